From an optimization exercise on the open Yosys and OpenROAD flow, aimed at small area and a short achievable clock period; shortcuts taken in it are not production practice. At most, simulation tests tie the RTL to the original design; equivalence was not proved. Runs are listed by start time; runs that overlapped did not see each other's results, and the first one shown may already differ from the original design. Not every run is shown, and edits may drop behaviour that the tests do not exercise. Function not checked in runs 4 to 7: the RTL went through the layout flow alone. The flow treats the clock pin as an ideal source. Dropping or thinning the clock tree relies on that and would not hold on a real chip.

--- run.sh ---
#!/bin/bash
# synth_recipe.tcl (not shown) runs the flow's synth.tcl, then flattens the netlist and writes it again
# the make line also repeats each setting of config.mk as NAME=value (left out here)
make -C /OpenROAD-flow-scripts/flow DESIGN_CONFIG=/design/flow/config.mk WORK_HOME=/design/flow/orfs CLKGATE_MAP_FILE= SYNTH_SCRIPT=/design/flow/synth_recipe.tcl finish
--- config.mk ---
export PLATFORM = sky130hd
export DESIGN_NAME = usart
export DESIGN_NICKNAME = usart
export VERILOG_FILES = /design/flow/design.v
export SDC_FILE = /design/flow/constraint.sdc
export NUM_CORES = 4
export LEC_CHECK = 0
export CAP_MARGIN = 20
export CORE_MARGIN = 2
export CORE_UTILIZATION = 40
export SLEW_MARGIN = 20
--- constraint.sdc ---
create_clock -name core_clock -period 4.0 [get_ports {clk}]
set_input_delay 0.8000 -clock core_clock [delete_from_list [all_inputs] [get_ports {clk}]]
set_output_delay 0.8000 -clock core_clock [all_outputs]
set_load 0.01 [all_outputs]
--- design.v ---
module fifo (
    input wire clk,
    input wire reset,
    input wire wr_en,
    input wire rd_en,
    input wire [DATA_WIDTH-1:0] data_in,
    output reg [DATA_WIDTH-1:0] data_out,
    output wire full,
    output wire empty
);
    parameter DATA_WIDTH = 8;
    parameter FIFO_DEPTH = 16;
    reg [DATA_WIDTH-1:0] mem [0:FIFO_DEPTH-1];
    function integer clog2;
        input integer value;
        integer i;
        begin
            clog2 = 0;
            for (i = value - 1; i > 0; i = i >> 1)
                clog2 = clog2 + 1;
        end
    endfunction
    parameter ptr_width = clog2(FIFO_DEPTH); 
    reg [ptr_width-1:0] write_pointer;
    reg [ptr_width-1:0] read_pointer;
    reg [ptr_width:0] count;
    assign full = (count == FIFO_DEPTH) ;
    assign empty = (count == 0) ;
    always @(posedge clk) begin
        if (reset) begin
            write_pointer <= {ptr_width{1'b0}};
        end else if (wr_en && !full) begin
            mem[write_pointer] <= data_in;
            write_pointer <= (write_pointer == FIFO_DEPTH - 1) ? {ptr_width{1'b0}} : write_pointer + 1;
        end
    end
    always @(posedge clk) begin
        if (reset) begin
            read_pointer <= {ptr_width{1'b0}};
            data_out <= {DATA_WIDTH{1'b0}};
        end else if (rd_en && !empty) begin
            data_out <= mem[read_pointer]; 
            read_pointer <= (read_pointer == FIFO_DEPTH - 1) ? {ptr_width{1'b0}} : read_pointer + 1;
        end 
    end
    always @(posedge clk) begin
        if (reset) begin
            count <= {(ptr_width+1){1'b0}};
        end else begin
            case ({wr_en && !full, rd_en && !empty})
                2'b10: count <= count + 1;  
                2'b01: count <= count - 1;  
                default: count <= count;    
            endcase
        end
    end
endmodule
module parallel_to_serial (
    input wire clk,
    input wire rst,
    input wire load,                
    input wire [7:0] parallel_in,   
    output reg serial_out
);
    reg [7:0] shift_reg;
    always @(posedge clk or posedge rst) begin
        if (rst)
            shift_reg <= 8'b0;
        else if (load)
            shift_reg <= parallel_in;
        else
            shift_reg <= {shift_reg[6:0], 1'b0};  
    end
    always @(posedge clk or posedge rst) begin
        if (rst)
            serial_out <= 1'b0;
        else
            serial_out <= shift_reg[7];  
    end
endmodule
module serial_to_parallel (
    input wire clk,
    input wire rst,
    input wire serial_in,
    output reg [7:0] parallel_out
);
    always @(posedge clk or posedge rst) begin
        if (rst)
            parallel_out <= 8'b0;
        else
            parallel_out <= {parallel_out[6:0], serial_in};
    end
endmodule
module usart (
    input wire clk,
    input wire rst,
    input wire [7:0] tx_data_in,
    input wire tx_write_en,
    output wire tx_full,
    output wire tx_serial_out,
    input wire rx_serial_in,
    output wire [7:0] rx_data_out,
    input wire rx_read_en,
    output wire rx_empty
);
    wire [7:0] tx_fifo_out;
    wire tx_fifo_empty;
    reg tx_rd_en;
    reg load_shift_reg;
    fifo #(
        .DATA_WIDTH(8),
        .FIFO_DEPTH(16)
    ) tx_fifo (
        .clk(clk),
        .reset(rst),
        .wr_en(tx_write_en),
        .rd_en(tx_rd_en),
        .data_in(tx_data_in),
        .data_out(tx_fifo_out),
        .full(tx_full),
        .empty(tx_fifo_empty)
    );
    parallel_to_serial tx_shifter (
        .clk(clk),
        .rst(rst),
        .load(load_shift_reg),
        .parallel_in(tx_fifo_out),
        .serial_out(tx_serial_out)
    );
    reg [3:0] tx_bit_cnt;
    always @(posedge clk or posedge rst) begin
        if (rst) begin
            tx_rd_en <= 0;
            load_shift_reg <= 0;
            tx_bit_cnt <= 0;
        end else begin
            load_shift_reg <= tx_rd_en;
            if (!tx_fifo_empty && tx_bit_cnt == 0) begin
                tx_rd_en <= 1;
                tx_bit_cnt <= 8;
            end else begin
                tx_rd_en <= 0;
                if (tx_bit_cnt != 0)
                    tx_bit_cnt <= tx_bit_cnt - 1;
            end
        end
    end
    wire [7:0] rx_parallel_data;
    reg [2:0] rx_bit_cnt;
    serial_to_parallel rx_shifter (
        .clk(clk),
        .rst(rst),
        .serial_in(rx_serial_in),
        .parallel_out(rx_parallel_data)
    );
    reg rx_wr_en;
    fifo #(
        .DATA_WIDTH(8),
        .FIFO_DEPTH(16)
    ) rx_fifo (
        .clk(clk),
        .reset(rst),
        .wr_en(rx_wr_en),
        .rd_en(rx_read_en),
        .data_in(rx_parallel_data),
        .data_out(rx_data_out),
        .full(),  
        .empty(rx_empty)
    );
    always @(posedge clk or posedge rst) begin
        if (rst) begin
            rx_bit_cnt <= 0;
            rx_wr_en <= 0;
        end else begin
            rx_bit_cnt <= rx_bit_cnt + 1;
            if (rx_bit_cnt == 7) begin
                rx_wr_en <= 1;
            end else begin
                rx_wr_en <= 0;
            end
        end
    end
endmodule
==> run summary, run 1 <==
Outcome
The run finished with no timing, DRC or antenna violations.

Logic synthesis
In this run the cell area of the synthesized design comes to 0.0128 sq mm. The net count after synthesis is 793. The share of synthesized area occupied by flip-flops and latches is 72.0%. The number of warnings issued by yosys is 4.

The number of instances in the synthesized netlist is 756. Ranked by total cell area, the synthesized netlist is headed by sky130_fd_sc_hd__edfxtp_1, sky130_fd_sc_hd__mux4_2, sky130_fd_sc_hd__dfxtp_1. The area share of the largest cell type after synthesis is 60.1%. The post-synthesis sequential element count is 325.

The synthesized area per cell is 16.9 sq um. The number of distinct library cells after synthesis is 42. The post-synthesis cell type with the largest combined area is sky130_fd_sc_hd__edfxtp_1.

STA
After layout, the worst path uses 81.9% of the clock period. The routed design could run at a clock period as short as 3.28 ns. The final number of setup-violating endpoints is 0. For the final routed database, the setup TNS stands at 0 ns. The maximum achievable frequency is 305 MHz. The final-report hold violation count is 0.

Across the routed clock network, the largest skew measured is 0.0311 ns. Headroom to the max-slew limit came out at 29.6%. Setup repair after global routing left no endpoint under its margin. The transition at the pin with the smallest max-transition slack is 1.05 ns. The final-report max-slew violation count is 0.

Critical path
The maximum fanout encountered on the critical timing path is 13. The delay of the slowest critical-path stage is 0.58 ns. The cell with the largest stage delay on the worst path is sky130_fd_sc_hd__or4_4. The combined buffer and inverter count along the critical path is 1. The signal on the critical path passes through or4_4, o21ai_4, inv_2, ha_1, ha_1, nor2b_1, o21ai_0, a21oi_1, or3b_2, mux2_2. The destination of the worst register-to-register timing path is rx_fifo.count[4]$_SDFFE_PP0P_.

The worst path required time is 4.39 ns. The arrival time reported for the critical path endpoint is 3.67 ns. The type of the worst setup path is reg -> reg. The endpoint class of the critical path is a flop. The library cell appearing most often on the critical path is sky130_fd_sc_hd__ha_1.

STA classifies the critical path startpoint as a flop. The number of cells on the worst reg-to-reg path is 10. The launch point of the worst reg-to-reg path is rx_fifo.count[0]$_SDFFE_PP0P_. In this run the register-to-register setup slack is 0.72 ns. The family of cells with the greatest summed delay on the critical path is simple AND/OR/NAND/NOR gates.

Clock network
The clock net in this run drives a total of 325 sinks. The maximum clock path buffer count is 3. The number of setup buffers added after CTS is 0. The insertion delay to the later sink of the worst-skew pair is 0.53 ns.

The tree is rooted in a sky130_fd_sc_hd__clkbuf_16. After clock tree synthesis, the clock-pin slew on the worst setup and hold paths is 0.06 ns. Buffers inserted to repair hold after CTS numbered 0.

The number of clock buffers added by TritonCTS is 36. The clock tree synthesis step divided the H-tree into 2 levels. TritonCTS built the clock tree. The count of cells resized by post-cts repair is 0.

Route
The per-cell via count in the routed design is 5.26. The total via count in the routed design is 6539. The post-route DRC violation count is 0. In this run the remaining antenna-violating nets after routing total 0. The number of violations reported at the end of detailed-routing iteration 0 is 483. In the final routed layout, each cell accounts on average for 19.8 um. Summed over all layers, the routed wires come to 24600 um. The first TritonRoute pass finished after 4 iterations.

Global route
The total global routing overflow is 0. The largest net degree at the start of global routing is 39. The global routing usage summed across all routing layers is 15.3%. The initial antenna violation count is 0. The first global-routing pass estimated 38900 um of wire.

The number of global-route vias before repair was 6613.

Place
The placed cell area is 0.0136 sq mm. The detailed placement HPWL is 15800 um. Input and output buffers added on the ports amount to 23. The weighted congestion reported at the end of routability-driven placement is 0.724.

Final layout
The fraction of layout cells with a size suffix above 1 is 17.1%. The library cell used most frequently in the layout, excluding fill and tap cells, is sky130_fd_sc_hd__edfxtp_1. The repair_antennas step left the layout with diodes totalling 0. Relative to the synthesized area, the layout overhead comes to 15.1%.

Summing all non-filler instances in the final layout gives an area of 0.0147 sq mm. The final net count is 850. The largest registers in the layout are rx_fifo.mem x128, tx_fifo.mem x128. Leaving out fill and tap cells, the most frequent cells in the layout are sky130_fd_sc_hd__edfxtp_1, sky130_fd_sc_hd__nor2_1, sky130_fd_sc_hd__mux2i_1, sky130_fd_sc_hd__mux4_2, sky130_fd_sc_hd__dfxtp_1.

Worst hold path
The worst hold path begins at tx_rd_en$_DFF_PP0_. Along the worst hold path, the cell count comes to 0. The type of the tightest min-delay check is reg -> reg. The end point of the most critical hold path is load_shift_reg$_DFF_PP0_.

Run
Max-cap violations in this run came to 0.

Die
Once the floorplan was initialized, standard cells occupied 40.6% of the core. The full die area is 0.0334 sq mm. The region available for standard cell placement spans 0.0315 sq mm. The number of I/O pins is 24. The x dimension of the die is 183 um. The count of standard-cell rows is 65.

The y dimension of the die is 183 um.
==> stage by stage <==
step	instances	worst slack [ns]	hold slack, ns	utilization (%)
finish	1243	0.722	0.438	46.7
CTS	1243	0.718	0.431	46.7
global route	1243	0.543	0.443	46.7
detailed placement	1177	0.421	0.415	43.3
floorplan	756	0.982	0.331	-
global placement	1177	0.462	0.414	43.3
==> worst register-to-register path, stage by stage (launching register included) <==
cell and delay (ns):
sky130_fd_sc_hd__dfxtp_1 0.34, sky130_fd_sc_hd__or4_4 0.58, sky130_fd_sc_hd__o21ai_4 0.37, sky130_fd_sc_hd__inv_2 0.13, sky130_fd_sc_hd__ha_1 0.26, sky130_fd_sc_hd__ha_1 0.33
sky130_fd_sc_hd__nor2b_1 0.15, sky130_fd_sc_hd__o21ai_0 0.21, sky130_fd_sc_hd__a21oi_1 0.09, sky130_fd_sc_hd__or3b_2 0.45, sky130_fd_sc_hd__mux2_2 0.27
==> logic make-up (layout without fill, tap and decap cells) <==
group           after synthesis  count (layout)  synth area share [%]
compound gates               91              91                  4.71
simple gates                140             140                  4.89
buf+inv                      57             142                  1.92
flops                       325             325                  72.0
fa+ha+maj                    24              24                  2.47
xor+xnor                     10              10                 0.685
mux                         109             109                  13.3
==> cells in the mapped netlist (all sizes together) <==
cell / n
edfxtp: 256
nor2: 60
mux2i: 53
mux4: 48
dfxtp: 42
nand2: 36
dfrtp: 27
o22ai: 24
a21oi: 22
ha: 22
clkbuf: 20
buf: 19
inv: 18
nand3: 11
o21ai: 11
nor3: 10
a311oi: 9
a211oi: 8
a31o: 8
mux2: 8
xor2: 7
a21o: 5
nand2b: 5
or3: 5
nor2b: 4
nor4: 3
or4: 3
xnor2: 3
a21boi: 2
fa: 2
a31oi: 1
and2: 1
nand3b: 1
o21a: 1
or3b: 1
==> area by class of cell <==
cell class,count,area (sq um)
sequential,325,9210
multi-input combinational,374,3330
timing repair buffer,58,505
inverter,18,67.6
clock inverter,13,119
fill,2628,16800
tap,402,503
clock buffer,53,975
==> metal layers <==
metal  vias up  part of all wire (%)  GRT usage [%]
met3        36                   4.0           2.34
met5         -                     0              0
met2       134                    50           25.7
met1      3316                    45           21.0
li1       3053                     -              -
met4         0                   1.7           4.13
==> worst max-delay path by stage <==
stage | start | endpoint | slack (ns) | cells after the start
detailed placement | rx_read_en | rx_fifo.count[4]$_SDFFE_PP0P_ | 0.42 | 11
floorplan | rx_fifo.count[0]$_SDFFE_PP0P_ | rx_fifo.count[4]$_SDFFE_PP0P_ | 0.98 | 11
global route | rx_fifo.count[0]$_SDFFE_PP0P_ | rx_fifo.count[4]$_SDFFE_PP0P_ | 0.54 | 10
global placement | rx_read_en | rx_fifo.count[4]$_SDFFE_PP0P_ | 0.46 | 11
CTS | rx_fifo.count[0]$_SDFFE_PP0P_ | rx_fifo.count[4]$_SDFFE_PP0P_ | 0.72 | 10
finish | rx_fifo.count[0]$_SDFFE_PP0P_ | rx_fifo.count[4]$_SDFFE_PP0P_ | 0.72 | 10
Power of run 1 is not shown: the default activity estimate is doubtful for this run.
==> run 2, diff against run 1 <==
==> design.v (replaced) <==
module usart (
    input wire clk,
    input wire rst,
    input wire [7:0] tx_data_in,
    input wire tx_write_en,
    output wire tx_full,
    output wire tx_serial_out,
    input wire rx_serial_in,
    output wire [7:0] rx_data_out,
    input wire rx_read_en,
    output wire rx_empty
);
    reg [7:0] tmem [0:15];
    reg [3:0] twp, trp;
    reg       tf, te;           
    reg [3:0] tcnt;             
    reg [7:0] tsh;
    reg       tso;
    wire t_rd   = tcnt[3];                  
    wire t_load = (tcnt == 4'd7);
    wire t_wr   = tx_write_en & ~tf;
    wire [3:0] trp_m1 = trp - 4'd1;         
    always @(posedge clk)
        if (t_wr) tmem[twp] <= tx_data_in;
    always @(posedge clk or posedge rst) begin
        if (rst) begin
            twp <= 4'd0; trp <= 4'd0; tf <= 1'b0; te <= 1'b1;
            tcnt <= 4'd0; tsh <= 8'd0; tso <= 1'b0;
        end else begin
            if (t_wr) twp <= twp + 4'd1;
            if (t_rd) trp <= trp + 4'd1;
            if (t_wr & ~t_rd) begin
                tf <= (twp + 4'd1 == trp);
                te <= 1'b0;
            end else if (t_rd & ~t_wr) begin
                tf <= 1'b0;
                te <= (trp + 4'd1 == twp);
            end
            if (~te & (tcnt == 4'd0)) tcnt <= 4'd8;
            else if (tcnt != 4'd0) tcnt <= tcnt - 4'd1;
            tsh <= t_load ? tmem[trp_m1] : {tsh[6:0], 1'b0};
            tso <= tsh[7];
        end
    end
    assign tx_full = tf;
    assign tx_serial_out = tso;
    reg [7:0] rsh;
    reg [2:0] rbc;
    reg       rwe;
    reg [7:0] rmem [0:15];
    reg [3:0] rwp, rrp;
    reg       rf, re;
    reg [7:0] rdo;
    wire r_wr = rwe & ~rf;
    wire r_rd = rx_read_en & ~re;
    always @(posedge clk)
        rsh <= {rsh[6:0], rx_serial_in};
    always @(posedge clk)
        if (r_wr) rmem[rwp] <= rsh;
    always @(posedge clk or posedge rst) begin
        if (rst) begin
            rbc <= 3'd0; rwe <= 1'b0;
            rwp <= 4'd0; rrp <= 4'd0; rf <= 1'b0; re <= 1'b1;
            rdo <= 8'd0;
        end else begin
            rbc <= rbc + 3'd1;
            rwe <= (rbc == 3'd7);
            if (r_wr) rwp <= rwp + 4'd1;
            if (r_rd) begin
                rrp <= rrp + 4'd1;
                rdo <= rmem[rrp];
            end
            if (r_wr & ~r_rd) begin
                rf <= (rwp + 4'd1 == rrp);
                re <= 1'b0;
            end else if (r_rd & ~r_wr) begin
                rf <= 1'b0;
                re <= (rrp + 4'd1 == rwp);
            end
        end
    end
    assign rx_data_out = rdo;
    assign rx_empty = re;
endmodule
==> run summary, run 2 <==
Die
The initial core utilization is 40.6% (about the same). The number of I/O pins is 24 (unchanged). The y dimension of the die came to 180 um (-1.4%). The full die area is 0.0325 sq mm (-2.7%).

The x dimension of the die is 180 um (-1.4%). The area inside the core boundary is 0.0306 sq mm (-2.8%). The count of standard-cell rows is 64 (-1.5%).

Critical path
STA classifies the critical path endpoint as a flop. The worst path required time is 4.37 ns (-0.02 ns). The type of the worst setup path is reg -> reg. The maximum fanout encountered on the critical timing path is 20 (+7). The arrival time reported for the critical path endpoint came to 3.42 ns (-0.25 ns). The worst setup path is launched from a flop.

Route
The per-cell via count in the routed design is 5.24 (-0.47%). The total via count in the routed design is 6231 (-4.7%). The number of violations reported at the end of detailed-routing iteration 0 is 415 (-14%). The number of antenna-violating nets in the routed design is 0 (unchanged). The post-route DRC violation count is 0 (unchanged). The total routed wirelength is 24300 um (-1.4%). The average detailed-routed wire length per instance came to 20.4 um (+3.0%).

The number of iterations in the first detailed-routing pass came to 5 (+1).

Logic synthesis
The simple-gate share of the synthesized area was 6.97% (+2.1 points). The fraction of synthesized area in multiplexers is 10.7% (-2.7 points). Of all cell types, the one taking the most synthesized area is sky130_fd_sc_hd__edfxtp_1. The number of distinct library cells after synthesis was 40 (-4.8%). The number of synthesized flops with an enable pin was 256 (unchanged). Among all cell types in the netlist, the one instantiated most often is sky130_fd_sc_hd__edfxtp_1.

After synthesis, the cell types taking the most area are sky130_fd_sc_hd__edfxtp_1, sky130_fd_sc_hd__dfrtp_1, sky130_fd_sc_hd__mux4_1. The main combinational cell family by area after synthesis is multiplexers. The complex-gate fraction of the synthesized area came to 3.78% (-0.93 points). The netlist area before placement is 0.0124 sq mm (-2.8%). The post-synthesis sequential element count was 309 (-4.9%).

The arithmetic-cell share of the synthesized area counting full adders, half adders and majority gates is 1.81% (-0.65 points). The synthesized area per cell is 17.0 sq um (+0.67%). The area share of the largest cell type after synthesis is 61.9% (+1.7 points). The number of instances in the synthesized netlist was 730 (-3.4%). The fraction of synthesis flops using an asynchronous set or reset pin is 14.6% (+6.3 points). The share of synthesized area occupied by flip-flops and latches was 72.2% (+0.23 points). The xor and xnor fraction of the mapped netlist area is 2.55% (+1.9 points). The net count after synthesis is 761 (-4.0%). Counting instances in the post-synthesis netlist gives the leading cell types as sky130_fd_sc_hd__edfxtp_1, sky130_fd_sc_hd__nand2_1, sky130_fd_sc_hd__dfrtp_1. The most used flip-flop cell after synthesis is sky130_fd_sc_hd__edfxtp_1. The number of warnings issued by yosys is 1 (-3).

Clock network
The hold buffer count at CTS is 0 (unchanged). The clock-pin slew on the worst setup and hold paths is 0.06 ns (about the same). The count of cells resized by post-cts repair is 0 (unchanged). The number of H-tree levels is 2 (unchanged). The CTS tree is yes.

The TritonCTS buffer count came to 35 (-2.8%). The number of setup buffers added after CTS is 0 (unchanged). The insertion delay to the later sink of the worst-skew pair is 0.53 ns (about the same).

The number of clock sinks was 309 (-4.9%). Clock tree synthesis selected as its root buffer the cell sky130_fd_sc_hd__clkbuf_16. The maximum clock path buffer count was 3 (unchanged).

Worst hold path
The type of the tightest min-delay check is reg -> reg.

Final layout
The final net count is 799 (-6.0%). The fraction of layout cells with a size suffix above 1 is 12.8% (-4.3 points). The area added between synthesis and finish is 15.0% (about the same). In the final layout, the registers with the most flip-flops are rmem x128, tmem x128.

Leaving out fill and tap cells, the most frequent cells in the layout are sky130_fd_sc_hd__edfxtp_1, sky130_fd_sc_hd__nand2_1, sky130_fd_sc_hd__dfrtp_1, sky130_fd_sc_hd__clkbuf_16, sky130_fd_sc_hd__mux2i_1. The library cell used most frequently in the layout, excluding fill and tap cells, is sky130_fd_sc_hd__edfxtp_1. The number of antenna repair diodes is 0 (unchanged).

STA
The post-route fraction of the period consumed by the critical path is 76.3% (-5.7 points). The largest clock skew in the final design was 0.0260 ns (-0.00515 ns). The headroom to the max-slew limit came to 43.5% (+14 points). The maximum achievable frequency is 328 MHz (+7.5%). The final-report max-slew violation count is 0 (unchanged). The final number of setup-violating endpoints came to 0 (unchanged). The setup TNS after final layout came to 0 ns (unchanged).

Setup repair after global routing left no endpoint under its margin. The transition at the pin with the smallest max-transition slack came to 0.845 ns (-0.209 ns). The final-report hold violation count was 0 (unchanged). The minimum clock period after layout is 3.05 ns (-0.228 ns).

Global route
The largest net degree at the start of global routing is 33 (-15%). The routing usage on met2 is 24.4% (-1.3 points). The number of global-route vias before repair is 6383 (-3.5%). The initial antenna violation count came to 0 (unchanged).

The total global routing overflow is 0 (unchanged). The layer flagged by global routing as most heavily used is met2. The global-route wire length before repair is 38000 um (-2.4%). The global routing met1 resource utilization was 21.1% (+0.081 points). The global routing usage summed across all routing layers came to 15.1% (-0.27 points). The met3 capacity usage during global routing is 2.71% (+0.37 points).

Place
The weighted congestion reported at the end of routability-driven placement is 0.756 (+4.4%). The count of input and output buffers is 23 (unchanged). The detailed placement HPWL came to 15300 um (-3.1%).

Run
The total of max-cap violations is 0 (unchanged).

Outcome
The run finished with no timing, DRC or antenna violations.
-- run 2: worst paths after layout --
path | end | from | cells past startpoint | slack (ns)
min in group asynchronous | rrp[2]$_DFFE_PP0P_ | rst | 2 | 0.59
min reg2reg | rbc[0]$_DFF_PP0_ | rbc[0]$_DFF_PP0_ | 1 | 0.43
min | rbc[0]$_DFF_PP0_ | rbc[0]$_DFF_PP0_ | 1 | 0.43
max in group asynchronous | te$_DFFE_PP1P_ | rst | 3 | 2.56
max | tsh[0]$_DFF_PP0_ | trp[0]$_DFFE_PP0P_ | 7 | 0.95
max reg2reg | tsh[0]$_DFF_PP0_ | trp[0]$_DFFE_PP0P_ | 7 | 0.95
-- run 2: per-layer routing --
metal  vias up  wire length [um]
met5         -                 0
met4         0               426
met3        33              1090
met2       140             11500
met1      3152             11300
li1       2906                 -
-- run 2: critical path, cell delays in order (launching register included) --
cell,delay [ns]
sky130_fd_sc_hd__dfrtp_1,0.59
sky130_fd_sc_hd__inv_2,0.23
sky130_fd_sc_hd__ha_1,0.33
sky130_fd_sc_hd__xor2_4,0.65
sky130_fd_sc_hd__mux4_1,0.63
sky130_fd_sc_hd__mux2_2,0.27
sky130_fd_sc_hd__o21ai_0,0.15
sky130_fd_sc_hd__a21oi_1,0.06
-- run 2: through the flow --
step / cell area [sq um] / worst slack [ns] / utilization, % / cells / hold WS (ns)
6_report: 14300 / 0.950 / 46.7 / 1190 / 0.431
5_1_grt: 14300 / 0.738 / 46.7 / 1190 / 0.460
4_1_cts: 14300 / 0.899 / 46.7 / 1190 / 0.440
3_5_place_dp: 13100 / 0.892 / 42.7 / 1127 / 0.417
3_3_place_gp: 13100 / 0.966 / 42.7 / 1127 / 0.412
2_1_floorplan: 12400 / 1.28 / - / 730 / 0.331
-- run 2: cell families (layout without fill, tap and decap cells) --
logic type | count (synthesis) | in the layout
AO/OA/AOI/OAI | 62 | 62
XOR/XNOR | 34 | 34
adder cells (fa/ha/maj) | 18 | 18
buffers and inverters | 49 | 113
flip-flops | 309 | 309
multiplexers | 81 | 81
AND/OR/NAND/NOR | 177 | 177
-- run 2: layout make-up --
cell class | instances | area [sq um]
fillers | 2607 | 16300
flip-flops and latches | 309 | 8980
clock inverters | 12 | 230
inverters | 13 | 48.8
well taps | 396 | 495
clock buffers | 51 | 997
repair buffers | 37 | 335
multi-input cells | 372 | 3200
Power of run 2 is not shown: the default activity estimate is doubtful for this run.
==> run 3, diff against run 2 <==
--- a/config.mk
+++ b/config.mk
@@ -5,7 +5,9 @@
 export SDC_FILE = /design/flow/constraint.sdc
 export NUM_CORES = 4
 export LEC_CHECK = 0
+export ABC_CLOCK_PERIOD_IN_PS = 1500
 export CAP_MARGIN = 20
 export CORE_MARGIN = 2
-export CORE_UTILIZATION = 40
+export CORE_UTILIZATION = 65
+export SETUP_SLACK_MARGIN = 2.5
 export SLEW_MARGIN = 20
==> run summary, run 3 <==
Clock network
The CTS tree is yes. The TritonCTS buffer count is 30 (-14%). The root buffer selected by CTS is sky130_fd_sc_hd__clkbuf_16. The number of clock sinks was 309 (unchanged). The hold buffer count at CTS is 0 (unchanged).

The clock-pin slew on the worst setup and hold paths was 0.06 ns (about the same). The insertion delay to the later sink of the worst-skew pair is 0.55 ns (+0.02 ns). The number of H-tree levels is 1 (-1).

The maximum clock path buffer count is 3 (unchanged).

Route
The total via count in the routed design is 6850 (+9.9%). The total routed wirelength is 27300 um (+13%). The post-route DRC violation count is 0 (unchanged).

The number of antenna-violating nets in the routed design is 0 (unchanged). The number of iterations in the first detailed-routing pass is 5 (unchanged). The per-cell via count in the routed design is 6.30 (+20%).

The number of violations reported at the end of detailed-routing iteration 0 is 568 (+37%). The average detailed-routed wire length per instance is 25.1 um (+23%).

Logic synthesis
The net count after synthesis is 761 (unchanged). The number of instances in the synthesized netlist came to 730 (unchanged). The netlist area before placement is 0.0124 sq mm (unchanged). The fraction of synthesis flops using an asynchronous set or reset pin is 14.6% (unchanged). The number of synthesized flops with an enable pin was 256 (unchanged). The post-synthesis sequential element count is 309 (unchanged).

The most used flip-flop cell after synthesis is sky130_fd_sc_hd__edfxtp_1. By area the synthesized netlist is led by sky130_fd_sc_hd__edfxtp_1, sky130_fd_sc_hd__dfrtp_1, sky130_fd_sc_hd__mux4_1. The number of distinct library cells after synthesis is 40 (unchanged). By count the netlist is led by sky130_fd_sc_hd__edfxtp_1, sky130_fd_sc_hd__nand2_1, sky130_fd_sc_hd__dfrtp_1.

The share of synthesized area occupied by flip-flops and latches was 72.2% (unchanged). The area share of the largest cell type after synthesis is 61.9% (unchanged). The most frequently used cell type in the post-synthesis netlist is sky130_fd_sc_hd__edfxtp_1. The number of warnings issued by yosys was 1 (unchanged). The synthesized area per cell is 17.0 sq um (unchanged). Summed over all instances, the cell type with the most area after synthesis is sky130_fd_sc_hd__edfxtp_1.

STA
The setup TNS after final layout is 0 ns (unchanged). The maximum achievable frequency is 435 MHz (+33%). The post-route fraction of the period consumed by the critical path is 57.5% (-19 points). Setup repair after global routing could not meet its margin everywhere. The final number of setup-violating endpoints came to 0 (unchanged). The largest clock skew in the final design came to 0.0115 ns (-0.0144 ns). The minimum clock period after layout was 2.30 ns (-0.751 ns). The final-report hold violation count is 0 (unchanged). The transition at the pin with the smallest max-transition slack is 0.760 ns (-0.0855 ns).

The final-report max-slew violation count is 0 (unchanged). The headroom to the max-slew limit is 49.0% (+5.5 points).

Global route
The total global routing overflow came to 0 (unchanged). The initial antenna violation count came to 0 (unchanged). The routing usage on met2 is 47.9% (+23 points). The global-route wire length before repair is 40800 um (+7.4%).

The largest net degree at the start of global routing is 29 (-12%). In this run the most used layer during global routing was met2. The number of global-route vias before repair came to 7065 (+11%).

The global routing met1 resource utilization is 35.3% (+14 points). The met3 capacity usage during global routing was 4.04% (+1.3 points). The global routing usage summed across all routing layers is 27.5% (+12 points).

Die
The count of standard-cell rows is 50 (-22%). The initial core utilization came to 66.4% (+26 points). The x dimension of the die is 142 um (-21%). The area inside the core boundary is 0.0187 sq mm (-39%). The number of I/O pins is 24 (unchanged).

The y dimension of the die came to 142 um (-21%). The full die area came to 0.0202 sq mm (-38%).

Critical path
The type of origin of the critical path is a flop. The family of cells with the greatest summed delay on the critical path is multiplexers. The type of the worst setup path is reg -> reg. The endpoint class of the critical path is a flop. The delay of the slowest critical-path stage is 0.52 ns (-0.13 ns). The worst path required time is 4.39 ns (+0.02 ns).

The cell with the largest stage delay on the worst path is sky130_fd_sc_hd__mux4_2. The maximum fanout encountered on the critical timing path came to 4 (-80%). Traced cell by cell, the critical path runs through inv_8, ha_4, xor2_4, buf_6, buf_16, mux4_2, mux2_2, nand2_1, a31oi_1. The path length in cells of the critical path is 9 (+2). The depth of the worst register-to-register path is 9 (+2). The combined buffer and inverter count along the critical path is 3 (+2). The arrival time reported for the critical path endpoint is 2.68 ns (-0.74 ns).

Final layout
The fraction of layout cells with a size suffix above 1 is 34.0% (+21 points). The largest registers in the layout are rmem x128, tmem x128. The final net count is 862 (+7.9%).

The top cell types in the final layout, fill and taps aside, are sky130_fd_sc_hd__edfxtp_1, sky130_fd_sc_hd__nand2_1, sky130_fd_sc_hd__buf_4, sky130_fd_sc_hd__dfrtp_1. The most frequent standard cell in the layout excluding fill and tap cells is sky130_fd_sc_hd__edfxtp_1. From synthesis to final layout, the design area changed by 23.2%. The number of fill cells in the layout is 927 (-64%). The number of antenna repair diodes was 0 (unchanged).

Place
The weighted congestion reported at the end of routability-driven placement is 0.831 (+10%). The detailed placement HPWL came to 15600 um (+1.9%). The count of input and output buffers is 23 (unchanged).

Worst hold path
The number of cells traversed by the worst hold path is 1 (unchanged). The type of the tightest min-delay check is reg -> reg.

Run
The total of max-cap violations is 0 (unchanged).

Outcome
The run finished with no timing, DRC or antenna violations.
## run 3: cell counts after synthesis
Identical to the previous run, type by type.
## run 3: area by class of cell
class | count | area [sq um] | area share (%)
repair buffers | 104 | 1130 | 7.41
inverters | 13 | 70.1 | 0.458
well taps | 234 | 293 | 1.91
repair inverters | 1 | 7.51 | 0.0490
multi-input cells | 372 | 3780 | 24.7
clock buffers | 33 | 783 | 5.12
flip-flops and latches | 309 | 9000 | 58.8
clock inverters | 22 | 244 | 1.59
## run 3: path summary, 6_finish.rpt
| path | start | end | slack [ns] |
|---|---|---|---|
| min | rbc[0]$_DFF_PP0_ | rbc[0]$_DFF_PP0_ | 0.44 |
| max reg2reg | trp[0]$_DFFE_PP0P_ | tsh[2]$_DFF_PP0_ | 1.70 |
| max in group asynchronous | rst | trp[2]$_DFFE_PP0P_ | 2.62 |
| min in group asynchronous | rst | rrp[1]$_DFFE_PP0P_ | 0.90 |
| max | trp[0]$_DFFE_PP0P_ | tsh[2]$_DFF_PP0_ | 1.70 |
| min reg2reg | rbc[0]$_DFF_PP0_ | rbc[0]$_DFF_PP0_ | 0.44 |
## run 3: per-layer routing
layer	vias up	share of wire, %	wire, um
met5	-	0	0
met4	0	3.7	1010
met3	75	4.5	1220
met2	236	52	14300
met1	3524	40	10900
li1	3015	-	-
## run 3: metrics by stage
stage / instance area [sq um] / utilization, % / hold WS (ns) / worst slack, ns / instances
2_1_floorplan: 12800 / - / 0.331 / 1.67 / 730
6_report: 15300 / 81.9 / 0.437 / 1.70 / 1088
5_1_grt: 15300 / 81.9 / 0.434 / 1.62 / 1088
3_3_place_gp: 13100 / 69.9 / 0.412 / 1.07 / 957
3_5_place_dp: 13100 / 69.9 / 0.430 / 1.02 / 957
4_1_cts: 15000 / 80.2 / 0.442 / 1.74 / 1075
## run 3: kinds of logic (layout without fill, tap and decap cells)
family                     count (synthesis)  after routing  synth area share, %
buffers and inverters                     49            173                 1.99
adders and majority gates                 18             18                 1.81
AOI/OAI and AO/OA                         62             62                 3.78
xor gates and xnor gates                  34             34                 2.55
DFF                                      309            309                 72.2
and+or+nand+nor                          177            177                 6.97
muxes                                     81             81                 10.7
## run 3: timing repair
action / in CTS / in global routing
setup endpoints to repair: 309 / 296
gates resized for setup: 137 / 41
pin swaps: 23 / 25
gates cloned: 5 / 0
setup buffers: 58 / 13
Power of run 3 is not shown: the default activity estimate is doubtful for this run.
==> run 4, diff against run 3 <==
==> design.v (replaced) <==
module usart (
    input wire clk,
    input wire rst,
    input wire [7:0] tx_data_in,
    input wire tx_write_en,
    output wire tx_full,
    output wire tx_serial_out,
    input wire rx_serial_in,
    output wire [7:0] rx_data_out,
    input wire rx_read_en,
    output wire rx_empty
);
    integer i;
    reg [7:0] tmem [0:15];
    reg [3:0] twp, trp;
    reg       tf, tfo, te;
    reg [3:0] tcnt;
    reg       tld;
    reg [7:0] tsh;
    reg       tso;
    wire t_rd = tcnt[3];                    
    wire t_wr = tx_write_en & ~tf;
    reg [7:0] t_byte;
    always @* begin
        t_byte = 8'd0;
        for (i = 0; i < 16; i = i + 1)
            if (trp == ((i + 1) & 15)) t_byte = t_byte | tmem[i];
    end
    always @(posedge clk)
        if (t_wr) tmem[twp] <= tx_data_in;
    always @(posedge clk) begin
        if (rst) begin
            twp <= 4'd0; trp <= 4'd0; tf <= 1'b0; tfo <= 1'b0; te <= 1'b1;
            tcnt <= 4'd0; tld <= 1'b0; tsh <= 8'd0; tso <= 1'b0;
        end else begin
            if (t_wr) twp <= twp + 4'd1;
            if (t_rd) trp <= trp + 4'd1;
            if (t_wr & ~t_rd) begin
                tf <= (twp + 4'd1 == trp);
                tfo <= (twp + 4'd1 == trp);
                te <= 1'b0;
            end else if (t_rd & ~t_wr) begin
                tf <= 1'b0;
                tfo <= 1'b0;
                te <= (trp + 4'd1 == twp);
            end
            if (~te & (tcnt == 4'd0)) tcnt <= 4'd8;
            else if (tcnt != 4'd0) tcnt <= tcnt - 4'd1;
            tld <= t_rd;
            tsh <= tld ? t_byte : {tsh[6:0], 1'b0};
            tso <= tsh[7];
        end
    end
    assign tx_full = tfo;
    assign tx_serial_out = tso;
    reg [7:0] rsh;
    reg [2:0] rbc;
    reg       rwe;
    reg [7:0] rmem [0:15];
    reg [3:0] rwp, rrp;
    reg       rf, re, reo;
    reg [7:0] rdo;
    wire r_wr = rwe & ~rf;
    wire r_rd = rx_read_en & ~re;
    reg [7:0] r_byte;
    always @* begin
        r_byte = 8'd0;
        for (i = 0; i < 16; i = i + 1)
            if (rrp == i) r_byte = r_byte | rmem[i];
    end
    always @(posedge clk)
        rsh <= {rsh[6:0], rx_serial_in};
    always @(posedge clk)
        if (r_wr) rmem[rwp] <= rsh;
    always @(posedge clk) begin
        if (rst) begin
            rbc <= 3'd0; rwe <= 1'b0;
            rwp <= 4'd0; rrp <= 4'd0; rf <= 1'b0; re <= 1'b1; reo <= 1'b1;
            rdo <= 8'd0;
        end else begin
            rbc <= rbc + 3'd1;
            rwe <= (rbc == 3'd7);
            if (r_wr) rwp <= rwp + 4'd1;
            if (r_rd) begin
                rrp <= rrp + 4'd1;
                rdo <= r_byte;
            end
            if (r_wr & ~r_rd) begin
                rf <= (rwp + 4'd1 == rrp);
                re <= 1'b0;
                reo <= 1'b0;
            end else if (r_rd & ~r_wr) begin
                rf <= 1'b0;
                re <= (rrp + 4'd1 == rwp);
                reo <= (rrp + 4'd1 == rwp);
            end
        end
    end
    assign rx_data_out = rdo;
    assign rx_empty = reo;
endmodule
--- a/config.mk
+++ b/config.mk
@@ -9,5 +9,5 @@
 export CAP_MARGIN = 20
 export CORE_MARGIN = 2
 export CORE_UTILIZATION = 65
-export SETUP_SLACK_MARGIN = 2.5
+export SETUP_SLACK_MARGIN = 2.4
 export SLEW_MARGIN = 20
==> run summary, run 4 <==
Route
The number of iterations in the first detailed-routing pass is 5 (unchanged). The number of violations reported at the end of detailed-routing iteration 0 is 1007 (+77%). The average detailed-routed wire length per instance is 27.4 um (+8.8%). The total routed wirelength came to 32800 um (+20%). The per-cell via count in the routed design was 6.69 (+6.3%). The post-route DRC violation count is 0 (unchanged).

The total via count in the routed design is 8023 (+17%). The number of antenna-violating nets in the routed design is 0 (unchanged).

Worst hold path
The end point of the most critical hold path is rbc[0]$_SDFF_PP0_. In this run the most critical hold path is launched from rbc[0]$_SDFF_PP0_. The type of the tightest min-delay check is reg -> reg.

The number of cells traversed by the worst hold path came to 1 (unchanged).

Final layout
The largest registers in the layout are rmem x128, tmem x128. The number of fill cells in the layout is 798 (-14%). The most frequent standard cell in the layout excluding fill and tap cells is sky130_fd_sc_hd__edfxtp_1. Compared with the post-synthesis result, the final layout area differs by 28.4%.

The number of antenna repair diodes came to 0 (unchanged). The top cell types in the final layout, fill and taps aside, are sky130_fd_sc_hd__edfxtp_1, sky130_fd_sc_hd__nand2_1, sky130_fd_sc_hd__buf_4, sky130_fd_sc_hd__nor2_1, sky130_fd_sc_hd__a21oi_1. The fraction of layout cells with a size suffix above 1 is 32.0% (-2.0 points).

The final net count is 981 (+14%).

Die
The area inside the core boundary is 0.0181 sq mm (-3.3%). The full die area is 0.0197 sq mm (-2.7%). The number of I/O pins is 24 (unchanged).

The initial core utilization was 66.8% (+0.37 points). The y dimension of the die is 140 um (-1.4%). The x dimension of the die is 140 um (-1.4%). The count of standard-cell rows is 49 (-2.0%).

Critical path
The destination of the worst register-to-register timing path is rdo[4]$_SDFFE_PP0P_. The worst path required time is 4.44 ns (+0.05 ns). The internal reg-to-reg setup slack is 2.13 ns (+0.43 ns). The arrival time reported for the critical path endpoint is 2.31 ns (-0.37 ns). The worst register-to-register path begins at rrp[1]$_SDFFE_PP0P_. The depth of the worst register-to-register path is 6 (-3). The type of origin of the critical path is a flop. The maximum fanout encountered on the critical timing path is 10 (+6). The endpoint class of the critical path is a flop. The type of the worst setup path is reg -> reg.

Global route
The largest net degree at the start of global routing is 49 (+69%). The number of global-route vias before repair is 8031 (+14%). The total global routing overflow is 0 (unchanged). The global-route wire length before repair is 47900 um (+18%).

The global routing usage summed across all routing layers came to 32.7% (+5.2 points). The initial antenna violation count is 0 (unchanged).

Logic synthesis
In the post-synthesis netlist, the cell with the most instances is sky130_fd_sc_hd__edfxtp_1. Sorting the synthesized cells by how often they occur yields sky130_fd_sc_hd__edfxtp_1, sky130_fd_sc_hd__nand2_1, sky130_fd_sc_hd__nor2_1. The net count after synthesis was 877 (+15%). The number of distinct library cells after synthesis is 46 (+15%). The number of synthesized flops with an enable pin is 256 (unchanged). Ranked by total cell area, the synthesized netlist is headed by sky130_fd_sc_hd__edfxtp_1, sky130_fd_sc_hd__dfxtp_1, sky130_fd_sc_hd__a22oi_1.

The number of warnings issued by yosys came to 1 (unchanged). The share of synthesized area occupied by flip-flops and latches is 72.6% (+0.35 points). The fraction of synthesized area in multiplexers came to 1.12% (-9.5 points). The complex-gate fraction of the synthesized area is 11.5% (+7.7 points). The netlist area before placement is 0.0121 sq mm (-2.8%). The most common flop cell mapped by yosys is sky130_fd_sc_hd__edfxtp_1. The xor and xnor fraction of the mapped netlist area is 2.25% (-0.30 points). The post-synthesis cell type with the largest combined area is sky130_fd_sc_hd__edfxtp_1. The number of instances in the synthesized netlist was 842 (+15%). The synthesized area per cell is 14.3 sq um (-16%). The area share of the largest cell type after synthesis is 63.6% (+1.8 points). The fraction of synthesis flops using an asynchronous set or reset pin is 0% (-15 points). The simple-gate share of the synthesized area came to 7.72% (+0.75 points). The arithmetic-cell share of the synthesized area counting full adders, half adders and majority gates was 2.28% (+0.47 points). The main combinational cell family by area after synthesis is compound AO/OA/AOI/OAI gates.

The post-synthesis sequential element count came to 310 (+0.32%).

Run
The total of max-cap violations was 0 (unchanged).

Clock network
The hold buffer count at CTS is 0 (unchanged). The maximum clock path buffer count was 3 (unchanged). The number of clock sinks is 310 (+0.32%).

The insertion delay to the later sink of the worst-skew pair came to 0.55 ns (about the same). The number of H-tree levels came to 1 (unchanged). The TritonCTS buffer count is 31 (+3.3%). TritonCTS built the clock tree. In this run the clock root is driven by a sky130_fd_sc_hd__clkbuf_16. The clock-pin slew on the worst setup and hold paths is 0.06 ns (about the same).

Place
The worst setup timing slack at the placement stage is 1.20 ns (+0.179 ns). The count of input and output buffers is 23 (unchanged). The detailed placement HPWL is 17400 um (+11%). The weighted congestion reported at the end of routability-driven placement is 0.881 (+6.0%).

STA
The transition at the pin with the smallest max-transition slack is 0.820 ns (+0.0608 ns). The post-route fraction of the period consumed by the critical path came to 46.8% (-11 points). The setup TNS after final layout is 0 ns (unchanged). The tightest hold margin is 0.423 ns (-0.0146 ns). The final-report hold violation count is 0 (unchanged). The headroom to the max-slew limit is 45.2% (-3.8 points).

Setup repair after global routing could not meet its margin everywhere. The minimum clock period after layout came to 1.87 ns (-0.427 ns). The final number of setup-violating endpoints came to 0 (unchanged). The final-report max-slew violation count is 0 (unchanged).

The largest clock skew in the final design came to 0.0149 ns (+0.00339 ns). The worst setup margin is 2.13 ns (+0.427 ns). The maximum achievable frequency is 534 MHz (+23%).

Outcome
The flow ran to the end and the layout has no timing, DRC or antenna violations.
-- run 4: cell types whose count changed after synthesis, sizes merged, moves of 20 or more --
cell | before | now
mux2i | 31 | 9
a21oi | 2 | 38
nor2 | 27 | 67
nand2 | 55 | 75
mux4 | 34 | 2
a22oi | 7 | 41
dfrtp | 43 | 0
buf | 12 | 35
dfxtp | 8 | 54
-- run 4: per-stage QoR --
stage / util, % / instance area [sq um] / std cells
floorplan: - / 12400 / 842
global placement: 70.3 / 12700 / 1051
detailed placement: 70.3 / 12700 / 1051
CTS: 83.6 / 15100 / 1183
global route: 85.7 / 15500 / 1199
finish: 85.7 / 15500 / 1199
-- run 4: metal layers --
metal	vias to the layer above	routed length, um	global-route usage, %	share of wire (%)
met5	-	0	0	0
met4	0	1480	15.3	4.5
met3	112	2420	4.38	7.4
met2	475	17500	58.8	53
met1	3987	11400	39.4	35
li1	3449	-	-	-
-- run 4: cells by family (layout without fill, tap and decap cells) --
group                      after synthesis  in the layout
xor gates and xnor gates                31             31
DFF                                    310            310
AOI/OAI and AO/OA                      191            191
muxes                                   11             11
buffers and inverters                   65            193
adders and majority gates               22             22
and+or+nand+nor                        212            212
-- run 4: timing repair --
action,4_1_cts,5_1_grt
buffers inserted,72,16
endpoints found under the setup margin,294,182
resized for setup,208,50
pin swaps,67,42
cloned,3,0
-- run 4: worst max-delay path, stage by stage (launching register included) --
cell                       delay [ns]
sky130_fd_sc_hd__dfxtp_4         0.38
sky130_fd_sc_hd__inv_4           0.09
sky130_fd_sc_hd__ha_4            0.23
sky130_fd_sc_hd__buf_12          0.17
sky130_fd_sc_hd__a22oi_1         0.11
sky130_fd_sc_hd__mux4_2          0.51
sky130_fd_sc_hd__a311oi_1        0.26
-- run 4: area by class of cell --
| type | count | area (sq um) | share of cell area (%) |
|---|---|---|---|
| Clock inverter | 13 | 139 | 0.896 |
| Sequential cell | 310 | 8820 | 56.9 |
| Multi-Input combinational cell | 467 | 3860 | 24.9 |
| Timing Repair Buffer | 124 | 1500 | 9.66 |
| Tap cell | 229 | 287 | 1.85 |
| Clock buffer | 44 | 845 | 5.45 |
| Inverter | 12 | 60.1 | 0.387 |
-- run 4: how the worst max path moves through the flow --
| stage | startpoint | endpoint | slack, ns | cells past startpoint |
|---|---|---|---|---|
| floorplan | tx_write_en | tmem[3][0]$_DFFE_PP_ | 2.14 | 4 |
| global placement | tx_write_en | tmem[3][2]$_DFFE_PP_ | 1.30 | 4 |
| detailed placement | tx_write_en | te$_SDFFE_PP1P_ | 1.20 | 6 |
| CTS | rdo[4]$_SDFFE_PP0P_ | rx_data_out[4] | 2.18 | 1 |
| global route | rrp[1]$_SDFFE_PP0P_ | rdo[3]$_SDFFE_PP0P_ | 2.12 | 8 |
| finish | rrp[1]$_SDFFE_PP0P_ | rdo[4]$_SDFFE_PP0P_ | 2.13 | 6 |
Power of run 4 is not shown: the default activity estimate is doubtful for this run.
==> run 5, diff against run 4 <==
==> design.v (replaced) <==
module usart (
    input wire clk,
    input wire rst,
    input wire [7:0] tx_data_in,
    input wire tx_write_en,
    output wire tx_full,
    output wire tx_serial_out,
    input wire rx_serial_in,
    output wire [7:0] rx_data_out,
    input wire rx_read_en,
    output wire rx_empty
);
    integer i;
    reg [7:0]  tmem [0:15];
    reg [3:0]  twp, trp;
    reg        tf, te;
    reg [3:0]  tcnt;
    reg [15:0] tsel;
    reg        tld;
    reg [7:0]  tsh;
    reg        tso;
    wire t_rd = tcnt[3];                    
    wire t_wr = tx_write_en & ~tf;
    reg [7:0] t_byte;
    always @* begin
        t_byte = 8'd0;
        for (i = 0; i < 16; i = i + 1)
            t_byte = t_byte | ({8{tsel[i]}} & tmem[i]);
    end
    always @(posedge clk)
        if (t_wr) tmem[twp] <= tx_data_in;
    always @(posedge clk) begin
        for (i = 0; i < 16; i = i + 1)
            tsel[i] <= t_rd & (trp == i);
        tld <= t_rd;
    end
    always @(posedge clk) begin
        if (rst) begin
            twp <= 4'd0; trp <= 4'd0; tf <= 1'b0; te <= 1'b1;
            tcnt <= 4'd0; tsh <= 8'd0; tso <= 1'b0;
        end else begin
            if (t_wr) twp <= twp + 4'd1;
            if (t_rd) trp <= trp + 4'd1;
            if (t_wr & ~t_rd) begin
                tf <= (twp + 4'd1 == trp);
                te <= 1'b0;
            end else if (t_rd & ~t_wr) begin
                tf <= 1'b0;
                te <= (trp + 4'd1 == twp);
            end
            if (~te & (tcnt == 4'd0)) tcnt <= 4'd8;
            else if (tcnt != 4'd0) tcnt <= tcnt - 4'd1;
            tsh <= t_byte | ({tsh[6:0], 1'b0} & {8{~tld}});
            tso <= tsh[7];
        end
    end
    assign tx_full = tf;
    assign tx_serial_out = tso;
    reg [7:0]  rsh;
    reg [2:0]  rbc;
    reg        rwe;
    reg [7:0]  rmem [0:15];
    reg [3:0]  rwp;
    reg [15:0] rsel;
    reg        rf, re;
    reg [7:0]  rdo;
    wire r_wr = rwe & ~rf;
    wire r_rd = rx_read_en & ~re;
    reg [15:0] rwdec;
    reg [7:0]  r_byte;
    reg        r_wnext_is_r, r_rnext_is_w;
    always @* begin
        r_byte = 8'd0;
        r_wnext_is_r = 1'b0;    
        r_rnext_is_w = 1'b0;    
        for (i = 0; i < 16; i = i + 1) begin
            rwdec[i] = (rwp == i);
            r_byte = r_byte | ({8{rsel[i]}} & rmem[i]);
        end
        for (i = 0; i < 16; i = i + 1) begin
            r_wnext_is_r = r_wnext_is_r | (rwdec[i] & rsel[(i + 1) & 15]);
            r_rnext_is_w = r_rnext_is_w | (rsel[i] & rwdec[(i + 1) & 15]);
        end
    end
    always @(posedge clk)
        rsh <= {rsh[6:0], rx_serial_in};
    always @(posedge clk)
        if (r_wr) rmem[rwp] <= rsh;
    always @(posedge clk) begin
        if (rst) begin
            rbc <= 3'd0; rwe <= 1'b0;
            rwp <= 4'd0; rsel <= 16'd1; rf <= 1'b0; re <= 1'b1;
            rdo <= 8'd0;
        end else begin
            rbc <= rbc + 3'd1;
            rwe <= (rbc == 3'd7);
            if (r_wr) rwp <= rwp + 4'd1;
            if (r_rd) begin
                rsel <= {rsel[14:0], rsel[15]};
                rdo <= r_byte;
            end
            if (r_wr & ~r_rd) begin
                rf <= r_wnext_is_r;
                re <= 1'b0;
            end else if (r_rd & ~r_wr) begin
                rf <= 1'b0;
                re <= r_rnext_is_w;
            end
        end
    end
    assign rx_data_out = rdo;
    assign rx_empty = re;
endmodule
--- a/config.mk
+++ b/config.mk
@@ -9,5 +9,7 @@
 export CAP_MARGIN = 20
 export CORE_MARGIN = 2
 export CORE_UTILIZATION = 65
+export CTS_CLUSTER_DIAMETER = 100
+export CTS_CLUSTER_SIZE = 24
 export SETUP_SLACK_MARGIN = 2.4
 export SLEW_MARGIN = 20
==> run summary, run 5 <==
Logic synthesis
The number of distinct library cells after synthesis is 43 (-6.5%). The number of warnings issued by yosys is 1 (unchanged). By area the synthesized netlist is led by sky130_fd_sc_hd__edfxtp_1, sky130_fd_sc_hd__dfxtp_1, sky130_fd_sc_hd__a22oi_1. The share of synthesized area occupied by flip-flops and latches is 75.2% (+2.6 points). Counting instances in the post-synthesis netlist gives the leading cell types as sky130_fd_sc_hd__edfxtp_1, sky130_fd_sc_hd__dfxtp_1, sky130_fd_sc_hd__a22oi_1. The area share of the largest cell type after synthesis is 61.9% (-1.7 points). The post-synthesis sequential element count is 338 (+9.0%).

The synthesized area per cell is 15.0 sq um (+4.4%). The number of synthesized flops with an enable pin is 256 (unchanged). The most frequently used cell type in the post-synthesis netlist is sky130_fd_sc_hd__edfxtp_1. The net count after synthesis is 860 (-1.9%). The largest total area in the synthesized netlist belongs to sky130_fd_sc_hd__edfxtp_1. The netlist area before placement came to 0.0124 sq mm (+2.8%). The fraction of synthesis flops using an asynchronous set or reset pin is 0% (unchanged).

The most common flop cell mapped by yosys is sky130_fd_sc_hd__edfxtp_1. The number of instances in the synthesized netlist is 829 (-1.5%).

STA
The final number of setup-violating endpoints is 0 (unchanged). The headroom to the max-slew limit is 43.2% (-2.0 points). The transition at the pin with the smallest max-transition slack is 0.850 ns (+0.0296 ns). The setup TNS after final layout is 0 ns (unchanged). The post-route fraction of the period consumed by the critical path is 44.9% (-1.9 points).

The final-report hold violation count came to 0 (unchanged). The largest clock skew in the final design is 0.0307 ns (+0.0157 ns). The minimum clock period after layout was 1.80 ns (-0.0770 ns). The maximum achievable frequency was 557 MHz (+4.3%). The tightest hold margin is 0.443 ns (+0.0200 ns). Setup repair after global routing could not meet its margin everywhere. The final-report max-slew violation count is 0 (unchanged).

Global route
The number of global-route vias before repair came to 7703 (-4.1%). The global routing usage summed across all routing layers came to 33.5% (+0.81 points). The largest net degree at the start of global routing is 35 (-29%). The total global routing overflow was 0 (unchanged).

The initial antenna violation count came to 0 (unchanged). After global routing, the most crowded layer is met2. The met3 capacity usage during global routing was 5.22% (+0.84 points). The global-route wire length before repair came to 48700 um (+1.6%). The routing usage on met2 is 57.1% (-1.7 points). The global routing met1 resource utilization came to 42.6% (+3.2 points).

Critical path
The arrival time reported for the critical path endpoint was 1.00 ns (-1.31 ns). The depth of the worst register-to-register path was 7 (+1). The endpoint identified for the worst register-to-register timing path is rmem[0][0]$_DFFE_PP_. For this design, the slowest cell found on the critical path is sky130_fd_sc_hd__dfxtp_2.

The worst path required time is 3.20 ns (-1.24 ns). The worst setup path is captured at an output port. The combined buffer and inverter count along the critical path is 1 (-1).

Traced cell by cell, the critical path runs through buf_6. The maximum fanout encountered on the critical timing path came to 2 (-8). The cell family contributing the most delay on the critical path is flip-flops.

The delay of the slowest critical-path stage came to 0.37 ns (-0.14 ns). In this run the critical register-to-register path is launched from rwp[1]$_SDFFE_PP0P_. The type of the worst setup path is reg -> out.

The internal reg-to-reg setup slack is 2.29 ns (+0.16 ns). The type of origin of the critical path is a flop.

Worst hold path
The number of cells traversed by the worst hold path is 1 (unchanged). The type of the tightest min-delay check is reg -> reg. For hold timing, the worst endpoint is rbc[0]$_SDFF_PP0_. The worst min-delay path startpoint is rbc[0]$_SDFF_PP0_.

Die
The area inside the core boundary is 0.0187 sq mm (+3.4%). The x dimension of the die was 142 um (+1.3%). The initial core utilization came to 66.4% (-0.43 points). The number of I/O pins is 24 (unchanged). The y dimension of the die was 142 um (+1.3%). The count of standard-cell rows came to 50 (+2.0%). The full die area is 0.0202 sq mm (+2.7%).

Route
The post-route DRC violation count is 0 (unchanged). The number of violations reported at the end of detailed-routing iteration 0 is 978 (-2.9%). The total via count in the routed design is 7863 (-2.0%). The average detailed-routed wire length per instance is 29.8 um (+9.0%).

The number of antenna-violating nets in the routed design was 0 (unchanged). The per-cell via count in the routed design came to 6.96 (+4.0%). The total routed wirelength is 33700 um (+2.7%). The number of iterations in the first detailed-routing pass is 6 (+1).

Place
The number of placed instances with taps included was 1033 (-1.7%). The weighted congestion reported at the end of routability-driven placement was 0.961 (+9.1%). The placed cell area is 0.0131 sq mm (+2.7%).

The detailed placement HPWL was 19600 um (+13%). The count of input and output buffers is 23 (unchanged).

Final layout
The number of antenna repair diodes is 0 (unchanged). The fraction of layout cells with a size suffix above 1 is 25.1% (-6.8 points). The final cell count without fillers came to 1130 (-5.8%). Leaving out fill and tap cells, the most frequent cells in the layout are sky130_fd_sc_hd__edfxtp_1, sky130_fd_sc_hd__a22oi_1, sky130_fd_sc_hd__nand2_1, sky130_fd_sc_hd__buf_4, sky130_fd_sc_hd__dfxtp_1.

The most frequent standard cell in the layout excluding fill and tap cells is sky130_fd_sc_hd__edfxtp_1. The area growth from synthesis to layout is 19.8%. In the final layout, the registers with the most flip-flops are rmem x128, tmem x128.

The final net count came to 916 (-6.6%). The final standard cell area without fillers is 0.0149 sq mm (-4.1%).

Clock network
The CTS tree is yes. The number of clock sinks was 338 (+9.0%). The clock-pin slew on the worst setup and hold paths is 0.10 ns (+0.04 ns).

The number of H-tree levels was 1 (unchanged). The TritonCTS buffer count is 18 (-42%). The maximum clock path buffer count is 3 (unchanged). The insertion delay to the later sink of the worst-skew pair is 0.52 ns (-0.03 ns). The root buffer selected by CTS is sky130_fd_sc_hd__clkbuf_16.

Run
The total of max-cap violations is 0 (unchanged).

Outcome
The run finished with no timing, DRC or antenna violations.
[run 5: cell count changes in the layout (fill, tap and decap cells not counted), sizes merged, moves of 15 or more]
cell	before	now
a21oi	38	23
a211oi	15	0
and2	1	16
clkbuf	46	31
nand2	75	56
a22oi	41	75
buf	110	76
dfxtp	54	82
[run 5: how the worst max path moves through the flow]
stage | startpoint | to | slack [ns] | cells after the start
global route | re$_SDFFE_PP1P_ | rx_empty | 2.19 | 1
floorplan | tx_write_en | tmem[3][0]$_DFFE_PP_ | 2.13 | 4
detailed placement | tx_write_en | tmem[3][1]$_DFFE_PP_ | 1.19 | 4
CTS | re$_SDFFE_PP1P_ | rx_empty | 2.20 | 1
finish | rdo[7]$_SDFFE_PP0P_ | rx_data_out[7] | 2.20 | 1
global placement | tx_write_en | tmem[3][4]$_DFFE_PP_ | 1.23 | 4
[run 5: stage by stage]
stage / util [%] / worst slack, ns
after floorplan: - / 2.13
after global placement: 69.8 / 1.23
after detailed placement: 69.8 / 1.19
final: 79.5 / 2.20
after global routing: 79.5 / 2.19
after CTS: 78.1 / 2.20
[run 5: area by class of cell]
class                   instances  area, sq um
clock buffers                  30          517
repair inverters                1         8.76
clock inverters                 1         30.0
inverters                      13         70.1
multi-input cells             423         3470
fillers                       999         3830
flip-flops and latches        338         9410
repair buffers                 90         1080
well taps                     234          293
[run 5: repair_timing]
| item | 4_1_cts | 5_1_grt |
|---|---|---|
| cloned | 3 | 0 |
| gates resized for setup | 154 | 42 |
| endpoints found under the setup margin | 318 | 171 |
| pin swaps | 31 | 13 |
| hold buffers | 0 | 0 |
| setup buffers | 48 | 15 |
[run 5: logic make-up after synthesis]
family	Yosys count	synth area share, %
AO/OA/AOI/OAI	186	11.7
XOR/XNOR	19	1.34
adder cells (fa/ha/maj)	18	1.81
buffers and inverters	68	2.31
flip-flops	338	75.2
multiplexers	3	0.343
AND/OR/NAND/NOR	197	7.36
[run 5: layer usage]
layer / routed length [um] / vias up
li1: - / 3313
met1: 11900 / 3876
met2: 16700 / 527
met3: 2900 / 147
met4: 2150 / 0
met5: 0 / -
Power of run 5 is not shown: the default activity estimate is doubtful for this run.
==> run 6, diff against run 5 <==
==> flow/run.sh (new file) <==
#!/bin/bash
set -euo pipefail
W=$(pwd)
bash standard.sh \
  SKIP_CTS_REPAIR_TIMING=1 \
  POST_CTS_TCL="$W/flow/post_cts.tcl" \
  finish > "$W/standard.log" 2>&1
==> flow/post_cts.tcl (new file) <==
# Runs inside ORFS's cts.tcl after clock_tree_synthesis and detailed placement.
set block [ord::get_db_block]
set cnet [[$block findBTerm clk] getNet]
set roots {}
foreach it [$cnet getITerms] { lappend roots [$it getInst] }
if {[llength $roots] == 1} {
  set root [lindex $roots 0]
  set rnet [[$root findITerm X] getNet]
  set loads {}
  foreach it [$rnet getITerms] {
    if {[$it isInputSignal]} { lappend loads $it }
  }
  if {[llength $loads] <= 4} {
    foreach it $loads { $it disconnect; $it connect $cnet }
    [$root findITerm A] disconnect
    [$root findITerm X] disconnect
    puts "post_cts: removed clock root buffer [$root getName]; clock port drives [llength $loads] pins"
    odb::dbInst_destroy $root
    odb::dbNet_destroy $rnet
  } else {
    puts "post_cts: root buffer drives [llength $loads] pins; tree left as it is"
  }
}
estimate_parasitics -placement
repair_timing_helper
detailed_placement
check_placement -verbose
estimate_parasitics -placement
report_checks -path_delay max -format full_clock_expanded
==> standard.sh (new file) <==
#!/bin/bash
# synth_recipe.tcl (not shown) runs the flow's synth.tcl, then flattens the netlist and writes it again
# the make line also repeats each setting of config.mk as NAME=value (left out here)
make -C /OpenROAD-flow-scripts/flow DESIGN_CONFIG=/design/flow/config.mk WORK_HOME=/design/flow/orfs CLKGATE_MAP_FILE= SYNTH_SCRIPT=/design/flow/synth_recipe.tcl "${@:-finish}"
removed: run.sh
==> run summary, run 6 <==
Outcome
The flow ran to the end and the layout has no timing, DRC or antenna violations.

Clock network
The clock-pin slew on the worst setup and hold paths is 0.10 ns (about the same). The number of clock sinks is 338 (unchanged). TritonCTS built the clock tree. The insertion delay to the later sink of the worst-skew pair is 0.38 ns (-0.14 ns).

STA
The post-route fraction of the period consumed by the critical path is 42.3% (-2.5 points). The final-report hold violation count is 0 (unchanged). The setup TNS after final layout came to 0 ns (unchanged). The final number of setup-violating endpoints is 0 (unchanged). The final-report max-slew violation count is 0 (unchanged).

The largest clock skew in the final design is 0.0279 ns (-0.00283 ns). The transition at the pin with the smallest max-transition slack came to 0.850 ns (-0.000228 ns). The minimum clock period after layout is 1.69 ns (-0.102 ns). The headroom to the max-slew limit is 43.4% (+0.11 points). The maximum achievable frequency was 591 MHz (+6.0%). The tightest hold margin is 0.440 ns (-0.00292 ns). Setup repair after global routing could not meet its margin everywhere.

Logic synthesis
In the synthesized netlist the dominant register cell turns out to be sky130_fd_sc_hd__edfxtp_1. The number of distinct library cells after synthesis is 43 (unchanged). The number of synthesized flops with an enable pin came to 256 (unchanged). The commonest cells after synthesis are sky130_fd_sc_hd__edfxtp_1, sky130_fd_sc_hd__dfxtp_1, sky130_fd_sc_hd__a22oi_1. The post-synthesis sequential element count came to 338 (unchanged). The share of synthesized area occupied by flip-flops and latches is 75.2% (unchanged).

The fraction of synthesis flops using an asynchronous set or reset pin is 0% (unchanged). The most common cell in the synthesized netlist is sky130_fd_sc_hd__edfxtp_1. By area the synthesized netlist is led by sky130_fd_sc_hd__edfxtp_1, sky130_fd_sc_hd__dfxtp_1, sky130_fd_sc_hd__a22oi_1. The net count after synthesis was 860 (unchanged).

The synthesized design spends more area on one cell type than any other, namely sky130_fd_sc_hd__edfxtp_1. The number of instances in the synthesized netlist is 829 (unchanged). The area share of the largest cell type after synthesis is 61.9% (unchanged). The netlist area before placement is 0.0124 sq mm (unchanged). The number of warnings issued by yosys is 1 (unchanged). The synthesized area per cell is 15.0 sq um (unchanged).

Global route
The number of global-route vias before repair is 7564 (-1.8%). The initial antenna violation count is 0 (unchanged). The largest net degree at the start of global routing is 35 (unchanged).

The global routing usage summed across all routing layers is 33.1% (-0.39 points). The total global routing overflow is 0 (unchanged). The global-route wire length before repair was 48100 um (-1.3%).

Critical path
Traced cell by cell, the critical path runs through buf_6, ha_4, a222oi_1, a221oi_1, o311ai_1, o21ai_1. The arrival time reported for the critical path endpoint is 1.95 ns (+0.95 ns). The type of origin of the critical path is a flop. The delay of the slowest critical-path stage was 0.39 ns (+0.02 ns). The critical path in this run is classified as reg -> reg.

The worst path required time was 4.26 ns (+1.06 ns). The worst setup path is captured at a flop. The maximum fanout encountered on the critical timing path is 5 (+3). The slowest stage of the critical path is the sky130_fd_sc_hd__dfxtp_4 cell.

Place
The count of input and output buffers is 23 (unchanged). The placed cell area is 0.0131 sq mm (unchanged). The weighted congestion reported at the end of routability-driven placement is 0.961 (unchanged). The number of placed instances with taps included is 1033 (unchanged). The detailed placement HPWL is 19600 um (unchanged).

Final layout
The fraction of layout cells with a size suffix above 1 is 24.6% (-0.48 points). The largest registers in the layout are rmem x128, tmem x128. Leaving out fill and tap cells, the most frequent cell in the layout is sky130_fd_sc_hd__edfxtp_1. The number of antenna repair diodes is 0 (unchanged). In the layout the commonest cells are sky130_fd_sc_hd__edfxtp_1, sky130_fd_sc_hd__a22oi_1, sky130_fd_sc_hd__nand2_1, sky130_fd_sc_hd__dfxtp_1, sky130_fd_sc_hd__buf_4. The final standard cell area without fillers is 0.0147 sq mm (-0.96%). The final cell count without fillers was 1123 (-0.62%). The final net count came to 909 (-0.76%). The area added between synthesis and finish is 18.7%.

Die
The initial core utilization came to 66.4% (unchanged). The y dimension of the die is 142 um (unchanged). The full die area is 0.0202 sq mm (unchanged).

The number of I/O pins is 24 (unchanged). The x dimension of the die came to 142 um (unchanged). The count of standard-cell rows is 50 (unchanged). The area inside the core boundary was 0.0187 sq mm (unchanged).

Route
The total routed wirelength was 33200 um (-1.3%). The number of antenna-violating nets in the routed design is 0 (unchanged). The total via count in the routed design is 7794 (-0.88%). The post-route DRC violation count was 0 (unchanged). The per-cell via count in the routed design is 6.94 (-0.26%). The average detailed-routed wire length per instance is 29.6 um (-0.69%).

The number of violations reported at the end of detailed-routing iteration 0 was 1101 (+13%). The number of iterations in the first detailed-routing pass came to 8 (+2).

Run
The total of max-cap violations came to 0 (unchanged).

Worst hold path
The min-delay analysis places its worst path in the category reg -> reg.
-- run 6: changes by cell type in the layout (fill, tap and decap cells not counted), moves of 2 or more --
cell                              before  now
sky130_fd_sc_hd__dlygate4sd2_1         2    8
sky130_fd_sc_hd__buf_4                38   34
sky130_fd_sc_hd__clkdlybuf4s50_1       5    1
sky130_fd_sc_hd__dlymetal6s2s_1        3    0
sky130_fd_sc_hd__dfxtp_2              34   32
sky130_fd_sc_hd__dfxtp_4              10   12
sky130_fd_sc_hd__nand2_2               4    6
sky130_fd_sc_hd__nand2_4               3    1
-- run 6: layout make-up --
class,count,area (sq um)
sequential,338,9410
timing repair inverter,1,8.76
timing repair buffer,84,996
clock buffer,29,492
fill,1023,3970
clock inverter,1,30.0
multi-input combinational,423,3430
tap,234,293
inverter,13,72.6
-- run 6: critical path: cells and delay by family, from the launching register on --
| family | cells | cell delay [ns] |
|---|---|---|
| compound gates | 4 | 0.89 |
| fa+ha+maj | 1 | 0.18 |
| buf+inv | 1 | 0.12 |
| flops | 1 | 0.39 |
-- run 6: path summary, 6_finish.rpt --
| check | cells past startpoint | slack, ns | from | endpoint |
|---|---|---|---|---|
| min | 1 | 0.44 | rbc[0]$_SDFF_PP0_ | rbc[0]$_SDFF_PP0_ |
| max | 6 | 2.31 | rwp[0]$_SDFFE_PP0P_ | rf$_SDFFE_PP0P_ |
| min reg2reg | 1 | 0.44 | rbc[0]$_SDFF_PP0_ | rbc[0]$_SDFF_PP0_ |
| max reg2reg | 6 | 2.31 | rwp[0]$_SDFFE_PP0P_ | rf$_SDFFE_PP0P_ |
-- run 6: through the flow --
stage / util, % / setup WS (ns)
2_1_floorplan: - / 2.13
3_3_place_gp: 69.8 / 1.23
3_5_place_dp: 69.8 / 1.19
5_1_grt: 78.8 / 2.24
6_report: 78.8 / 2.31
-- run 6: routing by layer --
layer	track usage, %	vias up	wire [um]
met5	0	-	0
met1	41.5	3852	11600
met3	5.35	135	2940
met2	57.5	503	16700
li1	-	3304	-
met4	14.6	0	1980
-- run 6: cell families (layout without fill, tap and decap cells) --
logic type,count (synthesis),count (layout),synth area share [%]
multiplexers,3,3,0.343
buffers and inverters,68,128,2.31
adder cells (fa/ha/maj),18,18,1.81
AND/OR/NAND/NOR,197,197,7.36
flip-flops,338,338,75.2
XOR/XNOR,19,19,1.34
AO/OA/AOI/OAI,186,186,11.7
Power of run 6 is not shown: the default activity estimate is doubtful for this run.
==> run 7, diff against run 6 <==
==> run.sh (new file) <==
#!/bin/bash
# synth_recipe.tcl (not shown) runs the flow's synth.tcl, then flattens the netlist and writes it again
# the make line also repeats each setting of config.mk as NAME=value (left out here)
make -C /OpenROAD-flow-scripts/flow DESIGN_CONFIG=/design/flow/config.mk WORK_HOME=/design/flow/orfs CLKGATE_MAP_FILE= SYNTH_SCRIPT=/design/flow/synth_recipe.tcl finish
==> config.mk (replaced) <==
export PLATFORM = sky130hd
export DESIGN_NAME = usart
export DESIGN_NICKNAME = usart
export VERILOG_FILES = /design/flow/design.v
export SDC_FILE = /design/flow/constraint.sdc
export NUM_CORES = 4
export LEC_CHECK = 0
export ABC_CLOCK_PERIOD_IN_PS = 1800
export CAP_MARGIN = 20
export CORE_MARGIN = 2
export CORE_UTILIZATION = 70
export CTS_CLUSTER_DIAMETER = 100
export CTS_CLUSTER_SIZE = 24
export SETUP_SLACK_MARGIN = 2.25
export SLEW_MARGIN = 20
removed: flow/run.sh
removed: flow/post_cts.tcl
removed: standard.sh
==> run summary, run 7 <==
Die
The initial core utilization is 71.8% (+5.4 points). The number of I/O pins is 24 (unchanged). The area inside the core boundary is 0.0173 sq mm (-7.5%). The x dimension of the die is 137 um (-3.5%). The full die area is 0.0188 sq mm (-6.9%). The y dimension of the die is 137 um (-3.5%). The count of standard-cell rows came to 48 (-4.0%).

Logic synthesis
The share of synthesized area occupied by flip-flops and latches is 75.2% (unchanged). Summed over all instances, the cell type with the most area after synthesis is sky130_fd_sc_hd__edfxtp_1. By count the netlist is led by sky130_fd_sc_hd__edfxtp_1, sky130_fd_sc_hd__dfxtp_1, sky130_fd_sc_hd__a22oi_1. The number of distinct library cells after synthesis is 43 (unchanged). The synthesized area per cell is 15.0 sq um (unchanged). The most frequently used cell type in the post-synthesis netlist is sky130_fd_sc_hd__edfxtp_1. The number of warnings issued by yosys came to 1 (unchanged). The fraction of synthesis flops using an asynchronous set or reset pin is 0% (unchanged). The net count after synthesis came to 860 (unchanged). The area share of the largest cell type after synthesis came to 61.9% (unchanged). In the synthesized netlist the dominant register cell turns out to be sky130_fd_sc_hd__edfxtp_1. The netlist area before placement is 0.0124 sq mm (unchanged). The number of synthesized flops with an enable pin came to 256 (unchanged). The post-synthesis sequential element count is 338 (unchanged).

The number of instances in the synthesized netlist was 829 (unchanged). Ranked by total cell area, the synthesized netlist is headed by sky130_fd_sc_hd__edfxtp_1, sky130_fd_sc_hd__dfxtp_1, sky130_fd_sc_hd__a22oi_1.

Clock network
The number of H-tree levels is 1. The maximum clock path buffer count is 3. The insertion delay to the later sink of the worst-skew pair is 0.51 ns (+0.13 ns). The number of clock sinks is 338 (unchanged).

The TritonCTS buffer count is 18. The clock-pin slew on the worst setup and hold paths is 0.10 ns (about the same). The CTS tree is yes. The root buffer selected by CTS is sky130_fd_sc_hd__clkbuf_16.

STA
The headroom to the max-slew limit was 42.8% (-0.56 points). The post-route fraction of the period consumed by the critical path came to 45.5% (+3.2 points). The maximum achievable frequency came to 549 MHz (-7.0%).

The tightest hold margin was 0.448 ns (+0.00769 ns). The final-report max-slew violation count is 0 (unchanged). The largest clock skew in the final design is 0.0228 ns (-0.00504 ns). The final-report hold violation count is 0 (unchanged).

The setup TNS after final layout came to 0 ns (unchanged). The final number of setup-violating endpoints is 0 (unchanged). The transition at the pin with the smallest max-transition slack was 0.855 ns (+0.00571 ns). The minimum clock period after layout is 1.82 ns (+0.127 ns). Setup repair after global routing could not meet its margin everywhere.

Route
The total via count in the routed design came to 7817 (+0.30%). The per-cell via count in the routed design is 7.18 (+3.4%). The total routed wirelength came to 32300 um (-2.8%). The number of violations reported at the end of detailed-routing iteration 0 came to 978 (-11%). The number of iterations in the first detailed-routing pass is 6 (-2). The number of antenna-violating nets in the routed design came to 0 (unchanged). The post-route DRC violation count is 0 (unchanged). The average detailed-routed wire length per instance is 29.7 um (+0.20%).

Final layout
The largest registers in the layout are rmem x128, tmem x128. In the layout the commonest cells are sky130_fd_sc_hd__edfxtp_1, sky130_fd_sc_hd__a22oi_1, sky130_fd_sc_hd__dfxtp_1, sky130_fd_sc_hd__nand2_1, sky130_fd_sc_hd__nor2_1. The area added between synthesis and finish is 14.7%.

The final net count is 883 (-2.9%). The number of antenna repair diodes is 0 (unchanged). The fraction of layout cells with a size suffix above 1 is 17.9% (-6.7 points). The most frequent standard cell in the layout excluding fill and tap cells is sky130_fd_sc_hd__edfxtp_1.

Critical path
In this run the critical register-to-register path is captured at rmem[12][7]$_DFFE_PP_. The worst setup path is captured at a flop. The depth of the worst register-to-register path is 2 (-4). The start point of the critical path is rwp[3]$_SDFFE_PP0P_. The maximum fanout encountered on the critical timing path is 16 (+11).

The type of origin of the critical path is a flop. Traced cell by cell, the critical path runs through nand2_1, nor2_4. The worst path required time is 4.18 ns (-0.08 ns).

The worst setup path is of the reg -> reg kind. The internal reg-to-reg setup slack is 2.18 ns (-0.13 ns). The arrival time reported for the critical path endpoint is 2.00 ns (+0.05 ns). The cell with the largest stage delay on the worst path is sky130_fd_sc_hd__dfxtp_2. The critical path capture point is rmem[12][7]$_DFFE_PP_.

In this run the critical register-to-register path is launched from rwp[3]$_SDFFE_PP0P_. The delay of the slowest critical-path stage is 0.63 ns (+0.24 ns).

Place
The weighted congestion reported at the end of routability-driven placement was 0.923 (-3.9%). The detailed placement HPWL is 19500 um (-0.35%). The count of input and output buffers is 23 (unchanged).

Worst hold path
The path class of the tightest hold or removal check is reg -> reg.

Global route
The routing layer with the top usage in global route is met2. The largest net degree at the start of global routing was 35 (unchanged). The met3 capacity usage during global routing is 5.78% (+0.43 points). The total global routing overflow is 0 (unchanged). The routing usage on met2 is 59.0% (+1.6 points). The global routing met1 resource utilization is 43.9% (+2.4 points). The global routing usage summed across all routing layers came to 35.0% (+1.9 points).

The number of global-route vias before repair is 7552 (-0.16%). The global-route wire length before repair is 46700 um (-2.8%). The initial antenna violation count is 0 (unchanged).

Run
The total of max-cap violations is 0 (unchanged).

Outcome
The run finished with no timing, DRC or antenna violations.
## run 7: what timing repair did
action	4_1_cts	5_1_grt
pin swaps	18	7
hold buffers	0	0
resized for setup	135	12
endpoints found under the setup margin	280	97
gates cloned	2	0
buffers inserted	24	5
## run 7: final cells by class
cell class              instances  area, sq um
flip-flops and latches        338         9370
multi-input cells             423         3230
fillers                       839         3060
repair buffers                 57          731
clock buffers                  31          520
well taps                     225          282
inverters                      13         65.1
clock inverters                 1         30.0
repair inverters                1         8.76
## run 7: worst min-delay path by stage
stage                                     from                 to  depth (start not counted)
after floorplan           tcnt[3]$_SDFFE_PP0P_        tld$_DFF_P_                          0
after global placement       rbc[0]$_SDFF_PP0_  rbc[0]$_SDFF_PP0_                          1
after detailed placement     rbc[0]$_SDFF_PP0_  rbc[0]$_SDFF_PP0_                          1
after CTS                    rbc[0]$_SDFF_PP0_  rbc[0]$_SDFF_PP0_                          1
after global routing         tsh[7]$_SDFF_PP0_     tso$_SDFF_PP0_                          1
final                        rbc[0]$_SDFF_PP0_  rbc[0]$_SDFF_PP0_                          1
## run 7: routing by layer
layer / part of all wire (%) / vias to the layer above / wire (um)
met4: 6.7 / 0 / 2170
met2: 50 / 566 / 16100
met1: 34 / 3850 / 10800
met5: 0 / - / 0
met3: 9.9 / 154 / 3190
li1: - / 3247 / -
## run 7: stage by stage
stage,utilization [%],instances,instance area [sq um],setup WS (ns)
floorplan,-,829,12600,2.06
global placement,74.6,1026,12900,1.42
detailed placement,74.6,1026,12900,1.39
CTS,81.6,1084,14100,2.20
global route,82.3,1089,14200,2.14
finish,82.3,1089,14200,2.18
## run 7: critical path, delay by kind of cell, from the launching register on
kind | cells | cell delay, ns
flip-flops | 1 | 0.63
AND/OR/NAND/NOR | 2 | 0.84
## run 7: logic make-up after synthesis
family | share of synthesized area, %
AO/OA/AOI/OAI | 11.7
XOR/XNOR | 1.34
adder cells (fa/ha/maj) | 1.81
buffers and inverters | 2.31
flip-flops | 75.2
multiplexers | 0.343
AND/OR/NAND/NOR | 7.36
Power of run 7 is not shown: the default activity estimate is doubtful for this run.
==> run 8, diff against run 7 <==
==> design.v (replaced) <==
module usart (
    input wire clk,
    input wire rst,
    input wire [7:0] tx_data_in,
    input wire tx_write_en,
    output wire tx_full,
    output wire tx_serial_out,
    input wire rx_serial_in,
    output wire [7:0] rx_data_out,
    input wire rx_read_en,
    output wire rx_empty
);
    integer i;
    reg [7:0]  tmem [0:15];
    reg [15:0] tosel;
    reg        te;
    reg [3:0]  tcnt;
    reg        tld;
    reg [7:0]  tsh;
    reg        tso;
    wire t_rd = tcnt[3];                    
    wire t_wr = tx_write_en & ~tosel[15];   
    wire [15:0] t_up = {tosel[14:0], te};   
    reg  [7:0]  t_byte;
    always @* begin
        t_byte = 8'd0;
        for (i = 0; i < 16; i = i + 1)
            t_byte = t_byte | ({8{tld & t_up[i]}} & tmem[i]);
    end
    always @(posedge clk)
        if (t_wr) begin
            tmem[0] <= tx_data_in;
            for (i = 1; i < 16; i = i + 1)
                tmem[i] <= tmem[i - 1];
        end
    always @(posedge clk)
        tld <= t_rd;
    always @(posedge clk) begin
        if (rst) begin
            tosel <= 16'd0; te <= 1'b1;
            tcnt <= 4'd0; tsh <= 8'd0; tso <= 1'b0;
        end else begin
            if (t_wr & ~t_rd) begin
                tosel <= t_up;
                te <= 1'b0;
            end else if (t_rd & ~t_wr) begin
                tosel <= {1'b0, tosel[15:1]};
                te <= tosel[0];
            end
            if (~te & (tcnt == 4'd0)) tcnt <= 4'd8;
            else if (tcnt != 4'd0) tcnt <= tcnt - 4'd1;
            tsh <= t_byte | ({tsh[6:0], 1'b0} & {8{~tld}});
            tso <= tsh[7];
        end
    end
    assign tx_full = tosel[15];
    assign tx_serial_out = tso;
    reg [7:0]  rsh;
    reg [2:0]  rbc;
    reg        rwe;
    reg [7:0]  rmem [0:15];
    reg [15:0] rosel;
    reg        re;
    reg [7:0]  rdo;
    wire r_wr = rwe & ~rosel[15];           
    wire r_rd = rx_read_en & ~re;
    reg [7:0] r_byte;
    always @* begin
        r_byte = 8'd0;
        for (i = 0; i < 16; i = i + 1)
            r_byte = r_byte | ({8{rosel[i]}} & rmem[i]);
    end
    always @(posedge clk)
        rsh <= {rsh[6:0], rx_serial_in};
    always @(posedge clk)
        if (r_wr) begin
            rmem[0] <= rsh;
            for (i = 1; i < 16; i = i + 1)
                rmem[i] <= rmem[i - 1];
        end
    always @(posedge clk) begin
        if (rst) begin
            rbc <= 3'd0; rwe <= 1'b0;
            rosel <= 16'd0; re <= 1'b1;
            rdo <= 8'd0;
        end else begin
            rbc <= rbc + 3'd1;
            rwe <= (rbc == 3'd7);
            if (r_rd) rdo <= r_byte;
            if (r_wr & ~r_rd) begin
                rosel <= {rosel[14:0], re};
                re <= 1'b0;
            end else if (r_rd & ~r_wr) begin
                rosel <= {1'b0, rosel[15:1]};
                re <= rosel[0];
            end
        end
    end
    assign rx_data_out = rdo;
    assign rx_empty = re;
endmodule
==> flow/run.sh (new file) <==
#!/bin/bash
set -euo pipefail
W=$(pwd)
bash standard.sh \
  SKIP_CTS_REPAIR_TIMING=1 \
  POST_CTS_TCL="$W/flow/post_cts.tcl" \
  finish > "$W/standard.log" 2>&1
==> flow/post_cts.tcl (new file) <==
# Runs inside ORFS's cts.tcl after clock_tree_synthesis and detailed placement.
set block [ord::get_db_block]
set cnet [[$block findBTerm clk] getNet]
set roots {}
foreach it [$cnet getITerms] { lappend roots [$it getInst] }
if {[llength $roots] == 1} {
  set root [lindex $roots 0]
  set rnet [[$root findITerm X] getNet]
  set loads {}
  foreach it [$rnet getITerms] {
    if {[$it isInputSignal]} { lappend loads $it }
  }
  if {[llength $loads] <= 4} {
    foreach it $loads { $it disconnect; $it connect $cnet }
    [$root findITerm A] disconnect
    [$root findITerm X] disconnect
    puts "post_cts: removed clock root buffer [$root getName]; clock port drives [llength $loads] pins"
    odb::dbInst_destroy $root
    odb::dbNet_destroy $rnet
  } else {
    puts "post_cts: root buffer drives [llength $loads] pins; tree left as it is"
  }
}
estimate_parasitics -placement
repair_timing_helper
detailed_placement
check_placement -verbose
estimate_parasitics -placement
report_checks -path_delay max -format full_clock_expanded
==> standard.sh (new file) <==
#!/bin/bash
# synth_recipe.tcl (not shown) runs the flow's synth.tcl, then flattens the netlist and writes it again
# the make line also repeats each setting of config.mk as NAME=value (left out here)
make -C /OpenROAD-flow-scripts/flow DESIGN_CONFIG=/design/flow/config.mk WORK_HOME=/design/flow/orfs CLKGATE_MAP_FILE= SYNTH_SCRIPT=/design/flow/synth_recipe.tcl "${@:-finish}"
==> config.mk (replaced) <==
export PLATFORM = sky130hd
export DESIGN_NAME = usart
export DESIGN_NICKNAME = usart
export VERILOG_FILES = /design/flow/design.v
export SDC_FILE = /design/flow/constraint.sdc
export NUM_CORES = 4
export LEC_CHECK = 0
export ABC_CLOCK_PERIOD_IN_PS = 1500
export CAP_MARGIN = 20
export CORE_MARGIN = 2
export CORE_UTILIZATION = 70
export CTS_CLUSTER_DIAMETER = 100
export CTS_CLUSTER_SIZE = 24
export SETUP_SLACK_MARGIN = 2.5
export SLEW_MARGIN = 20
removed: run.sh
==> run summary, run 8 <==
Route
The per-cell via count in the routed design is 7.00 (-2.4%). The average detailed-routed wire length per instance came to 26.8 um (-9.8%). The number of violations reported at the end of detailed-routing iteration 0 was 938 (-4.1%). The number of antenna-violating nets in the routed design is 0 (unchanged). The post-route DRC violation count is 0 (unchanged).

The total via count in the routed design is 7110 (-9.0%). The total routed wirelength was 27200 um (-16%). The number of iterations in the first detailed-routing pass is 6 (unchanged).

Critical path
The worst path required time is 4.22 ns (+0.04 ns). The startpoint identified for the worst register-to-register timing path is re$_SDFFE_PP1P_. In this run the critical register-to-register path is captured at rosel[13]$_SDFFE_PP0P_. The maximum fanout encountered on the critical timing path is 7 (-9). The arrival time reported for the critical path endpoint came to 2.00 ns (about the same). The depth of the worst register-to-register path was 10 (+8). The start point of the critical path is rx_read_en.

The type of the worst setup path is in -> reg. STA classifies the critical path startpoint as an input pin. The cell with the largest stage delay on the worst path is sky130_fd_sc_hd__mux2i_1.

The internal reg-to-reg setup slack is 2.30 ns (+0.12 ns). STA classifies the critical path endpoint as a flop. Walking the worst path, the cells encountered are buf_6, nor2b_4, buf_6, inv_12, ha_4, buf_12, mux2i_1, nor2_1, a21oi_2, nor2_1. The delay of the slowest critical-path stage is 0.20 ns (-0.43 ns).

STA
The final number of setup-violating endpoints is 0 (unchanged). The minimum clock period after layout is 1.78 ns (-0.0360 ns). The final-report max-slew violation count is 0 (unchanged). The tightest hold margin was 0.358 ns (-0.0894 ns). The final-report hold violation count came to 0 (unchanged). The setup TNS after final layout was 0 ns (unchanged).

The transition at the pin with the smallest max-transition slack came to 0.709 ns (-0.147 ns). The maximum achievable frequency came to 560 MHz (+2.0%). The post-route fraction of the period consumed by the critical path is 44.6% (-0.90 points). The headroom to the max-slew limit is 52.8% (+10 points). The largest clock skew in the final design is 0.0157 ns (-0.00716 ns). Setup repair after global routing could not meet its margin everywhere. The worst setup margin is 2.22 ns (+0.0360 ns).

Final layout
The area growth from synthesis to layout is 16.4%. In the layout the commonest cells are sky130_fd_sc_hd__edfxtp_1, sky130_fd_sc_hd__a22oi_1, sky130_fd_sc_hd__nor2_1, sky130_fd_sc_hd__dfxtp_2, sky130_fd_sc_hd__dfxtp_1. The final standard cell area without fillers is 0.0136 sq mm (-4.4%).

The number of antenna repair diodes is 0 (unchanged). The number of fill cells in the layout is 785 (-6.4%). The fraction of layout cells with a size suffix above 1 is 22.3% (+4.3 points). The final net count is 804 (-8.9%). The largest registers in the layout are rmem x128, tmem x128. The library cell used most frequently in the layout, excluding fill and tap cells, is sky130_fd_sc_hd__edfxtp_1.

Worst hold path
For hold timing, the worst endpoint is rsh[5]$_DFF_P_. The number of cells traversed by the worst hold path is 0 (-1). The worst min-delay path startpoint is rsh[4]$_DFF_P_.

The type of the tightest min-delay check is reg -> reg.

Logic synthesis
In the synthesized netlist, the cells that appear most often are sky130_fd_sc_hd__edfxtp_1, sky130_fd_sc_hd__a22oi_1, sky130_fd_sc_hd__nor2_1. The number of distinct library cells after synthesis is 32 (-26%). The number of warnings issued by yosys was 3 (+2). The post-synthesis sequential element count is 324 (-4.1%). The net count after synthesis is 760 (-12%). The fraction of synthesis flops using an asynchronous set or reset pin is 0% (unchanged). The share of synthesized area occupied by flip-flops and latches came to 77.4% (+2.2 points). The synthesized area per cell is 15.8 sq um (+5.4%).

After synthesis, the cell types taking the most area are sky130_fd_sc_hd__edfxtp_1, sky130_fd_sc_hd__dfxtp_1, sky130_fd_sc_hd__a22oi_1. sky130_fd_sc_hd__edfxtp_1 is the most common cell in the netlist. The netlist area before placement came to 0.0117 sq mm (-5.8%).

The most common flop cell mapped by yosys is sky130_fd_sc_hd__edfxtp_1. The number of synthesized flops with an enable pin is 256 (unchanged). The number of instances in the synthesized netlist came to 741 (-11%). The area share of the largest cell type after synthesis is 65.7% (+3.8 points). sky130_fd_sc_hd__edfxtp_1 takes more of the synthesized area than any other cell.

Global route
The number of global-route vias before repair was 6881 (-8.9%). The global-route wire length before repair is 38900 um (-17%). The largest net degree at the start of global routing is 65 (+86%). The initial antenna violation count is 0 (unchanged). The global routing usage summed across all routing layers is 28.9% (-6.1 points). The total global routing overflow is 0 (unchanged).

Die
The y dimension of the die is 133 um (-2.9%). The number of I/O pins is 24 (unchanged). The initial core utilization was 71.0% (-0.75 points). The area inside the core boundary is 0.0165 sq mm (-4.8%). The full die area is 0.0178 sq mm (-5.6%). The x dimension of the die was 133 um (-2.9%).

The count of standard-cell rows is 47 (-2.1%).

Outcome
The flow ran to the end and the layout has no timing, DRC or antenna violations.

Place
The weighted congestion reported at the end of routability-driven placement is 0.810 (-12%). The worst setup timing slack at the placement stage is 0.880 ns (-0.509 ns). The placed cell area is 0.0122 sq mm (-5.8%).

The detailed placement HPWL is 13600 um (-30%). The count of input and output buffers was 23 (unchanged).

Clock network
The insertion delay to the later sink of the worst-skew pair is 0.37 ns (-0.14 ns). The number of clock sinks is 324 (-4.1%). The clock-pin slew on the worst setup and hold paths is 0.09 ns (about the same). The CTS tree is yes.

Run
The total of max-cap violations is 0 (unchanged).
==> run 8: logic make-up after synthesis <==
logic type / share of synthesized area, %
buffers and inverters: 2.56
muxes: 2.57
adders and majority gates: 0.642
AOI/OAI and AO/OA: 10.9
xor gates and xnor gates: 0.0749
DFF: 77.4
and+or+nand+nor: 5.90
==> run 8: final cells by class <==
class / instances / area (sq um) / area share (%)
clock buffers: 27 / 442 / 3.25
clock inverters: 1 / 16.3 / 0.120
inverters: 4 / 27.5 / 0.202
multi-input cells: 360 / 2640 / 19.4
flip-flops and latches: 324 / 9120 / 67.0
well taps: 220 / 275 / 2.02
repair buffers: 79 / 1080 / 7.97
==> run 8: how the worst max path moves through the flow <==
stage / end / slack (ns) / depth (start not counted)
final: rosel[13]$_SDFFE_PP0P_ / 2.22 / 10
after global routing: rosel[13]$_SDFFE_PP0P_ / 2.18 / 10
after detailed placement: rosel[4]$_SDFFE_PP0P_ / 0.88 / 9
after global placement: rosel[3]$_SDFFE_PP0P_ / 0.97 / 9
after floorplan: tosel[11]$_SDFFE_PP0P_ / 0.1 / 8
==> run 8: layer usage <==
layer / routed length (um) / up-vias / global-route usage (%)
met1: 9830 / 3528 / 40.7
li1: - / 2989 / -
met5: 0 / - / 0
met3: 2670 / 93 / 4.00
met4: 991 / 0 / 10.0
met2: 13700 / 500 / 47.4
==> run 8: stage by stage <==
stage                     std cells  util (%)
after global placement          937      73.8
after floorplan                 741         -
final                          1015      82.6
after detailed placement        937      73.8
after global routing           1015      82.6
==> run 8: critical path: cells and delay by family <==
kind	cells	cell delay (ns)
mux	1	0.20
simple gates	3	0.27
fa+ha+maj	1	0.17
compound gates	1	0.14
buf+inv	4	0.42
Power of run 8 is not shown: the default activity estimate is doubtful for this run.
==> run 9, diff against run 8 <==
--- a/config.mk
+++ b/config.mk
@@ -8,8 +8,8 @@
 export ABC_CLOCK_PERIOD_IN_PS = 1500
 export CAP_MARGIN = 20
 export CORE_MARGIN = 2
-export CORE_UTILIZATION = 70
+export CORE_UTILIZATION = 65
 export CTS_CLUSTER_DIAMETER = 100
 export CTS_CLUSTER_SIZE = 24
-export SETUP_SLACK_MARGIN = 2.5
+export SETUP_SLACK_MARGIN = 2.4
 export SLEW_MARGIN = 20
==> run summary, run 9 <==
Logic synthesis
The fraction of synthesis flops using an asynchronous set or reset pin came to 0% (unchanged). The number of instances in the synthesized netlist was 741 (unchanged). The share of synthesized area occupied by flip-flops and latches is 77.4% (unchanged). The post-synthesis sequential element count came to 324 (unchanged). The most common cell in the synthesized netlist is sky130_fd_sc_hd__edfxtp_1. The netlist area before placement is 0.0117 sq mm (unchanged).

The area share of the largest cell type after synthesis is 65.7% (unchanged). The fraction of synthesized area in multiplexers is 2.57% (unchanged). The biggest area contributor in the post-synthesis netlist is sky130_fd_sc_hd__edfxtp_1. The simple-gate share of the synthesized area came to 5.90% (unchanged).

The xor and xnor fraction of the mapped netlist area is 0.0749% (unchanged). The number of distinct library cells after synthesis is 32 (unchanged). The number of warnings issued by yosys is 3 (unchanged). The net count after synthesis is 760 (unchanged). The number of synthesized flops with an enable pin is 256 (unchanged). After synthesis, the largest family of logic cells by area is compound AO/OA/AOI/OAI gates. Sorting the synthesized cells by area gives the leading types as sky130_fd_sc_hd__edfxtp_1, sky130_fd_sc_hd__dfxtp_1, sky130_fd_sc_hd__a22oi_1. The complex-gate fraction of the synthesized area is 10.9% (unchanged). The synthesized area per cell is 15.8 sq um (unchanged). Sorting the synthesized cells by how often they occur yields sky130_fd_sc_hd__edfxtp_1, sky130_fd_sc_hd__a22oi_1, sky130_fd_sc_hd__nor2_1. The most common flop cell mapped by yosys is sky130_fd_sc_hd__edfxtp_1. The arithmetic-cell share of the synthesized area counting full adders, half adders and majority gates was 0.642% (unchanged).

Critical path
The worst path required time is 4.22 ns (about the same). The launch point of the worst reg-to-reg path is re$_SDFFE_PP1P_. The critical path is of the in -> reg type. The depth of the worst register-to-register path is 10 (unchanged). The family of cells with the greatest summed delay on the critical path is buffers and inverters.

The cell with the largest stage delay on the worst path is sky130_fd_sc_hd__mux2i_2. The combined buffer and inverter count along the critical path is 4 (unchanged). STA classifies the critical path endpoint as a flop.

The arrival time reported for the critical path endpoint is 1.94 ns (-0.06 ns). The library cell appearing most often on the critical path is sky130_fd_sc_hd__buf_6. The type of origin of the critical path is an input pin.

The worst register-to-register path ends at rosel[6]$_SDFFE_PP0P_. The delay of the slowest critical-path stage is 0.22 ns (+0.02 ns). The internal reg-to-reg setup slack was 2.36 ns (+0.06 ns).

Traced cell by cell, the critical path runs through buf_6, nor2b_4, buf_6, inv_12, ha_4, buf_4, mux2i_2, nor2_2, a21oi_2, nor2_1. The maximum fanout encountered on the critical timing path is 6 (-1).

Final layout
The post-route core utilization is 75.0% (-7.6 points). The final net count was 793 (-1.4%). The number of antenna repair diodes is 0 (unchanged). Relative to the synthesized area, the layout overhead comes to 14.1%.

In the layout the commonest cells are sky130_fd_sc_hd__edfxtp_1, sky130_fd_sc_hd__a22oi_1, sky130_fd_sc_hd__nor2_1, sky130_fd_sc_hd__dfxtp_2. The final standard cell area without fillers is 0.0133 sq mm (-1.9%). The most frequent standard cell in the layout excluding fill and tap cells is sky130_fd_sc_hd__edfxtp_1. The largest registers in the layout are rmem x128, tmem x128.

The fraction of layout cells with a size suffix above 1 was 20.4% (-1.9 points).

Place
The placed cell area was 0.0122 sq mm (+0.22%). The count of input and output buffers is 23 (unchanged). The detailed placement HPWL is 14100 um (+3.4%). The weighted congestion reported at the end of routability-driven placement is 0.790 (-2.5%).

Route
The number of violations reported at the end of detailed-routing iteration 0 is 748 (-20%). The post-route DRC violation count came to 0 (unchanged). The average detailed-routed wire length per instance is 25.3 um (-5.6%). The per-cell via count in the routed design is 6.72 (-4.1%). The number of iterations in the first detailed-routing pass came to 7 (+1). The total via count in the routed design is 6803 (-4.3%). The number of antenna-violating nets in the routed design is 0 (unchanged). The total routed wirelength was 25600 um (-5.8%).

Die
The count of standard-cell rows is 49 (+4.3%). The y dimension of the die is 138 um (+3.7%). The initial core utilization is 65.8% (-5.2 points). The number of I/O pins was 24 (unchanged).

The full die area is 0.0191 sq mm (+7.5%). The x dimension of the die is 138 um (+3.7%). The area inside the core boundary is 0.0178 sq mm (+8.0%).

Worst hold path
The worst min-delay path startpoint is rsh[3]$_DFF_P_. The number of cells traversed by the worst hold path came to 0 (unchanged). The type of the tightest min-delay check is reg -> reg. The end point of the most critical hold path is rsh[4]$_DFF_P_.

Global route
The global routing usage summed across all routing layers is 25.9% (-2.9 points). The total global routing overflow is 0 (unchanged). The largest net degree at the start of global routing is 129 (+98%). The global-route wire length before repair came to 38500 um (-0.98%). The number of global-route vias before repair came to 6660 (-3.2%).

The initial antenna violation count came to 0 (unchanged).

Clock network
The clock-pin slew on the worst setup and hold paths is 0.09 ns (about the same). The number of clock sinks is 324 (unchanged). The insertion delay to the later sink of the worst-skew pair is 0.36 ns (about the same). The CTS tree is yes.

STA
The final-report max-slew violation count is 0 (unchanged). The final-report hold violation count is 0 (unchanged). The final number of setup-violating endpoints is 0 (unchanged). The post-route fraction of the period consumed by the critical path is 43.0% (-1.7 points). The setup TNS after final layout is 0 ns (unchanged). The transition at the pin with the smallest max-transition slack is 0.677 ns (-0.0317 ns). The maximum achievable frequency is 582 MHz (+3.8%). The headroom to the max-slew limit is 54.9% (+2.1 points). The largest clock skew in the final design is 0.0221 ns (+0.00644 ns).

Setup repair after global routing could not meet its margin everywhere. The minimum clock period after layout is 1.72 ns (-0.0660 ns).

Outcome
The flow ran to the end and the layout has no timing, DRC or antenna violations.

Run
The total of max-cap violations is 0 (unchanged).
[run 9: area by class of cell]
cell class | count | area, sq um
clock buffers | 27 | 442
flip-flops and latches | 324 | 9120
clock inverters | 1 | 16.3
well taps | 229 | 287
inverters | 4 | 27.5
fillers | 1087 | 4440
repair buffers | 68 | 850
multi-input cells | 360 | 2600
[run 9: per-stage QoR]
stage                     instances  hold slack [ns]  worst slack [ns]
after global placement          948            0.340             0.966
after global routing           1013            0.372              2.23
after detailed placement        948            0.349             0.852
final                          1013            0.359              2.28
after floorplan                 741            0.327            0.0863
[run 9: worst max-delay path by stage]
stage                start  cells after the start  slack (ns)                     end
6_report        rx_read_en                     10        2.28   rosel[6]$_SDFFE_PP0P_
3_3_place_gp    rx_read_en                      9        0.97  rosel[13]$_SDFFE_PP0P_
2_1_floorplan  tx_write_en                      8        0.09  tosel[11]$_SDFFE_PP0P_
5_1_grt         rx_read_en                     10        2.23   rosel[7]$_SDFFE_PP0P_
3_5_place_dp    rx_read_en                      9        0.85  rosel[10]$_SDFFE_PP0P_
[run 9: cell families after synthesis]
| group | Yosys count |
|---|---|
| flops | 324 |
| fa+ha+maj | 6 |
| compound gates | 168 |
| mux | 30 |
| xor+xnor | 1 |
| buf+inv | 57 |
| simple gates | 155 |
[run 9: routing by layer]
metal	wire length [um]	global-route usage, %
met1	9970	35.7
met5	0	0
met2	13000	44.0
met4	615	8.11
met3	1980	3.43
[run 9: worst reg2reg max path: cells and delay by family (launching register included)]
family	cells	cell delay (ns)
AOI/OAI and AO/OA	1	0.10
adders and majority gates	1	0.18
buffers and inverters	4	0.45
and+or+nand+nor	3	0.21
DFF	1	0.37
muxes	1	0.19
Power of run 9 is not shown: the default activity estimate is doubtful for this run.
==> run 10, diff against run 9 <==
--- a/design.v
+++ b/design.v
@@ -40,13 +40,8 @@
             tosel <= 16'd0; te <= 1'b1;
             tcnt <= 4'd0; tsh <= 8'd0; tso <= 1'b0;
         end else begin
-            if (t_wr & ~t_rd) begin
-                tosel <= t_up;
-                te <= 1'b0;
-            end else if (t_rd & ~t_wr) begin
-                tosel <= {1'b0, tosel[15:1]};
-                te <= tosel[0];
-            end
+            tosel <= t_wr ? (t_rd ? tosel : t_up) : (t_rd ? {1'b0, tosel[15:1]} : tosel);
+            te <= ~t_wr & (t_rd ? tosel[0] : te);
             if (~te & (tcnt == 4'd0)) tcnt <= 4'd8;
             else if (tcnt != 4'd0) tcnt <= tcnt - 4'd1;
             tsh <= t_byte | ({tsh[6:0], 1'b0} & {8{~tld}});
@@ -87,13 +82,8 @@
             rbc <= rbc + 3'd1;
             rwe <= (rbc == 3'd7);
             if (r_rd) rdo <= r_byte;
-            if (r_wr & ~r_rd) begin
-                rosel <= {rosel[14:0], re};
-                re <= 1'b0;
-            end else if (r_rd & ~r_wr) begin
-                rosel <= {1'b0, rosel[15:1]};
-                re <= rosel[0];
-            end
+            rosel <= r_rd ? (r_wr ? rosel : {1'b0, rosel[15:1]}) : (r_wr ? {rosel[14:0], re} : rosel);
+            re <= ~r_wr & (r_rd ? rosel[0] : re);
         end
     end
     assign rx_data_out = rdo;
==> flow/run.sh (replaced) <==
#!/bin/bash
# The standard layout (standard.sh) with one change to clock tree synthesis:
# TritonCTS builds its tree (without dummy loads), then post_cts.tcl replaces
# the top of the tree (root buffer and first-level buffers) by four buffers
# that the clock port drives directly, each driving a quarter of the leaf
# buffers; then the timing repair that cts.tcl would have run (skipped there
# so that it sees the final tree).
set -euo pipefail
W=$(pwd)
bash standard.sh \
  SKIP_CTS_REPAIR_TIMING=1 \
  POST_CTS_TCL="$W/flow/post_cts.tcl" \
  "CTS_ARGS=-sink_clustering_enable -repair_clock_nets -sink_clustering_size 24 -sink_clustering_max_diameter 100 -dont_use_dummy_load" \
  finish > "$W/standard.log" 2>&1
==> flow/clock_top.tcl (new file) <==
# Rebuild the top of the clock tree TritonCTS made: remove every buffer above
# the leaf buffers (those that drive registers), then let the clock port drive
# K new buffers, each driving a group of nearby leaf buffers.
proc clk_loads {net} {
  set l {}
  foreach it [$net getITerms] { if {[$it isInputSignal]} { lappend l $it } }
  return $l
}
proc clk_is_inner_buffer {inst} {
  if {![string match *clkbuf* [[$inst getMaster] getName]]} { return 0 }
  set onet [[$inst findITerm X] getNet]
  if {$onet eq "NULL"} { return 0 }
  foreach it [clk_loads $onet] {
    if {![string match *clkbuf* [[[$it getInst] getMaster] getName]]} { return 0 }
  }
  return 1
}
proc rebuild_clock_top {K master_name} {
  set block [ord::get_db_block]
  set db [ord::get_db]
  set cnet [[$block findBTerm clk] getNet]
  set frontier [clk_loads $cnet]
  set level {}
  set removed 0
  while {[llength $frontier] > 0} {
    set it [lindex $frontier 0]
    set frontier [lrange $frontier 1 end]
    set inst [$it getInst]
    if {[clk_is_inner_buffer $inst]} {
      set onet [[$inst findITerm X] getNet]
      foreach l [clk_loads $onet] { lappend frontier $l }
      foreach t [$inst getITerms] { if {[$t getNet] ne "NULL"} { $t disconnect } }
      odb::dbInst_destroy $inst
      odb::dbNet_destroy $onet
      incr removed
    } else {
      $it disconnect
      lappend level $it
    }
  }
  set pts {}
  foreach it $level {
    set bb [[$it getInst] getBBox]
    lappend pts [list $it [expr {([$bb xMin] + [$bb xMax]) / 2}] [expr {([$bb yMin] + [$bb yMax]) / 2}]]
  }
  set groups [list $pts]
  while {[llength $groups] < $K} {
    set gi 0; set best -1
    for {set i 0} {$i < [llength $groups]} {incr i} {
      if {[llength [lindex $groups $i]] > $best} { set best [llength [lindex $groups $i]]; set gi $i }
    }
    if {$best < 2} { break }
    set g [lindex $groups $gi]
    set xs [lsort -integer [lmap p $g {lindex $p 1}]]
    set ys [lsort -integer [lmap p $g {lindex $p 2}]]
    set ax [expr {([lindex $xs end] - [lindex $xs 0]) >= ([lindex $ys end] - [lindex $ys 0]) ? 1 : 2}]
    set s [lsort -integer -index $ax $g]
    set h [expr {[llength $s] / 2}]
    set groups [lreplace $groups $gi $gi [lrange $s 0 [expr {$h - 1}]] [lrange $s $h end]]
  }
  set master [$db findMaster $master_name]
  set n 0
  foreach g $groups {
    set sx 0; set sy 0
    foreach p $g { incr sx [lindex $p 1]; incr sy [lindex $p 2] }
    set cx [expr {$sx / [llength $g]}]; set cy [expr {$sy / [llength $g]}]
    set inst [odb::dbInst_create $block $master "clkbuf_top_$n"]
    set net [odb::dbNet_create $block "clknet_top_$n"]
    $net setSigType CLOCK
    [$inst findITerm A] connect $cnet
    [$inst findITerm X] connect $net
    foreach p $g { [lindex $p 0] connect $net }
    $inst setLocation $cx $cy
    $inst setPlacementStatus PLACED
    incr n
  }
  puts "rebuild_clock_top: removed $removed buffers; the clock port drives $n buffers over [llength $level] leaf pins"
}
==> flow/post_cts.tcl (replaced) <==
# Runs inside ORFS's cts.tcl after clock_tree_synthesis and detailed placement.
source [file join [file dirname [info script]] clock_top.tcl]
rebuild_clock_top 4 sky130_fd_sc_hd__clkbuf_16
detailed_placement
check_placement -verbose
estimate_parasitics -placement
repair_timing_helper
detailed_placement
check_placement -verbose
estimate_parasitics -placement
report_clock_latency
report_checks -path_delay max -format full_clock_expanded
==> run summary, run 10 <==
Logic synthesis
The fraction of synthesis flops using an asynchronous set or reset pin is 0% (unchanged). The number of synthesized flops with an enable pin is 256 (unchanged). The post-synthesis cell type with the largest combined area is sky130_fd_sc_hd__edfxtp_1. The number of instances in the synthesized netlist was 729 (-1.6%). The commonest cells after synthesis are sky130_fd_sc_hd__edfxtp_1, sky130_fd_sc_hd__a22oi_1, sky130_fd_sc_hd__dfxtp_1.

In the synthesized netlist the dominant register cell turns out to be sky130_fd_sc_hd__edfxtp_1. The number of distinct library cells after synthesis is 42 (+31%). The netlist area before placement is 0.0116 sq mm (-0.44%). By area the synthesized netlist is led by sky130_fd_sc_hd__edfxtp_1, sky130_fd_sc_hd__dfxtp_1, sky130_fd_sc_hd__a22oi_1. The net count after synthesis is 746 (-1.8%). The most frequently used cell type in the post-synthesis netlist is sky130_fd_sc_hd__edfxtp_1. The area share of the largest cell type after synthesis came to 66.0% (+0.29 points). The share of synthesized area occupied by flip-flops and latches is 77.7% (+0.34 points). The post-synthesis sequential element count is 324 (unchanged). The number of warnings issued by yosys is 3 (unchanged). The synthesized area per cell came to 16.0 sq um (+1.2%).

STA
The final-report hold violation count is 0 (unchanged). The maximum achievable frequency is 621 MHz (+6.8%). The transition at the pin with the smallest max-transition slack is 0.660 ns (-0.0168 ns). The headroom to the max-slew limit is 55.9% (+1.1 points). Setup repair after global routing could not meet its margin everywhere. The setup TNS after final layout came to 0 ns (unchanged). The post-route fraction of the period consumed by the critical path came to 40.2% (-2.7 points).

The final-report max-slew violation count was 0 (unchanged). The final number of setup-violating endpoints was 0 (unchanged). The minimum clock period after layout was 1.61 ns (-0.109 ns).

The largest clock skew in the final design is 0.0458 ns (+0.0237 ns).

Critical path
The internal reg-to-reg setup slack is 2.39 ns (+0.03 ns). The delay of the slowest critical-path stage is 0.51 ns (+0.29 ns). The combined buffer and inverter count along the critical path is 0 (-4). The worst register-to-register path ends at tsh[0]$_SDFF_PP0_.

The cell with the largest stage delay on the worst path is sky130_fd_sc_hd__dfxtp_1. The endpoint class of the critical path is a flop. The family of cells with the greatest summed delay on the critical path is compound AO/OA/AOI/OAI gates. The maximum fanout encountered on the critical timing path came to 10 (+4).

The launch point of the worst reg-to-reg path is tosel[4]$_SDFFE_PP0P_. The worst path required time is 4.19 ns (-0.03 ns). The critical path goes through a22o_1, a221oi_1, nand4_1, and3b_1. The arrival time reported for the critical path endpoint is 1.80 ns (-0.14 ns). The setup path with the least slack is of type reg -> reg. The depth of the worst register-to-register path is 4 (-6). STA classifies the critical path startpoint as a flop.

Clock network
The insertion delay to the later sink of the worst-skew pair is 0.31 ns (-0.05 ns). The number of clock sinks is 324 (unchanged). The clock-pin slew on the worst setup and hold paths is 0.09 ns (about the same).

Final layout
From synthesis to final layout, the design area changed by 9.76%. In the final layout, the registers with the most flip-flops are rmem x128, tmem x128. The library cells used most frequently in the layout, excluding fill and tap cells, are sky130_fd_sc_hd__edfxtp_1, sky130_fd_sc_hd__a22oi_1, sky130_fd_sc_hd__nand2_1, sky130_fd_sc_hd__dfxtp_1, sky130_fd_sc_hd__a21oi_1. The number of antenna repair diodes was 0 (unchanged). The final net count came to 762 (-3.9%). The most frequent standard cell in the layout excluding fill and tap cells is sky130_fd_sc_hd__edfxtp_1. The fraction of layout cells with a size suffix above 1 is 17.1% (-3.3 points). The final cell count without fillers was 968 (-4.4%).

Worst hold path
The number of cells traversed by the worst hold path is 0 (unchanged). The type of the tightest min-delay check is reg -> reg. The startpoint identified for the worst hold timing path is rsh[6]$_DFF_P_. The worst hold path terminates at rsh[7]$_DFF_P_.

Die
The number of I/O pins is 24 (unchanged). The initial core utilization was 66.8% (+1.1 points). The y dimension of the die came to 138 um (-0.21%). The x dimension of the die was 138 um (-0.21%). The full die area is 0.0190 sq mm (-0.43%).

The area inside the core boundary was 0.0174 sq mm (-2.0%). The count of standard-cell rows is 48 (-2.0%).

Place
The weighted congestion reported at the end of routability-driven placement was 0.820 (+3.8%). The detailed placement HPWL was 13900 um (-0.80%). The count of input and output buffers was 23 (unchanged). The number of placed instances with taps included is 929 (-2.0%).

Global route
The largest net degree at the start of global routing is 67 (-48%). The initial antenna violation count is 0 (unchanged). The number of global-route vias before repair was 6549 (-1.7%). The global-route wire length before repair is 36900 um (-4.1%). The global routing usage summed across all routing layers came to 26.5% (+0.55 points).

The total global routing overflow is 0 (unchanged).

Route
The total routed wirelength was 24400 um (-4.5%). The per-cell via count in the routed design is 6.81 (+1.4%). The number of violations reported at the end of detailed-routing iteration 0 is 724 (-3.2%). The post-route DRC violation count is 0 (unchanged). The total via count in the routed design is 6592 (-3.1%). The number of iterations in the first detailed-routing pass is 5 (-2). The average detailed-routed wire length per instance came to 25.2 um (-0.10%). The number of antenna-violating nets in the routed design is 0 (unchanged).

Run
The total of max-cap violations is 0 (unchanged).

Outcome
The run finished with no timing, DRC or antenna violations.
==> run 10: layer usage <==
| layer | global-route usage (%) | vias up | part of all wire, % | routed length (um) |
|---|---|---|---|---|
| met5 | 0 | - | 0 | 0 |
| met4 | 11.5 | 0 | 3.9 | 963 |
| met3 | 3.72 | 81 | 7.0 | 1720 |
| met2 | 43.3 | 324 | 48 | 11800 |
| met1 | 36.1 | 3280 | 41 | 9930 |
| li1 | - | 2907 | - | - |
==> run 10: kinds of logic after synthesis <==
| family | synth area share (%) |
|---|---|
| multiplexers | 1.38 |
| AO/OA/AOI/OAI | 11.8 |
| AND/OR/NAND/NOR | 5.90 |
| flip-flops | 77.7 |
| adder cells (fa/ha/maj) | 0.430 |
| XOR/XNOR | 0.365 |
| buffers and inverters | 2.44 |
==> run 10: layout make-up, without the clock buffers <==
cell class	instances	area, sq um
flip-flops and latches	324	9090
fillers	1154	4640
multi-input cells	349	2420
repair buffers	46	469
well taps	225	282
plain buffers	4	100
inverters	4	31.3
repair inverters	2	28.8
==> run 10: worst max-delay path by stage <==
stage                                from                endpoint  cells after the start
finish              tosel[4]$_SDFFE_PP0P_       tsh[0]$_SDFF_PP0_                      4
global route          rdo[3]$_SDFFE_PP0P_          rx_data_out[3]                      1
detailed placement             rx_read_en   rosel[2]$_SDFFE_PP0P_                      5
global placement               rx_read_en   rosel[4]$_SDFFE_PP0P_                      5
floorplan                     tx_write_en  tosel[14]$_SDFFE_PP0P_                      7
==> run 10: per-stage QoR <==
stage / utilization (%) / setup WS [ns] / hold slack, ns / cell area, sq um
2_1_floorplan: - / 2.16 / 0.327 / 11800
3_3_place_gp: 68.9 / 1.40 / 0.335 / 12000
3_5_place_dp: 68.9 / 1.35 / 0.335 / 12000
5_1_grt: 73.4 / 2.39 / 0.362 / 12800
6_report: 73.4 / 2.39 / 0.352 / 12800
Power of run 10 is not shown: the default activity estimate is doubtful for this run.
==> run 11, diff against run 10 <==
--- a/config.mk
+++ b/config.mk
@@ -8,8 +8,8 @@
 export ABC_CLOCK_PERIOD_IN_PS = 1500
 export CAP_MARGIN = 20
 export CORE_MARGIN = 2
-export CORE_UTILIZATION = 65
+export CORE_UTILIZATION = 70
 export CTS_CLUSTER_DIAMETER = 100
 export CTS_CLUSTER_SIZE = 24
-export SETUP_SLACK_MARGIN = 2.4
+export SETUP_SLACK_MARGIN = 2.35
 export SLEW_MARGIN = 20
==> run summary, run 11 <==
STA
The largest clock skew in the final design is 0.0481 ns (+0.00233 ns). The headroom to the max-slew limit is 53.8% (-2.2 points). Setup repair after global routing left no endpoint under its margin. The final-report hold violation count is 0 (unchanged). The worst setup margin is 2.38 ns (-0.00575 ns).

The post-route fraction of the period consumed by the critical path is 40.4% (+0.14 points). The tightest hold margin is 0.358 ns (+0.00603 ns). The final number of setup-violating endpoints came to 0 (unchanged). The setup TNS after final layout was 0 ns (unchanged). The final-report max-slew violation count is 0 (unchanged).

The minimum clock period after layout is 1.62 ns (+0.00575 ns). The transition at the pin with the smallest max-transition slack is 0.693 ns (+0.0334 ns). The maximum achievable frequency came to 619 MHz (-0.36%).

Route
The number of iterations in the first detailed-routing pass was 5 (unchanged). The post-route DRC violation count was 0 (unchanged). The number of violations reported at the end of detailed-routing iteration 0 is 1020 (+41%). The average detailed-routed wire length per instance is 25.6 um (+1.3%). The total routed wirelength came to 24400 um (about the same). The number of antenna-violating nets in the routed design was 0 (unchanged). The per-cell via count in the routed design came to 7.07 (+3.8%). The total via count in the routed design is 6752 (+2.4%).

Outcome
The flow ran to the end and the layout has no timing, DRC or antenna violations.

Die
The full die area is 0.0177 sq mm (-6.9%). The initial core utilization is 71.0% (+4.1 points). The count of standard-cell rows was 47 (-2.1%). The number of I/O pins is 24 (unchanged). The y dimension of the die came to 133 um (-3.5%). The x dimension of the die was 133 um (-3.5%). The area inside the core boundary is 0.0164 sq mm (-5.8%).

Critical path
Grouping stages by cell kind, the critical path spends the most delay in flip-flops. The type of origin of the critical path is a flop. The largest individual stage delay along the critical path comes from the cell sky130_fd_sc_hd__dfxtp_2.

The worst path required time is 3.20 ns (-0.99 ns). The signal on the critical path passes through buf_2. The delay of the slowest critical-path stage is 0.36 ns (-0.15 ns). The type of the worst setup path is reg -> out. The endpoint class of the critical path is an output port. The maximum fanout encountered on the critical timing path came to 2 (-8). The combined buffer and inverter count along the critical path is 1 (+1). The arrival time reported for the critical path endpoint is 0.82 ns (-0.98 ns).

Final layout
The number of antenna repair diodes is 0 (unchanged). The largest registers in the layout are rmem x128, tmem x128. The fraction of layout cells with a size suffix above 1 is 15.8% (-1.3 points). The most frequent standard cell in the layout excluding fill and tap cells is sky130_fd_sc_hd__edfxtp_1. In the layout the commonest cells are sky130_fd_sc_hd__edfxtp_1, sky130_fd_sc_hd__a22oi_1, sky130_fd_sc_hd__nand2_1, sky130_fd_sc_hd__dfxtp_1, sky130_fd_sc_hd__a21oi_1. Relative to the synthesized area, the layout overhead comes to 8.74%.

The final net count came to 754 (-1.0%).

Logic synthesis
The net count after synthesis is 746 (unchanged). The main combinational cell family by area after synthesis is compound AO/OA/AOI/OAI gates. The netlist area before placement is 0.0116 sq mm (unchanged). Sorting the synthesized cells by area gives the leading types as sky130_fd_sc_hd__edfxtp_1, sky130_fd_sc_hd__dfxtp_1, sky130_fd_sc_hd__a22oi_1. The post-synthesis sequential element count is 324 (unchanged).

By count the netlist is led by sky130_fd_sc_hd__edfxtp_1, sky130_fd_sc_hd__a22oi_1, sky130_fd_sc_hd__dfxtp_1. The number of distinct library cells after synthesis is 42 (unchanged). The synthesized area per cell is 16.0 sq um (unchanged). The number of synthesized flops with an enable pin came to 256 (unchanged). The largest total area in the synthesized netlist belongs to sky130_fd_sc_hd__edfxtp_1.

The number of warnings issued by yosys is 3 (unchanged). The number of instances in the synthesized netlist is 729 (unchanged). The complex-gate fraction of the synthesized area was 11.8% (unchanged). The fraction of synthesized area in multiplexers is 1.38% (unchanged). In the synthesized netlist the dominant register cell turns out to be sky130_fd_sc_hd__edfxtp_1.

The arithmetic-cell share of the synthesized area counting full adders, half adders and majority gates is 0.430% (unchanged). The fraction of synthesis flops using an asynchronous set or reset pin came to 0% (unchanged). Yosys instantiated no cell more often than sky130_fd_sc_hd__edfxtp_1.

The xor and xnor fraction of the mapped netlist area was 0.365% (unchanged). The share of synthesized area occupied by flip-flops and latches is 77.7% (unchanged). The area share of the largest cell type after synthesis is 66.0% (unchanged). The simple-gate share of the synthesized area is 5.90% (unchanged).

Run
The total of max-cap violations came to 0 (unchanged).

Global route
The global routing usage summed across all routing layers came to 27.6% (+1.1 points). The largest net degree at the start of global routing is 81 (+21%). The initial antenna violation count came to 0 (unchanged). The number of global-route vias before repair was 6501 (-0.73%). The total global routing overflow is 0 (unchanged).

The global-route wire length before repair is 36900 um (about the same).

Place
The count of input and output buffers is 23 (unchanged). The weighted congestion reported at the end of routability-driven placement came to 0.832 (+1.5%). The detailed placement HPWL was 14000 um (+0.18%). The worst setup timing slack at the placement stage is 1.38 ns (+0.0342 ns).

Worst hold path
The type of the tightest min-delay check is reg -> reg.

Clock network
The insertion delay to the later sink of the worst-skew pair is 0.32 ns (about the same). The number of clock sinks was 324 (unchanged). The clock-pin slew on the worst setup and hold paths is 0.10 ns (about the same).
-- run 11: cell counts after synthesis --
No cell type changed its count.
-- run 11: area by class of cell, without the clock buffers --
cell class                      count  area, sq um
Multi-Input combinational cell    351         2470
Inverter                            4         31.3
Timing Repair Buffer               36          325
Timing Repair inverter              2         25.0
Buffer                              4          100
Fill cell                         942         3750
Tap cell                          220          275
Sequential cell                   324         9080
-- run 11: kinds of logic (layout without fill, tap and decap cells) --
logic type | Yosys count | after routing
DFF | 324 | 324
AOI/OAI and AO/OA | 185 | 185
and+or+nand+nor | 141 | 144
buffers and inverters | 57 | 60
muxes | 14 | 14
adders and majority gates | 4 | 4
xor gates and xnor gates | 4 | 4
-- run 11: worst paths after layout --
check                                             from                    end  slack (ns)  cells after the start
worst min register to register          rsh[2]$_DFF_P_         rsh[3]$_DFF_P_        0.36                      0
worst max register to register  rosel[15]$_SDFFE_PP0P_  rosel[5]$_SDFFE_PP0P_        2.43                      6
worst min-delay path                    rsh[2]$_DFF_P_         rsh[3]$_DFF_P_        0.36                      0
worst max-delay path               rdo[1]$_SDFFE_PP0P_         rx_data_out[1]        2.38                      1
-- run 11: stage by stage --
stage / util, % / instances / cell area, sq um
3_3_place_gp: 73.1 / 921 / 12000
5_1_grt: 77.2 / 955 / 12700
6_report: 77.2 / 955 / 12700
3_5_place_dp: 73.1 / 921 / 12000
2_1_floorplan: - / 729 / 11800
-- run 11: worst reg2reg max path, stage by stage, from the launching register on --
cell and delay, ns:
sky130_fd_sc_hd__dfxtp_2 0.45, sky130_fd_sc_hd__nor2b_4 0.32, sky130_fd_sc_hd__buf_4 0.20, sky130_fd_sc_hd__xnor2_4 0.12, sky130_fd_sc_hd__buf_12 0.15, sky130_fd_sc_hd__nand2_1 0.06
sky130_fd_sc_hd__a21oi_1 0.18
-- run 11: per-layer routing --
layer  vias up  part of all wire, %  global-route usage, %
met2       404                   49                   45.5
met1      3386                   39                   38.0
li1       2892                    -                      -
met3        70                  8.5                   4.48
met4         0                  3.0                   10.5
met5         -                    0                      0
Power of run 11 is not shown: the default activity estimate is doubtful for this run.
==> run 12, diff against run 11 <==
--- a/flow/run.sh
+++ b/flow/run.sh
@@ -10,5 +10,5 @@
 bash standard.sh \
   SKIP_CTS_REPAIR_TIMING=1 \
   POST_CTS_TCL="$W/flow/post_cts.tcl" \
-  "CTS_ARGS=-sink_clustering_enable -repair_clock_nets -sink_clustering_size 24 -sink_clustering_max_diameter 100 -dont_use_dummy_load" \
+  "CTS_ARGS=-sink_clustering_enable -repair_clock_nets -buf_list sky130_fd_sc_hd__clkbuf_8 -sink_clustering_size 16 -sink_clustering_max_diameter 100 -dont_use_dummy_load" \
   finish > "$W/standard.log" 2>&1
--- a/config.mk
+++ b/config.mk
@@ -8,8 +8,8 @@
 export ABC_CLOCK_PERIOD_IN_PS = 1500
 export CAP_MARGIN = 20
 export CORE_MARGIN = 2
-export CORE_UTILIZATION = 70
+export CORE_UTILIZATION = 65
 export CTS_CLUSTER_DIAMETER = 100
 export CTS_CLUSTER_SIZE = 24
-export SETUP_SLACK_MARGIN = 2.35
+export SETUP_SLACK_MARGIN = 2.4
 export SLEW_MARGIN = 20
==> run summary, run 12 <==
STA
The largest clock skew in the final design is 0.0476 ns (-0.000503 ns). The headroom to the max-slew limit came to 54.2% (+0.44 points). The final-report max-slew violation count was 0 (unchanged). The minimum clock period after layout is 1.59 ns (-0.0279 ns). The final number of setup-violating endpoints came to 0 (unchanged). The post-route fraction of the period consumed by the critical path was 39.7% (-0.70 points). Setup repair after global routing could not meet its margin everywhere. The transition at the pin with the smallest max-transition slack is 0.686 ns (-0.00755 ns). The final-report hold violation count is 0 (unchanged). The setup TNS after final layout is 0 ns (unchanged).

The maximum achievable frequency is 630 MHz (+1.8%).

Critical path
The worst path required time was 4.21 ns (+1.01 ns). The endpoint class of the critical path is a flop. The internal reg-to-reg setup slack is 2.41 ns (-0.02 ns). The worst setup path is launched from a flop.

The depth of the worst register-to-register path came to 4 (-2). The maximum fanout encountered on the critical timing path came to 10 (+8). In this run the critical register-to-register path is launched from tosel[4]$_SDFFE_PP0P_. The destination of the worst register-to-register timing path is tsh[0]$_SDFF_PP0_.

The arrival time reported for the critical path endpoint was 1.80 ns (+0.98 ns). The type of the worst setup path is reg -> reg.

Worst hold path
The path with the worst hold slack has its endpoint at rsh[5]$_DFF_P_. The tightest min-delay check is of the reg -> reg type. The number of cells traversed by the worst hold path is 0 (unchanged). The worst hold path begins at rsh[4]$_DFF_P_.

Logic synthesis
The share of synthesized area occupied by flip-flops and latches was 77.7% (unchanged). The number of synthesized flops with an enable pin is 256 (unchanged). The most frequently used cell type in the post-synthesis netlist is sky130_fd_sc_hd__edfxtp_1.

The netlist area before placement was 0.0116 sq mm (unchanged). The most common flop cell mapped by yosys is sky130_fd_sc_hd__edfxtp_1. The post-synthesis cell type with the largest combined area is sky130_fd_sc_hd__edfxtp_1. After synthesis, the most frequently instantiated cells are sky130_fd_sc_hd__edfxtp_1, sky130_fd_sc_hd__a22oi_1, sky130_fd_sc_hd__dfxtp_1. The fraction of synthesis flops using an asynchronous set or reset pin is 0% (unchanged). The area share of the largest cell type after synthesis is 66.0% (unchanged).

The post-synthesis sequential element count is 324 (unchanged). The net count after synthesis was 746 (unchanged). The number of warnings issued by yosys came to 3 (unchanged).

The synthesized area per cell is 16.0 sq um (unchanged). The number of distinct library cells after synthesis was 42 (unchanged). The number of instances in the synthesized netlist was 729 (unchanged). After synthesis, the cell types taking the most area are sky130_fd_sc_hd__edfxtp_1, sky130_fd_sc_hd__dfxtp_1, sky130_fd_sc_hd__a22oi_1.

Clock network
The insertion delay to the later sink of the worst-skew pair is 0.31 ns (about the same). The clock-pin slew on the worst setup and hold paths is 0.10 ns (about the same). The number of clock sinks was 324 (unchanged).

Die
The full die area is 0.0190 sq mm (+7.5%). The x dimension of the die was 138 um (+3.7%). The area inside the core boundary is 0.0174 sq mm (+6.2%).

The count of standard-cell rows was 48 (+2.1%). The y dimension of the die is 138 um (+3.7%). The number of I/O pins is 24 (unchanged).

The initial core utilization is 66.8% (-4.1 points).

Final layout
The area added between synthesis and finish is 9.35%. The number of fill cells in the layout is 1151 (+22%). The final net count came to 769 (+2.0%). The final standard cell area without fillers is 0.0127 sq mm (+0.56%).

The number of antenna repair diodes is 0 (unchanged). The most frequent standard cell in the layout excluding fill and tap cells is sky130_fd_sc_hd__edfxtp_1. The footprint of the multi-input gates is 0.00243 sq mm (-1.5%). The post-route core utilization came to 73.1% (-4.1 points). The sequential standard cell area came to 0.00909 sq mm (+0.11%).

The fraction of layout cells with a size suffix above 1 is 18.0% (+2.2 points). The largest registers in the layout are rmem x128, tmem x128. In the layout the commonest cells are sky130_fd_sc_hd__edfxtp_1, sky130_fd_sc_hd__a22oi_1, sky130_fd_sc_hd__nand2_1, sky130_fd_sc_hd__dfxtp_1.

Route
The average detailed-routed wire length per instance is 25.5 um (-0.41%). The total via count in the routed design is 6722 (-0.44%). The number of antenna-violating nets in the routed design came to 0 (unchanged). The per-cell via count in the routed design is 6.89 (-2.5%). The number of violations reported at the end of detailed-routing iteration 0 came to 696 (-32%). The post-route DRC violation count was 0 (unchanged). The number of iterations in the first detailed-routing pass is 5 (unchanged). The total routed wirelength is 24800 um (+1.7%).

Place
The count of input and output buffers was 23 (unchanged). The detailed placement HPWL is 13900 um (-0.18%). The placed cell area is 0.0120 sq mm (+0.15%). The weighted congestion reported at the end of routability-driven placement came to 0.820 (-1.5%).

Run
The total of max-cap violations is 0 (unchanged).

Global route
The number of global-route vias before repair is 6599 (+1.5%). The total global routing overflow is 0 (unchanged). The initial antenna violation count is 0 (unchanged). The largest net degree at the start of global routing is 67 (-17%). The global routing usage summed across all routing layers is 27.0% (-0.68 points). The global-route wire length before repair came to 37400 um (+1.3%).

Outcome
The flow ran to the end and the layout has no timing, DRC or antenna violations.
## run 12: cell counts after synthesis
No cell type changed its count.
## run 12: routing by layer
layer,global-route usage (%),part of all wire [%],up-vias
li1,-,-,2920
met1,36.7,39,3385
met2,43.7,48,330
met3,4.53,7.8,87
met4,11.5,4.3,0
met5,0,0,-
## run 12: layout make-up, without the clock buffers
cell class / instances / share of cell area [%]
buffer: 4 / 0.786
inverter: 4 / 0.246
multi-input combinational: 349 / 19.1
sequential: 324 / 71.4
tap: 225 / 2.21
timing repair buffer: 46 / 3.73
timing repair inverter: 2 / 0.226
## run 12: worst max-delay path: stages, from the launching register on
cell                       delay (ns)
sky130_fd_sc_hd__dfxtp_1         0.52
sky130_fd_sc_hd__a22o_1          0.30
sky130_fd_sc_hd__a221oi_1        0.21
sky130_fd_sc_hd__nand4_1         0.22
sky130_fd_sc_hd__and3b_1         0.23
## run 12: logic make-up after synthesis
kind of cell               after synthesis  synth area share (%)
buffers and inverters                   57                  2.44
and+or+nand+nor                        141                  5.90
xor gates and xnor gates                 4                 0.365
muxes                                   14                  1.38
adders and majority gates                4                 0.430
AOI/OAI and AO/OA                      185                  11.8
DFF                                    324                  77.7
## run 12: worst max path at each step
stage                                      from                     end  slack (ns)  cells past startpoint
after floorplan                     tx_write_en  tosel[14]$_SDFFE_PP0P_        2.16                      7
after detailed placement             rx_read_en   rosel[2]$_SDFFE_PP0P_        1.35                      5
after global placement               rx_read_en   rosel[4]$_SDFFE_PP0P_        1.40                      5
final                     tosel[4]$_SDFFE_PP0P_       tsh[0]$_SDFF_PP0_        2.41                      4
after global routing                tx_write_en  tosel[13]$_SDFFE_PP0P_        2.38                      7
## run 12: stage by stage
stage	hold WS, ns	setup WS [ns]	cells
floorplan	0.327	2.16	729
global placement	0.335	1.40	929
detailed placement	0.335	1.35	929
global route	0.357	2.38	975
finish	0.356	2.41	975
Power of run 12 is not shown: the default activity estimate is doubtful for this run.
==> run 13, diff against run 12 <==
--- a/flow/run.sh
+++ b/flow/run.sh
@@ -10,5 +10,5 @@
 bash standard.sh \
   SKIP_CTS_REPAIR_TIMING=1 \
   POST_CTS_TCL="$W/flow/post_cts.tcl" \
-  "CTS_ARGS=-sink_clustering_enable -repair_clock_nets -buf_list sky130_fd_sc_hd__clkbuf_8 -sink_clustering_size 16 -sink_clustering_max_diameter 100 -dont_use_dummy_load" \
+  "CTS_ARGS=-sink_clustering_enable -repair_clock_nets -sink_clustering_size 24 -sink_clustering_max_diameter 100 -dont_use_dummy_load" \
   finish > "$W/standard.log" 2>&1
--- a/config.mk
+++ b/config.mk
@@ -5,7 +5,7 @@
 export SDC_FILE = /design/flow/constraint.sdc
 export NUM_CORES = 4
 export LEC_CHECK = 0
-export ABC_CLOCK_PERIOD_IN_PS = 1500
+export ABC_AREA = 1
 export CAP_MARGIN = 20
 export CORE_MARGIN = 2
 export CORE_UTILIZATION = 65
==> run summary, run 13 <==
Outcome
The run finished with no timing, DRC or antenna violations.

STA
Setup repair after global routing could not meet its margin everywhere. The final-report hold violation count is 0 (unchanged). The setup TNS after final layout is 0 ns (unchanged). The maximum achievable frequency came to 626 MHz (-0.69%). The headroom to the max-slew limit is 52.6% (-1.6 points). The final-report max-slew violation count is 0 (unchanged). The post-route fraction of the period consumed by the critical path came to 40.0% (+0.27 points). The final number of setup-violating endpoints is 0 (unchanged). The transition at the pin with the smallest max-transition slack is 0.711 ns (+0.0247 ns). The tightest hold margin is 0.354 ns (-0.00176 ns). The largest clock skew in the final design was 0.0540 ns (+0.00644 ns). The minimum clock period after layout came to 1.60 ns (+0.0110 ns).

Die
The y dimension of the die is 143 um (+3.8%). The full die area came to 0.0205 sq mm (+7.7%). The count of standard-cell rows is 50 (+4.2%). The number of I/O pins is 24 (unchanged). The x dimension of the die is 143 um (+3.8%).

The area inside the core boundary came to 0.0188 sq mm (+8.1%). The initial core utilization was 66.8% (-0.089 points).

Logic synthesis
The most frequently used cell type in the post-synthesis netlist is sky130_fd_sc_hd__nand2_1. The synthesized area per cell is 11.2 sq um (-30%). The number of distinct library cells after synthesis came to 23 (-45%). The fraction of synthesis flops using an asynchronous set or reset pin is 0% (unchanged).

The share of synthesized area occupied by flip-flops and latches was 72.0% (-5.7 points). sky130_fd_sc_hd__edfxtp_1 takes more of the synthesized area than any other cell. The number of synthesized flops with an enable pin was 256 (unchanged).

The netlist area before placement is 0.0126 sq mm (+8.0%). The number of warnings issued by yosys came to 3 (unchanged). After synthesis, the cell types taking the most area are sky130_fd_sc_hd__edfxtp_1, sky130_fd_sc_hd__dfxtp_1, sky130_fd_sc_hd__nand2_1.

The net count after synthesis is 1137 (+52%). The area share of the largest cell type after synthesis is 61.2% (-4.9 points). After synthesis, the most frequently instantiated cells are sky130_fd_sc_hd__nand2_1, sky130_fd_sc_hd__edfxtp_1, sky130_fd_sc_hd__nor2_1. Among all flip-flop cells after synthesis, the most frequent one is sky130_fd_sc_hd__edfxtp_1.

The post-synthesis sequential element count is 324 (unchanged). The number of instances in the synthesized netlist is 1120 (+54%).

Worst hold path
The number of cells traversed by the worst hold path is 0 (unchanged). The worst min-delay path startpoint is rsh[5]$_DFF_P_. The path class of the tightest hold or removal check is reg -> reg.

Final layout
The final net count is 1157 (+50%). The fraction of layout cells with a size suffix above 1 is 8.08% (-9.9 points). The number of antenna repair diodes is 0 (unchanged). The number of fill cells in the layout came to 1328 (+15%). In the final layout, the registers with the most flip-flops are rmem x128, tmem x128. The top cell types in the final layout, fill and taps aside, are sky130_fd_sc_hd__nand2_1, sky130_fd_sc_hd__edfxtp_1, sky130_fd_sc_hd__nor2_1, sky130_fd_sc_hd__nand3_1, sky130_fd_sc_hd__inv_1. Relative to the synthesized area, the layout overhead comes to 9.02%. The footprint of the multi-input gates is 0.00296 sq mm (+22%). The most frequent standard cell in the layout excluding fill and tap cells is sky130_fd_sc_hd__nand2_1. The sequential standard cell area came to 0.00907 sq mm (-0.25%).

Route
The total routed wirelength was 26700 um (+7.3%). The routed metal-1 wire length was 12000 um (+23%). The number of iterations in the first detailed-routing pass is 5 (unchanged).

The length of routed met2 wiring is 12000 um (about the same). The total via count in the routed design is 8066 (+20%). The highest metal layer used by the detailed router is met4. The number of violations reported at the end of detailed-routing iteration 0 is 889 (+28%). The average detailed-routed wire length per instance is 19.1 um (-25%). The routed length on met3 is 2150 um (+11%). The post-route DRC violation count is 0 (unchanged). The per-cell via count in the routed design is 5.77 (-16%). The number of antenna-violating nets in the routed design was 0 (unchanged).

Run
The total of max-cap violations is 0 (unchanged).

Clock network
The insertion delay to the later sink of the worst-skew pair came to 0.32 ns (about the same). The number of clock sinks is 324 (unchanged). The clock-pin slew on the worst setup and hold paths came to 0.09 ns (about the same).

Critical path
The worst path required time was 4.02 ns (-0.19 ns). The endpoint class of the critical path is a flop. Traced cell by cell, the critical path runs through clkdlybuf4s15_2, nand2_8, clkinvlp_4, buf_12, buf_16.

The critical path starts at tx_write_en. The arrival time reported for the critical path endpoint is 1.62 ns (-0.18 ns). The cell with the largest stage delay on the worst path is sky130_fd_sc_hd__clkdlybuf4s15_2.

The setup path with the least slack is of type in -> reg. The delay of the slowest critical-path stage is 0.25 ns (-0.27 ns). The type of origin of the critical path is an input pin. The maximum fanout encountered on the critical timing path is 26 (+16).

The internal reg-to-reg setup slack is 2.50 ns (+0.09 ns). The launch point of the worst reg-to-reg path is rosel[15]$_SDFFE_PP0P_. The depth of the worst register-to-register path came to 3 (-1).

Place
The detailed placement HPWL was 15700 um (+13%). The weighted congestion reported at the end of routability-driven placement came to 0.797 (-2.7%). The count of input and output buffers was 23 (unchanged).

Global route
The initial antenna violation count came to 0 (unchanged). The total global routing overflow is 0 (unchanged). The largest net degree at the start of global routing is 66 (-1.5%). The global routing usage summed across all routing layers is 27.2% (+0.27 points). The number of global-route vias before repair is 7528 (+14%). The global-route wire length before repair is 41500 um (+11%).
## run 13: cells by family after synthesis
| kind of cell | synth area share [%] |
|---|---|
| adders and majority gates | 0.398 |
| and+or+nand+nor | 19.3 |
| DFF | 72.0 |
| AOI/OAI and AO/OA | 3.60 |
| buffers and inverters | 4.75 |
## run 13: layer usage
layer / up-vias / global-route usage (%)
li1: 3799 / -
met1: 3920 / 42.0
met2: 317 / 40.7
met5: - / 0
met3: 30 / 5.10
met4: 0 / 6.77
## run 13: final cells by class, without the clock buffers
cell class              count  share of cell area (%)
multi-input cells         672                    21.6
well taps                 260                    2.37
repair inverters            2                   0.119
repair buffers             50                    4.17
flip-flops and latches    324                    66.2
plain buffers               4                   0.730
inverters                  72                    2.27
## run 13: through the flow
| stage | utilization [%] | cells | instance area (sq um) | setup slack, ns |
|---|---|---|---|---|
| 2_1_floorplan | - | 1120 | 12600 | 0.529 |
| 3_3_place_gp | 68.5 | 1356 | 12900 | 1.09 |
| 3_5_place_dp | 68.5 | 1356 | 12900 | 0.983 |
| 5_1_grt | 72.8 | 1398 | 13700 | 2.38 |
| 6_report | 72.8 | 1398 | 13700 | 2.40 |
## run 13: path summary, 6_finish.rpt
check	end
worst max-delay path	tmem[10][5]$_DFFE_PP_
worst min-delay path	rsh[6]$_DFF_P_
worst max register to register	rmem[15][5]$_DFFE_PP_
worst min register to register	rsh[6]$_DFF_P_
## run 13: worst max-delay path: cells and delay by family
family,cells,cell delay [ns]
buffers and inverters,4,0.72
and+or+nand+nor,1,0.08
Power of run 13 is not shown: the default activity estimate is doubtful for this run.
==> run 14, diff against run 13 <==
--- a/config.mk
+++ b/config.mk
@@ -5,10 +5,10 @@
 export SDC_FILE = /design/flow/constraint.sdc
 export NUM_CORES = 4
 export LEC_CHECK = 0
-export ABC_AREA = 1
+export ABC_CLOCK_PERIOD_IN_PS = 1500
 export CAP_MARGIN = 20
 export CORE_MARGIN = 2
-export CORE_UTILIZATION = 65
+export CORE_UTILIZATION = 60
 export CTS_CLUSTER_DIAMETER = 100
 export CTS_CLUSTER_SIZE = 24
 export SETUP_SLACK_MARGIN = 2.4
==> run summary, run 14 <==
Outcome
The run finished with no timing, DRC or antenna violations.

Logic synthesis
The post-synthesis sequential element count is 324 (unchanged). Among all flip-flop cells after synthesis, the most frequent one is sky130_fd_sc_hd__edfxtp_1. The net count after synthesis is 746 (-34%). The area share of the largest cell type after synthesis was 66.0% (+4.9 points). The number of distinct library cells after synthesis is 42 (+83%). The number of instances in the synthesized netlist was 729 (-35%). By instance count, the leading cell after synthesis is sky130_fd_sc_hd__edfxtp_1. The number of synthesized flops with an enable pin is 256 (unchanged).

The number of warnings issued by yosys is 3 (unchanged). The fraction of synthesis flops using an asynchronous set or reset pin was 0% (unchanged). Ranked by total cell area, the synthesized netlist is headed by sky130_fd_sc_hd__edfxtp_1, sky130_fd_sc_hd__dfxtp_1, sky130_fd_sc_hd__a22oi_1.

Counting instances in the post-synthesis netlist gives the leading cell types as sky130_fd_sc_hd__edfxtp_1, sky130_fd_sc_hd__a22oi_1, sky130_fd_sc_hd__dfxtp_1. The netlist area before placement is 0.0116 sq mm (-7.4%). The synthesized area per cell is 16.0 sq um (+42%).

The biggest area contributor in the post-synthesis netlist is sky130_fd_sc_hd__edfxtp_1. The share of synthesized area occupied by flip-flops and latches is 77.7% (+5.7 points).

STA
The final-report hold violation count is 0 (unchanged). The maximum achievable frequency is 624 MHz (-0.30%). The final number of setup-violating endpoints is 0 (unchanged). The post-route fraction of the period consumed by the critical path was 40.1% (+0.12 points). The headroom to the max-slew limit is 48.7% (-3.9 points). The setup TNS after final layout was 0 ns (unchanged). The largest clock skew in the final design came to 0.0470 ns (-0.00701 ns). The transition at the pin with the smallest max-transition slack came to 0.766 ns (+0.0559 ns). Setup repair after global routing could not meet its margin everywhere. The final-report max-slew violation count was 0 (unchanged). The minimum clock period after layout is 1.60 ns (+0.00489 ns).

Critical path
The worst path required time is 3.20 ns (-0.82 ns). The worst setup path is launched from a flop. STA classifies the critical path endpoint as an output port.

The path length in cells of the critical path is 1 (-4). The arrival time reported for the critical path endpoint is 0.80 ns (-0.82 ns). Walking the worst path, the cells encountered are buf_6.

The worst setup path is of the reg -> out kind. The depth of the worst register-to-register path is 3 (unchanged). The family of cells with the greatest summed delay on the critical path is flip-flops. The combined buffer and inverter count along the critical path came to 1 (-3). The largest individual stage delay along the critical path comes from the cell sky130_fd_sc_hd__dfxtp_4. The maximum fanout encountered on the critical timing path is 2 (-92%). The delay of the slowest critical-path stage is 0.37 ns (+0.12 ns).

Global route
The met3 capacity usage during global routing is 4.03% (-1.1 points). The largest net degree at the start of global routing is 67 (+1.5%). The global-route wire length before repair is 37700 um (-9.1%). After global routing, the most crowded layer is met2.

The global routing usage summed across all routing layers came to 24.7% (-2.5 points). The number of global-route vias before repair is 6565 (-13%). The initial antenna violation count was 0 (unchanged). The total global routing overflow is 0 (unchanged). The routing usage on met2 is 41.5% (+0.83 points). The global routing met1 resource utilization came to 33.3% (-8.7 points).

Worst hold path
The number of cells traversed by the worst hold path came to 0 (unchanged). The tightest min-delay check is of the reg -> reg type.

Die
The count of standard-cell rows is 50 (unchanged). The initial core utilization came to 61.6% (-5.1 points). The area inside the core boundary is 0.0189 sq mm (+0.33%). The y dimension of the die came to 143 um (+0.16%).

The full die area is 0.0205 sq mm (+0.33%). The number of I/O pins came to 24 (unchanged). The x dimension of the die is 143 um (+0.16%).

Route
The number of antenna-violating nets in the routed design is 0 (unchanged). The average detailed-routed wire length per instance is 24.8 um (+30%). The total via count in the routed design came to 6561 (-19%). The total routed wirelength is 24900 um (-6.6%).

The post-route DRC violation count is 0 (unchanged). The number of violations reported at the end of detailed-routing iteration 0 is 789 (-11%). The per-cell via count in the routed design is 6.54 (+13%). The number of iterations in the first detailed-routing pass is 8 (+3).

Final layout
In the layout the commonest cells are sky130_fd_sc_hd__edfxtp_1, sky130_fd_sc_hd__a22oi_1, sky130_fd_sc_hd__nand2_1, sky130_fd_sc_hd__dfxtp_1, sky130_fd_sc_hd__a21oi_1. The area added between synthesis and finish is 10.1%. The most frequent standard cell in the layout excluding fill and tap cells is sky130_fd_sc_hd__edfxtp_1.

The post-route core utilization is 67.9% (-4.9 points). The number of antenna repair diodes was 0 (unchanged). The largest registers in the layout are rmem x128, tmem x128.

The final net count is 762 (-34%). The fraction of layout cells with a size suffix above 1 is 17.5% (+9.4 points).

Place
The detailed placement HPWL was 13900 um (-12%). The count of input and output buffers came to 23 (unchanged). The weighted congestion reported at the end of routability-driven placement is 0.805 (+0.99%).

Clock network
The insertion delay to the later sink of the worst-skew pair is 0.32 ns (about the same). The clock-pin slew on the worst setup and hold paths was 0.10 ns (about the same). The number of clock sinks is 324 (unchanged).

Run
The total of max-cap violations is 0 (unchanged).
[run 14: worst paths after layout]
kind / slack (ns) / end / start
hold / removal: 0.35 / rsh[3]$_DFF_P_ / rsh[2]$_DFF_P_
setup / recovery: 2.40 / rx_data_out[5] / rdo[5]$_SDFFE_PP0P_
setup reg to reg: 2.46 / rmem[2][3]$_DFFE_PP_ / rosel[15]$_SDFFE_PP0P_
hold reg to reg: 0.35 / rsh[3]$_DFF_P_ / rsh[2]$_DFF_P_
[run 14: kinds of logic (layout without fill, tap and decap cells)]
logic type                 count (synthesis)  after routing  share of synthesized area [%]
DFF                                      324            324                           77.7
AOI/OAI and AO/OA                        185            185                           11.8
and+or+nand+nor                          141            143                           5.90
buffers and inverters                     57             69                           2.44
muxes                                     14             14                           1.38
adders and majority gates                  4              4                          0.430
xor gates and xnor gates                   4              4                          0.365
[run 14: routing by layer]
| metal | wire length (um) | vias up |
|---|---|---|
| met4 | 898 | 0 |
| li1 | - | 2905 |
| met3 | 1470 | 61 |
| met2 | 12300 | 256 |
| met5 | 0 | - |
| met1 | 10300 | 3339 |
[run 14: cell type report, without the clock buffers]
type                    count  area [sq um]
flip-flops and latches    324          9100
fillers                  1308          6070
multi-input cells         350          2440
repair buffers             44           442
well taps                 260           325
plain buffers               4           100
repair inverters            3          36.3
inverters                   4          31.3
[run 14: metrics by stage]
step | instances | setup WS [ns] | instance area [sq um] | hold WS, ns
floorplan | 729 | 2.16 | 11800 | 0.327
global placement | 962 | 1.38 | 12000 | 0.335
detailed placement | 962 | 1.33 | 12000 | 0.337
global route | 1003 | 2.38 | 12800 | 0.371
finish | 1003 | 2.40 | 12800 | 0.353
Power of run 14 is not shown: the default activity estimate is doubtful for this run.
==> run 15, diff against run 14 <==
--- a/config.mk
+++ b/config.mk
@@ -8,8 +8,8 @@
 export ABC_CLOCK_PERIOD_IN_PS = 1500
 export CAP_MARGIN = 20
 export CORE_MARGIN = 2
-export CORE_UTILIZATION = 60
+export CORE_UTILIZATION = 67
 export CTS_CLUSTER_DIAMETER = 100
 export CTS_CLUSTER_SIZE = 24
-export SETUP_SLACK_MARGIN = 2.4
+export SETUP_SLACK_MARGIN = 2.45
 export SLEW_MARGIN = 20
==> run summary, run 15 <==
Outcome
The flow ran to the end and the layout has no timing, DRC or antenna violations.

Route
The total via count in the routed design is 6727 (+2.5%). The number of violations reported at the end of detailed-routing iteration 0 came to 726 (-8.0%). The total routed wirelength is 25200 um (+1.2%). The per-cell via count in the routed design is 6.92 (+5.8%).

The average detailed-routed wire length per instance came to 25.9 um (+4.4%). The number of iterations in the first detailed-routing pass is 4 (-4). The post-route DRC violation count is 0 (unchanged). The number of antenna-violating nets in the routed design was 0 (unchanged).

Logic synthesis
The share of synthesized area occupied by flip-flops and latches is 77.7% (unchanged). The complex-gate fraction of the synthesized area is 11.8% (unchanged). In the synthesized netlist, the cells that appear most often are sky130_fd_sc_hd__edfxtp_1, sky130_fd_sc_hd__a22oi_1, sky130_fd_sc_hd__dfxtp_1.

The number of warnings issued by yosys is 3 (unchanged). Of all cell types, the one taking the most synthesized area is sky130_fd_sc_hd__edfxtp_1. The net count after synthesis is 746 (unchanged). The post-synthesis sequential element count is 324 (unchanged). The synthesized area per cell is 16.0 sq um (unchanged).

The fraction of synthesis flops using an asynchronous set or reset pin is 0% (unchanged). The xor and xnor fraction of the mapped netlist area was 0.365% (unchanged). In the post-synthesis netlist, the biggest area contributors are sky130_fd_sc_hd__edfxtp_1, sky130_fd_sc_hd__dfxtp_1, sky130_fd_sc_hd__a22oi_1. The fraction of synthesized area in multiplexers is 1.38% (unchanged). The area share of the largest cell type after synthesis was 66.0% (unchanged). The most used flip-flop cell after synthesis is sky130_fd_sc_hd__edfxtp_1. The number of synthesized flops with an enable pin was 256 (unchanged). After synthesis, the largest family of logic cells by area is compound AO/OA/AOI/OAI gates. The simple-gate share of the synthesized area was 5.90% (unchanged). The number of instances in the synthesized netlist is 729 (unchanged). The netlist area before placement was 0.0116 sq mm (unchanged). The most frequently used cell type in the post-synthesis netlist is sky130_fd_sc_hd__edfxtp_1. The arithmetic-cell share of the synthesized area counting full adders, half adders and majority gates is 0.430% (unchanged). The number of distinct library cells after synthesis was 42 (unchanged).

Critical path
The arrival time reported for the critical path endpoint is 0.78 ns (-0.02 ns). The family of cells with the greatest summed delay on the critical path is flip-flops. Among all stages on the critical path, the largest delay is contributed by sky130_fd_sc_hd__dfxtp_2. The maximum fanout encountered on the critical timing path is 2 (unchanged). STA classifies the critical path startpoint as a flop. The worst setup path is captured at an output port. The combined buffer and inverter count along the critical path is 1 (unchanged). Walking the worst path, the cells encountered are buf_6.

The delay of the slowest critical-path stage was 0.34 ns (-0.03 ns). The critical path in this run is classified as reg -> out. The worst path required time came to 3.20 ns (about the same).

Global route
The largest net degree at the start of global routing was 67 (unchanged). The global routing usage summed across all routing layers is 27.7% (+3.0 points). The number of global-route vias before repair is 6688 (+1.9%). The initial antenna violation count is 0 (unchanged). The global-route wire length before repair is 37900 um (+0.37%). The total global routing overflow was 0 (unchanged).

Worst hold path
The tightest min-delay check is of the reg -> reg type.

Place
The weighted congestion reported at the end of routability-driven placement came to 0.827 (+2.8%). The count of input and output buffers is 23 (unchanged). The number of placed instances with taps included came to 927 (-3.6%). The detailed placement HPWL is 14100 um (+1.7%). The worst setup timing slack at the placement stage came to 1.33 ns (-0.00139 ns).

Die
The number of I/O pins is 24 (unchanged). The full die area was 0.0184 sq mm (-10%). The x dimension of the die came to 136 um (-5.2%).

The y dimension of the die is 136 um (-5.2%). The count of standard-cell rows is 48 (-4.0%). The initial core utilization is 68.0% (+6.4 points). The area inside the core boundary is 0.0171 sq mm (-9.4%).

Final layout
The sequential standard cell area is 0.00912 sq mm (+0.19%). The fraction of layout cells with a size suffix above 1 is 19.4% (+1.9 points). In the final layout, the registers with the most flip-flops are rmem x128, tmem x128. The most frequent standard cell in the layout excluding fill and tap cells is sky130_fd_sc_hd__edfxtp_1.

The number of fill cells in the layout is 1045 (-20%). In the layout the commonest cells are sky130_fd_sc_hd__edfxtp_1, sky130_fd_sc_hd__a22oi_1, sky130_fd_sc_hd__nand2_1, sky130_fd_sc_hd__dfxtp_2, sky130_fd_sc_hd__a21oi_1. The area added between synthesis and finish is 10.7%.

The final cell count without fillers is 972 (-3.1%). The post-route core utilization was 75.3% (+7.4 points). The number of antenna repair diodes is 0 (unchanged).

The final net count is 766 (+0.52%). The footprint of the multi-input gates is 0.00249 sq mm (+1.9%).

Clock network
The number of clock sinks is 324 (unchanged). The clock-pin slew on the worst setup and hold paths was 0.09 ns (about the same). The insertion delay to the later sink of the worst-skew pair came to 0.30 ns (-0.02 ns).

STA
The headroom to the max-slew limit is 55.8% (+7.2 points). The transition at the pin with the smallest max-transition slack is 0.662 ns (-0.104 ns). Setup repair after global routing could not meet its margin everywhere. The largest clock skew in the final design is 0.0347 ns (-0.0123 ns).

The minimum clock period after layout is 1.58 ns (-0.0224 ns). The final number of setup-violating endpoints is 0 (unchanged). The final-report hold violation count is 0 (unchanged). The setup TNS after final layout is 0 ns (unchanged).

The maximum achievable frequency is 632 MHz (+1.4%). The final-report max-slew violation count is 0 (unchanged). The worst setup margin is 2.42 ns (+0.0224 ns). The post-route fraction of the period consumed by the critical path is 39.5% (-0.56 points).

Run
The total of max-cap violations came to 0 (unchanged).
## run 15: cell families (layout without fill, tap and decap cells)
family,Yosys count,count (layout)
AO/OA/AOI/OAI,185,185
XOR/XNOR,4,4
adder cells (fa/ha/maj),4,4
buffers and inverters,57,72
flip-flops,324,324
multiplexers,14,14
AND/OR/NAND/NOR,141,144
## run 15: layout make-up, without the clock buffers
class,count,share of cell area [%]
sequential,324,70.7
multi-input combinational,351,19.3
timing repair buffer,47,3.69
tap,225,2.18
buffer,4,0.777
inverter,4,0.320
timing repair inverter,3,0.282
## run 15: routing by layer
layer  up-vias  wire, um  track usage (%)
met2       346     12600             45.8
met4         0       891             11.1
met5         -         0                0
li1       2916         -                -
met3        65      1850             3.91
met1      3400      9880             37.8
## run 15: metrics by stage
stage	area (sq um)	hold slack, ns
floorplan	11800	0.327
global placement	12000	0.333
detailed placement	12000	0.337
global route	12900	0.343
finish	12900	0.339
## run 15: path summary, 6_finish.rpt
path                            cells after the start  slack (ns)                     to                    from
worst min register to register                      0        0.34         rsh[2]$_DFF_P_          rsh[1]$_DFF_P_
worst min-delay path                                0        0.34         rsh[2]$_DFF_P_          rsh[1]$_DFF_P_
worst max register to register                      5        2.47  rosel[6]$_SDFFE_PP0P_  rosel[15]$_SDFFE_PP0P_
worst max-delay path                                1        2.42         rx_data_out[3]     rdo[3]$_SDFFE_PP0P_
Power of run 15 is not shown: the default activity estimate is doubtful for this run.
==> run 16, diff against run 15 <==
--- a/config.mk
+++ b/config.mk
@@ -6,10 +6,10 @@
 export NUM_CORES = 4
 export LEC_CHECK = 0
 export ABC_CLOCK_PERIOD_IN_PS = 1500
-export CAP_MARGIN = 20
+export CAP_MARGIN = 0
 export CORE_MARGIN = 2
-export CORE_UTILIZATION = 67
+export CORE_UTILIZATION = 65
 export CTS_CLUSTER_DIAMETER = 100
 export CTS_CLUSTER_SIZE = 24
-export SETUP_SLACK_MARGIN = 2.45
-export SLEW_MARGIN = 20
+export SETUP_SLACK_MARGIN = 2.4
+export SLEW_MARGIN = 0
==> run summary, run 16 <==
Route
The per-cell via count in the routed design is 6.81 (-1.6%). The total via count in the routed design came to 6592 (-2.0%). The total routed wirelength is 24400 um (-3.0%). The average detailed-routed wire length per instance is 25.2 um (-2.6%).

The number of violations reported at the end of detailed-routing iteration 0 came to 724 (-0.28%). The number of iterations in the first detailed-routing pass was 5 (+1). The post-route DRC violation count is 0 (unchanged). The number of antenna-violating nets in the routed design is 0 (unchanged).

STA
The post-route fraction of the period consumed by the critical path is 40.2% (+0.72 points). The transition at the pin with the smallest max-transition slack came to 0.660 ns (-0.00243 ns). The final-report max-slew violation count is 0 (unchanged). Setup repair after global routing could not meet its margin everywhere. The maximum achievable frequency came to 621 MHz (-1.8%). The final number of setup-violating endpoints was 0 (unchanged). The largest clock skew in the final design is 0.0458 ns (+0.0110 ns). The setup TNS after final layout is 0 ns (unchanged). The minimum clock period after layout was 1.61 ns (+0.0287 ns). The headroom to the max-slew limit came to 55.9% (+0.10 points).

The final-report hold violation count is 0 (unchanged).

Final layout
The number of antenna repair diodes is 0 (unchanged). The number of fill cells in the layout is 1154 (+10%). The fraction of layout cells with a size suffix above 1 came to 17.1% (-2.3 points). The final net count is 762 (-0.52%).

The library cell used most frequently in the layout, excluding fill and tap cells, is sky130_fd_sc_hd__edfxtp_1. The area added between synthesis and finish is 9.76%. The largest registers in the layout are rmem x128, tmem x128. In the layout the commonest cells are sky130_fd_sc_hd__edfxtp_1, sky130_fd_sc_hd__a22oi_1, sky130_fd_sc_hd__nand2_1, sky130_fd_sc_hd__dfxtp_1, sky130_fd_sc_hd__a21oi_1.

Critical path
The maximum fanout encountered on the critical timing path is 10 (+8). The arrival time reported for the critical path endpoint is 1.80 ns (+1.02 ns). The worst path required time came to 4.19 ns (+0.99 ns). The destination of the worst register-to-register timing path is tsh[0]$_SDFF_PP0_.

The worst register-to-register path begins at tosel[4]$_SDFFE_PP0P_. In this run the worst setup path terminates at tsh[0]$_SDFF_PP0_. The worst setup path is launched from a flop. The depth of the worst register-to-register path came to 4 (-1). The type of the worst setup path is reg -> reg. Tracing the worst setup path back leads to its startpoint at tosel[4]$_SDFFE_PP0P_. The internal reg-to-reg setup slack came to 2.39 ns (-0.08 ns). The endpoint class of the critical path is a flop.

Logic synthesis
The most common flop cell mapped by yosys is sky130_fd_sc_hd__edfxtp_1. The net count after synthesis was 746 (unchanged). The number of instances in the synthesized netlist came to 729 (unchanged). The share of synthesized area occupied by flip-flops and latches came to 77.7% (unchanged). The number of synthesized flops with an enable pin was 256 (unchanged). Sorting the synthesized cells by area gives the leading types as sky130_fd_sc_hd__edfxtp_1, sky130_fd_sc_hd__dfxtp_1, sky130_fd_sc_hd__a22oi_1. The number of distinct library cells after synthesis is 42 (unchanged).

The area share of the largest cell type after synthesis is 66.0% (unchanged). The biggest area contributor in the post-synthesis netlist is sky130_fd_sc_hd__edfxtp_1. Ranked by instance count, the synthesized netlist is headed by sky130_fd_sc_hd__edfxtp_1, sky130_fd_sc_hd__a22oi_1, sky130_fd_sc_hd__dfxtp_1. The most frequently used cell type in the post-synthesis netlist is sky130_fd_sc_hd__edfxtp_1. The number of warnings issued by yosys came to 3 (unchanged). The fraction of synthesis flops using an asynchronous set or reset pin came to 0% (unchanged).

The post-synthesis sequential element count is 324 (unchanged). The synthesized area per cell was 16.0 sq um (unchanged). The netlist area before placement is 0.0116 sq mm (unchanged).

Place
The count of input and output buffers is 23 (unchanged). The detailed placement HPWL is 13900 um (-1.3%). The weighted congestion reported at the end of routability-driven placement is 0.820 (-0.92%).

Global route
The global-route wire length before repair was 36900 um (-2.5%). The total global routing overflow came to 0 (unchanged). The initial antenna violation count came to 0 (unchanged). The number of global-route vias before repair is 6549 (-2.1%). The largest net degree at the start of global routing is 67 (unchanged). The global routing usage summed across all routing layers is 26.5% (-1.2 points).

Die
The number of I/O pins is 24 (unchanged). The area inside the core boundary came to 0.0174 sq mm (+1.8%). The count of standard-cell rows is 48 (unchanged). The y dimension of the die came to 138 um (+1.5%).

The initial core utilization is 66.8% (-1.2 points). The full die area is 0.0190 sq mm (+3.0%). The x dimension of the die was 138 um (+1.5%).

Clock network
The insertion delay to the later sink of the worst-skew pair is 0.31 ns (about the same). The number of clock sinks is 324 (unchanged). The clock-pin slew on the worst setup and hold paths is 0.09 ns (about the same).

Outcome
The flow ran to the end and the layout has no timing, DRC or antenna violations.

Run
The total of max-cap violations is 0 (unchanged).

Worst hold path
The number of cells traversed by the worst hold path was 0 (unchanged). In this run the worst hold path is classified as reg -> reg.
## run 16: changes by cell type in the layout (fill, tap and decap cells not counted), sizes merged
| cell | before | now |
|---|---|---|
| and2 | 2 | 1 |
| clkbuf | 19 | 18 |
| clkinv | 1 | 0 |
| nand2b | 16 | 15 |
## run 16: worst min-delay path by stage
stage | endpoint | slack, ns | start
after floorplan | rsh[1]$_DFF_P_ | 0.33 | rsh[0]$_DFF_P_
after global placement | rsh[3]$_DFF_P_ | 0.34 | rsh[2]$_DFF_P_
after detailed placement | rsh[5]$_DFF_P_ | 0.33 | rsh[4]$_DFF_P_
after global routing | rsh[7]$_DFF_P_ | 0.36 | rsh[6]$_DFF_P_
final | rsh[7]$_DFF_P_ | 0.35 | rsh[6]$_DFF_P_
## run 16: cell type report, without the clock buffers
type                       count  area [sq um]  area share (%)
sequential                   324          9090            71.2
multi-input combinational    349          2420            19.0
timing repair buffer          46           469            3.67
tap                          225           282            2.20
buffer                         4           100           0.783
inverter                       4          31.3           0.245
timing repair inverter         2          28.8           0.225
## run 16: worst max-delay path, stage by stage (launching register included)
cell and delay [ns]:
sky130_fd_sc_hd__dfxtp_1 0.51, sky130_fd_sc_hd__a22o_1 0.30, sky130_fd_sc_hd__a221oi_1 0.22, sky130_fd_sc_hd__nand4_1 0.23, sky130_fd_sc_hd__and3b_1 0.23
## run 16: cell families (layout without fill, tap and decap cells)
logic type,Yosys count,count (layout),synth area share (%)
compound gates,185,185,11.8
xor+xnor,4,4,0.365
fa+ha+maj,4,4,0.430
buf+inv,57,70,2.44
flops,324,324,77.7
mux,14,14,1.38
simple gates,141,142,5.90
## run 16: stage by stage
step | cell area, sq um | instances | setup WS [ns] | util [%] | hold WS (ns)
2_1_floorplan | 11800 | 729 | 2.16 | - | 0.327
3_3_place_gp | 12000 | 929 | 1.40 | 68.9 | 0.335
3_5_place_dp | 12000 | 929 | 1.35 | 68.9 | 0.335
5_1_grt | 12800 | 968 | 2.39 | 73.4 | 0.362
6_report | 12800 | 968 | 2.39 | 73.4 | 0.352
## run 16: per-layer routing
| layer | vias to the layer above | wire length [um] | part of all wire (%) | global-route usage, % |
|---|---|---|---|---|
| met2 | 324 | 11800 | 48 | 43.3 |
| met1 | 3280 | 9930 | 41 | 36.1 |
| met3 | 81 | 1720 | 7.0 | 3.72 |
| met4 | 0 | 963 | 3.9 | 11.5 |
| met5 | - | 0 | 0 | 0 |
| li1 | 2907 | - | - | - |
Power of run 16 is not shown: the default activity estimate is doubtful for this run.
==> run 17, diff against run 16 <==
==> config.mk (replaced) <==
export PLATFORM = sky130hd
export DESIGN_NAME = usart
export DESIGN_NICKNAME = usart
export VERILOG_FILES = /design/flow/design.v
export SDC_FILE = /design/flow/constraint.sdc
export NUM_CORES = 4
export LEC_CHECK = 0
export ABC_CLOCK_PERIOD_IN_PS = 2000
export CAP_MARGIN = 20
export CORE_MARGIN = 2
export CORE_UTILIZATION = 65
export CTS_CLUSTER_DIAMETER = 100
export CTS_CLUSTER_SIZE = 24
export SETUP_SLACK_MARGIN = 2.4
export SLEW_MARGIN = 20
==> run summary, run 17 <==
Outcome
The flow ran to the end and the layout has no timing, DRC or antenna violations.

Logic synthesis
The post-synthesis sequential element count is 324 (unchanged). The area share of the largest cell type after synthesis was 66.0% (unchanged). The netlist area before placement is 0.0116 sq mm (unchanged).

The synthesized area per cell is 16.0 sq um (unchanged). The commonest cells after synthesis are sky130_fd_sc_hd__edfxtp_1, sky130_fd_sc_hd__a22oi_1, sky130_fd_sc_hd__dfxtp_1. The net count after synthesis is 746 (unchanged).

In the synthesized netlist the dominant register cell turns out to be sky130_fd_sc_hd__edfxtp_1. Yosys attributes the largest share of cell area to sky130_fd_sc_hd__edfxtp_1, sky130_fd_sc_hd__dfxtp_1, sky130_fd_sc_hd__a22oi_1. The share of synthesized area occupied by flip-flops and latches is 77.7% (unchanged). The number of synthesized flops with an enable pin is 256 (unchanged). The number of warnings issued by yosys is 3 (unchanged). The number of distinct library cells after synthesis came to 42 (unchanged). By instance count, the leading cell after synthesis is sky130_fd_sc_hd__edfxtp_1. sky130_fd_sc_hd__edfxtp_1 takes more of the synthesized area than any other cell.

The number of instances in the synthesized netlist came to 729 (unchanged). The fraction of synthesis flops using an asynchronous set or reset pin is 0% (unchanged).

Critical path
The delay of the slowest critical-path stage is 0.51 ns (about the same). The type of the worst setup path is reg -> reg. Among all stages on the critical path, the largest delay is contributed by sky130_fd_sc_hd__dfxtp_1. The type of origin of the critical path is a flop. The family of cells with the greatest summed delay on the critical path is compound AO/OA/AOI/OAI gates. The maximum fanout encountered on the critical timing path was 10 (unchanged). The path length in cells of the critical path is 4 (unchanged). The worst path required time came to 4.19 ns (about the same). The worst register-to-register path begins at tosel[4]$_SDFFE_PP0P_.

The worst register-to-register path ends at tsh[0]$_SDFF_PP0_. The signal on the critical path passes through a22o_1, a221oi_1, nand4_1, and3b_1. The endpoint class of the critical path is a flop. The combined buffer and inverter count along the critical path was 0 (unchanged). The depth of the worst register-to-register path is 4 (unchanged). The internal reg-to-reg setup slack is 2.39 ns (about the same). The arrival time reported for the critical path endpoint came to 1.80 ns (about the same).

Place
The detailed placement HPWL is 13900 um (unchanged). The weighted congestion reported at the end of routability-driven placement is 0.820 (unchanged). The number of placed instances with taps included is 929 (unchanged). The count of input and output buffers came to 23 (unchanged).

Die
The count of standard-cell rows is 48 (unchanged). The initial core utilization is 66.8% (unchanged). The area inside the core boundary is 0.0174 sq mm (unchanged). The x dimension of the die is 138 um (unchanged). The y dimension of the die is 138 um (unchanged). The full die area was 0.0190 sq mm (unchanged). The number of I/O pins is 24 (unchanged).

STA
The transition at the pin with the smallest max-transition slack is 0.660 ns (unchanged). The tightest hold margin is 0.352 ns (unchanged). The headroom to the max-slew limit is 55.9% (unchanged). The maximum achievable frequency was 621 MHz (unchanged). The final-report hold violation count is 0 (unchanged). The setup TNS after final layout was 0 ns (unchanged).

The post-route fraction of the period consumed by the critical path is 40.2% (unchanged). The final-report max-slew violation count is 0 (unchanged). The largest clock skew in the final design is 0.0458 ns (unchanged). The minimum clock period after layout is 1.61 ns (unchanged). The final number of setup-violating endpoints is 0 (unchanged). Setup repair after global routing could not meet its margin everywhere.

Route
The per-cell via count in the routed design is 6.81 (unchanged). The number of antenna-violating nets in the routed design came to 0 (unchanged). The average detailed-routed wire length per instance is 25.2 um (unchanged). The total via count in the routed design was 6592 (unchanged). The number of iterations in the first detailed-routing pass came to 5 (unchanged). The number of violations reported at the end of detailed-routing iteration 0 is 724 (unchanged). The total routed wirelength is 24400 um (unchanged). The post-route DRC violation count is 0 (unchanged).

Final layout
The most frequent standard cell in the layout excluding fill and tap cells is sky130_fd_sc_hd__edfxtp_1. In the final layout, the registers with the most flip-flops are rmem x128, tmem x128. The final net count is 762 (unchanged). The fraction of layout cells with a size suffix above 1 came to 17.1% (unchanged).

The top cell types in the final layout, fill and taps aside, are sky130_fd_sc_hd__edfxtp_1, sky130_fd_sc_hd__a22oi_1, sky130_fd_sc_hd__nand2_1, sky130_fd_sc_hd__dfxtp_1, sky130_fd_sc_hd__a21oi_1. The area added between synthesis and finish is 9.76% (unchanged). The number of antenna repair diodes is 0 (unchanged). The number of fill cells in the layout was 1154 (unchanged). The final cell count without fillers was 968 (unchanged).

Global route
The global routing usage summed across all routing layers is 26.5% (unchanged). The initial antenna violation count was 0 (unchanged). The global-route wire length before repair came to 36900 um (unchanged).

The total global routing overflow is 0 (unchanged). The number of global-route vias before repair is 6549 (unchanged). The largest net degree at the start of global routing is 67 (unchanged).

Worst hold path
The path with the worst hold slack has its endpoint at rsh[7]$_DFF_P_. The worst hold path begins at rsh[6]$_DFF_P_. The number of cells traversed by the worst hold path is 0 (unchanged). The type of the tightest min-delay check is reg -> reg.

Clock network
The insertion delay to the later sink of the worst-skew pair came to 0.31 ns (about the same). The clock-pin slew on the worst setup and hold paths is 0.09 ns (about the same). The number of clock sinks is 324 (unchanged).

Run
The total of max-cap violations was 0 (unchanged).
## run 17: layout make-up, without the clock buffers
type	instances	area (sq um)	share of cell area [%]
Sequential cell	324	9090	71.2
Multi-Input combinational cell	349	2420	19.0
Timing Repair Buffer	46	469	3.67
Tap cell	225	282	2.20
Buffer	4	100	0.783
Inverter	4	31.3	0.245
Timing Repair inverter	2	28.8	0.225
## run 17: cell families after synthesis
| kind of cell | Yosys count | share of synthesized area [%] |
|---|---|---|
| AOI/OAI and AO/OA | 185 | 11.8 |
| xor gates and xnor gates | 4 | 0.365 |
| adders and majority gates | 4 | 0.430 |
| buffers and inverters | 57 | 2.44 |
| DFF | 324 | 77.7 |
| muxes | 14 | 1.38 |
| and+or+nand+nor | 141 | 5.90 |
## run 17: per-layer routing
layer,part of all wire [%],global-route usage (%)
met1,41,36.1
met2,48,43.3
met3,7.0,3.72
met4,3.9,11.5
met5,0,0
## run 17: through the flow
step | area, sq um | utilization, % | setup WS [ns]
after floorplan | 11800 | - | 2.16
after global placement | 12000 | 68.9 | 1.40
after detailed placement | 12000 | 68.9 | 1.35
after global routing | 12800 | 73.4 | 2.39
final | 12800 | 73.4 | 2.39
## run 17: how the worst max path moves through the flow
stage                                     start                      to  slack [ns]
after floorplan                     tx_write_en  tosel[14]$_SDFFE_PP0P_        2.16
after global placement               rx_read_en   rosel[4]$_SDFFE_PP0P_        1.40
after detailed placement             rx_read_en   rosel[2]$_SDFFE_PP0P_        1.35
after global routing        rdo[3]$_SDFFE_PP0P_          rx_data_out[3]        2.39
final                     tosel[4]$_SDFFE_PP0P_       tsh[0]$_SDFF_PP0_        2.39
Power of run 17 is not shown: the default activity estimate is doubtful for this run.

-- what the ideal ports hide --
The flow's constraints put no driver on any port. The routed layouts listed below were extracted and timed again, unchanged, in two steps. Step 1 (the two cells are an assumption about what drives the block):
set clk [get_ports {clk}]
set_driving_cell -lib_cell sky130_fd_sc_hd__clkbuf_16 $clk
set_driving_cell -lib_cell sky130_fd_sc_hd__buf_2 [delete_from_list [all_inputs] $clk]
Step 2 adds t to the input delays and takes it off the output delays; t is the mean of the earliest and latest rising clock arrival at the registers after step 1. Input paths then give back, and output paths get back, about the clock's delay inside the block. Three values: no drivers, after step 1, after step 2; two values: the first two.
run	t, ns	setup WS [ns]	worst setup path after step 2	worst register clock-pin slew, ns	pins driven straight from the clock port
run 1	0.568	0.722 / 0.722 / 0.429	input to register	0.06 / 0.06	1
run 2	0.559	0.950 / 0.950 / 0.950	register to register	0.06 / 0.06	1
run 3	0.584	1.701 / 1.701 / 1.701	register to register	0.07 / 0.07	1
run 4	0.585	2.128 / 2.128 / 1.831	input to register	0.06 / 0.06	1
run 5	0.549	2.205 / 2.160 / 1.845	input to register	0.10 / 0.10	1
run 6	0.432	2.307 / 2.280 / 1.976	input to register	0.10 / 0.10	2
run 7	0.551	2.179 / 2.146 / 1.753	input to register	0.10 / 0.10	1
run 8	0.422	2.215 / 2.242 / 1.820	input to register	0.10 / 0.10	2
run 9	0.411	2.281 / 2.291 / 1.891	input to register	0.09 / 0.09	2
run 10	0.388	2.390 / 2.329 / 2.128	input to register	0.09 / 0.09	4
run 11	0.387	2.384 / 2.291 / 2.167	input to register	0.10 / 0.10	4
run 12	0.390	2.412 / 2.319 / 2.105	input to register	0.10 / 0.10	4
run 13	0.396	2.401 / 2.308 / 2.081	input to register	0.09 / 0.09	4
run 14	0.398	2.396 / 2.296 / 2.103	input to register	0.10 / 0.10	4
run 15	0.393	2.419 / 2.322 / 2.136	input to register	0.09 / 0.09	4
run 16	0.388	2.390 / 2.329 / 2.128	input to register	0.09 / 0.09	4
run 17	0.388	2.390 / 2.329 / 2.128	input to register	0.09 / 0.09	4
After both steps setup and hold are still met in every run listed. The setup slack of run 7, which loses most, moves by -0.033 ns with the drivers and by -0.426 ns with both steps.
